What follows belongs to an exercise in optimizing a design on an open flow for small area, a short achievable clock period and few clock cycles; a production flow would make more cautious choices. RTL that was checked went through simulation tests only; none was proved equivalent to the original. Order is by start time. A run may have started before the one above it ended, and the first run may already hold edits. The series may have gaps, and a smaller design here may also do less where the tests do not look. For run 7, only the layout was checked, not whether the RTL still works. Power and IR drop assume default switching activity.

==> design.v <==
module tomasulo_cpu(
    input  wire        clk,
    input  wire        rst,
    input  wire [31:0] inst_i,
    output wire [31:0] inst_addr_o,
    output wire        inst_ce_o,
    input  wire [31:0] mem_data_i,
    input  wire        mem_valid_i,
    input  wire        mem_ready_i,
    output wire [31:0] mem_addr_o,
    output wire [31:0] mem_data_o,
    output wire        mem_we_o,
    output wire        mem_req_o,
    output wire [3:0]  mem_sel_o
);
    integer i;
    reg  [31:0] pc;
    reg         d_valid;
    reg  [31:0] d_inst;
    reg         e_valid;
    reg  [31:0] e_a, e_b, e_c;
    reg  [4:0]  e_rd;
    reg         e_wr;           
    reg         e_ld, e_st, e_br, e_jalr, e_md, e_cres, e_addop, e_sub, e_sra, e_pred;
    reg  [2:0]  e_f3;
    reg         e_fa1, e_fa2, e_fb1, e_fb2, e_fc1, e_fc2;
    reg         m_wr, m_ld;
    reg  [4:0]  m_rd;
    reg  [31:0] m_res;
    reg  [2:0]  m_f3;
    reg         m_req, m_we;
    reg  [3:0]  m_sel;
    reg  [31:0] m_wdata;
    reg         w_wr;
    reg  [4:0]  w_rd;
    reg  [31:0] w_res;
    reg  [31:0] rf [1:31];
    reg  [31:1] rv;             
    assign inst_addr_o = pc;
    assign inst_ce_o   = 1'b1;
    assign mem_addr_o  = m_res;
    assign mem_data_o  = m_wdata;
    assign mem_we_o    = m_we;
    assign mem_req_o   = m_req;
    assign mem_sel_o   = m_sel;
    wire [4:0] opc = d_inst[6:2];
    wire [2:0] f3  = d_inst[14:12];
    wire [4:0] rd  = d_inst[11:7];
    wire [4:0] rs1 = d_inst[19:15];
    wire [4:0] rs2 = d_inst[24:20];
    wire is_lui   = (opc == 5'b01101);
    wire is_auipc = (opc == 5'b00101);
    wire is_jal   = (opc == 5'b11011);
    wire is_jalr  = (opc == 5'b11001);
    wire is_br    = (opc == 5'b11000);
    wire is_ld    = (opc == 5'b00000);
    wire is_st    = (opc == 5'b01000);
    wire is_opi   = (opc == 5'b00100);
    wire is_op    = (opc == 5'b01100);
    wire is_md    = is_op & d_inst[25];
    wire use_rs1 = is_jalr | is_br | is_ld | is_st | is_opi | is_op;
    wire use_rs2 = is_br | is_st | is_op;
    wire wr_rd   = (is_lui | is_auipc | is_jal | is_jalr | is_ld | is_opi | is_op) & (rd != 5'd0);
    wire [31:0] imm_i = {{20{d_inst[31]}}, d_inst[31:20]};
    wire [31:0] imm_s = {{20{d_inst[31]}}, d_inst[31:25], d_inst[11:7]};
    wire [31:0] imm_b = {{20{d_inst[31]}}, d_inst[7], d_inst[30:25], d_inst[11:8], 1'b0};
    wire [31:0] imm_u = {d_inst[31:12], 12'b0};
    wire [31:0] imm_j = {{12{d_inst[31]}}, d_inst[19:12], d_inst[20], d_inst[30:21], 1'b0};
    wire [31:0] id_pc  = pc - 32'd4;
    wire [31:0] t_imm  = is_jal ? imm_j : (is_br ? imm_b : imm_u);
    wire [31:0] id_tgt = id_pc + t_imm;
    wire id_pred = is_br & d_inst[31];      
    reg [31:0] r1, r2;
    always @(*) begin
        r1 = 32'd0;
        r2 = 32'd0;
        for (i = 1; i < 32; i = i + 1) begin
            if (rs1 == i[4:0] && rv[i]) r1 = r1 | rf[i];
            if (rs2 == i[4:0] && rv[i]) r2 = r2 | rf[i];
        end
        if (w_wr && w_rd == rs1) r1 = w_res;
        if (w_wr && w_rd == rs2) r2 = w_res;
    end
    wire f1_rs1 = e_valid & e_wr & (e_rd == rs1);
    wire f2_rs1 = m_wr & (m_rd == rs1);
    wire f1_rs2 = e_valid & e_wr & (e_rd == rs2);
    wire f2_rs2 = m_wr & (m_rd == rs2);
    wire stall_lu = d_valid & e_valid & e_ld & e_wr &
                    ((use_rs1 & (e_rd == rs1)) | (use_rs2 & (e_rd == rs2)));
    wire [31:0] fa = e_fa1 ? m_res : (e_fa2 ? w_res : e_a);
    wire [31:0] fb = e_fb1 ? m_res : (e_fb2 ? w_res : e_b);
    wire [31:0] fc = e_fc1 ? m_res : (e_fc2 ? w_res : e_c);
    wire [32:0] sum33 = {1'b0, fa} + {1'b0, fb ^ {32{e_sub}}} + {32'd0, e_sub};
    wire [31:0] sum   = sum33[31:0];
    wire        ltu   = ~sum33[32];
    wire        lt    = (fa[31] ^ fb[31]) ? fa[31] : ltu;
    wire        eq    = (fa == fb);
    wire        is_sll = (e_f3 == 3'b001);
    reg  [31:0] sh_in, sh_out;
    always @(*) begin
        for (i = 0; i < 32; i = i + 1) sh_in[i] = is_sll ? fa[31-i] : fa[i];
    end
    wire [32:0] sh_ext = {e_sra & fa[31], sh_in};
    wire [32:0] sh_r   = $signed(sh_ext) >>> fb[4:0];
    always @(*) begin
        for (i = 0; i < 32; i = i + 1) sh_out[i] = is_sll ? sh_r[31-i] : sh_r[i];
    end
    reg [31:0] alu;
    always @(*) begin
        case (e_f3)
            3'b000: alu = sum;
            3'b001: alu = sh_out;
            3'b010: alu = {31'd0, lt};
            3'b011: alu = {31'd0, ltu};
            3'b100: alu = fa ^ fb;
            3'b101: alu = sh_out;
            3'b110: alu = fa | fb;
            default: alu = fa & fb;
        endcase
    end
    wire br_taken = e_f3[0] ^ (e_f3[2] ? (e_f3[1] ? ltu : lt) : eq);
    wire ex_redirect = e_valid & (e_jalr | (e_br & (br_taken != e_pred)));
    wire [31:0] ex_tgt = e_jalr ? sum : e_c;
    localparam MD_IDLE = 3'd0, MD_NEGA = 3'd1, MD_NEGB = 3'd2, MD_ITER = 3'd3, MD_FIX = 3'd4;
    reg  [2:0]  md_ph;
    reg         md_done;
    reg  [4:0]  md_cnt;
    reg  [32:0] md_hi;
    reg  [31:0] md_lo;
    reg  [32:0] md_dv;
    reg  [2:0]  md_f3;
    reg         md_sa, md_sb, md_bz;
    wire md_isdiv = md_f3[2];
    wire md_start = e_valid & e_md & (md_ph == MD_IDLE) & ~md_done;
    wire stall_md = e_valid & e_md & ~md_done;
    reg  [33:0] md_x, md_y;
    reg         md_inv;
    always @(*) begin
        md_x = 34'd0;
        md_y = 34'd0;
        md_inv = 1'b0;
        case (md_ph)
            MD_NEGA: begin md_y = {2'b00, md_lo}; md_inv = 1'b1; end
            MD_NEGB: begin md_y = {1'b0, md_dv}; md_inv = 1'b1; end
            MD_ITER: begin
                if (md_isdiv) begin
                    md_x = {1'b0, md_hi[31:0], md_lo[31]};
                    md_y = {1'b0, md_dv};
                    md_inv = 1'b1;
                end else begin
                    md_x = {md_hi[32], md_hi};
                    md_y = md_lo[0] ? {md_dv[32], md_dv} : 34'd0;
                end
            end
            MD_FIX: begin
                if (md_isdiv) begin
                    md_y = md_f3[1] ? {1'b0, md_hi} : {2'b00, md_lo};
                    md_inv = 1'b1;
                end else begin
                    md_x = {md_hi[32], md_hi};
                    md_y = {md_dv[32], md_dv};
                    md_inv = 1'b1;
                end
            end
            default: ;
        endcase
    end
    wire [33:0] md_sum = md_x + (md_y ^ {34{md_inv}}) + {33'd0, md_inv};
    wire [31:0] md_res = (md_isdiv ? ~md_f3[1] : (md_f3[1:0] == 2'b00)) ? md_lo : md_hi[31:0];
    always @(posedge clk) begin
        if (rst) begin
            md_ph   <= MD_IDLE;
            md_done <= 1'b0;
        end else begin
            case (md_ph)
                MD_IDLE: begin
                    if (md_start) begin
                        md_f3  <= e_f3;
                        md_cnt <= 5'd0;
                        md_hi  <= 33'd0;
                        if (e_f3[2]) begin
                            md_lo <= fa;
                            md_dv <= {1'b0, fb};
                            md_sa <= ~e_f3[0] & fa[31];
                            md_sb <= ~e_f3[0] & fb[31];
                            md_bz <= (fb == 32'd0);
                            md_ph <= MD_NEGA;
                        end else begin
                            md_lo <= fb;
                            md_dv <= {(e_f3[1:0] != 2'b11) & fa[31], fa};
                            md_sb <= (e_f3[1:0] == 2'b01) & fb[31];
                            md_ph <= MD_ITER;
                        end
                    end else if (md_done & ~stall_mem) begin
                        md_done <= 1'b0;
                    end
                end
                MD_NEGA: begin
                    if (md_sa) md_lo <= md_sum[31:0];
                    md_ph <= MD_NEGB;
                end
                MD_NEGB: begin
                    if (md_sb) md_dv <= {1'b0, md_sum[31:0]};
                    md_ph <= MD_ITER;
                end
                MD_ITER: begin
                    md_cnt <= md_cnt + 5'd1;
                    if (md_isdiv) begin
                        md_hi <= md_sum[33] ? {md_hi[31:0], md_lo[31]} : md_sum[32:0];
                        md_lo <= {md_lo[30:0], ~md_sum[33]};
                    end else begin
                        md_hi <= md_sum[33:1];
                        md_lo <= {md_sum[0], md_lo[31:1]};
                    end
                    if (md_cnt == 5'd31) md_ph <= MD_FIX;
                end
                MD_FIX: begin
                    if (md_isdiv) begin
                        if (md_f3[1]) begin
                            if (md_sa) md_hi <= md_sum[32:0];
                        end else begin
                            if ((md_sa ^ md_sb) & ~md_bz) md_lo <= md_sum[31:0];
                        end
                    end else begin
                        if (md_sb) md_hi <= md_sum[32:0];
                    end
                    md_ph   <= MD_IDLE;
                    md_done <= 1'b1;
                end
                default: md_ph <= MD_IDLE;
            endcase
        end
    end
    wire [31:0] ex_res = e_md ? md_res : (e_cres ? e_c : (e_addop ? sum : alu));
    wire stall_mem = m_req & ~mem_ready_i;
    reg [31:0] ld_val;
    always @(*) begin
        case (m_f3)
            3'b000:  ld_val = {{24{mem_data_i[7]}}, mem_data_i[7:0]};
            3'b001:  ld_val = {{16{mem_data_i[15]}}, mem_data_i[15:0]};
            3'b100:  ld_val = {24'd0, mem_data_i[7:0]};
            3'b101:  ld_val = {16'd0, mem_data_i[15:0]};
            default: ld_val = mem_data_i;
        endcase
    end
    wire front_hold  = stall_mem | stall_md;
    wire id_redirect = d_valid & ~stall_lu & ~ex_redirect & (is_jal | id_pred);
    always @(posedge clk) begin
        if (w_wr) rf[w_rd] <= w_res;
    end
    always @(posedge clk) begin
        if (rst) rv <= 31'd0;
        else if (w_wr) rv[w_rd] <= 1'b1;
    end
    always @(posedge clk) begin
        if (rst) begin
            pc <= 32'd0;
            d_valid <= 1'b0;
        end else if (~front_hold) begin
            if (ex_redirect) begin
                pc <= ex_tgt;
                d_valid <= 1'b0;
            end else if (~stall_lu) begin
                pc <= id_redirect ? id_tgt : pc + 32'd4;
                d_valid <= ~id_redirect;
            end
        end
    end
    always @(posedge clk) begin
        if (~front_hold & ~stall_lu) d_inst <= inst_i;
    end
    always @(posedge clk) begin
        if (rst) begin
            e_valid <= 1'b0;
        end else if (~front_hold) begin
            e_valid <= d_valid & ~stall_lu & ~ex_redirect;
        end
    end
    always @(posedge clk) begin
        if (~front_hold) begin
            e_a    <= r1;
            e_b    <= (is_op | is_br) ? r2 : (is_st ? imm_s : imm_i);
            e_c    <= is_st ? r2 : (is_lui ? imm_u : ((is_auipc | (is_br & ~id_pred)) ? id_tgt : pc));
            e_rd   <= rd;
            e_wr   <= wr_rd;
            e_ld   <= is_ld;
            e_st   <= is_st;
            e_br   <= is_br;
            e_jalr <= is_jalr;
            e_md   <= is_md;
            e_cres <= is_lui | is_auipc | is_jal | is_jalr;
            e_addop <= is_ld | is_st | is_jalr;
            e_sub  <= is_br | ((is_op | is_opi) & (f3 == 3'b010 | f3 == 3'b011)) |
                      (is_op & (f3 == 3'b000) & d_inst[30]);
            e_sra  <= d_inst[30];
            e_pred <= id_pred;
            e_f3   <= f3;
            e_fa1  <= f1_rs1;
            e_fa2  <= ~f1_rs1 & f2_rs1;
            e_fb1  <= (is_op | is_br) & f1_rs2;
            e_fb2  <= (is_op | is_br) & ~f1_rs2 & f2_rs2;
            e_fc1  <= is_st & f1_rs2;
            e_fc2  <= is_st & ~f1_rs2 & f2_rs2;
        end
    end
    wire ex_go = e_valid & ~stall_md;
    always @(posedge clk) begin
        if (rst) begin
            m_wr  <= 1'b0;
            m_ld  <= 1'b0;
            m_req <= 1'b0;
            m_we  <= 1'b0;
        end else if (~stall_mem) begin
            m_wr  <= ex_go & e_wr;
            m_ld  <= ex_go & e_ld;
            m_req <= ex_go & (e_ld | e_st);
            m_we  <= ex_go & e_st;
        end
    end
    always @(posedge clk) begin
        if (~stall_mem) begin
            m_rd    <= e_rd;
            m_res   <= ex_res;
            m_f3    <= e_f3;
            m_wdata <= fc;
            m_sel   <= e_f3[1] ? 4'b1111 :
                       (e_f3[0] ? (4'b0011 << sum[1:0]) : (4'b0001 << sum[1:0]));
        end
    end
    always @(posedge clk) begin
        if (rst) begin
            w_wr <= 1'b0;
        end else if (~stall_mem) begin
            w_wr <= m_wr;
        end
    end
    always @(posedge clk) begin
        if (~stall_mem) begin
            w_rd  <= m_rd;
            w_res <= m_ld ? ld_val : m_res;
        end
    end
endmodule
==> run.sh <==
#!/bin/bash
# synth_recipe.tcl (not shown) runs the flow's synth.tcl, then flattens the netlist and writes it again
# the make line also repeats each setting of config.mk as NAME=value (left out here)
make -C /OpenROAD-flow-scripts/flow DESIGN_CONFIG=/design/flow/config.mk WORK_HOME=/design/flow/orfs CLKGATE_MAP_FILE= SYNTH_SCRIPT=/design/flow/synth_recipe.tcl finish
==> config.mk <==
export PLATFORM = sky130hd
export DESIGN_NAME = tomasulo_cpu
export DESIGN_NICKNAME = tomasulo_cpu
export VERILOG_FILES = /design/flow/design.v
export SDC_FILE = /design/flow/constraint.sdc
export NUM_CORES = 8
export LEC_CHECK = 0
export CAP_MARGIN = 20
export CORE_MARGIN = 2
export CORE_UTILIZATION = 28
export PLACE_DENSITY = 0.42
export SLEW_MARGIN = 20
==> constraint.sdc <==
create_clock -name core_clock -period 20.0 [get_ports {clk}]
set_input_delay 4.0000 -clock core_clock [delete_from_list [all_inputs] [get_ports {clk}]]
set_output_delay 4.0000 -clock core_clock [all_outputs]
set_load 0.01 [all_outputs]
==> flow_summary.yaml, run 1 <==
power:
  vdd_drop_max_mv: 0.0739
  p_leak_nw: 31.3
  pwr_density_cell_mw_per_mm2: 89.5
layout:
  area_growth_syn_to_layout_pct: 15.9
  seqCellArea_mm2: 0.0425
  multiInputGateArea_mm2: 0.0329
  layout-drive-gt1-share_pct: 11.3
  nFillCells: 27800
  layout.nets: 7263
hold_path:
  hold_class: "reg -> reg"
  hold_start: "m_we"
  min_path_cells: 2
  worstHoldEndpoint: "m_we"
timing:
  hold_viol_final: 0
  fin_crit_ns: 7.30
  rsz0062_at_grt: "no"
  fmax_ghz: 0.137
  tightest_slew_ns: 1.27
  relSlewSlack_pct: 15.0
  fin_crit_sh_pct: 36.5
  fin_setup_tns_ns: 0
  holdWs_ns: 0.467
  slew_viol_final: 0
  fin_worst_skew_ns: 0.0925
  setup_violations: 0
die:
  die-area_mm2: 0.282
  die_y_um: 531
  num_io_pins: 171
  die_w_um: 531
  start_util_pct: 28.2
  coreArea_mm2: 0.276
  num_rows: 193
setup_path:
  critPathKind: "in -> reg"
  cp_slowest_cell: "inv_6"
  critPathCaptureType: "flip-flop"
  path_max_fanout: 82
  cp_slowest_stage_delay_ns: 0.64
  rrSetupSlack_ns: 13.10
  reg2reg_to: "md_hi[19]"
  r2r-start: "md_ph[2]"
  cp-start-kind: "input pin"
  crit_required_ns: 20.67
  cp_data_arrival_time_ns: 7.97
  crit_path_start: "mem_ready_i"
  crit_chain: "clkdlybuf4s50_1 > nor2b_1 > buf_4 > inv_6 > nand2_1 > inv_6 > nand2b_1 > inv_1 > buf_4 > a21oi_4 > a221oi_1 > nor2_1"
  worstRegToRegCells: 19
yosys:
  synthArstFlopShare_pct: 0
  synthCells: 6902
  syn_nets: 7174
  synth_seq_cells: 1439
  yosys_warnings: 1
  synth_area_per_cell_um2: 11.3
  seq_area_frac_synth_pct: 54.5
  syn_area_mm2: 0.0779
  synthFlopType: "edfxtp_1"
  ys_types: 103
  synth-edff-count: 1365
clock_tree:
  clk_latency_ns: 0.90
  root_buffer: "clkbuf_16"
  cts_tree: "done"
  cts_buffer_depth: 4
  numCtsBuffers: 175
  h-tree-depth: 4
  clkSlewWorstSetupHoldPaths_ns: 0.06
  cts_setup_buffers: 0
  post_cts_resized: 0
  cts_hold_buf: 0
  clock-sinks: 1439
global_routing:
  track_usage_pct: 30.2
  antenna_found_initial: 47
  grt_max_degree: 83
  grt_pass1_vias: 64700
  grt_pass1_wl_um: 589000
  grt-ovfl-total: 0
outcome:
  status: "finished clean"
routing:
  num_vias: 69500
  vias_per_cell: 6.42
  ant_nets: 0
  wl_um: 446000
  wire_per_inst_um: 41.1
  drc_errors: 0
  drt-pass1-iter-count: 10
  drtIter0Drc: 13600
run:
  max_cap_violations: 0
placed_design:
  hpwl_um: 284000
  place.gp.congestion: 0.973
  portBuffers: 166
worst max path at each step:
stage	endpoint	slack, ns	cells past startpoint
after floorplan	pc[29]	7.49	9
after global placement	pc[12]	11.79	12
after detailed placement	pc[12]	11.77	12
after CTS	pc[12]	12.64	12
after global routing	pc[29]	12.35	12
final	pc[12]	12.70	12
report_power, final:
part           switching [W]  internal (W)
logic               0.000889      0.000344
clock network        0.00136       0.00180
registers           0.000154       0.00353
total                0.00240       0.00568
synthesized netlist by cell type, types with 35 or more instances:
cell type	number	area share, %
a21oi_1	461	3.0
o221ai_1	38	0.43
a222oi_1	94	1.2
and3_1	80	0.64
buf_1	52	0.25
xor2_1	75	0.84
o21a_1	39	0.38
a21o_1	84	0.81
buf_2	35	0.22
a22oi_1	322	3.1
o211ai_1	71	0.68
a31oi_1	44	0.35
nand2_1	458	2.2
nor2_1	475	2.3
a22o_1	324	3.6
xnor2_1	145	1.6
inv_1	195	0.94
nor3_1	117	0.75
a211oi_1	67	0.65
nand4_1	123	0.99
mux2_2	64	0.93
nand2b_1	37	0.30
nand3_1	186	1.2
o21ai_0	245	1.6
edfxtp_1	1365	53
a221oi_1	314	3.5
ha_1	201	3.2
dfxtp_1	74	1.9
clkbuf_1	463	2.2
mux2i_1	251	3.2
sequential cells by signal, indices dropped and copies added (netlist names), 32 cells and up:
signal,count
e_b,32
m_res,32
e_a,32
md_dv,33
e_c,32
w_res,32
rf,992
m_wdata,32
md_hi,33
md_lo,32
pc,32
metrics by stage:
stage	area (µm²)	total power [W]	util, %	setup slack, ns	std cells
after floorplan	77900	0.00425	-	7.49	6902
after CTS	90200	0.00805	32.6	12.64	10800
after global routing	90300	0.00825	32.6	12.35	10800
after global placement	84800	0.00493	30.7	11.79	10500
after detailed placement	84800	0.00493	30.7	11.77	10500
final	90300	0.00808	32.7	12.70	10800
metal layers:
layer / GRT usage (%) / vias to the layer above / part of all wire [%]
li1: - / 27500 / -
met2: 43.8 / 5655 / 41
met3: 9.11 / 1159 / 13
met1: 41.2 / 35200 / 40
met4: 13.3 / 36 / 5.3
met5: 0 / - / 0.053
cell families (layout without fill, tap and decap cells):
group | count (synthesis) | count (layout) | share of synthesized area, %
multiplexers | 323 | 323 | 4.35
adder cells (fa/ha/maj) | 204 | 204 | 3.31
AO/OA/AOI/OAI | 2315 | 2315 | 21.7
flip-flops | 1439 | 1439 | 54.5
buffers and inverters | 772 | 987 | 3.89
other | 1 | 14 | 0.00481
AND/OR/NAND/NOR | 1627 | 1627 | 9.73
XOR/XNOR | 221 | 221 | 2.49
final cells by class:
| class | count | share of cell area [%] |
|---|---|---|
| inverters | 205 | 0.863 |
| flip-flops and latches | 1439 | 47.0 |
| well taps | 3705 | 5.13 |
| multi-input cells | 4691 | 36.4 |
| diodes | 13 | 0.0360 |
| clock inverters | 92 | 0.905 |
| clock buffers | 211 | 5.10 |
| repair buffers | 479 | 4.48 |
worst max-delay path, delay by kind of cell:
kind                   cells  cell delay [ns]
and+or+nand+nor            4             0.84
AOI/OAI and AO/OA          2             0.63
buffers and inverters      6             2.38
placed cells by master, fill, tap and decap left out, types with 184 or more instances in the layout:
master / count
edfxtp_1: 1365
nand2_1: 458
a21oi_1: 458
nor2_1: 445
a22o_1: 324
a22oi_1: 322
a221oi_1: 314
buf_4: 310
mux2i_1: 250
o21ai_0: 245
ha_1: 201
inv_1: 194
nand3_1: 184
Testbench counts, summed over its fixed seeds: cycles 16,611.
==> inputs of run 2 (changes only) <==
==> design.v (replaced) <==
module tomasulo_cpu(
    input  wire        clk,
    input  wire        rst,
    input  wire [31:0] inst_i,
    output wire [31:0] inst_addr_o,
    output wire        inst_ce_o,
    input  wire [31:0] mem_data_i,
    input  wire        mem_valid_i,
    input  wire        mem_ready_i,
    output wire [31:0] mem_addr_o,
    output wire [31:0] mem_data_o,
    output wire        mem_we_o,
    output wire        mem_req_o,
    output wire [3:0]  mem_sel_o
);
    integer i, b;
    function [32:0] ks_add;
        input [31:0] x;
        input [31:0] y;
        input        cin;
        reg   [31:0] g, p, gg, pp;
        integer k, d;
        begin
            g = x & y;
            p = x ^ y;
            gg = g;
            pp = p;
            gg[0] = g[0] | (p[0] & cin);
            for (d = 1; d < 32; d = d * 2) begin
                for (k = 31; k >= d; k = k - 1) begin
                    gg[k] = gg[k] | (pp[k] & gg[k-d]);
                    pp[k] = pp[k] & pp[k-d];
                end
            end
            ks_add[0] = p[0] ^ cin;
            for (k = 1; k < 32; k = k + 1) ks_add[k] = p[k] ^ gg[k-1];
            ks_add[32] = gg[31];
        end
    endfunction
    reg  [31:0] pc;
    reg         d_valid;
    reg  [31:0] d_inst;
    reg  [31:0] d_pc;
    reg         d_taken;        
    reg  [31:0] e_a, e_b, e_c;
    reg  [4:0]  e_rd;
    reg  [2:0]  e_f3;
    reg         e_wr, e_ld, e_st, e_md;
    reg         e_sub, e_sra, e_sll;
    reg         e_s_sum, e_s_sh, e_s_slt, e_s_sltu, e_s_xor, e_s_or, e_s_and, e_s_c;
    reg         e_r_jalr, e_r_eq, e_r_ne, e_r_lt, e_r_ge, e_r_ltu, e_r_geu;
    reg         e_fa1, e_fa2, e_fb1, e_fb2, e_fc1, e_fc2;
    reg         m_wr, m_ld, m_md;
    reg  [4:0]  m_rd;
    reg  [31:0] m_res;
    reg  [2:0]  m_f3;
    reg         m_req, m_req_o, m_we;
    reg  [3:0]  m_sel;
    reg  [31:0] m_addr;
    reg  [31:0] m_wdata;
    reg         w_wr;
    reg  [4:0]  w_rd;
    reg  [31:0] w_res;
    reg  [31:0] rf [1:31];
    reg  [31:1] rv;             
    assign inst_addr_o = pc;
    assign inst_ce_o   = 1'b1;
    assign mem_addr_o  = m_addr;
    assign mem_data_o  = m_wdata;
    assign mem_we_o    = m_we;
    assign mem_req_o   = m_req_o;
    assign mem_sel_o   = m_sel;
    wire [4:0] opc = d_inst[6:2];
    wire [2:0] f3  = d_inst[14:12];
    wire [4:0] rd  = d_inst[11:7];
    wire [4:0] rs1 = d_inst[19:15];
    wire [4:0] rs2 = d_inst[24:20];
    wire is_lui   = (opc == 5'b01101);
    wire is_auipc = (opc == 5'b00101);
    wire is_jal   = (opc == 5'b11011);
    wire is_jalr  = (opc == 5'b11001);
    wire is_br    = (opc == 5'b11000);
    wire is_ld    = (opc == 5'b00000);
    wire is_st    = (opc == 5'b01000);
    wire is_opi   = (opc == 5'b00100);
    wire is_op    = (opc == 5'b01100);
    wire is_md    = is_op & d_inst[25];
    wire is_rr    = is_op & ~d_inst[25];
    wire is_alu   = is_rr | is_opi;
    wire use_rs1 = is_jalr | is_br | is_ld | is_st | is_opi | is_op;
    wire use_rs2 = is_br | is_st | is_op;
    wire wr_rd   = (is_lui | is_auipc | is_jal | is_jalr | is_ld | is_opi | is_op) & (rd != 5'd0);
    wire [31:0] imm_i = {{20{d_inst[31]}}, d_inst[31:20]};
    wire [31:0] imm_s = {{20{d_inst[31]}}, d_inst[31:25], d_inst[11:7]};
    wire [31:0] imm_b = {{20{d_inst[31]}}, d_inst[7], d_inst[30:25], d_inst[11:8], 1'b0};
    wire [31:0] imm_u = {d_inst[31:12], 12'b0};
    wire [31:0] id_tgt  = d_pc + (is_br ? imm_b : imm_u);
    wire [31:0] id_link = d_pc + 32'd4;
    wire        byp1 = w_wr & (w_rd == rs1);
    wire        byp2 = w_wr & (w_rd == rs2);
    wire [31:0] sel1 = (32'd1 << rs1) & {rv, 1'b0} & {32{~byp1}};
    wire [31:0] sel2 = (32'd1 << rs2) & {rv, 1'b0} & {32{~byp2}};
    reg  [31:0] r1, r2;
    always @(*) begin
        for (b = 0; b < 32; b = b + 1) begin
            r1[b] = byp1 & w_res[b];
            r2[b] = byp2 & w_res[b];
            for (i = 1; i < 32; i = i + 1) begin
                r1[b] = r1[b] | (sel1[i] & rf[i][b]);
                r2[b] = r2[b] | (sel2[i] & rf[i][b]);
            end
        end
    end
    wire f1_rs1 = e_wr & (e_rd == rs1);
    wire f2_rs1 = m_wr & (m_rd == rs1);
    wire f1_rs2 = e_wr & (e_rd == rs2);
    wire f2_rs2 = m_wr & (m_rd == rs2);
    wire stall_lu = d_valid & e_ld & ((use_rs1 & f1_rs1) | (use_rs2 & f1_rs2));
    wire [31:0] fa = ({32{e_fa1}} & m_res) | ({32{e_fa2}} & w_res) | ({32{~e_fa1 & ~e_fa2}} & e_a);
    wire [31:0] fb = ({32{e_fb1}} & m_res) | ({32{e_fb2}} & w_res) | ({32{~e_fb1 & ~e_fb2}} & e_b);
    wire [31:0] fc = ({32{e_fc1}} & m_res) | ({32{e_fc2}} & w_res) | ({32{~e_fc1 & ~e_fc2}} & e_c);
    wire [32:0] sumc = ks_add(fa, fb ^ {32{e_sub}}, e_sub);
    wire [31:0] sum  = sumc[31:0];
    wire        ltu  = ~sumc[32];
    wire        lt   = (fa[31] ^ fb[31]) ? fa[31] : ltu;
    wire        eq   = (fa == fb);
    reg  [31:0] sh_in, sh_out;
    always @(*) begin
        for (i = 0; i < 32; i = i + 1) sh_in[i] = e_sll ? fa[31-i] : fa[i];
    end
    wire [32:0] sh_ext = {e_sra & fa[31], sh_in};
    wire [32:0] sh_r   = $signed(sh_ext) >>> fb[4:0];
    always @(*) begin
        for (i = 0; i < 32; i = i + 1) sh_out[i] = e_sll ? sh_r[31-i] : sh_r[i];
    end
    wire ex_redirect = e_r_jalr | (e_r_eq & eq) | (e_r_ne & ~eq) | (e_r_lt & lt) | (e_r_ge & ~lt) |
                       (e_r_ltu & ltu) | (e_r_geu & ~ltu);
    wire [31:0] ex_tgt = e_r_jalr ? sum : e_c;
    wire [31:0] ex_res = ({32{e_s_sum}} & sum) | ({32{e_s_sh}} & sh_out) |
                         {31'd0, (e_s_slt & lt) | (e_s_sltu & ltu)} |
                         ({32{e_s_xor}} & (fa ^ fb)) | ({32{e_s_or}} & (fa | fb)) |
                         ({32{e_s_and}} & (fa & fb)) | ({32{e_s_c}} & e_c);
    reg         md_nega, md_negb, md_iter, md_fix;    
    reg         md_done;
    reg  [5:0]  md_cnt;
    reg         md_lead;            
    reg         md_hi32, md_dv32;
    reg         md_sa, md_sb;       
    reg         md_bp;              
    wire md_busy  = m_md & ~md_done;
    wire md_isdiv = m_f3[2];
    wire md_bz    = (m_wdata == 32'd0);
    wire [32:0] md_hi = {md_hi32, m_res};
    wire [31:0] md_lo = m_addr;
    wire [32:0] md_dv = {md_dv32, m_wdata};
    wire bzero = (md_lo[1] == md_lo[0]) & (md_lo[0] == md_bp);
    wire btwo  = (md_lo[1] & ~md_lo[0] & ~md_bp) | (~md_lo[1] & md_lo[0] & md_bp);
    wire bneg  = md_lo[1] & ~(md_lo[0] & md_bp);
    wire mul_it = md_iter & ~md_isdiv;
    wire xs_sh  = md_iter & md_isdiv;
    wire xs_hi  = (md_iter | md_fix) & ~md_isdiv;
    wire ys_lo  = md_nega | (md_fix & md_isdiv & ~m_f3[1]);
    wire ys_hi  = md_fix & md_isdiv & m_f3[1];
    wire ys_dv  = md_negb | (md_iter & md_isdiv) | (md_fix & ~md_isdiv) | (mul_it & ~bzero & ~btwo);
    wire ys_dv2 = mul_it & btwo;
    wire md_inv = md_nega | md_negb | (md_iter & md_isdiv) | (md_fix & (md_isdiv | md_sb)) |
                  (mul_it & bneg);
    wire [34:0] md_x = ({35{xs_sh}} & {2'b00, md_hi[31:0], md_lo[31]}) |
                       ({35{xs_hi}} & {{2{md_hi[32]}}, md_hi});
    wire [34:0] md_y = ({35{ys_lo}} & {3'b000, md_lo}) |
                       ({35{ys_hi}} & {{2{md_hi[32]}}, md_hi}) |
                       ({35{ys_dv}} & {{2{md_dv[32]}}, md_dv}) |
                       ({35{ys_dv2}} & {md_dv[32], md_dv, 1'b0});
    wire [34:0] md_sum = md_x + (md_y ^ {35{md_inv}}) + {34'd0, md_inv};
    wire        md_skip    = md_isdiv & md_lead & (md_lo[31:24] == 8'd0);
    wire [5:0]  md_cnt_nx  = md_cnt + (md_skip ? 6'd8 : (md_isdiv ? 6'd1 : 6'd2));
    wire        md_last    = md_cnt_nx[5];
    wire        md_needfix = md_isdiv ? (m_f3[1] ? md_sa : (md_sa ^ md_sb)) :
                             ((m_f3[1:0] != 2'b00) & (md_sb ^ md_lo[1]));
    wire        md_res_lo  = md_isdiv ? ~m_f3[1] : (m_f3[1:0] == 2'b00);
    wire [32:0] it_hi = md_isdiv ? (md_sum[34] ? {md_hi[31:0], md_lo[31]} : md_sum[32:0]) : md_sum[34:2];
    wire [31:0] it_lo = md_skip ? {md_lo[23:0], 8'd0} :
                        (md_isdiv ? {md_lo[30:0], ~md_sum[34]} : {md_sum[1:0], md_lo[31:2]});
    wire st_div = e_f3[2];
    wire st_sa  = st_div & ~e_f3[0] & fa[31];
    wire st_sb  = st_div & ~e_f3[0] & fc[31];
    wire st_bz  = st_div & (fc == 32'd0);
    always @(posedge clk) begin
        if (rst) begin
            md_nega <= 1'b0;
            md_negb <= 1'b0;
            md_iter <= 1'b0;
            md_fix  <= 1'b0;
            md_done <= 1'b0;
        end else if (~md_busy) begin
            if (~stall_mem) begin
                md_done <= 1'b0;
                md_cnt  <= 6'd0;
                md_lead <= 1'b1;
                md_hi32 <= 1'b0;
                md_bp   <= 1'b0;
                md_dv32 <= ~e_f3[2] & ~e_f3[1] & fc[31];
                md_sa   <= st_sa;
                md_sb   <= st_div ? st_sb : (((e_f3[1:0] == 2'b01) | (e_f3[1:0] == 2'b10)) & fa[31]);
                md_nega <= e_md & st_sa & ~st_bz;
                md_negb <= e_md & ~st_sa & st_sb & ~st_bz;
                md_iter <= e_md & ~st_sa & ~st_sb & ~st_bz;
                md_fix  <= e_md & st_bz;
            end
        end else begin
            if (md_nega) begin
                md_nega <= 1'b0;
                md_negb <= md_sb;
                md_iter <= ~md_sb;
            end
            if (md_negb) begin
                md_negb <= 1'b0;
                md_iter <= 1'b1;
            end
            if (md_iter) begin
                md_cnt <= md_cnt_nx;
                md_bp  <= md_lo[1];
                if (~md_skip) begin
                    md_lead <= 1'b0;
                    md_hi32 <= it_hi[32];
                end
                if (md_last) begin
                    md_iter <= 1'b0;
                    md_fix  <= md_needfix;
                    md_done <= ~md_needfix;
                end
            end
            if (md_fix) begin
                md_fix  <= 1'b0;
                md_done <= 1'b1;
            end
        end
    end
    wire stall_mem = m_req & ~mem_ready_i;
    reg [31:0] ld_val;
    always @(*) begin
        case (m_f3)
            3'b000:  ld_val = {{24{mem_data_i[7]}}, mem_data_i[7:0]};
            3'b001:  ld_val = {{16{mem_data_i[15]}}, mem_data_i[15:0]};
            3'b100:  ld_val = {24'd0, mem_data_i[7:0]};
            3'b101:  ld_val = {16'd0, mem_data_i[15:0]};
            default: ld_val = mem_data_i;
        endcase
    end
    wire front_hold = stall_mem | md_busy;
    wire ra_ok = ~(d_valid & wr_rd & (rd == 5'd1)) & ~(e_wr & (e_rd == 5'd1)) &
                 ~(m_wr & (m_rd == 5'd1));
    wire [31:0] ra_val = (w_wr && w_rd == 5'd1) ? w_res : (rv[1] ? rf[1] : 32'd0);
    wire        i_jb  = (inst_i[6:2] == 5'b11011) | ((inst_i[6:2] == 5'b11000) & inst_i[31]);
    wire        i_ret = (inst_i[6:2] == 5'b11001) & (inst_i[19:15] == 5'd1) &
                        (inst_i[31:20] == 12'd0) & ra_ok;
    wire [31:0] i_imm = {{12{inst_i[31]}},
                         inst_i[3] ? inst_i[19:12] : {8{inst_i[31]}},
                         inst_i[3] ? inst_i[20] : inst_i[7],
                         inst_i[30:25],
                         inst_i[3] ? inst_i[24:21] : inst_i[11:8],
                         1'b0};
    wire [32:0] if_sum = ks_add(pc, i_imm, 1'b0);
    wire [31:0] pc4    = pc + 32'd4;
    wire [31:0] pc_nx  = ex_redirect ? ex_tgt : (i_ret ? ra_val : (i_jb ? if_sum[31:0] : pc4));
    wire        if_en  = ~front_hold & ~stall_lu;    
    always @(posedge clk) begin
        if (w_wr) rf[w_rd] <= w_res;
    end
    always @(posedge clk) begin
        if (rst) rv <= 31'd0;
        else if (w_wr) rv[w_rd] <= 1'b1;
    end
    always @(posedge clk) begin
        if (rst) begin
            pc      <= 32'd0;
            d_valid <= 1'b0;
        end else if (if_en) begin
            pc      <= pc_nx;
            d_valid <= ~ex_redirect;
        end
    end
    always @(posedge clk) begin
        if (if_en) begin
            d_inst  <= inst_i;
            d_pc    <= pc;
            d_taken <= i_jb | i_ret;
        end
    end
    wire id_go = d_valid & ~stall_lu & ~ex_redirect;
    always @(posedge clk) begin
        if (rst) begin
            e_wr <= 1'b0; e_ld <= 1'b0; e_st <= 1'b0; e_md <= 1'b0;
            e_r_jalr <= 1'b0; e_r_eq <= 1'b0; e_r_ne <= 1'b0; e_r_lt <= 1'b0;
            e_r_ge <= 1'b0; e_r_ltu <= 1'b0; e_r_geu <= 1'b0;
        end else if (~front_hold) begin
            e_wr     <= id_go & wr_rd;
            e_ld     <= id_go & is_ld;
            e_st     <= id_go & is_st;
            e_md     <= id_go & is_md;
            e_r_jalr <= id_go & is_jalr & ~d_taken;
            e_r_eq   <= id_go & is_br & (d_taken ? (f3 == 3'b001) : (f3 == 3'b000));
            e_r_ne   <= id_go & is_br & (d_taken ? (f3 == 3'b000) : (f3 == 3'b001));
            e_r_lt   <= id_go & is_br & (d_taken ? (f3 == 3'b101) : (f3 == 3'b100));
            e_r_ge   <= id_go & is_br & (d_taken ? (f3 == 3'b100) : (f3 == 3'b101));
            e_r_ltu  <= id_go & is_br & (d_taken ? (f3 == 3'b111) : (f3 == 3'b110));
            e_r_geu  <= id_go & is_br & (d_taken ? (f3 == 3'b110) : (f3 == 3'b111));
        end
    end
    always @(posedge clk) begin
        if (~front_hold) begin
            e_a    <= r1;
            e_b    <= (is_rr | is_br) ? r2 : (is_md ? 32'd0 : (is_st ? imm_s : imm_i));
            e_c    <= (is_st | is_md) ? r2 :
                      (is_lui ? imm_u : ((is_auipc | (is_br & ~d_taken)) ? id_tgt : id_link));
            e_rd   <= rd;
            e_f3   <= f3;
            e_sub  <= is_br | (is_alu & (f3 == 3'b010 | f3 == 3'b011)) |
                      (is_rr & (f3 == 3'b000) & d_inst[30]);
            e_sra  <= d_inst[30];
            e_sll  <= (f3 == 3'b001);
            e_s_sum  <= (is_alu & (f3 == 3'b000)) | is_ld | is_st;
            e_s_sh   <= is_alu & (f3 == 3'b001 | f3 == 3'b101);
            e_s_slt  <= is_alu & (f3 == 3'b010);
            e_s_sltu <= is_alu & (f3 == 3'b011);
            e_s_xor  <= is_alu & (f3 == 3'b100);
            e_s_or   <= is_alu & (f3 == 3'b110);
            e_s_and  <= is_alu & (f3 == 3'b111);
            e_s_c    <= is_lui | is_auipc | is_jal | is_jalr;
            e_fa1  <= f1_rs1;
            e_fa2  <= ~f1_rs1 & f2_rs1;
            e_fb1  <= (is_rr | is_br) & f1_rs2;
            e_fb2  <= (is_rr | is_br) & ~f1_rs2 & f2_rs2;
            e_fc1  <= (is_st | is_md) & f1_rs2;
            e_fc2  <= (is_st | is_md) & ~f1_rs2 & f2_rs2;
        end
    end
    always @(posedge clk) begin
        if (rst) begin
            m_wr    <= 1'b0;
            m_ld    <= 1'b0;
            m_md    <= 1'b0;
            m_req   <= 1'b0;
            m_req_o <= 1'b0;
            m_we    <= 1'b0;
        end else if (~front_hold) begin
            m_wr    <= e_wr;
            m_ld    <= e_ld;
            m_md    <= e_md;
            m_req   <= e_ld | e_st;
            m_req_o <= e_ld | e_st;
            m_we    <= e_st;
        end
    end
    always @(posedge clk) begin
        if (~front_hold) begin
            m_rd    <= e_rd;
            m_f3    <= e_f3;
            m_sel   <= e_f3[1] ? 4'b1111 :
                       (e_f3[0] ? (4'b0011 << sum[1:0]) : (4'b0001 << sum[1:0]));
        end
    end
    always @(posedge clk) begin
        if (~md_busy) begin
            if (~stall_mem) begin
                m_res   <= ex_res;
                m_addr  <= sum;
                m_wdata <= fc;
            end
        end else begin
            if (md_nega) m_addr <= md_sum[31:0];
            if (md_negb) m_wdata <= md_sum[31:0];
            if (md_iter) begin
                m_addr <= it_lo;
                if (md_last & ~md_needfix & md_res_lo) m_res <= it_lo;
                else if (~md_skip) m_res <= it_hi[31:0];
            end
            if (md_fix) begin
                if (md_isdiv & md_bz) m_res <= m_f3[1] ? md_lo : 32'hFFFFFFFF;
                else m_res <= md_sum[31:0];
            end
        end
    end
    always @(posedge clk) begin
        if (rst) begin
            w_wr <= 1'b0;
        end else if (~front_hold) begin
            w_wr <= m_wr;
        end
    end
    always @(posedge clk) begin
        if (~front_hold) begin
            w_rd  <= m_rd;
            w_res <= m_ld ? ld_val : m_res;
        end
    end
endmodule
--- a/config.mk
+++ b/config.mk
@@ -5,8 +5,9 @@
 export SDC_FILE = /design/flow/constraint.sdc
 export NUM_CORES = 8
 export LEC_CHECK = 0
+export ABC_AREA = 1
 export CAP_MARGIN = 20
 export CORE_MARGIN = 2
-export CORE_UTILIZATION = 28
-export PLACE_DENSITY = 0.42
+export CORE_UTILIZATION = 45
+export PLACE_DENSITY = 0.6
 export SLEW_MARGIN = 20
==> run 2 against run 1 <==
Still clean. Via count up 26%. Clock-buffer cell count down 15. Final area up 4.7%. First-iteration DRC count up 27%. Sequential share of layout area down 2.9 points. Utilization up 18 points. Synthesized area up 7.8%. Power down 10%. Register-to-register slack better by 0.41 ns.
==> flow_summary.yaml, run 2 <==
outcome:
  status: "finished clean"
setup_path:
  cp-start-kind: "input pin"
  cp_slowest_cell: "o21ai_0"
  cp_slowest_stage_delay_ns: 0.76
  crit_family: "compound AO/OA/AOI/OAI gates"
  cp_data_arrival_time_ns: 8.34
  path_max_fanout: 13
  cp_common_cell: "nor2_1"
  crit_chain: "clkdlybuf4s50_1 > buf_4 > inv_1 > o21ai_0 > ha_1 > nand2_1 > nor2_1 > nand4_1 > o21ai_0 > a21oi_1 > o21bai_1 > nor2_1 > o21ai_0 > o21ai_0 > nor2_1 > nor2_1 > nor2_1"
  critPathKind: "in -> reg"
  critPathCaptureType: "flip-flop"
  crit_required_ns: 20.78
  path_buf_inv: 3
timing:
  fmax_ghz: 0.132
  tightest_slew_ns: 1.37
  fin_crit_ns: 7.56
  hold_viol_final: 0
  holdWs_ns: 0.463
  fin_setup_tns_ns: 0
  relSlewSlack_pct: 8.81
  fin_worst_skew_ns: 0.0827
  slew_viol_final: 0
  fin_crit_sh_pct: 37.8
  rsz0062_at_grt: "no"
  setup_violations: 0
layout:
  top_register: "rf"
  final_common_cell: "nand2_1"
  layout.nets: 10300
  design_area_mm2: 0.0946
  mostFrequentLayoutCells: "2218 x nand2_1, 1333 x edfxtp_1, 1245 x inv_1"
  layout-drive-gt1-share_pct: 7.43
  largest_reg_flops: 992
  area_growth_syn_to_layout_pct: 12.6
  utilization_pct: 51.0
clock_tree:
  numCtsBuffers: 161
  h-tree-depth: 4
  cts_setup_buffers: 0
  cts_tree: "done"
  cts_buffer_depth: 3
  root_buffer: "clkbuf_16"
  clock-sinks: 1419
  clk_latency_ns: 0.87
  clkSlewWorstSetupHoldPaths_ns: 0.06
  post_cts_resized: 0
  cts_hold_buf: 0
power:
  clkPwrFrac_pct: 42.9
  p_leak_nw: 37.5
  vdd_drop_max_mv: 0.0961
  power_w: 0.00723
  pwr-share-seq_pct: 47.2
  pwr_density_cell_mw_per_mm2: 76.5
  power_switching_w: 0.00199
  pwr-share-comb_pct: 10.0
  internal-power_w: 0.00525
  switching_share_pct: 27.5
yosys:
  seq_area_frac_synth_pct: 49.7
  synth-edff-count: 1333
  synth_seq_cells: 1419
  ys_types: 75
  yosys_warnings: 1
  synthCells: 9852
  ys_top_cells_by_count: "2226 x nand2_1, 1333 x edfxtp_1, 1254 x inv_1"
  synth_area_per_cell_um2: 8.52
  synthArstFlopShare_pct: 0
  synth_area_leaders: "edfxtp_1 48%, nand2_1 10%, inv_1 5.6%, nand3_1 4.0%, o22ai_1 3.6%"
  synthFlopType: "edfxtp_1"
  yosys.cell_count.top_type: "nand2_1"
  yosys.area.top_type_share_pct: 47.7
  yosys.area.top_type: "edfxtp_1"
  syn_nets: 10100
  syn_area_mm2: 0.0840
global_routing:
  grt_max_degree: 87
  grt-ovfl-total: 0
  track_usage_pct: 49.8
  grt_pass1_vias: 78200
  antenna_found_initial: 54
  grt_pass1_wl_um: 651000
routing:
  ant_nets: 0
  drc_errors: 0
  drtIter0Drc: 17200
  num_vias: 87300
  vias_per_cell: 6.91
  wire_per_inst_um: 38.9
  wl_um: 492000
  drt-pass1-iter-count: 11
die:
  start_util_pct: 45.3
  die_w_um: 436
  coreArea_mm2: 0.185
  die-area_mm2: 0.190
  num_io_pins: 171
  die_y_um: 436
  num_rows: 158
placed_design:
  hpwl_um: 327000
  place.gp.congestion: 1.04
  dpl_cell_area_mm2: 0.0889
  portBuffers: 166
run:
  max_cap_violations: 0
hold_path:
  hold_class: "reg -> reg"
run 2: worst min-delay path, cell delays in order, from the launching register on:
cell     delay, ns
dfxtp_1       0.30
nand2_1       0.06
a21oi_1       0.06
run 2: cell type report:
cell class,instances,area (µm²)
multi-input cells,6661,35600
flip-flops and latches,1419,41800
clock buffers,196,4320
inverters,1338,5040
well taps,2480,3100
repair buffers,412,3600
clock inverters,99,1090
diodes,40,100
fillers,17800,90900
run 2: power by group through the flow:
stage	clock, W	combinational [W]	sequential (W)
global route	0.00319	0.000745	0.00341
finish	0.00310	0.000722	0.00341
global placement	0	0.000667	0.00348
detailed placement	0	0.000670	0.00348
CTS	0.00307	0.000673	0.00341
floorplan	0	0.000337	0.00344
run 2: cell families (layout without fill, tap and decap cells):
group | count (synthesis) | after routing | share of synthesized area [%]
and+or+nand+nor | 4079 | 4079 | 21.0
AOI/OAI and AO/OA | 2199 | 2199 | 16.0
buffers and inverters | 1772 | 2045 | 8.34
DFF | 1419 | 1419 | 49.7
adders and majority gates | 213 | 213 | 3.22
xor gates and xnor gates | 167 | 167 | 1.76
muxes | 2 | 2 | 0.0238
other | 1 | 41 | 0.00447
run 2: metrics by stage:
stage                     instances  setup WS (ns)
after floorplan                9852          10.14
after global placement        12300          11.63
after detailed placement      12300          11.68
after CTS                     12600          12.54
after global routing          12600          12.07
final                         12600          12.44
run 2: final timing paths:
check	slack (ns)	from	endpoint	depth (start not counted)
setup / recovery	12.44	inst_i[3]	pc[22]	17
hold / removal	0.46	m_we	m_we	2
setup reg to reg	13.51	m_f3[2]	m_res[11]	28
hold reg to reg	0.46	m_we	m_we	2
run 2: per-layer routing:
metal | share of wire (%) | vias up | global-route usage [%]
li1 | - | 34900 | -
met1 | 34 | 41400 | 60.2
met2 | 40 | 8476 | 69.1
met3 | 16 | 2518 | 21.5
met4 | 10 | 40 | 38.3
met5 | 0.18 | - | 1.92
Testbench counts for the RTL of run 2, summed over its fixed seeds: cycles 13,587.
==> inputs of run 3 (changes only) <==
==> flow/run.sh (new file) <==
#!/bin/bash
# Own layout flow: the standard ORFS flow (standard.sh), with
#  - port buffers of a plain buffer cell (buf_2) instead of the default delay buffer,
#  - adders left to abc as plain logic (no full-adder cell mapping; registers unchanged), and
#  - ORFS's repair_timing asked for extra setup margin, so that the layout is optimised
#    for a short achieved period (the clock and its constraints are unchanged).
# make's full output goes to flow_make.log here; ORFS keeps each step's log under orfs/logs.
set -euo pipefail
bash standard.sh finish \
  SETUP_SLACK_MARGIN=14.5 \
  ADDER_MAP_FILE= \
  "BUFFER_PORTS_ARGS=-buffer_cell sky130_fd_sc_hd__buf_2" \
  > flow_make.log 2>&1
==> standard.sh (new file) <==
#!/bin/bash
# synth_recipe.tcl (not shown) runs the flow's synth.tcl, then flattens the netlist and writes it again
# the make line also repeats each setting of config.mk as NAME=value (left out here)
make -C /OpenROAD-flow-scripts/flow DESIGN_CONFIG=/design/flow/config.mk WORK_HOME=/design/flow/orfs CLKGATE_MAP_FILE= SYNTH_SCRIPT=/design/flow/synth_recipe.tcl "${@:-finish}"
removed: run.sh
==> run 3 against run 2 <==
Critical path depth did not move. Still clean on timing, DRC and antenna. Maximum frequency increased by 32%. Largest cell class unchanged. Combinational power grew 14%. Critical path type is now reg -> reg. Highest routed layer unchanged. Utilization grew 1.8 points. Sequential share of layout area shrank 1.3 points. Synthesized cell count is 2.9% higher.
==> flow_summary.yaml, run 3 <==
timing:
  rsz0062_at_grt: "yes"
  fin_worst_skew_ns: 0.0617
  fmax_ghz: 0.175
  fin_setup_tns_ns: 0
  slew_viol_final: 0
  fin_crit_sh_pct: 28.6
  tightest_slew_ns: 1.33
  fin_crit_ns: 5.71
  hold_viol_final: 0
  setup_violations: 0
  relSlewSlack_pct: 11.6
  holdWs_ns: 0.469
clock_tree:
  clk_latency_ns: 0.89
  numCtsBuffers: 159
  cts_tree: "done"
  h-tree-depth: 4
  root_buffer: "clkbuf_16"
  clock-sinks: 1419
  cts_hold_buf: 0
  clkSlewWorstSetupHoldPaths_ns: 0.06
  cts_buffer_depth: 3
yosys:
  synth_area_leaders: "edfxtp_1 48%, nand2_1 12%, inv_1 5.4%, nand3_1 3.9%, o21ai_0 3.8%"
  synth-edff-count: 1333
  yosys.area.top_type_share_pct: 47.9
  syn_area_mm2: 0.0835
  yosys.area.top_type: "edfxtp_1"
  synthFlopType: "edfxtp_1"
  synthArstFlopShare_pct: 0
  synth_seq_cells: 1419
  synth_top_family_by_area: "simple AND/OR/NAND/NOR gates"
  synth-simple-area-share_pct: 23.6
  ys_top_cells_by_count: "2662 x nand2_1, 1333 x edfxtp_1, 1205 x inv_1"
  synth_area_per_cell_um2: 8.24
  synthAdderAreaFrac_pct: 0
  seq_area_frac_synth_pct: 50.0
  yosys.area_share.xor_xnor_pct: 0.776
  yosys.cell_count.top_type: "nand2_1"
  yosys_warnings: 1
  synth_compound_area_share_pct: 17.3
  syn_nets: 10200
  synthMuxAreaShare_pct: 0.156
  synthCells: 10100
  ys_types: 75
hold_path:
  min_path_cells: 2
  hold_class: "reg -> reg"
  hold_start: "e_r_geu"
setup_path:
  r2r-start: "d_inst[16]"
  path_buf_inv: 7
  worst-path-stages: 17
  cp_common_cell: "buf_4"
  cp_slowest_cell: "a21oi_1"
  cp-start-kind: "flip-flop"
  cp_slowest_stage_delay_ns: 0.55
  crit_chain: "buf_4 > inv_1 > o22ai_1 > a21oi_1 > nand3_4 > buf_4 > nand2_1 > buf_4 > clkinv_1 > buf_4 > nand2_1 > o21ai_0 > a211oi_1 > nand3_1 > a2111oi_1 > buf_4 > nand4_1"
  worstRegToRegCells: 17
  crit_path_start: "d_inst[16]"
  crit_family: "buffers and inverters"
  path_max_fanout: 13
  crit_required_ns: 20.41
  critPathCaptureType: "flip-flop"
  cp_data_arrival_time_ns: 6.12
  critPathKind: "reg -> reg"
power:
  pwr_density_cell_mw_per_mm2: 73.7
  p_leak_nw: 39.6
  power_w: 0.00719
  vdd_drop_max_mv: 0.0830
layout:
  mostFrequentLayoutCells: "2585 x nand2_1, 1333 x edfxtp_1, 1167 x inv_1"
  design_area_mm2: 0.0977
  top_register: "rf"
  area_growth_syn_to_layout_pct: 16.9
  layout-drive-gt1-share_pct: 14.1
  layout.nets: 10600
  final_cells: 13200
  final_common_cell: "nand2_1"
  largest_reg_flops: 992
placed_design:
  dpl_cell_area_mm2: 0.0886
  hpwl_um: 337000
  place.gp.congestion: 1.08
  portBuffers: 166
  dp.cells: 12600
routing:
  drt-pass1-iter-count: 7
  drc_errors: 0
  drtIter0Drc: 14700
  wire_per_inst_um: 35.7
  num_vias: 87000
  wl_um: 470000
  vias_per_cell: 6.61
  ant_nets: 0
die:
  num_io_pins: 171
  coreArea_mm2: 0.185
  die_y_um: 435
  start_util_pct: 45.2
  die_w_um: 435
  die-area_mm2: 0.189
  num_rows: 158
global_routing:
  track_usage_pct: 47.7
  antenna_found_initial: 56
  grt_pass1_wl_um: 628000
  grt_max_degree: 71
  grt_pass1_vias: 77300
  grt-ovfl-total: 0
outcome:
  status: "finished clean"
run:
  max_cap_violations: 0
run 3: cell count changes after synthesis, sizes merged, moves of 53 or more:
| cell | previous run | this run |
|---|---|---|
| a2111oi | 11 | 75 |
| nor2 | 620 | 722 |
| clkbuf | 204 | 327 |
| a221oi | 92 | 172 |
| ha | 208 | 0 |
| o211ai | 64 | 128 |
| o21ai | 595 | 654 |
| nand2 | 2274 | 2696 |
| xor2 | 130 | 66 |
| a211oi | 111 | 43 |
| inv | 1326 | 1245 |
| o22ai | 477 | 332 |
| buf | 230 | 137 |
| a21oi | 547 | 494 |
run 3: worst min-delay path: cells and delay by family (launching register included):
| kind | cells | cell delay, ns |
|---|---|---|
| AND/OR/NAND/NOR | 1 | 0.06 |
| AO/OA/AOI/OAI | 1 | 0.06 |
| flip-flops | 1 | 0.31 |
run 3: final cells by class:
type	count	area, µm²
multi-input cells	6989	37400
clock buffers	202	4230
repair inverters	3	18.8
well taps	2480	3100
diodes	26	65.1
inverters	1270	4900
fillers	17400	87200
clock inverters	85	1000
flip-flops and latches	1419	41900
repair buffers	687	5100
run 3: final timing paths:
| path | to | slack, ns |
|---|---|---|
| worst max-delay path | e_a[8] | 14.29 |
| worst min-delay path | e_r_geu | 0.47 |
| worst max register to register | e_a[8] | 14.29 |
| worst min register to register | e_r_geu | 0.47 |
run 3: per-stage QoR:
step | setup WS, ns | utilization, %
6_report | 14.29 | 52.8
5_1_grt | 14.22 | 52.8
4_1_cts | 14.30 | 52.1
3_5_place_dp | 12.70 | 47.9
3_3_place_gp | 12.73 | 47.9
2_1_floorplan | 13.97 | -
run 3: cells by family (layout without fill, tap and decap cells):
group,Yosys count,after routing
mux,13,13
other cells,1,27
buf+inv,1734,2247
flops,1419,1419
compound gates,2274,2274
simple gates,4619,4627
xor+xnor,74,74
run 3: where the power goes:
| group | total [W] | switching [W] | internal [W] |
|---|---|---|---|
| sequential | 0.00339 | 0.0000753 | 0.00331 |
| clock | 0.00299 | 0.00132 | 0.00167 |
| combinational | 0.000820 | 0.000616 | 0.000205 |
run 3: timing repair:
action | CTS | global route
endpoints found under the setup margin | 293 | 225
pin swaps | 78 | 64
setup buffers | 151 | 58
resized for setup | 330 | 162
gates cloned | 5 | 6
run 3: per-layer routing:
metal  track usage (%)  vias up  wire (µm)
met3              15.6     1615      65000
li1                  -    36500          -
met5            0.0252        -        163
met1              58.9    41700     165000
met4              38.0       22      47800
met2              68.5     7071     192000
==> inputs of run 4 (changes only) <==
--- a/flow/run.sh
+++ b/flow/run.sh
@@ -7,7 +7,7 @@
 # make's full output goes to flow_make.log here; ORFS keeps each step's log under orfs/logs.
 set -euo pipefail
 bash standard.sh finish \
-  SETUP_SLACK_MARGIN=14.5 \
+  SETUP_SLACK_MARGIN=15.5 \
   ADDER_MAP_FILE= \
   "BUFFER_PORTS_ARGS=-buffer_cell sky130_fd_sc_hd__buf_2" \
   > flow_make.log 2>&1
==> run 4 against run 3 <==
Utilization is 3.5 points higher. Clock-buffer cell count fell by 10. Clock power grew 1%. Global-route usage up 2.0 points. Maximum frequency is 2.0% higher. Die area unchanged. Sequential share of layout area down 2.7 points. Sequential cell count stayed put. Final area is 6.6% higher.
==> flow_summary.yaml, run 4 <==
timing:
  fin_setup_tns_ns: 0
  setup_violations: 0
  hold_viol_final: 0
  rsz0062_at_grt: "yes"
  fmax_ghz: 0.179
  slew_viol_final: 0
  relSlewSlack_pct: 19.8
  fin_crit_sh_pct: 28.0
  fin_crit_ns: 5.60
  fin_worst_skew_ns: 0.0824
  tightest_slew_ns: 1.19
die:
  num_rows: 158
  die_y_um: 435
  start_util_pct: 45.2
  die_w_um: 435
  num_io_pins: 171
  die-area_mm2: 0.189
  coreArea_mm2: 0.185
yosys:
  seq_area_frac_synth_pct: 50.0
  synth-edff-count: 1333
  synthArstFlopShare_pct: 0
  synth_area_leaders: "edfxtp_1 48%, nand2_1 12%, inv_1 5.4%, nand3_1 3.9%, o21ai_0 3.8%"
  ys_top_cells_by_count: "2662 x nand2_1, 1333 x edfxtp_1, 1205 x inv_1"
  yosys.area_share.xor_xnor_pct: 0.776
  synth_compound_area_share_pct: 17.3
  synth_top_family_by_area: "simple AND/OR/NAND/NOR gates"
  synthCells: 10100
  yosys.area.top_type: "edfxtp_1"
  syn_nets: 10200
  synth_area_per_cell_um2: 8.24
  yosys.cell_count.top_type: "nand2_1"
  synthFlopType: "edfxtp_1"
  synth_seq_cells: 1419
  yosys_warnings: 1
  synth-simple-area-share_pct: 23.6
  yosys.area.top_type_share_pct: 47.9
  ys_types: 75
  synthAdderAreaFrac_pct: 0
  syn_area_mm2: 0.0835
  synthMuxAreaShare_pct: 0.156
clock_tree:
  cts_tree: "done"
  numCtsBuffers: 157
  clk_latency_ns: 0.87
  cts_buffer_depth: 3
  h-tree-depth: 4
  root_buffer: "clkbuf_16"
  clkSlewWorstSetupHoldPaths_ns: 0.06
  clock-sinks: 1419
power:
  pwr_density_cell_mw_per_mm2: 70.3
  p_leak_nw: 42.2
  power_w: 0.00732
  vdd_drop_max_mv: 0.109
routing:
  drt-pass1-iter-count: 9
  drc_errors: 0
  wl_um: 492000
  drtIter0Drc: 15600
  vias_per_cell: 6.65
  num_vias: 89600
  ant_nets: 0
  wire_per_inst_um: 36.5
placed_design:
  hpwl_um: 341000
  portBuffers: 166
  place.gp.congestion: 1.10
  dp.cells: 12600
  dpl_cell_area_mm2: 0.0889
layout:
  final_cells: 13500
  mostFrequentLayoutCells: "2538 x nand2_1, 1333 x edfxtp_1, 1113 x inv_1"
  layout-drive-gt1-share_pct: 19.6
  top_register: "rf"
  layout.nets: 10900
  largest_reg_flops: 992
  area_growth_syn_to_layout_pct: 24.7
  final_common_cell: "nand2_1"
  design_area_mm2: 0.104
  utilization_pct: 56.3
global_routing:
  antenna_found_initial: 48
  grt-ovfl-total: 0
  grt_pass1_wl_um: 653000
  grt_max_degree: 64
  track_usage_pct: 49.8
  grt_pass1_vias: 79400
setup_path:
  critPathCaptureType: "output pin"
  crit_chain: "buf_2"
  crit_family: "flip-flops"
  path_buf_inv: 1
  critPathKind: "reg -> out"
  crit_required_ns: 16.00
  cp_data_arrival_time_ns: 1.60
  path_max_fanout: 4
  cp_slowest_stage_delay_ns: 0.54
  cp_slowest_cell: "edfxtp_1"
  cp-start-kind: "flip-flop"
outcome:
  status: "finished clean"
hold_path:
  hold_class: "reg -> reg"
run:
  max_cap_violations: 0
[run 4: repair_timing]
action / CTS / global route
pin swaps: 176 / 129
hold buffers: 0 / 0
gates cloned: 35 / 17
resized for setup: 833 / 403
setup endpoints to repair: 650 / 400
buffers inserted: 339 / 133
[run 4: cell type report]
type | count | area [µm²]
fillers | 16600 | 80700
well taps | 2480 | 3100
repair inverters | 6 | 58.8
clock buffers | 192 | 4100
inverters | 1270 | 5180
diodes | 31 | 77.6
clock inverters | 103 | 1200
repair buffers | 989 | 9100
flip-flops and latches | 1419 | 41900
multi-input cells | 6999 | 39400
[run 4: kinds of logic after synthesis]
family / Yosys count
compound gates: 2274
simple gates: 4619
mux: 13
flops: 1419
buf+inv: 1734
xor+xnor: 74
other cells: 1
[run 4: layer usage]
metal / up-vias / track usage, % / part of all wire, %
met5: - / 0.554 / 0.086
met4: 40 / 42.7 / 11
met3: 1994 / 16.9 / 14
met2: 7611 / 70.6 / 40
met1: 42800 / 60.5 / 34
li1: 37200 / - / -
[run 4: worst paths after layout]
path	from	end	slack (ns)	cells after the start
worst max-delay path	m_wdata[27]	mem_data_o[27]	14.40	1
worst min-delay path	m_md	m_md	0.47	2
worst min register to register	m_md	m_md	0.47	2
worst max register to register	m_res[4]	pc[9]	15.21	25
[run 4: through the flow]
step	hold slack [ns]	setup slack, ns
2_1_floorplan	0.424	13.99
3_3_place_gp	0.449	12.73
3_5_place_dp	0.456	12.77
4_1_cts	0.463	14.40
5_1_grt	0.481	14.35
6_report	0.469	14.40
[run 4: report_power, final]
| group | total [W] | internal, W | switching, W |
|---|---|---|---|
| Clock | 0.00303 | 0.00170 | 0.00133 |
| Sequential | 0.00339 | 0.00331 | 0.0000768 |
| Combinational | 0.000899 | 0.000241 | 0.000658 |
| Total | 0.00732 | 0.00525 | 0.00206 |
==> inputs of run 5 (changes only) <==
--- a/flow/run.sh
+++ b/flow/run.sh
@@ -7,7 +7,7 @@
 # make's full output goes to flow_make.log here; ORFS keeps each step's log under orfs/logs.
 set -euo pipefail
 bash standard.sh finish \
-  SETUP_SLACK_MARGIN=15.5 \
+  SETUP_SLACK_MARGIN=13.5 \
   ADDER_MAP_FILE= \
   "BUFFER_PORTS_ARGS=-buffer_cell sky130_fd_sc_hd__buf_2" \
   > flow_make.log 2>&1
==> run 5 against run 4 <==
Still clean. Register-to-register slack got worse by 2.0 ns. Sequential cell count unchanged. Final cell count decreased by 3.9%. Final area decreased by 9.9%. Synthesized cell count unchanged. Combinational power decreased by 21%.
==> flow_summary.yaml, run 5 <==
layout:
  largest_reg_flops: 992
  layout-drive-gt1-share_pct: 9.61
  layout.nets: 10400
  mostFrequentLayoutCells: "2661 x nand2_1, 1333 x edfxtp_1, 1200 x inv_1"
  final_common_cell: "nand2_1"
  nFillCells: 17700
  seqCellArea_mm2: 0.0418
  area_growth_syn_to_layout_pct: 12.3
  design_area_mm2: 0.0938
  multiInputGateArea_mm2: 0.0357
  top_register: "rf"
yosys:
  yosys.area.top_type_share_pct: 47.9
  yosys.cell_count.top_type: "nand2_1"
  synth-edff-count: 1333
  ys_top_cells_by_count: "2662 x nand2_1, 1333 x edfxtp_1, 1205 x inv_1"
  yosys.area.top_type: "edfxtp_1"
  seq_area_frac_synth_pct: 50.0
  ys_types: 75
  synth_seq_cells: 1419
  synthFlopType: "edfxtp_1"
  syn_area_mm2: 0.0835
  yosys_warnings: 1
  syn_nets: 10200
  synth_area_leaders: "edfxtp_1 48%, nand2_1 12%, inv_1 5.4%, nand3_1 3.9%, o21ai_0 3.8%"
  synth_area_per_cell_um2: 8.24
  synthCells: 10100
  synthArstFlopShare_pct: 0
setup_path:
  path_max_fanout: 32
  crit_path_start: "d_inst[24]"
  worstRegToRegCells: 17
  crit_required_ns: 20.61
  r2r-start: "d_inst[24]"
  crit_chain: "buf_4 > clkinv_1 > buf_4 > o22ai_1 > nor2_1 > nand3_4 > buf_4 > nand2_1 > buf_4 > inv_1 > buf_4 > a221oi_2 > nand2_1 > nor4_1 > nand4_1 > nand2_1 > o31ai_1"
  reg2reg_to: "e_c[3]"
  cp-start-kind: "flip-flop"
  crit_end: "e_c[3]"
  rrSetupSlack_ns: 13.24
  critPathKind: "reg -> reg"
  cp_data_arrival_time_ns: 7.37
  cp_slowest_stage_delay_ns: 0.83
  cp_slowest_cell: "nand4_1"
  critPathCaptureType: "flip-flop"
  cp_common_cell: "buf_4"
global_routing:
  grt_pass1_wl_um: 625000
  grt-ovfl-total: 0
  grt_pass1_vias: 76500
  antenna_found_initial: 48
  track_usage_pct: 47.5
  grt_max_degree: 79
clock_tree:
  cts_buffer_depth: 3
  root_buffer: "clkbuf_16"
  cts_tree: "done"
  numCtsBuffers: 157
  h-tree-depth: 4
  clock-sinks: 1419
  clkSlewWorstSetupHoldPaths_ns: 0.06
  clk_latency_ns: 0.88
  cts_hold_buf: 0
timing:
  slew_viol_final: 0
  hold_viol_final: 0
  setup_violations: 0
  fin_worst_skew_ns: 0.0731
  tightest_slew_ns: 1.35
  fmax_ghz: 0.148
  fin_crit_sh_pct: 33.8
  fin_setup_tns_ns: 0
  rsz0062_at_grt: "yes"
  fin_crit_ns: 6.76
  fin_ws_ns: 13.24
  relSlewSlack_pct: 9.95
die:
  die_y_um: 435
  coreArea_mm2: 0.185
  die_w_um: 435
  num_rows: 158
  num_io_pins: 171
  start_util_pct: 45.2
  die-area_mm2: 0.189
power:
  vdd_drop_max_mv: 0.0875
  p_leak_nw: 38.0
  pwr_density_cell_mw_per_mm2: 74.8
placed_design:
  place.gp.congestion: 1.09
  hpwl_um: 341000
  dpl_cell_area_mm2: 0.0884
  portBuffers: 166
  post-place-ws_ns: 12.44
run:
  max_cap_violations: 0
hold_path:
  hold_class: "reg -> reg"
  hold_start: "rv[14]"
routing:
  vias_per_cell: 6.62
  drtIter0Drc: 14700
  wire_per_inst_um: 35.9
  drc_errors: 0
  num_vias: 85800
  drt-pass1-iter-count: 13
  ant_nets: 0
  wl_um: 465000
outcome:
  status: "finished clean"
-- run 5: cell types whose count changed in the layout (fill, tap and decap cells not counted), sizes merged, moves of 7 or more --
cell,before,now
buf,969,497
clkinvlp,64,7
inv,1201,1248
clkbuf,209,186
bufinv,18,9
nand3,670,663
-- run 5: kinds of logic (layout without fill, tap and decap cells) --
family | count (synthesis) | count (layout) | synth area share [%]
simple gates | 4619 | 4619 | 23.6
compound gates | 2274 | 2274 | 17.3
buf+inv | 1734 | 2048 | 8.12
flops | 1419 | 1419 | 50.0
xor+xnor | 74 | 74 | 0.776
mux | 13 | 13 | 0.156
other cells | 1 | 31 | 0.00449
-- run 5: critical path: cells and delay by family (launching register included) --
| kind | cells | cell delay (ns) |
|---|---|---|
| simple gates | 7 | 2.99 |
| buf+inv | 7 | 2.14 |
| compound gates | 3 | 0.92 |
| flops | 1 | 0.36 |
-- run 5: routing by layer --
metal | routed length (µm) | GRT usage [%]
met4 | 48300 | 39.2
met2 | 190000 | 67.6
met5 | 184 | 0
met3 | 63600 | 14.9
met1 | 164000 | 58.8
-- run 5: per-stage QoR --
stage	utilization (%)	total power, W	hold slack, ns	std cells
2_1_floorplan	-	0.00376	0.424	10100
3_3_place_gp	47.8	0.00413	0.450	12600
3_5_place_dp	47.8	0.00413	0.456	12600
4_1_cts	50.6	0.00695	0.468	12900
5_1_grt	50.7	0.00714	0.489	12900
6_report	50.7	0.00702	0.469	13000
-- run 5: worst min path at each step --
stage | slack, ns | cells past startpoint | endpoint
finish | 0.47 | 2 | rv[14]
global route | 0.49 | 2 | rv[18]
CTS | 0.47 | 2 | e_r_ltu
detailed placement | 0.46 | 2 | e_r_ltu
global placement | 0.45 | 2 | rv[14]
floorplan | 0.42 | 0 | e_f3[0]
-- run 5: layout make-up --
type	instances	share of cell area, %
clock buffers	185	4.39
repair buffers	498	3.61
clock inverters	95	0.935
well taps	2480	3.31
diodes	30	0.0801
inverters	1270	5.11
flip-flops and latches	1419	44.5
multi-input cells	6981	38.0
-- run 5: power by group --
part / total, W / leakage (nW) / internal (W) / switching, W
logic: 0.000712 / 21.8 / 0.000154 / 0.000558
clock network: 0.00290 / 2.44 / 0.00160 / 0.00130
registers: 0.00341 / 13.8 / 0.00331 / 0.0000948
total: 0.00702 / 38.0 / 0.00506 / 0.00195
-- run 5: timing repair --
action | in CTS | in global routing
setup endpoints to repair | 9 | 25
endpoints found under the hold margin | 0 | 0
gates cloned | 0 | 0
setup buffers | 0 | 5
gates resized for setup | 5 | 25
pin swaps | 0 | 1
==> inputs of run 6 (changes only) <==
--- a/flow/run.sh
+++ b/flow/run.sh
@@ -7,7 +7,7 @@
 # make's full output goes to flow_make.log here; ORFS keeps each step's log under orfs/logs.
 set -euo pipefail
 bash standard.sh finish \
-  SETUP_SLACK_MARGIN=13.5 \
+  SETUP_SLACK_MARGIN=14.5 \
   ADDER_MAP_FILE= \
   "BUFFER_PORTS_ARGS=-buffer_cell sky130_fd_sc_hd__buf_2" \
   > flow_make.log 2>&1
--- a/config.mk
+++ b/config.mk
@@ -9,5 +9,6 @@
 export CAP_MARGIN = 20
 export CORE_MARGIN = 2
 export CORE_UTILIZATION = 45
+export GPL_TIMING_DRIVEN = 1
 export PLACE_DENSITY = 0.6
 export SLEW_MARGIN = 20
==> run 6 against run 5 <==
Final area rose by 4.1%. Largest power group unchanged. Synthesized cell count did not move. Register-to-register slack improved by 1.1 ns. Utilization rose by 2.1 points. Hold slack barely moved. Largest cell class unchanged. Final cell count rose by 1.6%. Setup slack improved by 1.1 ns. Critical path depth did not move. Die area did not move. Sequential share of layout area fell by 1.7 points.
==> flow_summary.yaml, run 6 <==
outcome:
  status: "finished clean"
setup_path:
  cp_data_arrival_time_ns: 6.12
  critPathCaptureType: "flip-flop"
  crit_family: "buffers and inverters"
  crit_required_ns: 20.41
  path_max_fanout: 13
  cp_slowest_cell: "a21oi_1"
  crit_chain: "buf_4 > inv_1 > o22ai_1 > a21oi_1 > nand3_4 > buf_4 > nand2_1 > buf_4 > clkinv_1 > buf_4 > nand2_1 > o21ai_0 > a211oi_1 > nand3_1 > a2111oi_1 > buf_4 > nand4_1"
  path_buf_inv: 7
  cp_common_cell: "buf_4"
  critPathKind: "reg -> reg"
  cp_slowest_stage_delay_ns: 0.55
  cp-start-kind: "flip-flop"
power:
  vdd_drop_max_mv: 0.0830
  p_leak_nw: 39.6
  pwr_density_cell_mw_per_mm2: 73.7
  power_w: 0.00719
layout:
  mostFrequentLayoutCells: "2585 x nand2_1, 1333 x edfxtp_1, 1167 x inv_1"
  final_common_cell: "nand2_1"
  layout-drive-gt1-share_pct: 14.1
  largest_reg_flops: 992
  area_growth_syn_to_layout_pct: 16.9
  nFillCells: 17400
  layout.nets: 10600
  design_area_mm2: 0.0977
  top_register: "rf"
clock_tree:
  cts_buffer_depth: 3
  cts_tree: "done"
  clk_latency_ns: 0.89
  h-tree-depth: 4
  cts_hold_buf: 0
  clock-sinks: 1419
  root_buffer: "clkbuf_16"
  numCtsBuffers: 159
  clkSlewWorstSetupHoldPaths_ns: 0.06
yosys:
  synth_seq_cells: 1419
  yosys_warnings: 1
  synthFlopType: "edfxtp_1"
  synthArstFlopShare_pct: 0
  yosys.cell_count.top_type: "nand2_1"
  syn_area_mm2: 0.0835
  synth_area_per_cell_um2: 8.24
  yosys.area.top_type_share_pct: 47.9
  synth-edff-count: 1333
  ys_top_cells_by_count: "2662 x nand2_1, 1333 x edfxtp_1, 1205 x inv_1"
  yosys.area.top_type: "edfxtp_1"
  synth_area_leaders: "edfxtp_1 48%, nand2_1 12%, inv_1 5.4%, nand3_1 3.9%, o21ai_0 3.8%"
  ys_types: 75
  synthCells: 10100
  syn_nets: 10200
  seq_area_frac_synth_pct: 50.0
placed_design:
  portBuffers: 166
  dpl_cell_area_mm2: 0.0886
  hpwl_um: 337000
  post-place-ws_ns: 12.70
  place.gp.congestion: 1.08
global_routing:
  track_usage_pct: 47.7
  grt_pass1_vias: 77300
  antenna_found_initial: 56
  grt_max_degree: 71
  grt_pass1_wl_um: 628000
  grt-ovfl-total: 0
timing:
  fin_worst_skew_ns: 0.0617
  slew_viol_final: 0
  rsz0062_at_grt: "yes"
  tightest_slew_ns: 1.33
  hold_viol_final: 0
  setup_violations: 0
  fmax_ghz: 0.175
  fin_crit_ns: 5.71
  fin_crit_sh_pct: 28.6
  fin_ws_ns: 14.29
  relSlewSlack_pct: 11.6
  fin_setup_tns_ns: 0
die:
  die_w_um: 435
  num_io_pins: 171
  coreArea_mm2: 0.185
  die_y_um: 435
  die-area_mm2: 0.189
  start_util_pct: 45.2
  num_rows: 158
routing:
  wire_per_inst_um: 35.7
  num_vias: 87000
  wl_um: 470000
  drtIter0Drc: 14700
  drt-pass1-iter-count: 7
  drc_errors: 0
  ant_nets: 0
  vias_per_cell: 6.61
run:
  max_cap_violations: 0
hold_path:
  hold_class: "reg -> reg"
==> run 6: changes by cell type in the layout (fill, tap and decap cells not counted), sizes merged, moves of 10 or more <==
cell / previous run / this run
buf: 497 / 683
clkbuf: 186 / 206
clkinv: 101 / 91
clkinvlp: 7 / 18
inv: 1248 / 1236
==> run 6: worst min-delay path, stage by stage, from the launching register on <==
cell and delay (ns):
dfxtp_1 0.31, nand2_1 0.06, a21oi_1 0.06
==> run 6: repair_timing <==
action | 4_1_cts | 5_1_grt
gates resized for setup | 330 | 162
buffers inserted | 151 | 58
setup endpoints to repair | 293 | 225
pin swaps | 78 | 64
cloned | 5 | 6
==> run 6: per-layer routing <==
| metal | vias to the layer above | wire [µm] | track usage [%] |
|---|---|---|---|
| li1 | 36500 | - | - |
| met1 | 41700 | 165000 | 58.9 |
| met2 | 7071 | 192000 | 68.5 |
| met3 | 1615 | 65000 | 15.6 |
| met4 | 22 | 47800 | 38.0 |
| met5 | - | 163 | 0.0252 |
==> run 6: layout make-up <==
cell class	count	area, µm²	area share [%]
clock inverter	85	1000	1.03
inverter	1270	4900	5.02
antenna	26	65.1	0.0666
timing repair inverter	3	18.8	0.0192
sequential	1419	41900	42.9
tap	2480	3100	3.18
multi-input combinational	6989	37400	38.3
clock buffer	202	4230	4.33
timing repair buffer	687	5100	5.23
==> run 6: final timing paths <==
path	to	cells past startpoint	slack [ns]	start
max	e_a[8]	17	14.29	d_inst[16]
min	e_r_geu	2	0.47	e_r_geu
max reg2reg	e_a[8]	17	14.29	d_inst[16]
min reg2reg	e_r_geu	2	0.47	e_r_geu
==> run 6: logic make-up after synthesis <==
group	synth area share, %
compound gates	17.3
simple gates	23.6
xor+xnor	0.776
mux	0.156
other cells	0.00449
buf+inv	8.12
flops	50.0
==> run 6: report_power, final <==
group	internal (W)	switching [W]	total (W)	leakage [nW]
Sequential	0.00331	0.0000753	0.00339	13.8
Combinational	0.000205	0.000616	0.000820	23.3
Clock	0.00167	0.00132	0.00299	2.52
==> run 6: metrics by stage <==
| stage | utilization, % | hold WS (ns) | std cells |
|---|---|---|---|
| finish | 52.8 | 0.469 | 13200 |
| global route | 52.8 | 0.486 | 13100 |
| CTS | 52.1 | 0.470 | 13100 |
| detailed placement | 47.9 | 0.459 | 12600 |
| global placement | 47.9 | 0.451 | 12600 |
| floorplan | - | 0.424 | 10100 |
==> inputs of run 7 (changes only) <==
--- a/design.v
+++ b/design.v
@@ -42,6 +42,7 @@
     reg  [31:0] d_inst;
     reg  [31:0] d_pc;
     reg         d_taken;        
+    reg  [31:1] d_s1, d_s2;     
     reg  [31:0] e_a, e_b, e_c;
     reg  [4:0]  e_rd;
     reg  [2:0]  e_f3;
@@ -98,8 +99,8 @@
     wire [31:0] id_link = d_pc + 32'd4;
     wire        byp1 = w_wr & (w_rd == rs1);
     wire        byp2 = w_wr & (w_rd == rs2);
-    wire [31:0] sel1 = (32'd1 << rs1) & {rv, 1'b0} & {32{~byp1}};
-    wire [31:0] sel2 = (32'd1 << rs2) & {rv, 1'b0} & {32{~byp2}};
+    wire [31:0] sel1 = {d_s1 & rv & {31{~byp1}}, 1'b0};
+    wire [31:0] sel2 = {d_s2 & rv & {31{~byp2}}, 1'b0};
     reg  [31:0] r1, r2;
     always @(*) begin
         for (b = 0; b < 32; b = b + 1) begin
@@ -260,6 +261,8 @@
                          inst_i[30:25],
                          inst_i[3] ? inst_i[24:21] : inst_i[11:8],
                          1'b0};
+    wire [31:0] i_s1 = 32'd1 << inst_i[19:15];
+    wire [31:0] i_s2 = 32'd1 << inst_i[24:20];
     wire [32:0] if_sum = ks_add(pc, i_imm, 1'b0);
     wire [31:0] pc4    = pc + 32'd4;
     wire [31:0] pc_nx  = ex_redirect ? ex_tgt : (i_ret ? ra_val : (i_jb ? if_sum[31:0] : pc4));
@@ -285,6 +288,8 @@
             d_inst  <= inst_i;
             d_pc    <= pc;
             d_taken <= i_jb | i_ret;
+            d_s1    <= i_s1[31:1];
+            d_s2    <= i_s2[31:1];
         end
     end
     wire id_go = d_valid & ~stall_lu & ~ex_redirect;
--- a/flow/run.sh
+++ b/flow/run.sh
@@ -7,7 +7,7 @@
 # make's full output goes to flow_make.log here; ORFS keeps each step's log under orfs/logs.
 set -euo pipefail
 bash standard.sh finish \
-  SETUP_SLACK_MARGIN=14.5 \
+  SETUP_SLACK_MARGIN=14.8 \
   ADDER_MAP_FILE= \
   "BUFFER_PORTS_ARGS=-buffer_cell sky130_fd_sc_hd__buf_2" \
   > flow_make.log 2>&1
--- a/config.mk
+++ b/config.mk
@@ -9,6 +9,5 @@
 export CAP_MARGIN = 20
 export CORE_MARGIN = 2
 export CORE_UTILIZATION = 45
-export GPL_TIMING_DRIVEN = 1
 export PLACE_DENSITY = 0.6
 export SLEW_MARGIN = 20
==> run 7 against run 6 <==
Now fails the layout checks on max-slew violations. First-iteration DRC count is 5.3% higher. Sequential share of layout area is 0.64 points higher. Utilization is 0.64 points higher. Routed wire length is 2.0% higher. Global-route usage is 0.69 points higher. Sequential cell count is 62 higher. Non-clock buffer count is 39 higher.
==> flow_summary.yaml, run 7 <==
outcome:
  status: "finished with violations"
  so_faults: "max-slew violations"
setup_path:
  worstRegToRegCells: 17
  cp-start-kind: "input pin"
  critPathKind: "in -> reg"
  crit_required_ns: 20.69
  path_max_fanout: 8
  cp_data_arrival_time_ns: 6.49
  critPathCaptureType: "flip-flop"
layout:
  mostFrequentLayoutCells: "2529 x nand2_1, 1395 x edfxtp_1, 1172 x inv_1"
  layout-drive-gt1-share_pct: 14.9
  largest_reg_flops: 992
  area_growth_syn_to_layout_pct: 18.0
  seqCellArea_mm2: 0.0437
  final_cells: 13200
  layout.nets: 10600
  multiInputGateArea_mm2: 0.0373
  top_register: "rf"
  nFillCells: 17600
  final_common_cell: "nand2_1"
yosys:
  synth_top_family_by_area: "simple AND/OR/NAND/NOR gates"
  seq_area_frac_synth_pct: 51.2
  ys_types: 80
  synthCells: 10100
  synthFlopType: "edfxtp_1"
  synth_seq_cells: 1481
  yosys.area.top_type: "edfxtp_1"
  syn_area_mm2: 0.0852
  yosys.area.top_type_share_pct: 49.2
  synthArstFlopShare_pct: 0
  synth_area_leaders: "edfxtp_1 49%, nand2_1 11%, inv_1 5.3%, nand3_1 3.9%, o21ai_0 3.8%"
  synth-simple-area-share_pct: 22.7
  synth-edff-count: 1395
  synth_compound_area_share_pct: 17.1
  yosys.cell_count.top_type: "nand2_1"
  synthMuxAreaShare_pct: 0.106
  yosys_warnings: 1
  yosys.area_share.xor_xnor_pct: 0.905
  synth_area_per_cell_um2: 8.40
  ys_top_cells_by_count: "2610 x nand2_1, 1395 x edfxtp_1, 1212 x inv_1"
  synthAdderAreaFrac_pct: 0
  syn_nets: 10200
run:
  max_cap_violations: 0
routing:
  num_vias: 87400
  wl_um: 480000
  drc_errors: 0
  drt-pass1-iter-count: 9
  drtIter0Drc: 15500
  vias_per_cell: 6.61
  ant_nets: 0
  wire_per_inst_um: 36.3
clock_tree:
  cts_tree: "done"
  h-tree-depth: 4
  cts_hold_buf: 0
  clk_latency_ns: 0.87
  clock-sinks: 1481
  numCtsBuffers: 162
  root_buffer: "clkbuf_16"
  clkSlewWorstSetupHoldPaths_ns: 0.06
  cts_buffer_depth: 3
placed_design:
  hpwl_um: 342000
  dp.cells: 12600
  place.gp.congestion: 1.08
  portBuffers: 166
global_routing:
  grt_pass1_wl_um: 644000
  track_usage_pct: 48.4
  grt_pass1_vias: 78500
  grt-ovfl-total: 0
  antenna_found_initial: 41
  grt_max_degree: 79
timing:
  hold_viol_final: 0
  fmax_ghz: 0.172
  setup_violations: 0
  slew_viol_final: 1
  fin_setup_tns_ns: 0
  fin_crit_ns: 5.80
  fin_crit_sh_pct: 29.0
  fin_worst_skew_ns: 0.0938
  relSlewSlack_pct: -0.606
  tightest_slew_ns: 1.51
  rsz0062_at_grt: "yes"
die:
  die_y_um: 439
  start_util_pct: 45.3
  die_w_um: 439
  num_io_pins: 171
  die-area_mm2: 0.193
  num_rows: 159
  coreArea_mm2: 0.188
hold_path:
  hold_class: "reg -> reg"
  min_path_cells: 0
power:
  vdd_drop_max_mv: 0.0772
  p_leak_nw: 41.1
  pwr_density_cell_mw_per_mm2: 74.2
==> run 7: cell count changes in the layout (fill, tap and decap cells not counted), sizes merged, moves of 24 or more <==
cell,delta
buf,+35
o211ai,-25
edfxtp,+62
a22o,+24
nor3,-45
nand2,-56
==> run 7: routing by layer <==
layer / routed length, µm / part of all wire, % / GRT usage, % / up-vias
met2: 193000 / 40 / 68.1 / 7241
met1: 170000 / 35 / 60.6 / 41900
met4: 49300 / 10 / 38.7 / 24
met3: 67200 / 14 / 16.1 / 1674
met5: 265 / 0.055 / 0.422 / -
li1: - / - / - / 36600
==> run 7: worst paths after layout <==
kind,start,endpoint,slack [ns]
setup / recovery,inst_i[3],pc[24],14.20
hold / removal,e_rd[0],m_rd[0],0.46
setup reg to reg,d_inst[24],e_b[3],14.53
hold reg to reg,e_rd[0],m_rd[0],0.46
==> run 7: critical path, cell delays in order <==
cell	delay (ns)
buf_16	0.12
clkinvlp_4	0.11
buf_6	0.15
nand2_8	0.13
o21ai_4	0.08
or2_4	0.25
nand2_4	0.10
nor2_4	0.05
inv_2	0.08
o21ai_2	0.06
a21oi_2	0.19
nand3_2	0.16
a31o_4	0.28
or2_4	0.23
nand3_4	0.10
nand3_4	0.08
o21ai_4	0.09
nor2_1	0.07
nor2_1	0.09
nor2_1	0.04
==> run 7: metrics by stage <==
stage | worst slack [ns] | instance area, µm² | utilization, % | power (W) | hold WS (ns)
floorplan | 14.00 | 85800 | - | 0.00392 | 0.424
global placement | 12.24 | 90400 | 48.1 | 0.00428 | 0.431
detailed placement | 12.24 | 90400 | 48.1 | 0.00429 | 0.441
CTS | 14.37 | 99400 | 52.9 | 0.00736 | 0.453
global route | 14.10 | 100000 | 53.4 | 0.00757 | 0.476
finish | 14.20 | 101000 | 53.5 | 0.00746 | 0.463
==> run 7: area by class of cell <==
class                   instances  share of cell area [%]
inverters                    1283                    4.94
well taps                    2495                    3.11
clock buffers                 207                    4.29
multi-input cells            6906                    37.1
diodes                         26                  0.0647
repair buffers                726                    5.85
flip-flops and latches       1481                    43.5
clock inverters                93                    1.05
repair inverters                5                  0.0510
==> run 7: power by group <==
part | leakage, nW | switching [W] | internal, W
clock network | 2.59 | 0.00135 | 0.00173
registers | 14.6 | 0.0000770 | 0.00346
logic | 24.0 | 0.000629 | 0.000213
==> run 7: what timing repair did <==
item,CTS,global route
cloned,18,0
setup buffers,187,55
pin swaps,106,72
resized for setup,442,127
setup endpoints to repair,456,250
==> run 7: logic make-up (layout without fill, tap and decap cells) <==
family / Yosys count / count (layout)
AOI/OAI and AO/OA: 2281 / 2281
xor gates and xnor gates: 88 / 88
buffers and inverters: 1753 / 2314
DFF: 1481 / 1481
muxes: 9 / 9
other: 1 / 27
and+or+nand+nor: 4524 / 4527
==> inputs of run 8 (changes only) <==
--- a/design.v
+++ b/design.v
@@ -42,7 +42,6 @@
     reg  [31:0] d_inst;
     reg  [31:0] d_pc;
     reg         d_taken;        
-    reg  [31:1] d_s1, d_s2;     
     reg  [31:0] e_a, e_b, e_c;
     reg  [4:0]  e_rd;
     reg  [2:0]  e_f3;
@@ -99,8 +98,8 @@
     wire [31:0] id_link = d_pc + 32'd4;
     wire        byp1 = w_wr & (w_rd == rs1);
     wire        byp2 = w_wr & (w_rd == rs2);
-    wire [31:0] sel1 = {d_s1 & rv & {31{~byp1}}, 1'b0};
-    wire [31:0] sel2 = {d_s2 & rv & {31{~byp2}}, 1'b0};
+    wire [31:0] sel1 = (32'd1 << rs1) & {rv, 1'b0} & {32{~byp1}};
+    wire [31:0] sel2 = (32'd1 << rs2) & {rv, 1'b0} & {32{~byp2}};
     reg  [31:0] r1, r2;
     always @(*) begin
         for (b = 0; b < 32; b = b + 1) begin
@@ -261,8 +260,6 @@
                          inst_i[30:25],
                          inst_i[3] ? inst_i[24:21] : inst_i[11:8],
                          1'b0};
-    wire [31:0] i_s1 = 32'd1 << inst_i[19:15];
-    wire [31:0] i_s2 = 32'd1 << inst_i[24:20];
     wire [32:0] if_sum = ks_add(pc, i_imm, 1'b0);
     wire [31:0] pc4    = pc + 32'd4;
     wire [31:0] pc_nx  = ex_redirect ? ex_tgt : (i_ret ? ra_val : (i_jb ? if_sum[31:0] : pc4));
@@ -288,8 +285,6 @@
             d_inst  <= inst_i;
             d_pc    <= pc;
             d_taken <= i_jb | i_ret;
-            d_s1    <= i_s1[31:1];
-            d_s2    <= i_s2[31:1];
         end
     end
     wire id_go = d_valid & ~stall_lu & ~ex_redirect;
==> run 8 against run 7 <==
The run now finishes clean. Register-to-register slack about the same. Setup slack better by 0.095 ns. Maximum frequency up 1.7%. Global-route usage is 0.43 points higher. Critical path type is now reg -> out. Sequential power decreased by 4%. Die area down 2.0%. Sequential cell count decreased by 62. Utilization up 0.12 points. Clock power is 6% lower.
==> flow_summary.yaml, run 8 <==
setup_path:
  cp-start-kind: "flip-flop"
  crit_required_ns: 16.00
  crit_family: "flip-flops"
  rrSetupSlack_ns: 14.54
  r2r-start: "d_inst[19]"
  critPathCaptureType: "output pin"
  path_max_fanout: 3
  path_buf_inv: 1
  cp_slowest_cell: "edfxtp_1"
  critPathKind: "reg -> out"
  worstRegToRegCells: 14
  reg2reg_to: "e_a[0]"
  crit_chain: "buf_2"
  cp_slowest_stage_delay_ns: 0.65
  cp_data_arrival_time_ns: 1.71
routing:
  wl_um: 482000
  drtIter0Drc: 16400
  ant_nets: 0
  num_vias: 87800
  wire_per_inst_um: 36.5
  vias_per_cell: 6.65
  drt-pass1-iter-count: 8
  drc_errors: 0
layout:
  layout.nets: 10700
  area_growth_syn_to_layout_pct: 18.6
  final_common_cell: "nand2_1"
  seqCellArea_mm2: 0.0419
  nFillCells: 17300
  utilization_pct: 53.6
  mostFrequentLayoutCells: "2563 x nand2_1, 1333 x edfxtp_1, 1150 x inv_1"
  final_cells: 13200
  largest_reg_flops: 992
  layout-drive-gt1-share_pct: 15.5
  multiInputGateArea_mm2: 0.0379
  top_register: "rf"
yosys:
  synthArstFlopShare_pct: 0
  synth_area_per_cell_um2: 8.24
  ys_types: 75
  synth_seq_cells: 1419
  yosys.area.top_type: "edfxtp_1"
  syn_area_mm2: 0.0835
  synth_area_leaders: "edfxtp_1 48%, nand2_1 12%, inv_1 5.4%, nand3_1 3.9%, o21ai_0 3.8%"
  seq_area_frac_synth_pct: 50.0
  yosys.area.top_type_share_pct: 47.9
  ys_top_cells_by_count: "2662 x nand2_1, 1333 x edfxtp_1, 1205 x inv_1"
  synth-edff-count: 1333
  syn_nets: 10200
  synthFlopType: "edfxtp_1"
  yosys.cell_count.top_type: "nand2_1"
  yosys_warnings: 1
  synthCells: 10100
placed_design:
  hpwl_um: 343000
  portBuffers: 166
  dp.cells: 12600
  post-place-ws_ns: 12.06
  place.gp.congestion: 1.09
die:
  die_y_um: 435
  die_w_um: 435
  num_rows: 158
  num_io_pins: 171
  coreArea_mm2: 0.185
  start_util_pct: 45.2
  die-area_mm2: 0.189
timing:
  setup_violations: 0
  fin_ws_ns: 14.29
  fin_setup_tns_ns: 0
  fin_worst_skew_ns: 0.0481
  hold_viol_final: 0
  fmax_ghz: 0.175
  slew_viol_final: 0
  fin_crit_sh_pct: 28.5
  fin_crit_ns: 5.71
  rsz0062_at_grt: "yes"
  tightest_slew_ns: 1.34
  relSlewSlack_pct: 10.8
power:
  pwr_density_cell_mw_per_mm2: 72.1
  vdd_drop_max_mv: 0.0879
  p_leak_nw: 40.2
clock_tree:
  clkSlewWorstSetupHoldPaths_ns: 0.06
  clock-sinks: 1419
  cts_hold_buf: 0
  numCtsBuffers: 157
  root_buffer: "clkbuf_16"
  h-tree-depth: 4
  cts_tree: "done"
  cts_buffer_depth: 3
  clk_latency_ns: 0.87
global_routing:
  grt-ovfl-total: 0
  track_usage_pct: 48.9
  antenna_found_initial: 41
  grt_pass1_vias: 77600
  grt_max_degree: 82
  grt_pass1_wl_um: 642000
hold_path:
  worstHoldEndpoint: "d_pc[3]"
  hold_start: "pc[3]"
  min_path_cells: 0
  hold_class: "reg -> reg"
outcome:
  status: "finished clean"
run:
  max_cap_violations: 0
-- run 8: cell count changes after synthesis, moves of 8 or more --
cell and delta:
nand2_1 +52, nor3_1 +47, o2111ai_1 +12, edfxtp_1 -62, a22oi_1 +15, o21ai_1 -8
nor2_1 +12, a2111oi_0 -16, o21ai_0 -13, xnor2_1 -12, o22ai_1 +15, a22o_1 -24
o221ai_1 -9, o211ai_1 +28
-- run 8: worst max-delay path by stage --
| stage | endpoint | cells past startpoint | slack (ns) | startpoint |
|---|---|---|---|---|
| after global placement | pc[20] | 13 | 12.10 | mem_ready_i |
| after floorplan | pc[29] | 17 | 13.98 | inst_i[3] |
| final | mem_addr_o[27] | 1 | 14.29 | m_addr[27] |
| after global routing | pc[20] | 23 | 14.27 | inst_i[3] |
| after CTS | mem_data_o[23] | 1 | 14.38 | m_wdata[23] |
| after detailed placement | pc[20] | 13 | 12.06 | mem_ready_i |
-- run 8: layout make-up --
type                            instances  share of cell area, %
Multi-Input combinational cell       6989                   38.3
Timing Repair inverter                  3                 0.0366
Tap cell                             2480                   3.13
Sequential cell                      1419                   42.3
Clock buffer                          202                   4.21
Antenna cell                           24                 0.0606
Inverter                             1270                   5.03
Clock inverter                         86                  0.874
Timing Repair Buffer                  742                   6.11
-- run 8: power by group --
part	switching, W	internal, W	leakage (nW)
Sequential	0.0000732	0.00331	13.8
Clock	0.00133	0.00158	2.42
Combinational	0.000638	0.000215	24.0
Total	0.00204	0.00511	40.2
-- run 8: through the flow --
step	instance area, µm²	hold slack (ns)	power (W)
finish	99000	0.445	0.00714
global route	99000	0.453	0.00725
CTS	97400	0.436	0.00704
detailed placement	88500	0.420	0.00414
global placement	88500	0.425	0.00413
floorplan	84000	0.424	0.00377
-- run 8: logic make-up (layout without fill, tap and decap cells) --
group	count (synthesis)	after routing	synth area share [%]
compound gates	2274	2274	17.3
xor+xnor	74	74	0.776
buf+inv	1734	2303	8.12
flops	1419	1419	50.0
mux	13	13	0.156
other cells	1	25	0.00449
simple gates	4619	4627	23.6
-- run 8: metal layers --
layer	wire, µm	track usage (%)	up-vias
li1	-	-	36600
met1	168000	61.2	42100
met2	195000	68.8	7431
met3	69800	16.4	1636
met4	49100	38.9	32
met5	234	0	-
-- run 8: repair_timing --
item / in CTS / in global routing
resized for setup: 526 / 193
endpoints found under the setup margin: 490 / 254
setup buffers: 196 / 81
cloned: 12 / 9
pin swaps: 118 / 105
Testbench counts for the RTL of run 8, summed over its fixed seeds: cycles 13,587.
==> inputs of run 9 (changes only) <==
--- a/design.v
+++ b/design.v
@@ -172,14 +172,16 @@
                        ({35{ys_dv}} & {{2{md_dv[32]}}, md_dv}) |
                        ({35{ys_dv2}} & {md_dv[32], md_dv, 1'b0});
     wire [34:0] md_sum = md_x + (md_y ^ {35{md_inv}}) + {34'd0, md_inv};
-    wire        md_skip    = md_isdiv & md_lead & (md_lo[31:24] == 8'd0);
-    wire [5:0]  md_cnt_nx  = md_cnt + (md_skip ? 6'd8 : (md_isdiv ? 6'd1 : 6'd2));
+    wire        md_one     = md_isdiv & (md_cnt == 6'd0) & (m_wdata == 32'd1);
+    wire        md_skip    = md_isdiv & md_lead & ~md_one & (md_lo[31:24] == 8'd0);
+    wire        md_hold    = md_skip | md_one;
+    wire [5:0]  md_cnt_nx  = md_one ? 6'd32 : (md_cnt + (md_skip ? 6'd8 : (md_isdiv ? 6'd1 : 6'd2)));
     wire        md_last    = md_cnt_nx[5];
     wire        md_needfix = md_isdiv ? (m_f3[1] ? md_sa : (md_sa ^ md_sb)) :
                              ((m_f3[1:0] != 2'b00) & (md_sb ^ md_lo[1]));
     wire        md_res_lo  = md_isdiv ? ~m_f3[1] : (m_f3[1:0] == 2'b00);
     wire [32:0] it_hi = md_isdiv ? (md_sum[34] ? {md_hi[31:0], md_lo[31]} : md_sum[32:0]) : md_sum[34:2];
-    wire [31:0] it_lo = md_skip ? {md_lo[23:0], 8'd0} :
+    wire [31:0] it_lo = md_one ? md_lo : md_skip ? {md_lo[23:0], 8'd0} :
                         (md_isdiv ? {md_lo[30:0], ~md_sum[34]} : {md_sum[1:0], md_lo[31:2]});
     wire st_div = e_f3[2];
     wire st_sa  = st_div & ~e_f3[0] & fa[31];
@@ -220,7 +222,7 @@
             if (md_iter) begin
                 md_cnt <= md_cnt_nx;
                 md_bp  <= md_lo[1];
-                if (~md_skip) begin
+                if (~md_hold) begin
                     md_lead <= 1'b0;
                     md_hi32 <= it_hi[32];
                 end
@@ -373,7 +375,7 @@
             if (md_iter) begin
                 m_addr <= it_lo;
                 if (md_last & ~md_needfix & md_res_lo) m_res <= it_lo;
-                else if (~md_skip) m_res <= it_hi[31:0];
+                else if (~md_hold) m_res <= it_hi[31:0];
             end
             if (md_fix) begin
                 if (md_isdiv & md_bz) m_res <= m_f3[1] ? md_lo : 32'hFFFFFFFF;
==> run 9 against run 8 <==
Still clean on timing, DRC and antenna. Synthesized cell count rose by 0.84%. Routed wire length rose by 7.1%. Hold slack improved by 0.022 ns. Clock skew rose by 0.014 ns. Maximum frequency rose by 0.71%. Clock power rose by 5%. Combinational power rose by 2%. Via count rose by 4.3%. Register-to-register slack got worse by 0.04 ns. Sequential share of layout area fell by 0.28 points. Die area rose by 0.38%. Largest power group unchanged.
==> flow_summary.yaml, run 9 <==
outcome:
  status: "finished clean"
clock_tree:
  h-tree-depth: 4
  cts_buffer_depth: 3
  cts_tree: "done"
  clk_latency_ns: 0.88
  numCtsBuffers: 157
  clock-sinks: 1419
  clkSlewWorstSetupHoldPaths_ns: 0.07
  cts_hold_buf: 0
  root_buffer: "clkbuf_16"
global_routing:
  grt_pass1_vias: 81300
  grt_max_degree: 98
  grt-ovfl-total: 0
  track_usage_pct: 52.2
  antenna_found_initial: 67
  grt_pass1_wl_um: 678000
yosys:
  yosys.area.top_type: "edfxtp_1"
  syn_area_mm2: 0.0838
  seq_area_frac_synth_pct: 49.8
  yosys_warnings: 1
  synth-edff-count: 1333
  synth_area_per_cell_um2: 8.20
  synthFlopType: "edfxtp_1"
  synth_area_leaders: "edfxtp_1 48%, nand2_1 12%, inv_1 5.5%, nand3_1 4.0%, o21ai_0 4.0%"
  syn_nets: 10300
  yosys.cell_count.top_type: "nand2_1"
  synth_seq_cells: 1419
  synthArstFlopShare_pct: 0
  ys_top_cells_by_count: "2657 x nand2_1, 1333 x edfxtp_1, 1239 x inv_1"
  synthCells: 10200
  yosys.area.top_type_share_pct: 47.7
  ys_types: 76
routing:
  wire_per_inst_um: 38.6
  wl_um: 517000
  drt-pass1-iter-count: 9
  wl_met2_um: 205000
  wirelength_met1_um: 168000
  wl_met3_um: 82300
  num_vias: 91600
  drtIter0Drc: 17200
  vias_per_cell: 6.84
  drc_errors: 0
  ant_nets: 0
  top_layer_used: "met5"
placed_design:
  dp.cells: 12700
  place.gp.congestion: 1.12
  hpwl_um: 355000
  portBuffers: 166
run:
  max_cap_violations: 0
timing:
  slew_viol_final: 0
  fin_crit_sh_pct: 28.3
  rsz0062_at_grt: "yes"
  tightest_slew_ns: 1.26
  relSlewSlack_pct: 15.3
  fin_worst_skew_ns: 0.0625
  fmax_ghz: 0.176
  fin_setup_tns_ns: 0
  fin_crit_ns: 5.67
  setup_violations: 0
  hold_viol_final: 0
layout:
  mostFrequentLayoutCells: "2560 x nand2_1, 1333 x edfxtp_1, 1184 x inv_1"
  area_growth_syn_to_layout_pct: 18.8
  top_register: "rf"
  layout.nets: 10800
  final_cells: 13400
  layout-drive-gt1-share_pct: 15.4
  final_common_cell: "nand2_1"
  largest_reg_flops: 992
setup_path:
  path_buf_inv: 1
  cp_slowest_cell: "edfxtp_1"
  crit_chain: "buf_2"
  cp_slowest_stage_delay_ns: 0.58
  cp_data_arrival_time_ns: 1.67
  critPathKind: "reg -> out"
  crit_required_ns: 16.00
  path_max_fanout: 2
  cp-start-kind: "flip-flop"
  crit_family: "flip-flops"
  critPathCaptureType: "output pin"
power:
  internal-power_w: 0.00524
  clkPwrFrac_pct: 41.9
  vdd_drop_max_mv: 0.0847
  switching_share_pct: 28.5
  pwr-share-comb_pct: 11.8
  pwr_density_cell_mw_per_mm2: 73.6
  power_switching_w: 0.00209
  p_leak_nw: 40.6
  pwr-share-seq_pct: 46.3
die:
  die_y_um: 436
  die-area_mm2: 0.190
  die_w_um: 436
  num_io_pins: 171
  start_util_pct: 45.3
  num_rows: 158
  coreArea_mm2: 0.185
hold_path:
  hold_class: "reg -> reg"
## run 9: changes by cell type in the layout (fill, tap and decap cells not counted), moves of 25 or more
cell     delta
buf_4      +25
nand3_1    +37
o22ai_1    +35
inv_1      +34
a21oi_1    -33
diode_2    +41
## run 9: power groups by stage
stage | clock, W | combinational (W) | sequential (W)
final | 0.00307 | 0.000866 | 0.00339
after floorplan | 0 | 0.000338 | 0.00344
after detailed placement | 0 | 0.000672 | 0.00348
after global placement | 0 | 0.000669 | 0.00348
after CTS | 0.00304 | 0.000780 | 0.00339
after global routing | 0.00315 | 0.000880 | 0.00339
## run 9: per-stage QoR
| stage | worst slack, ns | area, µm² | hold slack (ns) | power, W | util (%) |
|---|---|---|---|---|---|
| after floorplan | 14.02 | 84400 | 0.424 | 0.00378 | - |
| after detailed placement | 12.37 | 89200 | 0.453 | 0.00415 | 48.1 |
| after global routing | 14.30 | 99500 | 0.486 | 0.00742 | 53.7 |
| after CTS | 14.38 | 97700 | 0.462 | 0.00720 | 52.7 |
| after global placement | 12.40 | 89200 | 0.449 | 0.00415 | 48.1 |
| final | 14.33 | 99600 | 0.467 | 0.00733 | 53.8 |
## run 9: cell type report
| cell class | instances | area, µm² |
|---|---|---|
| fill | 17400 | 85600 |
| sequential | 1419 | 41800 |
| multi-input combinational | 7032 | 37800 |
| timing repair buffer | 776 | 6210 |
| inverter | 1317 | 5150 |
| clock buffer | 190 | 4050 |
| tap | 2480 | 3100 |
| clock inverter | 99 | 1240 |
| antenna | 65 | 163 |
| timing repair inverter | 4 | 43.8 |
## run 9: path summary, 6_finish.rpt
kind	startpoint	end	slack, ns	cells past startpoint
max	m_addr[29]	mem_addr_o[29]	14.33	1
min	e_r_geu	e_r_geu	0.47	2
max reg2reg	d_inst[19]	e_a[19]	14.50	12
min reg2reg	e_r_geu	e_r_geu	0.47	2
## run 9: repair_timing
item / CTS / global route
gates cloned: 12 / 6
setup endpoints to repair: 425 / 264
pin swaps: 94 / 114
resized for setup: 413 / 195
buffers inserted: 178 / 96
## run 9: routing by layer
metal / global-route usage (%) / vias to the layer above
met2: 72.2 / 8706
met5: 1.08 / -
met1: 60.3 / 43400
met4: 47.7 / 36
li1: - / 37000
met3: 23.1 / 2472
## run 9: cells by family (layout without fill, tap and decap cells)
group | Yosys count | after routing | synth area share (%)
buffers and inverters | 1778 | 2386 | 8.24
xor gates and xnor gates | 77 | 77 | 0.804
AOI/OAI and AO/OA | 2278 | 2278 | 17.3
muxes | 13 | 13 | 0.157
other | 1 | 66 | 0.00447
and+or+nand+nor | 4653 | 4663 | 23.7
DFF | 1419 | 1419 | 49.8
Testbench counts for the RTL of run 9, summed over its fixed seeds: cycles 13,401.
==> inputs of run 10 (changes only) <==
--- a/flow/run.sh
+++ b/flow/run.sh
@@ -8,6 +8,5 @@
 set -euo pipefail
 bash standard.sh finish \
   SETUP_SLACK_MARGIN=14.8 \
-  ADDER_MAP_FILE= \
   "BUFFER_PORTS_ARGS=-buffer_cell sky130_fd_sc_hd__buf_2" \
   > flow_make.log 2>&1
==> run 10 against run 9 <==
Power decreased by 0.74%. Register-to-register slack better by 0.10 ns. Global-route usage decreased by 2.7 points. Hold slack got worse by 0.00055 ns. Clock-buffer cell count shrank 1. Largest cell class unchanged. Routed wire length is 4.4% lower. Utilization shrank 1.4 points. Setup slack lost 0.19 ns. Synthesized cell count down 3.5%.
==> flow_summary.yaml, run 10 <==
timing:
  fin_ws_ns: 14.14
  fin_setup_tns_ns: 0
  relSlewSlack_pct: 4.05
  fin_crit_ns: 5.86
  hold_viol_final: 0
  tightest_slew_ns: 1.44
  slew_viol_final: 0
  rsz0062_at_grt: "yes"
  setup_violations: 0
  fin_crit_sh_pct: 29.3
  fmax_ghz: 0.171
  fin_worst_skew_ns: 0.0874
yosys:
  synth_area_leaders: "edfxtp_1 47%, nand2_1 9.8%, inv_1 5.5%, nand3_1 3.8%, o21ai_0 3.5%"
  synthCells: 9865
  synthArstFlopShare_pct: 0
  syn_area_mm2: 0.0844
  yosys.cell_count.top_type: "nand2_1"
  synth_area_per_cell_um2: 8.56
  yosys_warnings: 1
  yosys.area.top_type_share_pct: 47.4
  yosys.area.top_type: "edfxtp_1"
  synth_seq_cells: 1419
  ys_types: 76
  ys_top_cells_by_count: "2206 x nand2_1, 1333 x edfxtp_1, 1244 x inv_1"
  synth-edff-count: 1333
  seq_area_frac_synth_pct: 49.5
  synthFlopType: "edfxtp_1"
  syn_nets: 10100
clock_tree:
  clk_latency_ns: 0.88
  numCtsBuffers: 159
  clkSlewWorstSetupHoldPaths_ns: 0.06
  clock-sinks: 1419
  cts_hold_buf: 0
  root_buffer: "clkbuf_16"
  cts_buffer_depth: 3
  h-tree-depth: 4
  cts_tree: "done"
layout:
  top_register: "rf"
  largest_reg_flops: 992
  mostFrequentLayoutCells: "2151 x nand2_1, 1333 x edfxtp_1, 1214 x inv_1"
  layout-drive-gt1-share_pct: 13.7
  area_growth_syn_to_layout_pct: 15.4
  final_cells: 12900
  design_area_mm2: 0.0974
  layout.nets: 10500
  nFillCells: 17600
  final_common_cell: "nand2_1"
  utilization_pct: 52.4
die:
  num_io_pins: 171
  num_rows: 158
  die-area_mm2: 0.191
  coreArea_mm2: 0.186
  die_y_um: 437
  die_w_um: 437
  start_util_pct: 45.4
global_routing:
  use_met3_pct: 20.4
  grt_pass1_vias: 78700
  grt_max_degree: 80
  grt-ovfl-total: 0
  grt_busiest_layer: "met2"
  track_usage_pct: 49.5
  met2_usage_pct: 69.0
  grt_pass1_wl_um: 651000
  antenna_found_initial: 55
  met1_usage_pct: 59.5
placed_design:
  post-place-ws_ns: 12.52
  place.gp.congestion: 1.06
  portBuffers: 166
  dpl_cell_area_mm2: 0.0884
  dp.cells: 12300
  hpwl_um: 322000
setup_path:
  crit_required_ns: 20.76
  worstRegToRegCells: 12
  critPathCaptureType: "flip-flop"
  critPathKind: "in -> reg"
  cp_data_arrival_time_ns: 6.62
  path_max_fanout: 6
  rrSetupSlack_ns: 14.60
  cp-start-kind: "input pin"
routing:
  wl_um: 494000
  vias_per_cell: 6.89
  drc_errors: 0
  num_vias: 88700
  drt-pass1-iter-count: 12
  ant_nets: 0
  wire_per_inst_um: 38.4
  drtIter0Drc: 17300
run:
  max_cap_violations: 0
power:
  pwr_density_cell_mw_per_mm2: 74.7
  p_leak_nw: 38.9
  vdd_drop_max_mv: 0.0732
hold_path:
  min_path_cells: 2
  hold_class: "reg -> reg"
outcome:
  status: "finished clean"
run 10: changes by cell type after synthesis, sizes merged, moves of 74 or more:
cell    delta
nand2    -408
ha       +208
clkbuf   -145
buf      +128
o22ai     +91
a21oi     +74
run 10: area by class of cell:
cell class	count	area, µm²	share of cell area (%)
Sequential cell	1419	41900	43.0
Multi-Input combinational cell	6680	37000	38.0
Inverter	1330	5130	5.27
Timing Repair Buffer	611	4750	4.87
Clock buffer	189	4140	4.25
Tap cell	2480	3100	3.19
Clock inverter	104	1220	1.25
Antenna cell	53	133	0.136
Timing Repair inverter	6	51.3	0.0527
run 10: timing repair:
action,4_1_cts,5_1_grt
cloned,8,7
setup buffers,126,90
pin swaps,62,79
resized for setup,289,153
endpoints found under the setup margin,380,223
run 10: worst max-delay path: stages:
cell and delay [ns]:
buf_12 0.10, inv_8 0.04, o21ai_4 0.25, ha_4 0.19, inv_2 0.04, fa_2 0.34
nand3b_1 0.18, nand2_2 0.11, a21oi_4 0.10, o21ai_4 0.22, buf_6 0.12, buf_6 0.11
nand4_1 0.10, nand3_1 0.11, nand3_2 0.13, nand2_2 0.10, o21ai_1 0.06, a21oi_1 0.13
nand2_1 0.07, a21oi_1 0.11
run 10: cells by family (layout without fill, tap and decap cells):
group,count (synthesis),after routing,synth area share [%]
XOR/XNOR,156,156,1.64
buffers and inverters,1774,2240,8.52
AO/OA/AOI/OAI,2237,2237,16.3
AND/OR/NAND/NOR,4065,4073,20.9
other,1,54,0.00444
flip-flops,1419,1419,49.5
adder cells (fa/ha/maj),213,213,3.20
run 10: stage by stage:
stage / total power, W / hold WS [ns]
global placement: 0.00412 / 0.456
CTS: 0.00717 / 0.465
global route: 0.00738 / 0.481
floorplan: 0.00378 / 0.424
detailed placement: 0.00412 / 0.456
finish: 0.00728 / 0.467
run 10: routing by layer:
| layer | routed length (µm) | part of all wire (%) | up-vias |
|---|---|---|---|
| met5 | 735 | 0.15 | - |
| met4 | 53300 | 11 | 40 |
| met3 | 77200 | 16 | 2619 |
| met2 | 196000 | 40 | 8730 |
| met1 | 166000 | 34 | 41900 |
| li1 | - | - | 35400 |
run 10: power by group:
part	internal (W)	switching [W]	total, W
registers	0.00331	0.0000790	0.00339
clock network	0.00172	0.00136	0.00308
logic	0.000222	0.000577	0.000799
run 10: worst paths after layout:
check,endpoint,from
worst min-delay path,e_r_ltu,e_r_ltu
worst max-delay path,pc[31],inst_i[3]
worst min register to register,e_r_ltu,e_r_ltu
worst max register to register,e_c[0],d_inst[20]
==> inputs of run 11 (changes only) <==
--- a/flow/run.sh
+++ b/flow/run.sh
@@ -7,6 +7,7 @@
 # make's full output goes to flow_make.log here; ORFS keeps each step's log under orfs/logs.
 set -euo pipefail
 bash standard.sh finish \
-  SETUP_SLACK_MARGIN=14.8 \
+  SETUP_SLACK_MARGIN=15.1 \
+  ADDER_MAP_FILE= \
   "BUFFER_PORTS_ARGS=-buffer_cell sky130_fd_sc_hd__buf_2" \
   > flow_make.log 2>&1
==> run 11 against run 10 <==
Still clean. Synthesized area decreased by 0.70%. Register-to-register slack improved by 0.27 ns. Critical path depth decreased by 3.
==> flow_summary.yaml, run 11 <==
power:
  pwr_density_cell_mw_per_mm2: 72.8
  internal-power_w: 0.00527
  vdd_drop_max_mv: 0.0703
  power_switching_w: 0.00209
  pwr-share-comb_pct: 12.0
  clkPwrFrac_pct: 41.9
  switching_share_pct: 28.4
  p_leak_nw: 41.2
  pwr-share-seq_pct: 46.1
timing:
  rsz0062_at_grt: "yes"
  fin_crit_sh_pct: 28.5
  hold_viol_final: 0
  fin_crit_ns: 5.70
  relSlewSlack_pct: 6.55
  tightest_slew_ns: 1.39
  holdWs_ns: 0.468
  fin_worst_skew_ns: 0.0882
  setup_violations: 0
  fin_setup_tns_ns: 0
  fmax_ghz: 0.175
  slew_viol_final: 0
  fin_ws_ns: 14.30
placed_design:
  place.gp.congestion: 1.09
  hpwl_um: 348000
  post-place-ws_ns: 12.20
  portBuffers: 166
die:
  num_rows: 158
  die-area_mm2: 0.190
  die_w_um: 436
  num_io_pins: 171
  coreArea_mm2: 0.185
  start_util_pct: 45.3
  die_y_um: 436
yosys:
  synth_area_leaders: "edfxtp_1 48%, nand2_1 12%, inv_1 5.5%, nand3_1 4.0%, o21ai_0 4.0%"
  synthFlopType: "edfxtp_1"
  syn_area_mm2: 0.0838
  yosys_warnings: 1
  synthArstFlopShare_pct: 0
  ys_types: 76
  yosys.cell_count.top_type: "nand2_1"
  synthCells: 10200
  yosys.area.top_type: "edfxtp_1"
  synth-edff-count: 1333
  syn_nets: 10300
  yosys.area.top_type_share_pct: 47.7
  synth_seq_cells: 1419
  seq_area_frac_synth_pct: 49.8
  synth_area_per_cell_um2: 8.20
  ys_top_cells_by_count: "2657 x nand2_1, 1333 x edfxtp_1, 1239 x inv_1"
hold_path:
  hold_class: "reg -> reg"
  min_path_cells: 2
  hold_start: "m_md"
  worstHoldEndpoint: "m_md"
global_routing:
  track_usage_pct: 52.0
  grt_pass1_wl_um: 677000
  grt_max_degree: 83
  grt-ovfl-total: 0
  grt_pass1_vias: 82000
  antenna_found_initial: 57
layout:
  layout.nets: 10800
  nFillCells: 17300
  top_register: "rf"
  mostFrequentLayoutCells: "2544 x nand2_1, 1333 x edfxtp_1, 1178 x inv_1"
  final_common_cell: "nand2_1"
  largest_reg_flops: 992
  area_growth_syn_to_layout_pct: 20.5
  layout-drive-gt1-share_pct: 16.6
routing:
  ant_nets: 0
  drt-pass1-iter-count: 9
  wire_per_inst_um: 38.1
  vias_per_cell: 6.82
  num_vias: 91500
  wl_um: 511000
  drc_errors: 0
  drtIter0Drc: 17700
clock_tree:
  root_buffer: "clkbuf_16"
  cts_tree: "done"
  cts_buffer_depth: 3
  h-tree-depth: 4
  clock-sinks: 1419
  cts_hold_buf: 0
  numCtsBuffers: 161
  clk_latency_ns: 0.90
  clkSlewWorstSetupHoldPaths_ns: 0.06
run:
  max_cap_violations: 0
setup_path:
  r2r-start: "d_inst[23]"
  critPathCaptureType: "flip-flop"
  crit_chain: "buf_16 > clkinv_16 > nand2_8 > inv_6 > a21oi_4 > nor2_4 > buf_4 > a21oi_2 > a21boi_4 > a21boi_4 > a21oi_1 > o21ai_1 > nand2_1 > o21ai_2 > nand4_1 > nand3_1 > a21oi_1"
  reg2reg_to: "e_c[25]"
  rrSetupSlack_ns: 14.87
  cp_data_arrival_time_ns: 6.40
  worstRegToRegCells: 15
  crit_required_ns: 20.69
  cp_slowest_cell: "a21boi_4"
  cp_slowest_stage_delay_ns: 0.28
  cp-start-kind: "input pin"
  path_max_fanout: 6
  critPathKind: "in -> reg"
outcome:
  status: "finished clean"
[run 11: cell count changes after synthesis, moves of 49 or more]
cell | before | now
nand2_1 | 2206 | 2657
ha_1 | 208 | 0
clkbuf_1 | 206 | 351
o22ai_1 | 461 | 368
buf_2 | 136 | 48
o21ai_0 | 583 | 666
a21oi_1 | 520 | 444
a2111oi_0 | 5 | 69
xor2_1 | 127 | 64
a221oi_1 | 116 | 177
nor2_1 | 636 | 691
o21ai_1 | 62 | 11
o211ai_1 | 72 | 121
[run 11: worst max-delay path, delay by kind of cell]
kind / cells / cell delay [ns]
buf+inv: 4 / 0.41
compound gates: 8 / 1.33
simple gates: 5 / 0.62
[run 11: per-layer routing]
| metal | part of all wire [%] | vias to the layer above | track usage, % |
|---|---|---|---|
| li1 | - | 37100 | - |
| met1 | 33 | 43700 | 61.5 |
| met2 | 39 | 8376 | 71.5 |
| met3 | 16 | 2250 | 21.4 |
| met4 | 12 | 38 | 47.3 |
| met5 | 0.055 | - | 0.0252 |
[run 11: cell families after synthesis]
group | count (synthesis) | synth area share (%)
buffers and inverters | 1778 | 8.24
other | 1 | 0.00447
AND/OR/NAND/NOR | 4653 | 23.7
multiplexers | 13 | 0.157
XOR/XNOR | 77 | 0.804
flip-flops | 1419 | 49.8
AO/OA/AOI/OAI | 2278 | 17.3
[run 11: how the worst max path moves through the flow]
stage	start	endpoint	cells past startpoint
after detailed placement	inst_i[3]	pc[31]	16
final	inst_i[3]	pc[19]	17
after CTS	m_addr[28]	mem_addr_o[28]	1
after floorplan	inst_i[3]	pc[26]	19
after global routing	inst_i[3]	pc[31]	22
after global placement	inst_i[3]	pc[31]	16
[run 11: stage by stage]
step                      util [%]  cell area (µm²)  total power [W]  std cells
final                         54.5           101000          0.00736      13400
after global routing          54.5           101000          0.00745      13400
after CTS                     53.4            98900          0.00723      13300
after detailed placement      48.2            89200          0.00414      12700
after global placement        48.1            89100          0.00414      12700
after floorplan                  -            84500          0.00378      10200
[run 11: cell type report]
| cell class | count | area, µm² | share of cell area (%) |
|---|---|---|---|
| Sequential cell | 1419 | 41900 | 41.5 |
| Inverter | 1317 | 5230 | 5.17 |
| Tap cell | 2480 | 3100 | 3.07 |
| Timing Repair Buffer | 816 | 6700 | 6.64 |
| Multi-Input combinational cell | 7038 | 38500 | 38.1 |
| Antenna cell | 45 | 113 | 0.112 |
| Clock inverter | 97 | 1200 | 1.19 |
| Timing Repair inverter | 6 | 75.1 | 0.0743 |
| Clock buffer | 198 | 4220 | 4.18 |
[run 11: power by group through the flow]
stage / Sequential [W] / Combinational [W] / Clock (W)
after floorplan: 0.00344 / 0.000338 / 0
after global placement: 0.00348 / 0.000656 / 0
after detailed placement: 0.00348 / 0.000662 / 0
after CTS: 0.00338 / 0.000782 / 0.00307
after global routing: 0.00339 / 0.000893 / 0.00318
final: 0.00339 / 0.000881 / 0.00308
[run 11: what timing repair did]
| action | CTS | global route |
|---|---|---|
| gates cloned | 21 | 7 |
| setup endpoints to repair | 489 | 396 |
| pin swaps | 145 | 112 |
| gates resized for setup | 550 | 243 |
| buffers inserted | 238 | 87 |
==> inputs of run 12 (changes only) <==
--- a/flow/run.sh
+++ b/flow/run.sh
@@ -7,7 +7,7 @@
 # make's full output goes to flow_make.log here; ORFS keeps each step's log under orfs/logs.
 set -euo pipefail
 bash standard.sh finish \
-  SETUP_SLACK_MARGIN=15.1 \
+  SETUP_SLACK_MARGIN=14.8 \
   ADDER_MAP_FILE= \
   "BUFFER_PORTS_ARGS=-buffer_cell sky130_fd_sc_hd__buf_2" \
   > flow_make.log 2>&1
--- a/config.mk
+++ b/config.mk
@@ -9,5 +9,7 @@
 export CAP_MARGIN = 20
 export CORE_MARGIN = 2
 export CORE_UTILIZATION = 45
+export CTS_CLUSTER_DIAMETER = 90
+export CTS_CLUSTER_SIZE = 24
 export PLACE_DENSITY = 0.6
 export SLEW_MARGIN = 20
==> run 12 against run 11 <==
Still clean on timing, DRC and antenna. Routed wire length grew 0.94%. Synthesized cell count is the same. Hold slack gained 0.0045 ns. Maximum frequency grew 0.85%. Highest routed layer unchanged.
==> flow_summary.yaml, run 12 <==
power:
  p_leak_nw: 39.4
  vdd_drop_max_mv: 0.0804
  pwr_density_cell_mw_per_mm2: 65.7
setup_path:
  crit_family: "flip-flops"
  reg2reg_to: "e_b[11]"
  path_max_fanout: 2
  crit_path_start: "m_addr[28]"
  cp_data_arrival_time_ns: 1.66
  r2r-start: "d_inst[23]"
  rrSetupSlack_ns: 14.54
  cp-start-kind: "flip-flop"
  critPathCaptureType: "output pin"
  path_buf_inv: 1
  worstRegToRegCells: 16
  worst-path-stages: 1
  cp_slowest_cell: "edfxtp_1"
  crit_chain: "buf_2"
  critPathKind: "reg -> out"
  cp_slowest_stage_delay_ns: 0.60
  crit_required_ns: 16.00
  crit_end: "mem_addr_o[28]"
die:
  num_io_pins: 171
  start_util_pct: 45.3
  num_rows: 158
  die_y_um: 436
  die-area_mm2: 0.190
  die_w_um: 436
  coreArea_mm2: 0.185
run:
  max_cap_violations: 0
routing:
  drc_errors: 0
  ant_nets: 0
  drt-pass1-iter-count: 13
  num_vias: 91400
  wl_um: 516000
  wire_per_inst_um: 39.0
  vias_per_cell: 6.90
  drtIter0Drc: 17600
clock_tree:
  h-tree-depth: 3
  cts_tree: "done"
  clkSlewWorstSetupHoldPaths_ns: 0.10
  root_buffer: "clkbuf_16"
  cts_buffer_depth: 3
  numCtsBuffers: 87
  clk_latency_ns: 0.86
  clock-sinks: 1419
global_routing:
  grt_pass1_vias: 80800
  grt-ovfl-total: 0
  track_usage_pct: 52.3
  grt_max_degree: 94
  grt_pass1_wl_um: 680000
  antenna_found_initial: 90
yosys:
  synthFlopType: "edfxtp_1"
  synth_area_leaders: "edfxtp_1 48%, nand2_1 12%, inv_1 5.5%, nand3_1 4.0%, o21ai_0 4.0%"
  synth-edff-count: 1333
  synth_seq_cells: 1419
  yosys_warnings: 1
  synth_area_per_cell_um2: 8.20
  synth_compound_area_share_pct: 17.3
  ys_top_cells_by_count: "2657 x nand2_1, 1333 x edfxtp_1, 1239 x inv_1"
  yosys.cell_count.top_type: "nand2_1"
  synthCells: 10200
  synthAdderAreaFrac_pct: 0
  yosys.area.top_type_share_pct: 47.7
  yosys.area.top_type: "edfxtp_1"
  syn_nets: 10300
  ys_types: 76
  syn_area_mm2: 0.0838
  yosys.area_share.xor_xnor_pct: 0.804
  synthMuxAreaShare_pct: 0.157
  synth-simple-area-share_pct: 23.7
  seq_area_frac_synth_pct: 49.8
  synth_top_family_by_area: "simple AND/OR/NAND/NOR gates"
  synthArstFlopShare_pct: 0
timing:
  slew_viol_final: 0
  fin_crit_sh_pct: 28.3
  rsz0062_at_grt: "yes"
  setup_violations: 0
  tightest_slew_ns: 1.30
  fin_ws_ns: 14.34
  fmax_ghz: 0.177
  fin_crit_ns: 5.66
  fin_setup_tns_ns: 0
  relSlewSlack_pct: 13.1
  fin_worst_skew_ns: 0.0889
  hold_viol_final: 0
layout:
  mostFrequentLayoutCells: "2560 x nand2_1, 1333 x edfxtp_1, 1184 x inv_1"
  area_growth_syn_to_layout_pct: 16.0
  layout-drive-gt1-share_pct: 14.7
  final_common_cell: "nand2_1"
  top_register: "rf"
  largest_reg_flops: 992
  layout.nets: 10700
  nFillCells: 17700
  utilization_pct: 52.5
outcome:
  status: "finished clean"
placed_design:
  hpwl_um: 355000
  post-place-ws_ns: 12.37
  place.gp.congestion: 1.12
  portBuffers: 166
hold_path:
  hold_class: "reg -> reg"
==> run 12: worst min path at each step <==
| stage | startpoint | to | cells past startpoint |
|---|---|---|---|
| finish | e_r_ltu | e_r_ltu | 2 |
| global route | e_r_ltu | e_r_ltu | 2 |
| CTS | e_r_geu | e_r_geu | 2 |
| detailed placement | e_r_geu | e_r_geu | 2 |
| global placement | rv[10] | rv[10] | 2 |
| floorplan | d_inst[12] | e_f3[0] | 0 |
==> run 12: cells by family after synthesis <==
logic type / after synthesis
mux: 13
other cells: 1
buf+inv: 1778
xor+xnor: 77
compound gates: 2278
simple gates: 4653
flops: 1419
==> run 12: timing repair <==
item | 4_1_cts | 5_1_grt
pin swaps | 123 | 91
setup endpoints to repair | 425 | 251
gates cloned | 15 | 3
buffers inserted | 185 | 71
gates resized for setup | 474 | 139
hold buffers | 0 | 0
==> run 12: where the power goes <==
| part | switching, W | internal (W) |
|---|---|---|
| combinational | 0.000643 | 0.000218 |
| clock | 0.00123 | 0.000912 |
| sequential | 0.0000816 | 0.00331 |
| total | 0.00195 | 0.00444 |
==> run 12: routing by layer <==
layer / global-route usage [%] / vias up / share of wire (%) / wire, µm
met3: 23.3 / 2561 / 16 / 81400
li1: - / 36800 / - / -
met5: 0.958 / - / 0.11 / 547
met4: 48.5 / 40 / 12 / 61300
met2: 72.0 / 8754 / 39 / 204000
met1: 60.4 / 43300 / 33 / 169000
==> run 12: area by class of cell <==
type                            instances  area (µm²)  share of cell area [%]
Inverter                             1317        5150                    5.29
Multi-Input combinational cell       7032       37800                    38.9
Clock inverter                         52         787                   0.809
Timing Repair inverter                  3        32.5                  0.0334
Antenna cell                           81         203                   0.208
Tap cell                             2480        3100                    3.19
Clock buffer                          100        2230                    2.29
Sequential cell                      1419       41800                    43.0
Timing Repair Buffer                  759        6080                    6.25
==> run 12: metrics by stage <==
stage,instances,cell area [µm²],hold slack (ns),power (W)
finish,13200,97300,0.472,0.00639
global route,13200,97100,0.495,0.00645
CTS,13100,95700,0.468,0.00626
detailed placement,12700,89200,0.453,0.00415
global placement,12700,89200,0.449,0.00415
floorplan,10200,84400,0.424,0.00378
==> inputs of run 13 (changes only) <==
--- a/config.mk
+++ b/config.mk
@@ -9,7 +9,6 @@
 export CAP_MARGIN = 20
 export CORE_MARGIN = 2
 export CORE_UTILIZATION = 45
-export CTS_CLUSTER_DIAMETER = 90
-export CTS_CLUSTER_SIZE = 24
 export PLACE_DENSITY = 0.6
 export SLEW_MARGIN = 20
+export TNS_END_PERCENT = 20
==> run 13 against run 12 <==
Still clean on timing, DRC and antenna. Routed wire length down 0.15%. Final cell count rose by 0.32%. Sequential power about the same. Register-to-register slack worse by 0.59 ns. Synthesized area did not move. Clock power increased by 44%. Hold slack worse by 0.0073 ns. Global-route usage increased by 0.077 points. Non-clock buffer count down 67. Critical path type is now reg -> reg. Critical endpoint is now e_a[4]. Highest routed layer unchanged.
==> flow_summary.yaml, run 13 <==
outcome:
  status: "finished clean"
clock_tree:
  cts_tree: "done"
  clkSlewWorstSetupHoldPaths_ns: 0.06
  clk_latency_ns: 0.89
  cts_hold_buf: 0
  root_buffer: "clkbuf_16"
  cts_buffer_depth: 3
  h-tree-depth: 4
  numCtsBuffers: 159
  clock-sinks: 1419
timing:
  tightest_slew_ns: 1.40
  fin_crit_sh_pct: 30.3
  hold_viol_final: 0
  setup_violations: 0
  slew_viol_final: 0
  fin_setup_tns_ns: 0
  fin_ws_ns: 13.95
  fmax_ghz: 0.165
  fin_crit_ns: 6.05
  relSlewSlack_pct: 6.44
  rsz0062_at_grt: "yes"
  fin_worst_skew_ns: 0.0853
die:
  die_y_um: 436
  num_rows: 158
  die_w_um: 436
  coreArea_mm2: 0.185
  num_io_pins: 171
  start_util_pct: 45.3
  die-area_mm2: 0.190
yosys:
  yosys.cell_count.top_type: "nand2_1"
  yosys.area.top_type: "edfxtp_1"
  syn_nets: 10300
  synth-edff-count: 1333
  synth_area_per_cell_um2: 8.20
  seq_area_frac_synth_pct: 49.8
  synth_area_leaders: "edfxtp_1 48%, nand2_1 12%, inv_1 5.5%, nand3_1 4.0%, o21ai_0 4.0%"
  synthCells: 10200
  synthFlopType: "edfxtp_1"
  ys_types: 76
  ys_top_cells_by_count: "2657 x nand2_1, 1333 x edfxtp_1, 1239 x inv_1"
  yosys.area.top_type_share_pct: 47.7
  syn_area_mm2: 0.0838
  synthArstFlopShare_pct: 0
  synth_seq_cells: 1419
  yosys_warnings: 1
layout:
  layout.nets: 10700
  mostFrequentLayoutCells: "2568 x nand2_1, 1333 x edfxtp_1, 1182 x inv_1"
  utilization_pct: 53.2
  top_register: "rf"
  final_common_cell: "nand2_1"
  layout-drive-gt1-share_pct: 14.5
  area_growth_syn_to_layout_pct: 17.5
  final_cells: 13300
  largest_reg_flops: 992
routing:
  ant_nets: 0
  drtIter0Drc: 18000
  num_vias: 91500
  drc_errors: 0
  wl_um: 515000
  drt-pass1-iter-count: 8
  wire_per_inst_um: 38.8
  vias_per_cell: 6.89
placed_design:
  place.gp.congestion: 1.10
  dp.cells: 12700
  portBuffers: 166
  post-place-ws_ns: 12.39
  hpwl_um: 355000
global_routing:
  track_usage_pct: 52.4
  grt_pass1_wl_um: 682000
  antenna_found_initial: 81
  grt_pass1_vias: 81700
  grt_max_degree: 98
  grt-ovfl-total: 0
setup_path:
  cp_slowest_cell: "edfxtp_1"
  crit_required_ns: 20.35
  path_max_fanout: 68
  crit_chain: "inv_1 > a21oi_1 > nand3_2 > buf_12 > nand2_1 > buf_4 > clkinv_1 > a21oi_1 > nand4_1 > nor2_1 > nand4_1"
  critPathCaptureType: "flip-flop"
  cp-start-kind: "flip-flop"
  critPathKind: "reg -> reg"
  cp_slowest_stage_delay_ns: 0.84
  cp_data_arrival_time_ns: 6.40
power:
  vdd_drop_max_mv: 0.0877
  power_w: 0.00733
  p_leak_nw: 40.2
  pwr_density_cell_mw_per_mm2: 74.4
hold_path:
  hold_class: "reg -> reg"
run:
  max_cap_violations: 0
==> run 13: final timing paths <==
path / start / endpoint / slack (ns) / cells after the start
worst max register to register: d_inst[15] / e_a[4] / 13.95 / 11
worst min-delay path: e_r_geu / e_r_geu / 0.47 / 2
worst min register to register: e_r_geu / e_r_geu / 0.47 / 2
worst max-delay path: d_inst[15] / e_a[4] / 13.95 / 11
==> run 13: power breakdown <==
group / switching [W] / internal [W]
sequential: 0.0000875 / 0.00331
combinational: 0.000633 / 0.000206
clock: 0.00136 / 0.00173
total: 0.00208 / 0.00525
==> run 13: worst max-delay path: cells and delay by family (launching register included) <==
family / cells / cell delay, ns
simple gates: 5 / 2.21
buf+inv: 4 / 1.49
compound gates: 2 / 0.88
flops: 1 / 0.84
==> run 13: metal layers <==
metal,vias to the layer above,track usage [%],share of wire (%)
met5,-,0.655,0.073
met3,2397,23.9,16
met1,43300,61.0,33
met4,40,48.1,11
met2,8901,71.4,39
li1,36800,-,-
==> run 13: cell type report <==
class | instances | area, µm²
well taps | 2480 | 3100
fillers | 17400 | 86700
repair buffers | 692 | 5330
inverters | 1317 | 5120
clock buffers | 195 | 4210
flip-flops and latches | 1419 | 41800
repair inverters | 2 | 20.0
multi-input cells | 7032 | 37600
diodes | 48 | 120
clock inverters | 101 | 1180
==> run 13: stage by stage <==
stage	hold slack [ns]	area [µm²]
floorplan	0.424	84000
global placement	0.436	89000
detailed placement	0.442	89000
CTS	0.459	96700
global route	0.482	98400
finish	0.465	98500
==> run 13: repair_timing <==
item | 4_1_cts | 5_1_grt
setup endpoints to repair | 430 | 275
buffers inserted | 110 | 67
pin swaps | 88 | 103
gates cloned | 10 | 6
resized for setup | 358 | 224
==> run 13: cell families after synthesis <==
group | count (synthesis) | share of synthesized area [%]
DFF | 1419 | 49.8
muxes | 13 | 0.157
other | 1 | 0.00447
AOI/OAI and AO/OA | 2278 | 17.3
and+or+nand+nor | 4653 | 23.7
buffers and inverters | 1778 | 8.24
xor gates and xnor gates | 77 | 0.804
==> inputs of run 14 (changes only) <==
--- a/config.mk
+++ b/config.mk
@@ -9,6 +9,7 @@
 export CAP_MARGIN = 20
 export CORE_MARGIN = 2
 export CORE_UTILIZATION = 45
+export CTS_CLUSTER_DIAMETER = 80
+export CTS_CLUSTER_SIZE = 20
 export PLACE_DENSITY = 0.6
 export SLEW_MARGIN = 20
-export TNS_END_PERCENT = 20
==> run 14 against run 13 <==
Still clean. First-iteration DRC count is 3.9% lower. Clock power is 27% lower. Hold slack improved by 0.0026 ns. Synthesized cell count unchanged. Largest cell class unchanged.
==> flow_summary.yaml, run 14 <==
outcome:
  status: "finished clean"
yosys:
  synth_area_per_cell_um2: 8.20
  synth_top_family_by_area: "simple AND/OR/NAND/NOR gates"
  synth_seq_cells: 1419
  synthMuxAreaShare_pct: 0.157
  synth-edff-count: 1333
  synthCells: 10200
  synth-simple-area-share_pct: 23.7
  ys_top_cells_by_count: "2657 x nand2_1, 1333 x edfxtp_1, 1239 x inv_1"
  yosys.area_share.xor_xnor_pct: 0.804
  seq_area_frac_synth_pct: 49.8
  synth_area_leaders: "edfxtp_1 48%, nand2_1 12%, inv_1 5.5%, nand3_1 4.0%, o21ai_0 4.0%"
  yosys.cell_count.top_type: "nand2_1"
  yosys_warnings: 1
  synthArstFlopShare_pct: 0
  syn_area_mm2: 0.0838
  synth_compound_area_share_pct: 17.3
  yosys.area.top_type: "edfxtp_1"
  synthAdderAreaFrac_pct: 0
  yosys.area.top_type_share_pct: 47.7
  syn_nets: 10300
  ys_types: 76
  synthFlopType: "edfxtp_1"
setup_path:
  cp_slowest_cell: "or2_4"
  critPathKind: "in -> reg"
  crit_chain: "buf_16 > clkinv_16 > nand2_8 > o21ai_4 > or2_4 > nand2_4 > o21ai_4 > nand2_1 > nand3_1 > o21bai_4 > a21oi_2 > nand2_2 > a21o_1 > or2_4 > nand3_4 > nand2_4 > o21ai_4 > nor2_1 > nor2_1 > nor2_1"
  cp_slowest_stage_delay_ns: 0.25
  cp_data_arrival_time_ns: 6.33
  crit_required_ns: 20.67
  critPathCaptureType: "flip-flop"
  cp-start-kind: "input pin"
  path_max_fanout: 7
routing:
  drt-pass1-iter-count: 10
  ant_nets: 0
  wl_um: 514000
  wire_per_inst_um: 38.8
  vias_per_cell: 6.88
  drtIter0Drc: 17300
  num_vias: 91100
  drc_errors: 0
layout:
  layout-drive-gt1-share_pct: 14.9
  largest_reg_flops: 992
  mostFrequentLayoutCells: "2561 x nand2_1, 1333 x edfxtp_1, 1184 x inv_1"
  area_growth_syn_to_layout_pct: 16.2
  nFillCells: 17700
  layout.nets: 10700
  final_cells: 13200
  top_register: "rf"
  final_common_cell: "nand2_1"
clock_tree:
  cts_tree: "done"
  clk_latency_ns: 0.84
  clkSlewWorstSetupHoldPaths_ns: 0.09
  h-tree-depth: 3
  cts_buffer_depth: 3
  numCtsBuffers: 101
  root_buffer: "clkbuf_16"
  clock-sinks: 1419
die:
  die-area_mm2: 0.190
  start_util_pct: 45.3
  num_io_pins: 171
  num_rows: 158
  coreArea_mm2: 0.185
  die_w_um: 436
  die_y_um: 436
placed_design:
  place.gp.congestion: 1.12
  dp.cells: 12700
  portBuffers: 166
  hpwl_um: 355000
timing:
  rsz0062_at_grt: "yes"
  fin_crit_ns: 5.65
  fin_worst_skew_ns: 0.0842
  slew_viol_final: 0
  fmax_ghz: 0.177
  tightest_slew_ns: 1.33
  setup_violations: 0
  relSlewSlack_pct: 10.7
  fin_crit_sh_pct: 28.3
  hold_viol_final: 0
  fin_setup_tns_ns: 0
power:
  pwr_density_cell_mw_per_mm2: 66.9
  vdd_drop_max_mv: 0.104
  p_leak_nw: 39.6
  power_w: 0.00652
global_routing:
  grt_max_degree: 94
  antenna_found_initial: 77
  grt-ovfl-total: 0
  grt_pass1_vias: 80700
  grt_pass1_wl_um: 677000
  track_usage_pct: 52.1
hold_path:
  hold_class: "reg -> reg"
run:
  max_cap_violations: 0
run 14: cell types whose count changed in the layout (fill, tap and decap cells not counted), moves of 10 or more:
cell / delta
buf_2: -39
buf_4: +81
buf_6: +49
bufinv_16: -11
clkbuf_1: -16
clkbuf_16: -56
clkbuf_8: -11
clkinv_1: -26
clkinv_2: -30
clkinv_8: +10
dfxtp_1: -23
dfxtp_4: +16
run 14: kinds of logic (layout without fill, tap and decap cells):
group | Yosys count | count (layout)
simple gates | 4653 | 4663
compound gates | 2278 | 2278
buf+inv | 1778 | 2259
flops | 1419 | 1419
xor+xnor | 77 | 77
mux | 13 | 13
other cells | 1 | 50
run 14: worst paths after layout:
check	startpoint	to	slack (ns)	cells past startpoint
worst max-delay path	inst_i[3]	pc[26]	14.35	20
worst min-delay path	e_r_geu	e_r_geu	0.47	2
worst max register to register	d_inst[23]	e_b[11]	14.51	16
worst min register to register	e_r_geu	e_r_geu	0.47	2
run 14: critical path, delay by kind of cell:
family | cells | cell delay [ns]
and+or+nand+nor | 12 | 1.30
AOI/OAI and AO/OA | 6 | 0.80
buffers and inverters | 2 | 0.22
run 14: cell type report:
class / count / area [µm²] / area share, %
Timing Repair Buffer: 771 / 6080 / 6.24
Inverter: 1317 / 5130 / 5.27
Multi-Input combinational cell: 7032 / 37700 / 38.7
Clock buffer: 115 / 2650 / 2.72
Timing Repair inverter: 3 / 32.5 / 0.0334
Tap cell: 2480 / 3100 / 3.19
Sequential cell: 1419 / 41800 / 42.9
Antenna cell: 49 / 123 / 0.126
Clock inverter: 53 / 738 / 0.758
run 14: power breakdown:
group          total (W)  switching [W]  internal [W]  leakage, nW
clock network    0.00227        0.00122       0.00106         1.63
registers        0.00339      0.0000811       0.00331         13.8
logic           0.000857       0.000640      0.000217         24.2
total            0.00652        0.00194       0.00458         39.6
run 14: metrics by stage:
stage / setup slack (ns) / cell area, µm² / hold WS, ns / utilization (%)
final: 14.35 / 97400 / 0.468 / 52.6
after global routing: 14.28 / 97300 / 0.492 / 52.5
after CTS: 14.45 / 95900 / 0.465 / 51.8
after detailed placement: 12.37 / 89200 / 0.453 / 48.1
after global placement: 12.40 / 89200 / 0.449 / 48.1
after floorplan: 14.02 / 84400 / 0.424 / -
run 14: metal layers:
layer | track usage, % | part of all wire, %
met3 | 22.4 | 16
met4 | 48.2 | 12
met1 | 60.3 | 33
met2 | 71.9 | 40
met5 | 0.958 | 0.089
run 14: repair_timing:
action,in CTS,in global routing
gates resized for setup,422,155
hold endpoints to repair,0,0
setup endpoints to repair,427,283
hold buffers,0,0
pin swaps,106,92
gates cloned,14,2
buffers inserted,189,85
==> inputs of run 15 (changes only) <==
--- a/flow/run.sh
+++ b/flow/run.sh
@@ -7,7 +7,7 @@
 # make's full output goes to flow_make.log here; ORFS keeps each step's log under orfs/logs.
 set -euo pipefail
 bash standard.sh finish \
-  SETUP_SLACK_MARGIN=14.8 \
+  SETUP_SLACK_MARGIN=14.6 \
   ADDER_MAP_FILE= \
   "BUFFER_PORTS_ARGS=-buffer_cell sky130_fd_sc_hd__buf_2" \
   > flow_make.log 2>&1
==> run 15 against run 14 <==
Clock-buffer cell count is 1 higher. Utilization down 0.32 points. Routed wire length fell by 0.52%. Register-to-register slack worse by 0.21 ns. Final cell count down 0.29%.
==> flow_summary.yaml, run 15 <==
global_routing:
  grt_pass1_vias: 80500
  grt-ovfl-total: 0
  grt_pass1_wl_um: 674000
  antenna_found_initial: 72
  track_usage_pct: 51.8
  grt_max_degree: 85
yosys:
  synth-edff-count: 1333
  synthArstFlopShare_pct: 0
  yosys.area.top_type: "edfxtp_1"
  seq_area_frac_synth_pct: 49.8
  ys_top_cells_by_count: "2657 x nand2_1, 1333 x edfxtp_1, 1239 x inv_1"
  syn_nets: 10300
  synth-simple-area-share_pct: 23.7
  synthMuxAreaShare_pct: 0.157
  synthFlopType: "edfxtp_1"
  synth_area_leaders: "edfxtp_1 48%, nand2_1 12%, inv_1 5.5%, nand3_1 4.0%, o21ai_0 4.0%"
  yosys.cell_count.top_type: "nand2_1"
  syn_area_mm2: 0.0838
  synth_area_per_cell_um2: 8.20
  yosys.area.top_type_share_pct: 47.7
  synth_compound_area_share_pct: 17.3
  synthAdderAreaFrac_pct: 0
  synth_seq_cells: 1419
  synth_top_family_by_area: "simple AND/OR/NAND/NOR gates"
  synthCells: 10200
  ys_types: 76
  yosys_warnings: 1
  yosys.area_share.xor_xnor_pct: 0.804
clock_tree:
  cts_tree: "done"
  numCtsBuffers: 98
  clk_latency_ns: 0.87
  cts_hold_buf: 0
  root_buffer: "clkbuf_16"
  clock-sinks: 1419
  cts_buffer_depth: 3
  clkSlewWorstSetupHoldPaths_ns: 0.09
  h-tree-depth: 3
routing:
  wire_per_inst_um: 38.7
  drtIter0Drc: 17300
  drc_errors: 0
  ant_nets: 0
  num_vias: 90600
  vias_per_cell: 6.86
  wl_um: 511000
  drt-pass1-iter-count: 10
die:
  die_y_um: 436
  die-area_mm2: 0.190
  die_w_um: 436
  start_util_pct: 45.3
  num_io_pins: 171
  coreArea_mm2: 0.185
  num_rows: 158
placed_design:
  place.gp.congestion: 1.11
  hpwl_um: 356000
  portBuffers: 166
  post-place-ws_ns: 12.50
power:
  pwr_density_cell_mw_per_mm2: 66.5
  p_leak_nw: 39.4
  vdd_drop_max_mv: 0.0788
setup_path:
  critPathCaptureType: "flip-flop"
  cp_data_arrival_time_ns: 6.53
  critPathKind: "in -> reg"
  worstRegToRegCells: 14
  cp-start-kind: "input pin"
  crit_required_ns: 20.76
  path_max_fanout: 4
timing:
  fin_crit_ns: 5.77
  fin_worst_skew_ns: 0.0899
  fin_crit_sh_pct: 28.9
  setup_violations: 0
  rsz0062_at_grt: "yes"
  fin_ws_ns: 14.23
  tightest_slew_ns: 1.32
  fin_setup_tns_ns: 0
  relSlewSlack_pct: 10.9
  fmax_ghz: 0.173
  hold_viol_final: 0
  slew_viol_final: 0
layout:
  nFillCells: 17700
  final_common_cell: "nand2_1"
  seqCellArea_mm2: 0.0418
  mostFrequentLayoutCells: "2565 x nand2_1, 1333 x edfxtp_1, 1184 x inv_1"
  layout.nets: 10700
  utilization_pct: 52.3
  largest_reg_flops: 992
  top_register: "rf"
  area_growth_syn_to_layout_pct: 15.5
  multiInputGateArea_mm2: 0.0376
  layout-drive-gt1-share_pct: 14.3
hold_path:
  hold_class: "reg -> reg"
  min_path_cells: 2
run:
  max_cap_violations: 0
outcome:
  status: "finished clean"
[run 15: power by group]
group	leakage (nW)	switching, W	internal (W)
logic	24.1	0.000641	0.000214
clock network	1.55	0.00121	0.000988
registers	13.8	0.0000866	0.00331
total	39.4	0.00193	0.00451
[run 15: worst max-delay path, cell delays in order]
cell	delay, ns
buf_16	0.13
buf_12	0.13
buf_8	0.12
nand2_4	0.04
o21ai_2	0.06
or2_4	0.28
buf_6	0.13
nor2_4	0.07
nand2_2	0.06
nand2_4	0.10
buf_4	0.12
nand2_4	0.05
a31oi_4	0.21
nand3_2	0.13
nand2_2	0.13
a21o_1	0.13
or2_4	0.11
nand3_2	0.07
nand2_2	0.11
o21ai_4	0.07
nor2_2	0.13
nor2_1	0.06
nor2_1	0.09
[run 15: area by class of cell]
| class | count | area share (%) |
|---|---|---|
| sequential | 1419 | 43.2 |
| timing repair buffer | 751 | 6.01 |
| tap | 2480 | 3.20 |
| inverter | 1317 | 5.29 |
| clock buffer | 116 | 2.66 |
| multi-input combinational | 7027 | 38.9 |
| clock inverter | 46 | 0.663 |
| antenna | 41 | 0.106 |
| timing repair inverter | 3 | 0.0336 |
[run 15: path summary, 6_finish.rpt]
path / start / endpoint / slack (ns)
worst max-delay path: inst_i[3] / pc[26] / 14.23
worst min-delay path: e_r_ltu / e_r_ltu / 0.47
worst max register to register: d_inst[16] / e_a[7] / 14.30
worst min register to register: e_r_ltu / e_r_ltu / 0.47
[run 15: kinds of logic (layout without fill, tap and decap cells)]
| group | count (synthesis) | count (layout) |
|---|---|---|
| other | 1 | 42 |
| AOI/OAI and AO/OA | 2278 | 2278 |
| muxes | 13 | 13 |
| xor gates and xnor gates | 77 | 77 |
| buffers and inverters | 1778 | 2233 |
| DFF | 1419 | 1419 |
| and+or+nand+nor | 4653 | 4658 |
[run 15: stage by stage]
| step | hold WS, ns | area, µm² | cells | total power (W) |
|---|---|---|---|---|
| 2_1_floorplan | 0.424 | 84300 | 10200 | 0.00378 |
| 3_3_place_gp | 0.449 | 89000 | 12700 | 0.00416 |
| 3_5_place_dp | 0.460 | 89000 | 12700 | 0.00416 |
| 4_1_cts | 0.472 | 95200 | 13100 | 0.00632 |
| 5_1_grt | 0.483 | 96700 | 13200 | 0.00652 |
| 6_report | 0.471 | 96800 | 13200 | 0.00644 |
[run 15: what timing repair did]
action	in CTS	in global routing
cloned	10	3
setup buffers	161	98
gates resized for setup	367	146
setup endpoints to repair	357	298
pin swaps	99	109
[run 15: layer usage]
metal  GRT usage, %  vias up  share of wire (%)
met5              0        -              0.083
met3           22.3     2395                 16
met1           61.7    43000                 33
li1               -    36700                  -
met4           45.9       52                 12
met2           70.5     8431                 39
==> inputs of run 16 (changes only) <==
--- a/flow/run.sh
+++ b/flow/run.sh
@@ -7,7 +7,7 @@
 # make's full output goes to flow_make.log here; ORFS keeps each step's log under orfs/logs.
 set -euo pipefail
 bash standard.sh finish \
-  SETUP_SLACK_MARGIN=14.6 \
+  SETUP_SLACK_MARGIN=14.8 \
   ADDER_MAP_FILE= \
   "BUFFER_PORTS_ARGS=-buffer_cell sky130_fd_sc_hd__buf_2" \
   > flow_make.log 2>&1
--- a/config.mk
+++ b/config.mk
@@ -9,7 +9,7 @@
 export CAP_MARGIN = 20
 export CORE_MARGIN = 2
 export CORE_UTILIZATION = 45
-export CTS_CLUSTER_DIAMETER = 80
-export CTS_CLUSTER_SIZE = 20
+export CTS_CLUSTER_DIAMETER = 60
+export CTS_CLUSTER_SIZE = 28
 export PLACE_DENSITY = 0.6
 export SLEW_MARGIN = 20
==> run 16 against run 15 <==
Die area stayed put. Clock-buffer cell count grew 6. Power rose by 8.2%. Synthesized cell count is the same. Global-route usage up 0.41 points. Setup slack improved by 0.093 ns. Hold slack worse by 0.0040 ns. Register-to-register slack improved by 0.09 ns.
==> flow_summary.yaml, run 16 <==
power:
  internal-power_w: 0.00482
  p_leak_nw: 40.2
  pwr_density_cell_mw_per_mm2: 70.6
  vdd_drop_max_mv: 0.100
  switching_share_pct: 30.8
  power_switching_w: 0.00215
  clkPwrFrac_pct: 39.0
  pwr-share-seq_pct: 48.6
  pwr-share-comb_pct: 12.4
global_routing:
  grt-ovfl-total: 0
  track_usage_pct: 52.2
  grt_pass1_wl_um: 678000
  antenna_found_initial: 79
  grt_pass1_vias: 81000
  grt_max_degree: 98
layout:
  mostFrequentLayoutCells: "2558 x nand2_1, 1333 x edfxtp_1, 1189 x inv_1"
  layout-drive-gt1-share_pct: 15.6
  nFillCells: 17500
  top_register: "rf"
  area_growth_syn_to_layout_pct: 17.9
  utilization_pct: 53.3
  largest_reg_flops: 992
  final_common_cell: "nand2_1"
  layout.nets: 10700
routing:
  wl_um: 517000
  wire_per_inst_um: 38.8
  drt-pass1-iter-count: 12
  drtIter0Drc: 17500
  num_vias: 91400
  vias_per_cell: 6.87
  ant_nets: 0
  drc_errors: 0
placed_design:
  portBuffers: 166
  place.gp.congestion: 1.12
  hpwl_um: 355000
setup_path:
  crit_chain: "buf_16 > clkinv_16 > nand2_8 > o21ai_4 > or2_4 > nand2_8 > o21ai_4 > nand2_1 > nand3_1 > o21bai_4 > a21oi_2 > nand2_2 > a21o_1 > or2_4 > nand3_4 > nand2_4 > o21ai_4 > nor2_1 > nor2_1 > nor2_1"
  cp-start-kind: "input pin"
  cp_data_arrival_time_ns: 6.36
  crit_required_ns: 20.68
  critPathKind: "in -> reg"
  crit_path_start: "inst_i[3]"
  cp_slowest_cell: "or2_4"
  path_max_fanout: 7
  critPathCaptureType: "flip-flop"
  cp_slowest_stage_delay_ns: 0.27
  r2r-start: "d_inst[23]"
timing:
  slew_viol_final: 0
  tightest_slew_ns: 1.33
  setup_violations: 0
  relSlewSlack_pct: 11.0
  fin_setup_tns_ns: 0
  fmax_ghz: 0.176
  fin_crit_ns: 5.68
  fin_worst_skew_ns: 0.0745
  rsz0062_at_grt: "yes"
  fin_crit_sh_pct: 28.4
  hold_viol_final: 0
clock_tree:
  clk_latency_ns: 0.87
  cts_tree: "done"
  root_buffer: "clkbuf_16"
  cts_hold_buf: 0
  clock-sinks: 1419
  clkSlewWorstSetupHoldPaths_ns: 0.08
  h-tree-depth: 3
  cts_buffer_depth: 3
  numCtsBuffers: 119
die:
  die_w_um: 436
  start_util_pct: 45.3
  coreArea_mm2: 0.185
  num_rows: 158
  die_y_um: 436
  num_io_pins: 171
  die-area_mm2: 0.190
yosys:
  synthArstFlopShare_pct: 0
  syn_area_mm2: 0.0838
  synth-edff-count: 1333
  syn_nets: 10300
  yosys.area.top_type: "edfxtp_1"
  synthCells: 10200
  seq_area_frac_synth_pct: 49.8
  synthFlopType: "edfxtp_1"
  yosys.area.top_type_share_pct: 47.7
  yosys.cell_count.top_type: "nand2_1"
  ys_types: 76
  yosys_warnings: 1
  synth_area_leaders: "edfxtp_1 48%, nand2_1 12%, inv_1 5.5%, nand3_1 4.0%, o21ai_0 4.0%"
  ys_top_cells_by_count: "2657 x nand2_1, 1333 x edfxtp_1, 1239 x inv_1"
  synth_area_per_cell_um2: 8.20
  synth_seq_cells: 1419
hold_path:
  hold_start: "e_r_geu"
  hold_class: "reg -> reg"
outcome:
  status: "finished clean"
run:
  max_cap_violations: 0
==> run 16: cell counts after synthesis <==
Identical to the previous run, type by type.
==> run 16: per-stage QoR <==
stage | std cells | setup slack (ns) | total power [W] | instance area [µm²] | hold slack [ns]
final | 13300 | 14.32 | 0.00697 | 98800 | 0.467
after global routing | 13300 | 14.22 | 0.00705 | 98700 | 0.492
after CTS | 13100 | 14.41 | 0.00685 | 96900 | 0.465
after detailed placement | 12700 | 12.37 | 0.00415 | 89200 | 0.453
after global placement | 12700 | 12.40 | 0.00415 | 89200 | 0.449
after floorplan | 10200 | 14.02 | 0.00378 | 84400 | 0.424
==> run 16: what timing repair did <==
action | CTS | global route
endpoints found under the hold margin | 0 | 0
cloned | 13 | 8
setup endpoints to repair | 425 | 327
gates resized for setup | 436 | 198
setup buffers | 182 | 90
pin swaps | 98 | 122
==> run 16: cells by family after synthesis <==
kind of cell,Yosys count,share of synthesized area [%]
flops,1419,49.8
simple gates,4653,23.7
xor+xnor,77,0.804
compound gates,2278,17.3
buf+inv,1778,8.24
mux,13,0.157
other cells,1,0.00447
==> run 16: per-layer routing <==
metal,global-route usage [%],part of all wire [%],vias to the layer above
met5,2.04,0.19,-
met2,72.0,40,8639
met4,48.4,12,46
li1,-,-,37000
met1,60.3,33,43300
met3,22.6,16,2483
==> run 16: critical path, delay by kind of cell <==
| kind | cells | cell delay [ns] |
|---|---|---|
| AO/OA/AOI/OAI | 6 | 0.81 |
| AND/OR/NAND/NOR | 12 | 1.33 |
| buffers and inverters | 2 | 0.22 |
==> run 16: layout make-up <==
type                       instances  area (µm²)  area share [%]
clock inverter                   103        1470            1.49
antenna                           53         133           0.134
inverter                        1317        5140            5.20
clock buffer                     122        3030            3.07
multi-input combinational       7032       37800            38.3
tap                             2480        3100            3.14
sequential                      1419       41800            42.3
timing repair buffer             774        6170            6.25
timing repair inverter             6        77.6          0.0785
==> run 16: path summary, 6_finish.rpt <==
path         slack [ns]  endpoint  depth (start not counted)
max               14.32    pc[26]                         20
min                0.47   e_r_geu                          2
max reg2reg       14.39   e_b[12]                         15
min reg2reg        0.47   e_r_geu                          2
==> run 16: power by group through the flow <==
stage / combinational, W / clock, W / sequential [W]
floorplan: 0.000338 / 0 / 0.00344
global placement: 0.000669 / 0 / 0.00348
detailed placement: 0.000672 / 0 / 0.00348
CTS: 0.000780 / 0.00269 / 0.00338
global route: 0.000878 / 0.00279 / 0.00338
finish: 0.000866 / 0.00272 / 0.00339
==> inputs of run 17 (changes only) <==
--- a/config.mk
+++ b/config.mk
@@ -9,7 +9,7 @@
 export CAP_MARGIN = 20
 export CORE_MARGIN = 2
 export CORE_UTILIZATION = 45
-export CTS_CLUSTER_DIAMETER = 60
-export CTS_CLUSTER_SIZE = 28
-export PLACE_DENSITY = 0.6
+export CTS_CLUSTER_DIAMETER = 80
+export CTS_CLUSTER_SIZE = 20
+export PLACE_DENSITY = 0.7
 export SLEW_MARGIN = 20
==> run 17 against run 16 <==
The layout now fails its checks (max-capacitance violations, max-slew violations). Die area unchanged. Register-to-register slack gained 0.12 ns. Highest routed layer unchanged. Setup slack improved by 0.064 ns. Final area down 1.9%.
==> flow_summary.yaml, run 17 <==
setup_path:
  cp-start-kind: "input pin"
  path_buf_inv: 2
  r2r-start: "d_inst[19]"
  crit_required_ns: 20.70
  crit_family: "compound AO/OA/AOI/OAI gates"
  cp_slowest_cell: "a221oi_2"
  crit_chain: "buf_2 > inv_2 > o21ai_4 > xor2_4 > o21ai_2 > a21boi_2 > o21ai_0 > a221oi_2 > a21oi_2 > o21ai_4 > o21ai_1 > nor2_1 > nor2_1 > nor2_1"
  cp_common_cell: "nor2_1"
  cp_slowest_stage_delay_ns: 0.34
  path_max_fanout: 4
  crit_path_start: "inst_i[16]"
  worstRegToRegCells: 17
  worst-path-stages: 14
  cp_data_arrival_time_ns: 6.31
  critPathCaptureType: "flip-flop"
  critPathKind: "in -> reg"
die:
  die_w_um: 436
  die-area_mm2: 0.190
  num_rows: 158
  die_y_um: 436
  coreArea_mm2: 0.185
  num_io_pins: 171
  start_util_pct: 45.3
clock_tree:
  cts_buffer_depth: 3
  h-tree-depth: 3
  clk_latency_ns: 0.83
  clkSlewWorstSetupHoldPaths_ns: 0.08
  cts_hold_buf: 0
  root_buffer: "clkbuf_16"
  numCtsBuffers: 97
  clock-sinks: 1419
  cts_tree: "done"
yosys:
  synth_area_per_cell_um2: 8.20
  ys_top_cells_by_count: "2657 x nand2_1, 1333 x edfxtp_1, 1239 x inv_1"
  yosys.area.top_type_share_pct: 47.7
  synthCells: 10200
  yosys.cell_count.top_type: "nand2_1"
  syn_area_mm2: 0.0838
  yosys.area.top_type: "edfxtp_1"
  ys_types: 76
  synth_area_leaders: "edfxtp_1 48%, nand2_1 12%, inv_1 5.5%, nand3_1 4.0%, o21ai_0 4.0%"
  synthFlopType: "edfxtp_1"
  synth_seq_cells: 1419
  synthArstFlopShare_pct: 0
  yosys_warnings: 1
  synth-edff-count: 1333
  syn_nets: 10300
  seq_area_frac_synth_pct: 49.8
layout:
  largest_reg_flops: 992
  final_common_cell: "nand2_1"
  mostFrequentLayoutCells: "2568 x nand2_1, 1333 x edfxtp_1, 1184 x inv_1"
  layout.nets: 10700
  layout-drive-gt1-share_pct: 14.3
  area_growth_syn_to_layout_pct: 15.6
  top_register: "rf"
  design_area_mm2: 0.0969
timing:
  fin_crit_sh_pct: 28.1
  slew_viol_final: 2
  fin_setup_tns_ns: 0
  hold_viol_final: 0
  rsz0062_at_grt: "yes"
  relSlewSlack_pct: -4.46
  fmax_ghz: 0.178
  fin_crit_ns: 5.61
  setup_violations: 0
  tightest_slew_ns: 1.56
  fin_worst_skew_ns: 0.0749
outcome:
  status: "finished with violations"
  so_faults: "max-capacitance violations, max-slew violations"
placed_design:
  dpl_cell_area_mm2: 0.0892
  hpwl_um: 343000
  place.gp.congestion: 1.14
  portBuffers: 166
global_routing:
  grt_pass1_wl_um: 663000
  grt_pass1_vias: 80500
  track_usage_pct: 50.7
  grt-ovfl-total: 0
  antenna_found_initial: 59
  grt_max_degree: 85
routing:
  num_vias: 90500
  wl_um: 501000
  drc_errors: 0
  vias_per_cell: 6.87
  drt-pass1-iter-count: 9
  wire_per_inst_um: 38.0
  ant_nets: 0
  drtIter0Drc: 18200
power:
  vdd_drop_max_mv: 0.0925
  p_leak_nw: 39.3
  pwr_density_cell_mw_per_mm2: 65.9
hold_path:
  hold_class: "reg -> reg"
  min_path_cells: 2
  hold_start: "e_r_ltu"
run:
  max_cap_violations: 1
-- run 17: report_power, final --
group	internal (W)	leakage [nW]	switching [W]	total [W]
Clock	0.000948	1.49	0.00119	0.00214
Sequential	0.00331	13.8	0.0000846	0.00339
Combinational	0.000216	24.1	0.000642	0.000858
-- run 17: cells by family after synthesis --
kind of cell	share of synthesized area (%)
AO/OA/AOI/OAI	17.3
XOR/XNOR	0.804
buffers and inverters	8.24
flip-flops	49.8
multiplexers	0.157
other	0.00447
AND/OR/NAND/NOR	23.7
-- run 17: area by class of cell --
type | count | area [µm²]
tap | 2480 | 3100
multi-input combinational | 7030 | 37700
clock inverter | 42 | 562
timing repair buffer | 741 | 5930
sequential | 1419 | 41800
clock buffer | 117 | 2500
timing repair inverter | 4 | 46.3
antenna | 35 | 87.6
inverter | 1317 | 5150
fill | 17400 | 88300
-- run 17: layer usage --
layer | share of wire (%) | track usage (%)
met5 | 0.065 | 0
met1 | 32 | 58.3
met4 | 12 | 45.6
met2 | 40 | 69.6
met3 | 16 | 23.9
-- run 17: worst paths after layout --
kind	endpoint	slack, ns
max	pc[31]	14.39
max reg2reg	e_a[17]	14.51
min reg2reg	e_r_ltu	0.47
min	e_r_ltu	0.47
-- run 17: timing repair --
item | in CTS | in global routing
pin swaps | 88 | 79
resized for setup | 389 | 199
cloned | 11 | 6
setup endpoints to repair | 417 | 377
buffers inserted | 152 | 86
-- run 17: worst min-delay path, stage by stage, from the launching register on --
cell and delay (ns):
dfxtp_1 0.32, nand2_1 0.06, a21oi_1 0.05
-- run 17: metrics by stage --
step / setup WS (ns) / hold WS [ns] / utilization, % / power (W) / instances
CTS: 14.44 / 0.468 / 51.4 / 0.00625 / 13100
floorplan: 14.02 / 0.424 / - / 0.00378 / 10200
global placement: 12.86 / 0.449 / 48.1 / 0.00415 / 12700
detailed placement: 12.85 / 0.457 / 48.2 / 0.00415 / 12700
global route: 14.32 / 0.490 / 52.3 / 0.00645 / 13200
finish: 14.39 / 0.468 / 52.3 / 0.00639 / 13200
==> inputs of run 18 (changes only) <==
--- a/config.mk
+++ b/config.mk
@@ -8,8 +8,8 @@
 export ABC_AREA = 1
 export CAP_MARGIN = 20
 export CORE_MARGIN = 2
-export CORE_UTILIZATION = 45
+export CORE_UTILIZATION = 40
 export CTS_CLUSTER_DIAMETER = 80
 export CTS_CLUSTER_SIZE = 20
-export PLACE_DENSITY = 0.7
+export PLACE_DENSITY = 0.5
 export SLEW_MARGIN = 20
==> run 18 against run 17 <==
The run now finishes clean. Critical endpoint is now mem_addr_o[17]. Combinational power shrank 2%. Sequential cell count did not move. Die area grew 12%. Clock skew rose by 0.013 ns. Register-to-register slack worse by 0.02 ns. Synthesized area stayed put. Clock-buffer cell count decreased by 10.
==> flow_summary.yaml, run 18 <==
global_routing:
  antenna_found_initial: 74
  grt-ovfl-total: 0
  grt_pass1_wl_um: 683000
  grt_max_degree: 73
  track_usage_pct: 47.3
  grt_pass1_vias: 79000
setup_path:
  cp_data_arrival_time_ns: 1.60
  crit_end: "mem_addr_o[17]"
  worst-path-stages: 1
  crit_family: "flip-flops"
  rrSetupSlack_ns: 14.49
  cp_slowest_stage_delay_ns: 0.56
  cp-start-kind: "flip-flop"
  reg2reg_to: "e_a[2]"
  r2r-start: "d_inst[16]"
  critPathKind: "reg -> out"
  crit_chain: "buf_2"
  critPathCaptureType: "output pin"
  cp_slowest_cell: "edfxtp_1"
  worstRegToRegCells: 12
  crit_path_start: "m_addr[17]"
  crit_required_ns: 16.00
  path_buf_inv: 1
  path_max_fanout: 2
layout:
  multiInputGateArea_mm2: 0.0377
  design_area_mm2: 0.0979
  seqCellArea_mm2: 0.0419
  area_growth_syn_to_layout_pct: 16.7
  utilization_pct: 46.8
  nFillCells: 20600
  layout.nets: 10700
  largest_reg_flops: 992
  top_register: "rf"
  mostFrequentLayoutCells: "2567 x nand2_1, 1333 x edfxtp_1, 1195 x inv_1"
  layout-drive-gt1-share_pct: 14.9
  final_common_cell: "nand2_1"
timing:
  fmax_ghz: 0.179
  fin_setup_tns_ns: 0
  fin_crit_ns: 5.60
  fin_crit_sh_pct: 28.0
  slew_viol_final: 0
  relSlewSlack_pct: 11.5
  rsz0062_at_grt: "yes"
  fin_ws_ns: 14.40
  fin_worst_skew_ns: 0.0883
  tightest_slew_ns: 1.32
  hold_viol_final: 0
  setup_violations: 0
placed_design:
  dpl_cell_area_mm2: 0.0898
  place.gp.congestion: 1.10
  hpwl_um: 361000
  portBuffers: 166
  post-place-ws_ns: 12.66
yosys:
  synth-simple-area-share_pct: 23.7
  seq_area_frac_synth_pct: 49.8
  syn_nets: 10300
  ys_types: 76
  synthCells: 10200
  synth_top_family_by_area: "simple AND/OR/NAND/NOR gates"
  synth_seq_cells: 1419
  yosys.area.top_type: "edfxtp_1"
  synthArstFlopShare_pct: 0
  yosys.area_share.xor_xnor_pct: 0.804
  yosys.cell_count.top_type: "nand2_1"
  synth_area_leaders: "edfxtp_1 48%, nand2_1 12%, inv_1 5.5%, nand3_1 4.0%, o21ai_0 4.0%"
  synthFlopType: "edfxtp_1"
  syn_area_mm2: 0.0838
  yosys.area.top_type_share_pct: 47.7
  synthMuxAreaShare_pct: 0.157
  synthAdderAreaFrac_pct: 0
  synth-edff-count: 1333
  synth_area_per_cell_um2: 8.20
  yosys_warnings: 1
  ys_top_cells_by_count: "2657 x nand2_1, 1333 x edfxtp_1, 1239 x inv_1"
  synth_compound_area_share_pct: 17.3
clock_tree:
  cts_tree: "done"
  h-tree-depth: 3
  clock-sinks: 1419
  clk_latency_ns: 0.85
  cts_buffer_depth: 3
  root_buffer: "clkbuf_16"
  numCtsBuffers: 103
  cts_hold_buf: 0
  clkSlewWorstSetupHoldPaths_ns: 0.08
run:
  max_cap_violations: 0
routing:
  wl_um: 523000
  num_vias: 89200
  drc_errors: 0
  ant_nets: 0
  wire_per_inst_um: 38.5
  vias_per_cell: 6.58
  drtIter0Drc: 15800
  drt-pass1-iter-count: 9
power:
  vdd_drop_max_mv: 0.0813
  pwr_density_cell_mw_per_mm2: 66.4
  p_leak_nw: 39.7
die:
  start_util_pct: 40.1
  die-area_mm2: 0.213
  die_y_um: 462
  num_io_pins: 171
  num_rows: 168
  coreArea_mm2: 0.209
  die_w_um: 462
hold_path:
  hold_class: "reg -> reg"
outcome:
  status: "finished clean"
[run 18: what timing repair did]
item,CTS,global route
buffers inserted,165,82
gates cloned,9,6
gates resized for setup,376,224
pin swaps,81,98
endpoints found under the setup margin,429,324
[run 18: stage by stage]
| step | power, W | hold slack [ns] | instances |
|---|---|---|---|
| floorplan | 0.00378 | 0.424 | 10200 |
| global placement | 0.00414 | 0.449 | 13100 |
| detailed placement | 0.00414 | 0.456 | 13100 |
| CTS | 0.00640 | 0.467 | 13400 |
| global route | 0.00660 | 0.486 | 13500 |
| finish | 0.00649 | 0.467 | 13600 |
[run 18: cell families (layout without fill, tap and decap cells)]
logic type                count (synthesis)  in the layout
muxes                                    13             13
other                                     1             39
xor gates and xnor gates                 77             77
DFF                                    1419           1419
AOI/OAI and AO/OA                      2278           2279
and+or+nand+nor                        4653           4660
buffers and inverters                  1778           2267
[run 18: how the worst min path moves through the flow]
stage	endpoint	slack (ns)	cells after the start	start
floorplan	e_f3[0]	0.42	0	d_inst[12]
global placement	rv[23]	0.45	2	rv[23]
detailed placement	m_md	0.46	2	m_md
CTS	m_md	0.47	2	m_md
global route	m_md	0.49	2	m_md
finish	m_md	0.47	2	m_md
[run 18: final cells by class]
cell class | count | area share, %
multi-input combinational | 7030 | 38.6
antenna | 38 | 0.0972
inverter | 1317 | 5.26
timing repair inverter | 4 | 0.0448
timing repair buffer | 776 | 6.23
clock buffer | 107 | 2.66
sequential | 1419 | 42.8
tap | 2805 | 3.59
clock inverter | 63 | 0.770
[run 18: metal layers]
| metal | GRT usage, % | share of wire [%] | wire (µm) |
|---|---|---|---|
| met3 | 14.9 | 13 | 67200 |
| met1 | 57.2 | 35 | 184000 |
| met4 | 42.1 | 11 | 57200 |
| met5 | 0 | 0.058 | 303 |
| met2 | 67.3 | 41 | 214000 |
[run 18: report_power, final]
part           switching [W]  leakage, nW  total, W  internal, W
registers          0.0000772         13.8   0.00338      0.00331
logic               0.000624         24.3  0.000843     0.000219
clock network        0.00124         1.63   0.00227      0.00103
==> inputs of run 19 (changes only) <==
--- a/config.mk
+++ b/config.mk
@@ -8,8 +8,8 @@
 export ABC_AREA = 1
 export CAP_MARGIN = 20
 export CORE_MARGIN = 2
-export CORE_UTILIZATION = 40
+export CORE_UTILIZATION = 35
 export CTS_CLUSTER_DIAMETER = 80
 export CTS_CLUSTER_SIZE = 20
-export PLACE_DENSITY = 0.5
+export PLACE_DENSITY = 0.45
 export SLEW_MARGIN = 20
==> run 19 against run 18 <==
Synthesized area is the same. Utilization is 5.3 points lower. Final area increased by 1.2%. Final cell count up 2.8%. Synthesized cell count unchanged. Maximum frequency shrank 0.43%. Still clean on timing, DRC and antenna. Critical path depth rose by 18.
==> flow_summary.yaml, run 19 <==
layout:
  mostFrequentLayoutCells: "2560 x nand2_1, 1333 x edfxtp_1, 1190 x inv_1"
  final_common_cell: "nand2_1"
  area_growth_syn_to_layout_pct: 18.1
  largest_reg_flops: 992
  layout-drive-gt1-share_pct: 15.2
  top_register: "rf"
  layout.nets: 10700
die:
  die_y_um: 493
  coreArea_mm2: 0.238
  die-area_mm2: 0.243
  die_w_um: 493
  num_io_pins: 171
  num_rows: 179
  start_util_pct: 35.2
global_routing:
  grt_pass1_wl_um: 707000
  antenna_found_initial: 57
  grt_pass1_vias: 78300
  track_usage_pct: 42.8
  grt-ovfl-total: 0
  grt_max_degree: 94
routing:
  ant_nets: 0
  wire_per_inst_um: 38.8
  vias_per_cell: 6.30
  wl_um: 541000
  num_vias: 87800
  drtIter0Drc: 14600
  drc_errors: 0
  drt-pass1-iter-count: 7
setup_path:
  path_max_fanout: 6
  critPathKind: "in -> reg"
  critPathCaptureType: "flip-flop"
  crit_required_ns: 20.66
  cp-start-kind: "input pin"
  cp_data_arrival_time_ns: 6.29
timing:
  relSlewSlack_pct: 13.3
  slew_viol_final: 0
  rsz0062_at_grt: "yes"
  hold_viol_final: 0
  setup_violations: 0
  fin_crit_sh_pct: 28.1
  fin_crit_ns: 5.62
  fin_setup_tns_ns: 0
  fin_worst_skew_ns: 0.111
  tightest_slew_ns: 1.30
  fmax_ghz: 0.178
yosys:
  yosys_warnings: 1
  synth_area_leaders: "edfxtp_1 48%, nand2_1 12%, inv_1 5.5%, nand3_1 4.0%, o21ai_0 4.0%"
  yosys.area.top_type_share_pct: 47.7
  synthFlopType: "edfxtp_1"
  synth_seq_cells: 1419
  yosys.cell_count.top_type: "nand2_1"
  synth_area_per_cell_um2: 8.20
  ys_top_cells_by_count: "2657 x nand2_1, 1333 x edfxtp_1, 1239 x inv_1"
  seq_area_frac_synth_pct: 49.8
  syn_nets: 10300
  syn_area_mm2: 0.0838
  synthArstFlopShare_pct: 0
  yosys.area.top_type: "edfxtp_1"
  synth-edff-count: 1333
  synthCells: 10200
  ys_types: 76
placed_design:
  hpwl_um: 384000
  place.gp.congestion: 1.05
  portBuffers: 166
power:
  pwr_density_cell_mw_per_mm2: 67.5
  power_w: 0.00668
  p_leak_nw: 40.0
  vdd_drop_max_mv: 0.0748
outcome:
  status: "finished clean"
clock_tree:
  clk_latency_ns: 0.87
  clock-sinks: 1419
  clkSlewWorstSetupHoldPaths_ns: 0.08
  root_buffer: "clkbuf_16"
  h-tree-depth: 3
  numCtsBuffers: 107
  cts_hold_buf: 0
  cts_tree: "done"
  cts_buffer_depth: 3
run:
  max_cap_violations: 0
hold_path:
  hold_class: "reg -> reg"
[run 19: cell types whose count changed in the layout (fill, tap and decap cells not counted), moves of 8 or more]
cell	delta
o21ai_4	+11
o21ai_0	-10
buf_6	+9
clkbuf_16	+9
clkinv_2	-9
buf_4	-8
nand2_2	+8
nor2_4	+8
[run 19: worst max-delay path: stages]
cell       delay (ns)
buf_16           0.14
clkinv_16        0.08
nand2_8          0.11
o21ai_2          0.08
or2_4            0.25
nand2_4          0.11
o21ai_4          0.09
a21oi_2          0.21
o21bai_4         0.08
a21oi_4          0.18
nand2_4          0.08
a21o_1           0.19
or2_4            0.24
nand3_4          0.08
nand2_4          0.06
o21ai_4          0.11
nor2_1           0.07
nor2_1           0.08
nor2_1           0.04
[run 19: per-layer routing]
metal / track usage, % / share of wire [%] / up-vias
met3: 11.0 / 11 / 1396
met4: 32.4 / 9.3 / 42
li1: - / - / 36900
met1: 54.1 / 37 / 43300
met2: 62.6 / 42 / 6248
met5: 0 / 0.065 / -
[run 19: worst paths after layout]
path | to | depth (start not counted) | slack (ns) | from
worst max-delay path | pc[26] | 19 | 14.38 | inst_i[3]
worst min-delay path | e_st | 2 | 0.47 | e_st
worst max register to register | e_a[4] | 15 | 14.60 | d_inst[17]
worst min register to register | e_st | 2 | 0.47 | e_st
[run 19: report_power, final]
part,switching [W],leakage [nW],internal [W]
registers,0.0000759,13.8,0.00331
clock network,0.00130,1.77,0.00113
logic,0.000652,24.4,0.000221
total,0.00202,40.0,0.00466
[run 19: kinds of logic (layout without fill, tap and decap cells)]
logic type | after synthesis | count (layout) | share of synthesized area (%)
simple gates | 4653 | 4662 | 23.7
compound gates | 2278 | 2279 | 17.3
buf+inv | 1778 | 2286 | 8.24
flops | 1419 | 1419 | 49.8
xor+xnor | 77 | 77 | 0.804
mux | 13 | 13 | 0.157
other cells | 1 | 39 | 0.00447
[run 19: area by class of cell]
type | instances | area [µm²]
diodes | 38 | 95.1
clock buffers | 119 | 2790
clock inverters | 69 | 917
fillers | 24100 | 139000
inverters | 1317 | 5130
multi-input cells | 7032 | 38000
flip-flops and latches | 1419 | 41900
well taps | 3167 | 3960
repair buffers | 778 | 6240
repair inverters | 3 | 30.0
[run 19: through the flow]
step           hold WS, ns  area (µm²)  setup WS [ns]  std cells  utilization, %
2_1_floorplan        0.424       84400          14.02      10200               -
3_3_place_gp         0.450       90200          12.62      13400            37.9
3_5_place_dp         0.459       90300          12.58      13400            37.9
4_1_cts              0.474       97500          14.39      13800            41.0
5_1_grt              0.495       98900          14.31      13900            41.6
6_report             0.473       99000          14.38      13900            41.6
[run 19: timing repair]
| item | 4_1_cts | 5_1_grt |
|---|---|---|
| resized for setup | 489 | 155 |
| setup buffers | 197 | 56 |
| setup endpoints to repair | 361 | 305 |
| gates cloned | 10 | 8 |
| pin swaps | 119 | 84 |
==> inputs of run 20 (changes only) <==
--- a/flow/run.sh
+++ b/flow/run.sh
@@ -7,7 +7,7 @@
 # make's full output goes to flow_make.log here; ORFS keeps each step's log under orfs/logs.
 set -euo pipefail
 bash standard.sh finish \
-  SETUP_SLACK_MARGIN=14.8 \
+  SETUP_SLACK_MARGIN=15.0 \
   ADDER_MAP_FILE= \
   "BUFFER_PORTS_ARGS=-buffer_cell sky130_fd_sc_hd__buf_2" \
   > flow_make.log 2>&1
--- a/config.mk
+++ b/config.mk
@@ -8,8 +8,8 @@
 export ABC_AREA = 1
 export CAP_MARGIN = 20
 export CORE_MARGIN = 2
-export CORE_UTILIZATION = 35
+export CORE_UTILIZATION = 40
 export CTS_CLUSTER_DIAMETER = 80
 export CTS_CLUSTER_SIZE = 20
-export PLACE_DENSITY = 0.45
+export PLACE_DENSITY = 0.5
 export SLEW_MARGIN = 20
==> run 20 against run 19 <==
Maximum frequency about the same. Clock skew down 0.051 ns. First-iteration DRC count up 6.7%. Setup slack about the same. Die area down 12%. Synthesized area unchanged. Global-route usage up 4.2 points. Critical path type is now reg -> out. Synthesized cell count unchanged. Critical path depth down 18. Sequential power about the same. Non-clock buffer count up 30. Critical endpoint is now mem_addr_o[31]. Largest power group unchanged. Highest routed layer unchanged.
==> flow_summary.yaml, run 20 <==
setup_path:
  path_buf_inv: 1
  critPathKind: "reg -> out"
  crit_path_start: "m_addr[31]"
  cp_slowest_stage_delay_ns: 0.59
  cp_data_arrival_time_ns: 1.62
  reg2reg_to: "e_a[23]"
  cp_slowest_cell: "edfxtp_1"
  crit_required_ns: 16.00
  crit_family: "flip-flops"
  cp-start-kind: "flip-flop"
  path_max_fanout: 2
  worstRegToRegCells: 13
  critPathCaptureType: "output pin"
  crit_end: "mem_addr_o[31]"
  rrSetupSlack_ns: 14.83
  crit_chain: "buf_2"
  worst-path-stages: 1
  r2r-start: "d_inst[16]"
timing:
  hold_viol_final: 0
  fin_crit_ns: 5.62
  tightest_slew_ns: 1.32
  fmax_ghz: 0.178
  setup_violations: 0
  rsz0062_at_grt: "yes"
  fin_setup_tns_ns: 0
  relSlewSlack_pct: 11.4
  slew_viol_final: 0
  fin_crit_sh_pct: 28.1
  fin_worst_skew_ns: 0.0597
power:
  switching_share_pct: 29.8
  vdd_drop_max_mv: 0.0771
  power_switching_w: 0.00193
  internal-power_w: 0.00454
  p_leak_nw: 39.9
  pwr_density_cell_mw_per_mm2: 65.6
  pwr-share-seq_pct: 52.3
  clkPwrFrac_pct: 34.6
  power_w: 0.00646
  pwr-share-comb_pct: 13.1
global_routing:
  grt_pass1_vias: 79300
  track_usage_pct: 47.0
  antenna_found_initial: 64
  grt_pass1_wl_um: 678000
  grt_max_degree: 70
  grt-ovfl-total: 0
yosys:
  synth_area_per_cell_um2: 8.20
  synth-edff-count: 1333
  synthArstFlopShare_pct: 0
  syn_nets: 10300
  synth_area_leaders: "edfxtp_1 48%, nand2_1 12%, inv_1 5.5%, nand3_1 4.0%, o21ai_0 4.0%"
  ys_types: 76
  yosys_warnings: 1
  yosys.cell_count.top_type: "nand2_1"
  seq_area_frac_synth_pct: 49.8
  synthFlopType: "edfxtp_1"
  ys_top_cells_by_count: "2657 x nand2_1, 1333 x edfxtp_1, 1239 x inv_1"
  syn_area_mm2: 0.0838
  yosys.area.top_type_share_pct: 47.7
  synth_seq_cells: 1419
  yosys.area.top_type: "edfxtp_1"
  synthCells: 10200
run:
  max_cap_violations: 0
placed_design:
  place.gp.congestion: 1.10
  portBuffers: 166
  hpwl_um: 358000
  dpl_cell_area_mm2: 0.0897
routing:
  wire_per_inst_um: 38.2
  vias_per_cell: 6.53
  wl_um: 519000
  num_vias: 88800
  drc_errors: 0
  drt-pass1-iter-count: 7
  drtIter0Drc: 15600
  ant_nets: 0
clock_tree:
  clock-sinks: 1419
  root_buffer: "clkbuf_16"
  cts_tree: "done"
  cts_hold_buf: 0
  clkSlewWorstSetupHoldPaths_ns: 0.08
  cts_buffer_depth: 3
  clk_latency_ns: 0.85
  numCtsBuffers: 102
  h-tree-depth: 3
layout:
  seqCellArea_mm2: 0.0419
  top_register: "rf"
  multiInputGateArea_mm2: 0.0380
  layout-drive-gt1-share_pct: 15.2
  nFillCells: 20600
  design_area_mm2: 0.0986
  final_common_cell: "nand2_1"
  area_growth_syn_to_layout_pct: 17.6
  largest_reg_flops: 992
  layout.nets: 10800
  mostFrequentLayoutCells: "2546 x nand2_1, 1333 x edfxtp_1, 1185 x inv_1"
die:
  num_io_pins: 171
  die_y_um: 462
  num_rows: 168
  die_w_um: 462
  die-area_mm2: 0.213
  start_util_pct: 40.1
  coreArea_mm2: 0.209
outcome:
  status: "finished clean"
hold_path:
  hold_class: "reg -> reg"
run 20: cell counts after synthesis:
Identical to the previous run, type by type.
run 20: tightest hold or removal path, delay by kind of cell, from the launching register on:
| kind | cells | cell delay (ns) |
|---|---|---|
| AO/OA/AOI/OAI | 1 | 0.05 |
| flip-flops | 1 | 0.31 |
| AND/OR/NAND/NOR | 1 | 0.06 |
run 20: how the worst min path moves through the flow:
stage	from	end	slack (ns)	cells past startpoint
final	e_r_ltu	e_r_ltu	0.46	2
after global routing	rv[9]	rv[9]	0.49	2
after CTS	e_r_geu	e_r_geu	0.47	2
after detailed placement	e_r_ltu	e_r_ltu	0.46	2
after global placement	rv[30]	rv[30]	0.45	2
after floorplan	d_inst[12]	e_f3[0]	0.42	0
run 20: power by group through the flow:
stage	Sequential (W)	Clock, W	Combinational (W)
6_report	0.00338	0.00224	0.000845
5_1_grt	0.00338	0.00233	0.000868
4_1_cts	0.00337	0.00223	0.000789
3_5_place_dp	0.00347	0	0.000677
2_1_floorplan	0.00344	0	0.000338
3_3_place_gp	0.00347	0	0.000675
run 20: cell families after synthesis:
family          count (synthesis)  share of synthesized area [%]
mux                            13                          0.157
xor+xnor                       77                          0.804
compound gates               2278                           17.3
other cells                     1                        0.00447
simple gates                 4653                           23.7
buf+inv                      1778                           8.24
flops                        1419                           49.8
run 20: timing repair:
action,CTS,global route
gates resized for setup,485,191
hold endpoints to repair,0,0
pin swaps,126,78
buffers inserted,222,73
endpoints found under the setup margin,472,258
gates cloned,10,10
run 20: metal layers:
layer  up-vias  track usage, %  share of wire, %
li1      36900               -                 -
met1     43100            56.8                35
met2      7051            67.2                41
met3      1728            14.3                13
met4        36            42.2                11
met5         -           0.271             0.059
run 20: cell type report:
cell class / count / share of cell area [%]
multi-input cells: 7034 / 38.5
repair buffers: 808 / 6.69
diodes: 41 / 0.104
clock buffers: 117 / 2.72
well taps: 2805 / 3.56
flip-flops and latches: 1419 / 42.5
clock inverters: 56 / 0.621
repair inverters: 2 / 0.0330
inverters: 1317 / 5.26
run 20: metrics by stage:
stage	util, %	std cells	hold slack, ns	worst slack (ns)
6_report	47.2	13600	0.464	14.38
5_1_grt	47.1	13600	0.489	14.37
4_1_cts	46.4	13500	0.467	14.41
3_5_place_dp	43.0	13100	0.456	12.79
3_3_place_gp	42.9	13100	0.449	12.80
2_1_floorplan	-	10200	0.424	14.02

## port drivers added, routing unchanged
Ports are ideal in the flow. The routed layouts listed here were re-timed in OpenROAD. Step 1, drivers: a clkbuf_16 drives clk and a buf_2 each remaining input, both assumed. Step 2 moves the port delays by t, midway between the first and last clock arrival at a register: inputs arrive t later, outputs are due t later. That takes back most of the time a late clock gives input paths. a / b / c = no drivers / after step 1 / after step 2; a / b = the first two.
run	t, ns	slack for setup (ns)	worst setup path at the end	slew at the worst register clock pin (ns)
run 1	0.942	12.698 / 12.762 / 11.821	input to register	0.07 / 0.07
run 2	0.925	12.435 / 12.502 / 11.577	input to register	0.07 / 0.07
run 3	0.954	14.288 / 14.277 / 13.405	input to register	0.07 / 0.07
run 4	0.922	14.398 / 14.304 / 13.438	input to register	0.08 / 0.08
run 5	0.921	13.237 / 13.237 / 12.772	input to register	0.07 / 0.07
run 6	0.954	14.288 / 14.277 / 13.405	input to register	0.07 / 0.07
run 7	0.926	14.197 / 14.147 / 13.221	input to register	0.07 / 0.07
run 8	0.954	14.292 / 14.183 / 13.365	input to register	0.07 / 0.07
run 9	0.952	14.332 / 14.234 / 13.409	input to register	0.08 / 0.08
run 10	0.935	14.137 / 14.170 / 13.234	input to register	0.08 / 0.08
run 11	0.953	14.297 / 14.225 / 13.273	input to register	0.07 / 0.07
run 12	0.922	14.345 / 14.242 / 13.376	input to register	0.11 / 0.11
run 13	0.945	13.948 / 13.948 / 13.347	input to register	0.07 / 0.07
run 14	0.893	14.346 / 14.273 / 13.380	input to register	0.10 / 0.10
run 15	0.922	14.229 / 14.202 / 13.280	input to register	0.10 / 0.10
run 16	0.933	14.322 / 14.257 / 13.324	input to register	0.10 / 0.10
run 17	0.893	14.387 / 14.302 / 13.422	input to register	0.10 / 0.10
run 18	0.907	14.402 / 14.300 / 13.453	input to register	0.09 / 0.09
run 19	0.916	14.378 / 14.293 / 13.388	input to register	0.09 / 0.09
run 20	0.919	14.378 / 14.277 / 13.456	input to register	0.09 / 0.09
For run 11, which loses most, drivers alone change the setup slack by -0.072 ns; drivers and shift together by -1.024 ns.
